From an optimization exercise on the open Yosys and OpenROAD flow, aimed at small area and a short achievable clock period; shortcuts taken in it are not production practice. RTL that was checked went through simulation tests only; none was proved equivalent to the original. Order is by start time. A run may have started before the one above it ended, and the first run may already hold edits. The series may have gaps, and a smaller design here may also do less where the tests do not look. The RTL of runs 14 and 23 was laid out without a check of its function. Power figures rest on the tool's default switching activity, not on a simulated workload.

==> flow/design.v <==
module bcdToBinary(
	input [12:0]operand,  
	output reg [10:0]binaryOperand
);
always @(operand) 
	begin
		if(operand[12] == 0)
		begin
			binaryOperand <= ((operand[11:8]* 8'b1100100) + (operand[7:4] * 4'b1010) + operand[3:0]);
		end
		else
			binaryOperand[10:0] <= (~((operand[11:8]* 8'b1100100) + (operand[7:4] * 4'b1010) + operand[3:0]) + 1'b1);
	end
endmodule
module binaryToBcd(
	input [20:0]binaryAnswer,  
	input sign,
	output wire [24:0]bcdAnswer
);
	reg [3:0]ones;
	reg [3:0]tens;
	reg [3:0]hundreds;
	reg [3:0]thousands;
	reg [3:0]tenThousands;
	reg [3:0]hundredThousands;
	assign bcdAnswer = {sign, hundredThousands, tenThousands, thousands, hundreds, tens, ones};
	integer i;
	always @(binaryAnswer)
		begin
			ones = 4'b0000;
			tens = 4'b0000;
			hundreds = 4'b0000;
			thousands = 4'b0000;
			tenThousands = 4'b0000;
			hundredThousands = 4'b0000;
			for(i = 19; i >= 0; i=i-1) 
			begin
				if(hundredThousands >= 5)
					hundredThousands = hundredThousands + 3;
				if(tenThousands >= 5)
					tenThousands = tenThousands + 3;
				if(thousands >= 5)
					thousands = thousands + 3;
				if(hundreds >= 5)	
					hundreds = hundreds + 3;
				if(tens >= 5)
					tens = tens + 3;
				if(ones >= 5)
					ones = ones + 3;
				hundredThousands = hundredThousands << 1;
				hundredThousands[0] = tenThousands[3];
				tenThousands = tenThousands << 1;
				tenThousands[0] = thousands[3];
				thousands = thousands << 1;
				thousands[0] = hundreds[3];
				hundreds = hundreds << 1;
				hundreds[0] = tens[3];
				tens = tens << 1;
				tens[0] = ones[3];
				ones = ones << 1;
				ones[0] = binaryAnswer[i]; 
			end
		end
endmodule
 module seg7 (number, hex);
	input [3:0]number;
	output reg [0:6]hex;
	always@(number)
		case(number)  
			4'b0000: hex = 7'b1000000;  
			4'b0001: hex = 7'b1111001;  
			4'b0010: hex = 7'b0100100;  
			4'b0011: hex = 7'b0110000;  
			4'b0100: hex = 7'b0011001;  
			4'b0101: hex = 7'b0010010;  
			4'b0110: hex = 7'b0000010;  
			4'b0111: hex = 7'b1111000;  
			4'b1000: hex = 7'b0000000;  
			4'b1001: hex = 7'b0011000;  
			4'b1010: hex = 7'b0111111;  
			default: hex = 7'b1111111;  
		endcase 	
endmodule
module calculator(
input Clock,
input [10:0]binaryOperand1,  
input [10:0]binaryOperand2,
input [3:0]operator,
output reg [20:0]answer,
output reg sign
);
	reg [3:0]selectedOperator;
	wire [10:0]normieOperand1 = ~binaryOperand1 + 1'b1; 
	wire [10:0]normieOperand2 = ~binaryOperand2 + 1'b1;
	always @(posedge Clock)
		begin
			case(operator) 
				4'b1101: 
					begin
						sign = (binaryOperand1[10] ^ binaryOperand2[10]);  
						if((binaryOperand1[10] == 0) && (binaryOperand2[10] == 0)) 
							answer = binaryOperand1 * binaryOperand2;
						else if((binaryOperand1[10] == 1) && (binaryOperand2[10] == 0))  
						begin
							answer = normieOperand1 * binaryOperand2; 
						end
						else if((binaryOperand1[10] == 0) && (binaryOperand2[10] == 1))  
						begin
							answer = binaryOperand1 * normieOperand2;
						end
						else if ((binaryOperand1[10] == 1) && (binaryOperand2[10] == 1)) 
							answer = (normieOperand1 * normieOperand2);
					end
				4'b1110: 
					begin
						answer = {{10{binaryOperand1[10]}}, binaryOperand1} - {{10{binaryOperand2[10]}}, binaryOperand2}; 
						if (answer[20] == 1)
						begin
							sign = 1;  
							answer = ~answer + 1'b1;  
						end
						else
							sign = 0; 
					end
				4'b1111: 
					begin
						answer = {{10{binaryOperand1[10]}}, binaryOperand1} + {{10{binaryOperand2[10]}}, binaryOperand2}; 
						if (answer[20] == 1)
						begin
							sign = 1;  
							answer = ~answer + 1'b1;  
						end
						else
							sign = 0; 
					end
				default: answer = answer;
			endcase
		end
endmodule
module calc_core (
	input clk,
	input [12:0] op_a,       
	input [12:0] op_b,       
	input [3:0] operator,    
	output [6:0] hex0,       
	output [6:0] hex1,
	output [6:0] hex2,
	output [6:0] hex3,
	output [6:0] hex4,
	output [6:0] hex5,       
	output [6:0] hex6        
);
	wire [10:0] binaryOperand1;
	wire [10:0] binaryOperand2;
	wire [20:0] binaryAnswer;
	wire sign;
	wire [24:0] bcdAnswer;
	bcdToBinary u_bin1 (op_a, binaryOperand1);
	bcdToBinary u_bin2 (op_b, binaryOperand2);
	calculator u_calc (clk, binaryOperand1, binaryOperand2, operator, binaryAnswer, sign);
	binaryToBcd u_bcd (binaryAnswer, sign, bcdAnswer);
	wire [3:0] signDigit = bcdAnswer[24] ? 4'b1010 : 4'b0000;
	seg7 u_seg0 (bcdAnswer[3:0], hex0);
	seg7 u_seg1 (bcdAnswer[7:4], hex1);
	seg7 u_seg2 (bcdAnswer[11:8], hex2);
	seg7 u_seg3 (bcdAnswer[15:12], hex3);
	seg7 u_seg4 (bcdAnswer[19:16], hex4);
	seg7 u_seg5 (bcdAnswer[23:20], hex5);
	seg7 u_seg6 (signDigit, hex6);
endmodule
==> flow/run.sh <==
#!/bin/bash
# synth_recipe.tcl (not shown) runs the flow's synth.tcl, then flattens the netlist and writes it again
# the make line also repeats each setting of config.mk as NAME=value (left out here)
make -C /OpenROAD-flow-scripts/flow DESIGN_CONFIG=/design/flow/config.mk WORK_HOME=/design/flow/orfs CLKGATE_MAP_FILE= SYNTH_SCRIPT=/design/flow/synth_recipe.tcl finish
==> flow/config.mk <==
export PLATFORM = sky130hd
export DESIGN_NAME = calc_core
export DESIGN_NICKNAME = calc_core
export VERILOG_FILES = /design/flow/design.v
export SDC_FILE = /design/flow/constraint.sdc
export NUM_CORES = 4
export LEC_CHECK = 0
export CAP_MARGIN = 20
export CORE_MARGIN = 2
export CORE_UTILIZATION = 40
export SLEW_MARGIN = 20
==> flow/constraint.sdc <==
create_clock -name core_clock -period 20.0 [get_ports {clk}]
set_input_delay 4.0000 -clock core_clock [delete_from_list [all_inputs] [get_ports {clk}]]
set_output_delay 4.0000 -clock core_clock [all_outputs]
set_load 0.01 [all_outputs]
==> results of run 1 <==
[sequential cells by signal (all words and copies together) (netlist names)]
| register | cells |
|---|---|
| u_calc.sign | 1 |
| u_calc.answer | 20 |
[layer usage]
layer / wire length (µm) / part of all wire (%)
met1: 37000 / 45
met2: 39000 / 47
met3: 3280 / 4.0
met4: 2890 / 3.5
met5: 0 / 0
[repair_timing]
action | CTS | global route
gates resized for setup | 33 | 117
setup endpoints to repair | 18 | 35
pin swaps | 7 | 44
setup buffers | 12 | 49
[worst min-delay path, delay by kind of cell]
family | cells | cell delay [ns]
and+or+nand+nor | 2 | 0.17
buffers and inverters | 1 | 0.45
[cell type report]
type	instances	area, µm²	share of cell area (%)
clock buffers	4	78.8	0.244
inverters	600	2250	6.99
multi-input cells	3026	25900	80.2
flip-flops and latches	21	631	1.96
well taps	950	1190	3.69
repair buffers	268	2230	6.90
[cells by family after synthesis]
logic type / Yosys count / share of synthesized area (%)
AOI/OAI and AO/OA: 864 / 21.0
xor gates and xnor gates: 215 / 6.87
adders and majority gates: 664 / 37.5
buffers and inverters: 771 / 10.4
DFF: 21 / 2.20
muxes: 65 / 2.43
and+or+nand+nor: 1218 / 19.6
[cells in the final DEF, fill, tap and decap left out, types with 13 or more instances in the layout]
cell and count:
mux2_2 21, buf_4 188, a21oi_2 15, a21o_1 37
o21bai_1 41, nor2_1 383, and3_1 19, a211oi_1 50
nand2_1 390, nand2b_1 36, inv_1 575, nand3_1 53
xor2_1 31, or3_1 27, mux2i_1 35, o21a_1 17
a31oi_1 26, xnor2_2 23, o221ai_1 13, o22ai_1 22
nand4_1 18, o211ai_1 32, a21oi_1 192, nor2b_1 20
edfxtp_1 21, xnor2_1 154, fa_1 328, o31ai_1 14
nor3_1 84, clkdlybuf4s50_1 68, ha_1 319, clkinv_1 13
and2_1 71, o21ai_1 23, o21ai_0 146
[through the flow]
step	setup TNS, ns	setup WS (ns)
floorplan	0	0.0501
global placement	-0.790	-0.140
global route	-0.781	-0.164
CTS	-0.0416	-0.0416
finish	0	0.828
detailed placement	-3.66	-0.452
[worst paths after layout]
kind / start / endpoint / cells past startpoint
setup / recovery: u_calc.answer[18] / hex4[5] / 82
hold / removal: operator[3] / u_calc.sign / 3
==> results.yml, run 1 <==
route:
  drc: 0
  via_per_inst: 5.50
  dr.pass1.iters: 5
  wire_per_inst_um: 16.9
  initialDrtViolationCount: 1785
  dr_total_vias: 26797
  wl_um: 82100
  final_antenna_net_count: 0
logic_synthesis:
  syn_area_per_cell_um2: 7.52
  synthFlopType: "edfxtp_1"
  synth.most_common_cell: "inv_1"
  syn_inst: 3818
  synth_top_area_share_pct: 22.9
  synth_area_um2: 28700
  synth_commonest_cells: "inv_1 (580), nand2_1 (392), nor2_1 (392), ha_1 (333), fa_1 (328)"
  synth_edf_count: 21
  ys_seq_elements: 21
  yosys_warnings: 4
  synth_fp_nets: 4510
  seq_area_frac_synth_pct: 2.20
  yosysTopAreaCell: "fa_1"
  ys_types: 128
  synthTopCellsByArea: "fa_1 (23%), ha_1 (15%), inv_1 (7.6%)"
  synthArstFlopShare_pct: 0
floorplanning:
  placementRows: 98
  io_pins: 80
  coreArea_um2: 71200
  die_w_um: 272
  die_h_um: 272
  dieArea_um2: 73900
  initial_utilization_pct: 40.3
setup_path:
  crit_type: "reg2out"
  slowest_stage: "or4_4"
  cp_max_fo: 9
  cpMostUsedCell: "inv_1"
  cp_slowest_stage_delay_ns: 0.55
  cp-start-kind: "flop"
  crit_family: "compound AO/OA/AOI/OAI gates"
  cp.arrival_ns: 15.17
  worst-path-buf-inv: 16
  critPathRequiredTime_ns: 16.00
  end_kind: "primary output"
timing:
  whs_ns: 4.51
  timing.fmax_mhz: 52.2
  post-route-period-util_pct: 95.9
  worst_slew_pin_slew_ns: 1.10
  setup_viol: 0
  period_needed_ns: 19.17
  slew_violations: 0
  slew_headroom_pct: 26.0
  hold_viol_final: 0
grt:
  use_met3_pct: 1.68
  grt_first_pass_wirelength_um: 133000
  first_global_vias: 25703
  grt_max_degree: 40
  met2_usage_pct: 37.4
  met1_usage_pct: 29.2
  antenna_found_initial: 1
  top_usage_layer: "met2"
  track_usage_pct: 21.8
  overflow: 0
status:
  status: "no timing/DRC/antenna violations"
clocking:
  cts_buffers: 3
  clock_path_buffers: 2
  cts_tree: "yes"
  clkSinkCount: 21
  ctsHoldBuffers: 0
  root_buffer: "clkbuf_16"
  cts_max_level: 1
  path_clk_slew_ns: 0.06
placed_design:
  dpl.hpwl_um: 63300
  placed_cell_area_um2: 31100
  io_buffer_count: 79
  place.gp.congestion: 0.893
  dp_cells: 4804
job:
  maxCapViolCount: 0
layout:
  stdcell_count: 4869
  final_cell_area_um2: 32300
  antennaDiodeCount: 0
  layout.nets: 4612
  utilization_pct: 45.3
  drive_gt1_share_pct: 11.5
  syn_to_final_growth_pct: 12.3
  n_fill_cell: 7165
hold_path:
  hold_class: "in2reg"
Power of run 1 is left out: the tool's default activity adds up to more than one toggle a clock period on the data nets, which glitch-free logic cannot reach.
==> inputs of run 2 (changes only) <==
==> flow/design.v (replaced) <==
module bcdToBinary(
	input [11:0] digits,
	output [9:0] mag
);
	assign mag = digits[11:8] * 7'd100 + digits[7:4] * 4'd10 + digits[3:0];
endmodule
module binaryToBcd(
	input [19:0] bin,
	output [23:0] bcd
);
	reg [43:0] s;
	integer i, d;
	always @(*) begin
		s = {24'd0, bin};
		for (i = 0; i < 20; i = i + 1) begin
			for (d = 0; d < 6; d = d + 1)
				if (s[20 + 4*d +: 4] >= 4'd5)
					s[20 + 4*d +: 4] = s[20 + 4*d +: 4] + 4'd3;
			s = s << 1;
		end
	end
	assign bcd = s[43:20];
endmodule
module seg7 (
	input [3:0] number,
	output reg [6:0] hex
);
	always @(*)
		case (number)
			4'd0: hex = 7'b1000000;
			4'd1: hex = 7'b1111001;
			4'd2: hex = 7'b0100100;
			4'd3: hex = 7'b0110000;
			4'd4: hex = 7'b0011001;
			4'd5: hex = 7'b0010010;
			4'd6: hex = 7'b0000010;
			4'd7: hex = 7'b1111000;
			4'd8: hex = 7'b0000000;
			4'd9: hex = 7'b0011000;
			default: hex = 7'bxxxxxxx;
		endcase
endmodule
module calculator(
	input Clock,
	input signA,
	input [9:0] magA,
	input signB,
	input [9:0] magB,
	input [3:0] operator,
	output reg [19:0] answer,
	output reg sign
);
	wire isMul = (operator == 4'd13);
	wire load = (operator[3:2] == 2'b11) && (operator[1:0] != 2'b00);
	wire [19:0] prod = magA * magB;
	wire negA = signA && (magA != 10'd0);
	wire negB = signB && (magB != 10'd0);
	wire subB = negB ^ (operator[1:0] == 2'b10);
	wire [11:0] va = negA ? -{2'b00, magA} : {2'b00, magA};
	wire [11:0] vb = subB ? -{2'b00, magB} : {2'b00, magB};
	wire [11:0] sum = va + vb;
	wire [10:0] sumMag = sum[11] ? -sum[10:0] : sum[10:0];
	always @(posedge Clock)
		if (load) begin
			if (isMul) begin
				answer <= prod;
				sign <= negA ^ negB;
			end else begin
				answer <= {9'd0, sumMag};
				sign <= sum[11];
			end
		end
endmodule
module calc_core (
	input clk,
	input [12:0] op_a,       
	input [12:0] op_b,       
	input [3:0] operator,    
	output [6:0] hex0,       
	output [6:0] hex1,
	output [6:0] hex2,
	output [6:0] hex3,
	output [6:0] hex4,
	output [6:0] hex5,       
	output [6:0] hex6        
);
	wire [9:0] magA, magB;
	bcdToBinary u_bin1 (op_a[11:0], magA);
	bcdToBinary u_bin2 (op_b[11:0], magB);
	wire [19:0] answer;
	wire sign;
	calculator u_calc (clk, op_a[12], magA, op_b[12], magB, operator, answer, sign);
	wire [23:0] bcd;
	binaryToBcd u_bcd (answer, bcd);
	seg7 u_seg0 (bcd[3:0], hex0);
	seg7 u_seg1 (bcd[7:4], hex1);
	seg7 u_seg2 (bcd[11:8], hex2);
	seg7 u_seg3 (bcd[15:12], hex3);
	seg7 u_seg4 (bcd[19:16], hex4);
	seg7 u_seg5 (bcd[23:20], hex5);
	assign hex6 = sign ? 7'b0111111 : 7'b1000000;
endmodule
==> run 2 against run 1 <==
- die area fell by 42%
- sequential share of layout area rose by 1.4 points
- critical path depth fell by 12
- still clean
- setup slack improved by 0.051 ns
- clock-buffer cell count fell by 1
==> results.yml, run 2 <==
layout:
  layout_commonest_cell: "inv_1"
  antennaDiodeCount: 0
  layout.nets: 2572
  multi_input_area_um2: 15000
  n_fill_cell: 4030
  seq_area_um2: 631
  mostFrequentLayoutCells: "inv_1 (199), nand2_1 (184), ha_1 (173), nor2_1 (170), a21oi_1 (144)"
  drive_gt1_share_pct: 13.1
  stdcell_count: 2815
  syn_to_final_growth_pct: 13.8
  largest_reg_flops: 20
logic_synthesis:
  synth_commonest_cells: "inv_1 (200), nand2_1 (186), ha_1 (184), nor2_1 (173), a21oi_1 (149)"
  ys_seq_elements: 21
  synth_fp_nets: 2494
  synth.most_common_cell: "inv_1"
  synth_area_um2: 16400
  seq_area_frac_synth_pct: 3.85
  synthFlopType: "edfxtp_1"
  synth_edf_count: 21
  syn_area_per_cell_um2: 7.43
  syn_inst: 2206
  ys_types: 142
  synthTopCellsByArea: "ha_1 (14%), fa_1 (8.9%), inv_1 (4.6%)"
  yosysTopAreaCell: "ha_1"
  synthArstFlopShare_pct: 0
  synth_top_area_share_pct: 14.0
  yosys_warnings: 3
route:
  dr.pass1.iters: 6
  final_antenna_net_count: 0
  wl_um: 40800
  initialDrtViolationCount: 1173
  drc: 0
  dr_total_vias: 16312
  wire_per_inst_um: 14.5
  via_per_inst: 5.79
setup_path:
  cp.arrival_ns: 15.12
  worst-path-buf-inv: 12
  cp_slowest_stage_delay_ns: 0.58
  slowest_stage: "or4_4"
  critPathRequiredTime_ns: 16.00
  crit_type: "reg2out"
  crit_family: "compound AO/OA/AOI/OAI gates"
  cp_max_fo: 8
  cp-start-kind: "flop"
  end_kind: "primary output"
clocking:
  path_clk_slew_ns: 0.07
  root_buffer: "clkbuf_16"
  clock_path_buffers: 2
  ctsHoldBuffers: 0
  cts_max_level: 1
  clkSinkCount: 21
  cts_tree: "yes"
  cts_buffers: 3
timing:
  worst_slew_pin_slew_ns: 0.979
  slew_violations: 0
  period_needed_ns: 19.12
  slew_headroom_pct: 34.0
  timing.fmax_mhz: 52.3
  setup_viol: 0
  rsz0062_at_grt: "true"
  hold_viol_final: 0
  post-route-period-util_pct: 95.6
grt:
  first_global_vias: 15514
  grt_max_degree: 32
  overflow: 0
  grt_first_pass_wirelength_um: 69900
  antenna_found_initial: 0
  track_usage_pct: 18.7
floorplanning:
  io_pins: 80
  die_h_um: 206
  die_w_um: 206
  initial_utilization_pct: 40.3
  placementRows: 74
  dieArea_um2: 42600
  coreArea_um2: 40600
hold_path:
  min-delay-start: "op_b[12]"
  hold_class: "in2reg"
  holdPathEnd: "u_calc.sign"
  holdPathStages: 5
job:
  maxCapViolCount: 0
placed_design:
  dp_cells: 2789
  dpl.hpwl_um: 31800
  io_buffer_count: 79
  place.gp.congestion: 0.831
status:
  status: "no timing/DRC/antenna violations"
==> run 2: cell types whose count changed in the layout (fill, tap and decap cells not counted), sizes merged, moves of 91 or more <==
cell and delta:
buf -93, fa -255, ha -149, inv -380, nand2 -205, nor2 -222, xnor2 -91
==> run 2: logic make-up after synthesis <==
group | synth area share [%]
mux | 4.19
buf+inv | 7.75
flops | 3.85
fa+ha+maj | 23.1
xor+xnor | 6.77
simple gates | 22.8
compound gates | 31.6
==> run 2: timing repair <==
item                       CTS  global route
buffers inserted             3            18
gates cloned                 0             1
setup endpoints to repair   35            35
pin swaps                    4            13
gates resized for setup     13            86
==> run 2: how the worst max path moves through the flow <==
stage | from | to | slack, ns | cells past startpoint
after floorplan | u_calc.answer[18] | hex5[5] | 0.79 | 76
after global placement | u_calc.answer[18] | hex5[3] | 0.25 | 73
after global routing | u_calc.answer[18] | hex3[5] | -0.22 | 70
after CTS | u_calc.answer[17] | hex5[3] | 0.05 | 72
final | u_calc.answer[18] | hex3[5] | 0.88 | 70
after detailed placement | u_calc.answer[18] | hex5[3] | -0.55 | 72
==> run 2: routing by layer <==
metal | global-route usage, % | wire length, µm
met1 | 24.6 | 19000
met2 | 34.2 | 20300
met3 | 0.662 | 974
met4 | 3.39 | 461
met5 | 0 | 0
==> run 2: final cells by class <==
| class | instances | share of cell area, % |
|---|---|---|
| Inverter | 211 | 4.26 |
| Tap cell | 532 | 3.57 |
| Timing Repair Buffer | 176 | 8.27 |
| Sequential cell | 21 | 3.38 |
| Clock inverter | 1 | 0.0268 |
| Clock buffer | 3 | 0.402 |
| Multi-Input combinational cell | 1871 | 80.1 |
==> run 2: stage by stage <==
step | setup TNS [ns] | utilization (%) | hold slack (ns) | setup slack (ns) | area, µm²
2_1_floorplan | 0 | - | 4.36 | 0.789 | 16400
3_3_place_gp | 0 | 44.2 | 4.94 | 0.255 | 18000
6_report | 0 | 45.9 | 4.69 | 0.878 | 18700
5_1_grt | -0.468 | 45.9 | 4.72 | -0.215 | 18700
3_5_place_dp | -3.96 | 44.2 | 4.95 | -0.547 | 18000
4_1_cts | 0 | 44.6 | 4.69 | 0.0527 | 18100
Power of run 2 is left out for the same reason.
==> inputs of run 3 (changes only) <==
==> flow/design.v (replaced) <==
module bcdToBinary(
	input [11:0] d,
	output [9:0] mag
);
	wire w1 = d[4] ^ d[9];
	wire w2 = d[4] & d[9];
	wire w3 = d[5] ^ d[10];
	wire w4 = d[5] & d[10];
	wire w5 = d[8] ^ d[6];
	wire w6 = d[8] & d[6];
	wire w7 = d[8] ^ d[9];
	wire w8 = d[8] & d[9];
	wire w9 = d[8] ^ d[5];
	wire w10 = d[8] & d[5];
	wire w11 = w1 ^ d[6] ^ d[3];
	wire w12 = (w1 & d[6]) | (w1 & d[3]) | (d[6] & d[3]);
	wire w13 = w2 ^ w3 ^ d[7];
	wire w14 = (w2 & w3) | (w2 & d[7]) | (w3 & d[7]);
	wire w15 = w4 ^ w5 ^ d[11];
	wire w16 = (w4 & w5) | (w4 & d[11]) | (w5 & d[11]);
	wire w17 = w6 ^ w7 ^ d[7];
	wire w18 = (w6 & w7) | (w6 & d[7]) | (w7 & d[7]);
	wire w19 = w8 ^ d[9] ^ d[10];
	wire w20 = (w8 & d[9]) | (w8 & d[10]) | (d[9] & d[10]);
	wire w21 = d[10] ^ d[11];
	wire w22 = d[10] & d[11];
	assign mag = {w22, w20, w18, w16, w14, w12, w10, w9, d[4], d[0]} + {d[11], w21, w19, w17, w15, w13, w11, d[2], d[1], 1'b0};
endmodule
module binaryToBcd(
	input [19:0] bin,
	output [23:0] bcd
);
	function [3:0] add3;
		input [3:0] d;
		begin
			add3[3] = d[3] | (d[2] & d[0]) | (d[2] & d[1]);
			add3[2] = (d[3] & d[0]) | (d[2] & ~d[1] & ~d[0]);
			add3[1] = (d[3] & ~d[0]) | (~d[2] & d[1]) | (d[1] & d[0]);
			add3[0] = (d[3] & ~d[0]) | (~d[3] & ~d[2] & d[0]) | (d[2] & d[1] & ~d[0]);
		end
	endfunction
	reg [43:0] s;
	integer i, d;
	always @(*) begin
		s = {24'd0, bin};
		for (i = 0; i < 20; i = i + 1) begin
			for (d = 0; d < 6; d = d + 1)
				s[20 + 4*d +: 4] = add3(s[20 + 4*d +: 4]);
			s = s << 1;
		end
	end
	assign bcd = s[43:20];
endmodule
module seg7 (
	input [3:0] number,
	output reg [6:0] hex
);
	always @(*)
		case (number)
			4'd0: hex = 7'b1000000;
			4'd1: hex = 7'b1111001;
			4'd2: hex = 7'b0100100;
			4'd3: hex = 7'b0110000;
			4'd4: hex = 7'b0011001;
			4'd5: hex = 7'b0010010;
			4'd6: hex = 7'b0000010;
			4'd7: hex = 7'b1111000;
			4'd8: hex = 7'b0000000;
			4'd9: hex = 7'b0011000;
			default: hex = 7'b1111111;
		endcase
endmodule
module calculator(
	input Clock,
	input signA,
	input zeroA,             
	input [9:0] magA,
	input signB,
	input zeroB,
	input [9:0] magB,
	input sameMag,           
	input [3:0] operator,
	output reg [19:0] answer,
	output reg sign
);
	wire isMul = (operator == 4'd13);
	wire load = (operator[3:2] == 2'b11) && (operator[1:0] != 2'b00);
	wire [19:0] prod;
	multiplier u_mul (magA, magB, prod);
	wire negA = signA & ~zeroA;
	wire negB = signB & ~zeroB;
	wire effB = negB ^ (operator[1:0] == 2'b10);
	wire diff = negA ^ effB;                  
	wire [11:0] t = {2'b00, magA} + ({2'b00, magB} ^ {12{diff}}) + {11'd0, diff};
	wire borrow = diff & t[11];              
	wire [10:0] sumMag = borrow ? (~t[10:0] + 11'd1) : t[10:0];
	wire sumSign = borrow ? effB : (negA & ~(diff & sameMag));
	always @(posedge Clock)
		if (load) begin
			if (isMul) begin
				answer <= prod;
				sign <= negA ^ negB;
			end else begin
				answer <= {9'd0, sumMag};
				sign <= sumSign;
			end
		end
endmodule
module multiplier(
	input [9:0] a,
	input [9:0] b,
	output [19:0] p
);
	wire pp0_0 = a[0] & b[0];
	wire pp0_1 = a[0] & b[1];
	wire pp0_2 = a[0] & b[2];
	wire pp0_3 = a[0] & b[3];
	wire pp0_4 = a[0] & b[4];
	wire pp0_5 = a[0] & b[5];
	wire pp0_6 = a[0] & b[6];
	wire pp0_7 = a[0] & b[7];
	wire pp0_8 = a[0] & b[8];
	wire pp0_9 = a[0] & b[9];
	wire pp1_0 = a[1] & b[0];
	wire pp1_1 = a[1] & b[1];
	wire pp1_2 = a[1] & b[2];
	wire pp1_3 = a[1] & b[3];
	wire pp1_4 = a[1] & b[4];
	wire pp1_5 = a[1] & b[5];
	wire pp1_6 = a[1] & b[6];
	wire pp1_7 = a[1] & b[7];
	wire pp1_8 = a[1] & b[8];
	wire pp1_9 = a[1] & b[9];
	wire pp2_0 = a[2] & b[0];
	wire pp2_1 = a[2] & b[1];
	wire pp2_2 = a[2] & b[2];
	wire pp2_3 = a[2] & b[3];
	wire pp2_4 = a[2] & b[4];
	wire pp2_5 = a[2] & b[5];
	wire pp2_6 = a[2] & b[6];
	wire pp2_7 = a[2] & b[7];
	wire pp2_8 = a[2] & b[8];
	wire pp2_9 = a[2] & b[9];
	wire pp3_0 = a[3] & b[0];
	wire pp3_1 = a[3] & b[1];
	wire pp3_2 = a[3] & b[2];
	wire pp3_3 = a[3] & b[3];
	wire pp3_4 = a[3] & b[4];
	wire pp3_5 = a[3] & b[5];
	wire pp3_6 = a[3] & b[6];
	wire pp3_7 = a[3] & b[7];
	wire pp3_8 = a[3] & b[8];
	wire pp3_9 = a[3] & b[9];
	wire pp4_0 = a[4] & b[0];
	wire pp4_1 = a[4] & b[1];
	wire pp4_2 = a[4] & b[2];
	wire pp4_3 = a[4] & b[3];
	wire pp4_4 = a[4] & b[4];
	wire pp4_5 = a[4] & b[5];
	wire pp4_6 = a[4] & b[6];
	wire pp4_7 = a[4] & b[7];
	wire pp4_8 = a[4] & b[8];
	wire pp4_9 = a[4] & b[9];
	wire pp5_0 = a[5] & b[0];
	wire pp5_1 = a[5] & b[1];
	wire pp5_2 = a[5] & b[2];
	wire pp5_3 = a[5] & b[3];
	wire pp5_4 = a[5] & b[4];
	wire pp5_5 = a[5] & b[5];
	wire pp5_6 = a[5] & b[6];
	wire pp5_7 = a[5] & b[7];
	wire pp5_8 = a[5] & b[8];
	wire pp5_9 = a[5] & b[9];
	wire pp6_0 = a[6] & b[0];
	wire pp6_1 = a[6] & b[1];
	wire pp6_2 = a[6] & b[2];
	wire pp6_3 = a[6] & b[3];
	wire pp6_4 = a[6] & b[4];
	wire pp6_5 = a[6] & b[5];
	wire pp6_6 = a[6] & b[6];
	wire pp6_7 = a[6] & b[7];
	wire pp6_8 = a[6] & b[8];
	wire pp6_9 = a[6] & b[9];
	wire pp7_0 = a[7] & b[0];
	wire pp7_1 = a[7] & b[1];
	wire pp7_2 = a[7] & b[2];
	wire pp7_3 = a[7] & b[3];
	wire pp7_4 = a[7] & b[4];
	wire pp7_5 = a[7] & b[5];
	wire pp7_6 = a[7] & b[6];
	wire pp7_7 = a[7] & b[7];
	wire pp7_8 = a[7] & b[8];
	wire pp7_9 = a[7] & b[9];
	wire pp8_0 = a[8] & b[0];
	wire pp8_1 = a[8] & b[1];
	wire pp8_2 = a[8] & b[2];
	wire pp8_3 = a[8] & b[3];
	wire pp8_4 = a[8] & b[4];
	wire pp8_5 = a[8] & b[5];
	wire pp8_6 = a[8] & b[6];
	wire pp8_7 = a[8] & b[7];
	wire pp8_8 = a[8] & b[8];
	wire pp8_9 = a[8] & b[9];
	wire pp9_0 = a[9] & b[0];
	wire pp9_1 = a[9] & b[1];
	wire pp9_2 = a[9] & b[2];
	wire pp9_3 = a[9] & b[3];
	wire pp9_4 = a[9] & b[4];
	wire pp9_5 = a[9] & b[5];
	wire pp9_6 = a[9] & b[6];
	wire pp9_7 = a[9] & b[7];
	wire pp9_8 = a[9] & b[8];
	wire pp9_9 = a[9] & b[9];
	wire m1 = pp0_9 ^ pp1_8;
	wire m2 = pp0_9 & pp1_8;
	wire m3 = pp1_9 ^ pp2_8;
	wire m4 = pp1_9 & pp2_8;
	wire m5 = pp0_6 ^ pp1_5;
	wire m6 = pp0_6 & pp1_5;
	wire m7 = pp0_7 ^ pp1_6 ^ pp2_5;
	wire m8 = (pp0_7 & pp1_6) | (pp0_7 & pp2_5) | (pp1_6 & pp2_5);
	wire m9 = pp3_4 ^ pp4_3;
	wire m10 = pp3_4 & pp4_3;
	wire m11 = pp0_8 ^ pp1_7 ^ pp2_6;
	wire m12 = (pp0_8 & pp1_7) | (pp0_8 & pp2_6) | (pp1_7 & pp2_6);
	wire m13 = pp3_5 ^ pp4_4 ^ pp5_3;
	wire m14 = (pp3_5 & pp4_4) | (pp3_5 & pp5_3) | (pp4_4 & pp5_3);
	wire m15 = pp6_2 ^ pp7_1;
	wire m16 = pp6_2 & pp7_1;
	wire m17 = m1 ^ pp2_7 ^ pp3_6;
	wire m18 = (m1 & pp2_7) | (m1 & pp3_6) | (pp2_7 & pp3_6);
	wire m19 = pp4_5 ^ pp5_4 ^ pp6_3;
	wire m20 = (pp4_5 & pp5_4) | (pp4_5 & pp6_3) | (pp5_4 & pp6_3);
	wire m21 = pp7_2 ^ pp8_1 ^ pp9_0;
	wire m22 = (pp7_2 & pp8_1) | (pp7_2 & pp9_0) | (pp8_1 & pp9_0);
	wire m23 = m2 ^ m3 ^ pp3_7;
	wire m24 = (m2 & m3) | (m2 & pp3_7) | (m3 & pp3_7);
	wire m25 = pp4_6 ^ pp5_5 ^ pp6_4;
	wire m26 = (pp4_6 & pp5_5) | (pp4_6 & pp6_4) | (pp5_5 & pp6_4);
	wire m27 = pp7_3 ^ pp8_2 ^ pp9_1;
	wire m28 = (pp7_3 & pp8_2) | (pp7_3 & pp9_1) | (pp8_2 & pp9_1);
	wire m29 = m4 ^ pp2_9 ^ pp3_8;
	wire m30 = (m4 & pp2_9) | (m4 & pp3_8) | (pp2_9 & pp3_8);
	wire m31 = pp4_7 ^ pp5_6 ^ pp6_5;
	wire m32 = (pp4_7 & pp5_6) | (pp4_7 & pp6_5) | (pp5_6 & pp6_5);
	wire m33 = pp7_4 ^ pp8_3 ^ pp9_2;
	wire m34 = (pp7_4 & pp8_3) | (pp7_4 & pp9_2) | (pp8_3 & pp9_2);
	wire m35 = pp3_9 ^ pp4_8 ^ pp5_7;
	wire m36 = (pp3_9 & pp4_8) | (pp3_9 & pp5_7) | (pp4_8 & pp5_7);
	wire m37 = pp6_6 ^ pp7_5 ^ pp8_4;
	wire m38 = (pp6_6 & pp7_5) | (pp6_6 & pp8_4) | (pp7_5 & pp8_4);
	wire m39 = pp4_9 ^ pp5_8 ^ pp6_7;
	wire m40 = (pp4_9 & pp5_8) | (pp4_9 & pp6_7) | (pp5_8 & pp6_7);
	wire m41 = pp0_4 ^ pp1_3;
	wire m42 = pp0_4 & pp1_3;
	wire m43 = pp0_5 ^ pp1_4 ^ pp2_3;
	wire m44 = (pp0_5 & pp1_4) | (pp0_5 & pp2_3) | (pp1_4 & pp2_3);
	wire m45 = pp3_2 ^ pp4_1;
	wire m46 = pp3_2 & pp4_1;
	wire m47 = m5 ^ pp2_4 ^ pp3_3;
	wire m48 = (m5 & pp2_4) | (m5 & pp3_3) | (pp2_4 & pp3_3);
	wire m49 = pp4_2 ^ pp5_1 ^ pp6_0;
	wire m50 = (pp4_2 & pp5_1) | (pp4_2 & pp6_0) | (pp5_1 & pp6_0);
	wire m51 = m6 ^ m7 ^ m9;
	wire m52 = (m6 & m7) | (m6 & m9) | (m7 & m9);
	wire m53 = pp5_2 ^ pp6_1 ^ pp7_0;
	wire m54 = (pp5_2 & pp6_1) | (pp5_2 & pp7_0) | (pp6_1 & pp7_0);
	wire m55 = m8 ^ m10 ^ m11;
	wire m56 = (m8 & m10) | (m8 & m11) | (m10 & m11);
	wire m57 = m13 ^ m15 ^ pp8_0;
	wire m58 = (m13 & m15) | (m13 & pp8_0) | (m15 & pp8_0);
	wire m59 = m12 ^ m14 ^ m16;
	wire m60 = (m12 & m14) | (m12 & m16) | (m14 & m16);
	wire m61 = m17 ^ m19 ^ m21;
	wire m62 = (m17 & m19) | (m17 & m21) | (m19 & m21);
	wire m63 = m18 ^ m20 ^ m22;
	wire m64 = (m18 & m20) | (m18 & m22) | (m20 & m22);
	wire m65 = m23 ^ m25 ^ m27;
	wire m66 = (m23 & m25) | (m23 & m27) | (m25 & m27);
	wire m67 = m24 ^ m26 ^ m28;
	wire m68 = (m24 & m26) | (m24 & m28) | (m26 & m28);
	wire m69 = m29 ^ m31 ^ m33;
	wire m70 = (m29 & m31) | (m29 & m33) | (m31 & m33);
	wire m71 = m30 ^ m32 ^ m34;
	wire m72 = (m30 & m32) | (m30 & m34) | (m32 & m34);
	wire m73 = m35 ^ m37 ^ pp9_3;
	wire m74 = (m35 & m37) | (m35 & pp9_3) | (m37 & pp9_3);
	wire m75 = m36 ^ m38 ^ m39;
	wire m76 = (m36 & m38) | (m36 & m39) | (m38 & m39);
	wire m77 = pp7_6 ^ pp8_5 ^ pp9_4;
	wire m78 = (pp7_6 & pp8_5) | (pp7_6 & pp9_4) | (pp8_5 & pp9_4);
	wire m79 = m40 ^ pp5_9 ^ pp6_8;
	wire m80 = (m40 & pp5_9) | (m40 & pp6_8) | (pp5_9 & pp6_8);
	wire m81 = pp7_7 ^ pp8_6 ^ pp9_5;
	wire m82 = (pp7_7 & pp8_6) | (pp7_7 & pp9_5) | (pp8_6 & pp9_5);
	wire m83 = pp6_9 ^ pp7_8 ^ pp8_7;
	wire m84 = (pp6_9 & pp7_8) | (pp6_9 & pp8_7) | (pp7_8 & pp8_7);
	wire m85 = pp0_3 ^ pp1_2;
	wire m86 = pp0_3 & pp1_2;
	wire m87 = m41 ^ pp2_2 ^ pp3_1;
	wire m88 = (m41 & pp2_2) | (m41 & pp3_1) | (pp2_2 & pp3_1);
	wire m89 = m42 ^ m43 ^ m45;
	wire m90 = (m42 & m43) | (m42 & m45) | (m43 & m45);
	wire m91 = m44 ^ m46 ^ m47;
	wire m92 = (m44 & m46) | (m44 & m47) | (m46 & m47);
	wire m93 = m48 ^ m50 ^ m51;
	wire m94 = (m48 & m50) | (m48 & m51) | (m50 & m51);
	wire m95 = m52 ^ m54 ^ m55;
	wire m96 = (m52 & m54) | (m52 & m55) | (m54 & m55);
	wire m97 = m56 ^ m58 ^ m59;
	wire m98 = (m56 & m58) | (m56 & m59) | (m58 & m59);
	wire m99 = m60 ^ m62 ^ m63;
	wire m100 = (m60 & m62) | (m60 & m63) | (m62 & m63);
	wire m101 = m64 ^ m66 ^ m67;
	wire m102 = (m64 & m66) | (m64 & m67) | (m66 & m67);
	wire m103 = m68 ^ m70 ^ m71;
	wire m104 = (m68 & m70) | (m68 & m71) | (m70 & m71);
	wire m105 = m72 ^ m74 ^ m75;
	wire m106 = (m72 & m74) | (m72 & m75) | (m74 & m75);
	wire m107 = m76 ^ m78 ^ m79;
	wire m108 = (m76 & m78) | (m76 & m79) | (m78 & m79);
	wire m109 = m80 ^ m82 ^ m83;
	wire m110 = (m80 & m82) | (m80 & m83) | (m82 & m83);
	wire m111 = m84 ^ pp7_9 ^ pp8_8;
	wire m112 = (m84 & pp7_9) | (m84 & pp8_8) | (pp7_9 & pp8_8);
	wire m113 = pp0_2 ^ pp1_1;
	wire m114 = pp0_2 & pp1_1;
	wire m115 = m85 ^ pp2_1 ^ pp3_0;
	wire m116 = (m85 & pp2_1) | (m85 & pp3_0) | (pp2_1 & pp3_0);
	wire m117 = m86 ^ m87 ^ pp4_0;
	wire m118 = (m86 & m87) | (m86 & pp4_0) | (m87 & pp4_0);
	wire m119 = m88 ^ m89 ^ pp5_0;
	wire m120 = (m88 & m89) | (m88 & pp5_0) | (m89 & pp5_0);
	wire m121 = m90 ^ m91 ^ m49;
	wire m122 = (m90 & m91) | (m90 & m49) | (m91 & m49);
	wire m123 = m92 ^ m93 ^ m53;
	wire m124 = (m92 & m93) | (m92 & m53) | (m93 & m53);
	wire m125 = m94 ^ m95 ^ m57;
	wire m126 = (m94 & m95) | (m94 & m57) | (m95 & m57);
	wire m127 = m96 ^ m97 ^ m61;
	wire m128 = (m96 & m97) | (m96 & m61) | (m97 & m61);
	wire m129 = m98 ^ m99 ^ m65;
	wire m130 = (m98 & m99) | (m98 & m65) | (m99 & m65);
	wire m131 = m100 ^ m101 ^ m69;
	wire m132 = (m100 & m101) | (m100 & m69) | (m101 & m69);
	wire m133 = m102 ^ m103 ^ m73;
	wire m134 = (m102 & m103) | (m102 & m73) | (m103 & m73);
	wire m135 = m104 ^ m105 ^ m77;
	wire m136 = (m104 & m105) | (m104 & m77) | (m105 & m77);
	wire m137 = m106 ^ m107 ^ m81;
	wire m138 = (m106 & m107) | (m106 & m81) | (m107 & m81);
	wire m139 = m108 ^ m109 ^ pp9_6;
	wire m140 = (m108 & m109) | (m108 & pp9_6) | (m109 & pp9_6);
	wire m141 = m110 ^ m111 ^ pp9_7;
	wire m142 = (m110 & m111) | (m110 & pp9_7) | (m111 & pp9_7);
	wire m143 = m112 ^ pp8_9 ^ pp9_8;
	wire m144 = (m112 & pp8_9) | (m112 & pp9_8) | (pp8_9 & pp9_8);
	assign p = {1'b0, m144, m142, m140, m138, m136, m134, m132, m130, m128, m126, m124, m122, m120, m118, m116, m114, m113, pp0_1, pp0_0} + {1'b0, pp9_9, m143, m141, m139, m137, m135, m133, m131, m129, m127, m125, m123, m121, m119, m117, m115, pp2_0, pp1_0, 1'b0};
endmodule
module calc_core (
	input clk,
	input [12:0] op_a,       
	input [12:0] op_b,       
	input [3:0] operator,    
	output [6:0] hex0,       
	output [6:0] hex1,
	output [6:0] hex2,
	output [6:0] hex3,
	output [6:0] hex4,
	output [6:0] hex5,       
	output [6:0] hex6        
);
	wire [9:0] magA, magB;
	bcdToBinary u_bin1 (op_a[11:0], magA);
	bcdToBinary u_bin2 (op_b[11:0], magB);
	wire zeroA = (op_a[11:0] == 12'd0);
	wire zeroB = (op_b[11:0] == 12'd0);
	wire sameMag = (op_a[11:0] == op_b[11:0]);
	wire [19:0] answer;
	wire sign;
	calculator u_calc (clk, op_a[12], zeroA, magA, op_b[12], zeroB, magB, sameMag, operator, answer, sign);
	wire [23:0] bcd;
	binaryToBcd u_bcd (answer, bcd);
	seg7 u_seg0 (bcd[3:0], hex0);
	seg7 u_seg1 (bcd[7:4], hex1);
	seg7 u_seg2 (bcd[11:8], hex2);
	seg7 u_seg3 (bcd[15:12], hex3);
	seg7 u_seg4 (bcd[19:16], hex4);
	seg7 u_seg5 (bcd[23:20], hex5);
	assign hex6 = sign ? 7'b0111111 : 7'b1000000;
endmodule
==> run 3 against run 2 <==
- final cell count decreased by 18%
- global-route usage increased by 0.63 points
- routed wire length decreased by 14%
- first-iteration DRC count decreased by 9.8%
- critical path type unchanged
- die area decreased by 18%
- critical path depth decreased by 42
==> results.yml, run 3 <==
setup_path:
  cp-start-kind: "flop"
  cp_slowest_stage_delay_ns: 0.91
  slowest_stage: "edfxtp_1"
  cp.arrival_ns: 9.93
  critPathRequiredTime_ns: 16.00
  worst-path-buf-inv: 5
  crit_type: "reg2out"
  cp_max_fo: 28
  cpMostUsedCell: "inv_1"
  crit_family: "compound AO/OA/AOI/OAI gates"
  end_kind: "primary output"
logic_synthesis:
  synth_commonest_cells: "nor2_1 (218), inv_1 (177), nand2_1 (172), a21oi_1 (117), ha_1 (92)"
  synth_edf_count: 21
  seq_area_frac_synth_pct: 4.74
  syn_inst: 1861
  yosysTopAreaCell: "fa_1"
  synthFlopType: "edfxtp_1"
  yosys_warnings: 3
  ys_seq_elements: 21
  synth_top_area_share_pct: 11.3
  ys_types: 123
  synth.most_common_cell: "nor2_1"
  synthTopCellsByArea: "fa_1 (11%), ha_1 (8.6%), nor2_1 (6.1%)"
  syn_area_per_cell_um2: 7.15
  synth_area_um2: 13300
  synth_fp_nets: 2059
  synthArstFlopShare_pct: 0
clocking:
  post_cts_resized: 0
  cts_buffers: 3
  root_buffer: "clkbuf_16"
  cts_max_level: 1
  cts_tree: "yes"
  post-cts-setup-buffers: 0
  clkSinkCount: 21
  path_clk_slew_ns: 0.06
  ctsHoldBuffers: 0
  clock_path_buffers: 2
layout:
  largest_reg_flops: 20
  drive_gt1_share_pct: 6.07
  multi_input_area_um2: 11500
  mostFrequentLayoutCells: "nor2_1 (218), inv_1 (177), nand2_1 (172), a21oi_1 (117), ha_1 (92)"
  layout_commonest_cell: "nor2_1"
  syn_to_final_growth_pct: 8.00
  n_fill_cell: 3343
  layout.nets: 2060
  antennaDiodeCount: 0
  final_cell_area_um2: 14400
  seq_area_um2: 631
timing:
  rsz0062_at_grt: "false"
  slew_headroom_pct: 25.9
  worst_slew_pin_slew_ns: 1.11
  period_needed_ns: 13.93
  slew_violations: 0
  hold_viol_final: 0
  setup_viol: 0
  worst_slack_ns: 6.07
  timing.fmax_mhz: 71.8
  post-route-period-util_pct: 69.6
  tns_ns: 0
hold_path:
  min-delay-start: "op_b[12]"
  holdPathStages: 6
  hold_class: "in2reg"
  holdPathEnd: "u_calc.sign"
floorplanning:
  die_h_um: 186
  die_w_um: 186
  dieArea_um2: 34800
  coreArea_um2: 32600
  placementRows: 66
  io_pins: 80
  initial_utilization_pct: 40.8
grt:
  grt_max_degree: 35
  first_global_vias: 12712
  track_usage_pct: 19.3
  antenna_found_initial: 0
  overflow: 0
  grt_first_pass_wirelength_um: 59500
placed_design:
  place.gp.congestion: 0.893
  io_buffer_count: 79
  placed_cell_area_um2: 14300
  dpl.hpwl_um: 27300
  place_ws_ns: 6.51
route:
  via_per_inst: 5.95
  wl_um: 35200
  wire_per_inst_um: 15.3
  dr.pass1.iters: 6
  initialDrtViolationCount: 1058
  drc: 0
  final_antenna_net_count: 0
  dr_total_vias: 13692
status:
  status: "no timing/DRC/antenna violations"
job:
  maxCapViolCount: 0
run 3: changes by cell type after synthesis, moves of 10 or more:
cell,previous run,this run
ha_1,184,92
and2_1,72,14
nor2_1,173,218
xnor2_1,80,47
a21oi_1,149,117
inv_1,200,177
mux2_2,18,4
nand2_1,186,172
nand3_1,72,58
xor2_1,24,37
o21ai_0,90,78
a211oi_1,31,20
and3_1,19,9
run 3: logic make-up (layout without fill, tap and decap cells):
kind of cell / count (synthesis) / count (layout) / share of synthesized area, %
adders and majority gates: 178 / 178 / 20.8
DFF: 21 / 21 / 4.74
AOI/OAI and AO/OA: 569 / 569 / 31.8
and+or+nand+nor: 688 / 688 / 25.4
buffers and inverters: 286 / 286 / 9.03
xor gates and xnor gates: 84 / 84 / 5.53
muxes: 35 / 35 / 2.68
run 3: worst max path at each step:
| stage | startpoint | to | cells past startpoint |
|---|---|---|---|
| after floorplan | u_calc.answer[18] | hex4[5] | 30 |
| after global placement | u_calc.answer[19] | hex2[3] | 28 |
| after detailed placement | u_calc.answer[19] | hex5[1] | 26 |
| after CTS | u_calc.answer[19] | hex5[1] | 26 |
| after global routing | u_calc.answer[19] | hex4[5] | 26 |
| final | u_calc.answer[19] | hex2[3] | 28 |
run 3: final cells by class:
class                           instances  area share, %
Clock buffer                            4          0.548
Inverter                              182           4.75
Multi-Input combinational cell       1554           79.9
Sequential cell                        21           4.39
Tap cell                              442           3.85
Timing Repair Buffer                  100           6.60
run 3: metal layers:
metal	global-route usage, %	routed length [µm]
met1	25.5	16300
met2	35.1	17200
met3	1.02	1230
met4	3.42	460
met5	0	0
run 3: metrics by stage:
| step | std cells | util [%] | hold WS, ns |
|---|---|---|---|
| 2_1_floorplan | 1861 | - | 4.34 |
| 3_3_place_gp | 2299 | 43.8 | 4.88 |
| 3_5_place_dp | 2299 | 43.8 | 4.92 |
| 4_1_cts | 2303 | 44.1 | 4.62 |
| 5_1_grt | 2303 | 44.1 | 4.69 |
| 6_report | 2303 | 44.1 | 4.63 |
Power of run 3 is left out for the same reason.
==> inputs of run 4 (changes only) <==
--- a/flow/config.mk
+++ b/flow/config.mk
@@ -5,6 +5,7 @@
 export SDC_FILE = /design/flow/constraint.sdc
 export NUM_CORES = 4
 export LEC_CHECK = 0
+export ABC_AREA = 1
 export CAP_MARGIN = 20
 export CORE_MARGIN = 2
 export CORE_UTILIZATION = 40
==> run 4 against run 3 <==
- still clean
- cell area decreased by 13%
- routed wire length decreased by 26%
- synthesized cell count increased by 0.32%
- via count decreased by 18%
- setup slack improved by 2.4 ns
- first-iteration DRC count decreased by 55%
- die area decreased by 15%
- sequential cell count unchanged
- critical path type is now in2reg
- largest cell class unchanged
==> results.yml, run 4 <==
logic_synthesis:
  synthTopCellsByArea: "nand2_1 (16%), fa_1 (13%), ha_1 (10%)"
  synth_edf_count: 21
  synthFlopType: "edfxtp_1"
  synth_area_um2: 11200
  synth.most_common_cell: "nand2_1"
  synth_top_area_share_pct: 15.5
  synth_commonest_cells: "nand2_1 (464), inv_1 (300), nor2_1 (231), nand3_1 (169), ha_1 (92)"
  ys_types: 42
  syn_inst: 1867
  synthArstFlopShare_pct: 0
  yosys_warnings: 3
  ys_seq_elements: 21
  yosysTopAreaCell: "nand2_1"
  synth_fp_nets: 2065
  syn_area_per_cell_um2: 6.01
  seq_area_frac_synth_pct: 5.62
route:
  dr_total_vias: 11249
  drc: 0
  dr.pass1.iters: 5
  via_per_inst: 4.85
  initialDrtViolationCount: 471
  wire_per_inst_um: 11.3
  wl_um: 26200
  final_antenna_net_count: 0
layout:
  syn_to_final_growth_pct: 11.8
  antennaDiodeCount: 0
  utilization_pct: 45.2
  n_fill_cell: 2924
  layout.nets: 2139
  largest_reg_flops: 20
  drive_gt1_share_pct: 12.0
  mostFrequentLayoutCells: "nand2_1 (464), inv_1 (300), nor2_1 (231), nand3_1 (169), ha_1 (92)"
  layout_commonest_cell: "nand2_1"
floorplanning:
  die_h_um: 171
  die_w_um: 171
  placementRows: 61
  dieArea_um2: 29400
  initial_utilization_pct: 40.5
  io_pins: 80
  coreArea_um2: 27700
timing:
  tns_ns: 0
  period_needed_ns: 11.56
  setup_viol: 0
  rsz0062_at_grt: "false"
  slew_headroom_pct: 27.5
  whs_ns: 4.58
  worst_slew_pin_slew_ns: 1.08
  timing.fmax_mhz: 86.5
  slew_violations: 0
  post-route-period-util_pct: 57.8
  hold_viol_final: 0
setup_path:
  crit_family: "adder cells"
  slowest_stage: "xor2_1"
  cp_max_fo: 11
  cp-start-kind: "primary input"
  end_kind: "flop"
  cp_slowest_stage_delay_ns: 0.73
  worst-path-buf-inv: 10
  critPathRequiredTime_ns: 20.11
  cpMostUsedCell: "inv_1"
  crit_type: "in2reg"
  cp.arrival_ns: 11.67
status:
  status: "no timing/DRC/antenna violations"
clocking:
  cts_max_level: 1
  post_cts_resized: 0
  clkSinkCount: 21
  root_buffer: "clkbuf_16"
  ctsHoldBuffers: 0
  clock_path_buffers: 2
  cts_tree: "yes"
  path_clk_slew_ns: 0.07
  post-cts-setup-buffers: 0
  cts_buffers: 3
placed_design:
  dpl.hpwl_um: 22700
  place.gp.congestion: 0.879
  io_buffer_count: 79
hold_path:
  hold_class: "in2reg"
grt:
  overflow: 0
  grt_max_degree: 22
  antenna_found_initial: 0
  first_global_vias: 10639
  grt_first_pass_wirelength_um: 45700
  track_usage_pct: 18.2
job:
  maxCapViolCount: 0
==> run 4: final timing paths <==
check                 to     start  cells after the start  slack (ns)
min          u_calc.sign  op_b[12]                      4        4.58
max    u_calc.answer[18]   op_b[4]                     41        8.44
==> run 4: kinds of logic after synthesis <==
logic type | after synthesis | share of synthesized area (%)
simple gates | 1068 | 44.2
buf+inv | 352 | 12.0
compound gates | 220 | 11.5
xor+xnor | 39 | 3.05
fa+ha+maj | 167 | 23.7
flops | 21 | 5.62
==> run 4: final cells by class <==
class / count / area, µm² / area share, %
Timing Repair Buffer: 87 / 851 / 6.79
Multi-Input combinational cell: 1494 / 9240 / 73.8
Inverter: 334 / 1250 / 10.0
Clock buffer: 3 / 75.1 / 0.599
Clock inverter: 1 / 5.00 / 0.0399
Sequential cell: 21 / 631 / 5.03
Tap cell: 378 / 473 / 3.77
==> run 4: through the flow <==
stage                     worst slack, ns  instances  cell area, µm²
after floorplan                      9.50       1867           11200
after global placement               8.44       2314           12500
after detailed placement             8.27       2314           12500
after CTS                            8.52       2318           12500
after global routing                 7.69       2318           12500
final                                8.44       2318           12500
==> run 4: layer usage <==
| metal | vias to the layer above | wire, µm | GRT usage (%) |
|---|---|---|---|
| met5 | - | 0 | 0 |
| met2 | 119 | 13300 | 35.0 |
| met4 | 0 | 393 | 3.57 |
| li1 | 6034 | - | - |
| met1 | 5072 | 12200 | 22.6 |
| met3 | 24 | 374 | 0.483 |
Power of run 4 is left out for the same reason.
==> inputs of run 5 (changes only) <==
--- a/flow/design.v
+++ b/flow/design.v
@@ -32,12 +32,15 @@
 );
 	function [3:0] add3;
 		input [3:0] d;
-		begin
-			add3[3] = d[3] | (d[2] & d[0]) | (d[2] & d[1]);
-			add3[2] = (d[3] & d[0]) | (d[2] & ~d[1] & ~d[0]);
-			add3[1] = (d[3] & ~d[0]) | (~d[2] & d[1]) | (d[1] & d[0]);
-			add3[0] = (d[3] & ~d[0]) | (~d[3] & ~d[2] & d[0]) | (d[2] & d[1] & ~d[0]);
-		end
+		case (d)
+			4'd5: add3 = 4'd8;
+			4'd6: add3 = 4'd9;
+			4'd7: add3 = 4'd10;
+			4'd8: add3 = 4'd11;
+			4'd9: add3 = 4'd12;
+			4'd10, 4'd11, 4'd12, 4'd13, 4'd14, 4'd15: add3 = 4'bxxxx;
+			default: add3 = d;
+		endcase
 	endfunction
 	reg [43:0] s;
 	integer i, d;
--- a/flow/config.mk
+++ b/flow/config.mk
@@ -8,5 +8,5 @@
 export ABC_AREA = 1
 export CAP_MARGIN = 20
 export CORE_MARGIN = 2
-export CORE_UTILIZATION = 40
+export CORE_UTILIZATION = 60
 export SLEW_MARGIN = 20
==> run 5 against run 4 <==
- still clean
- non-clock buffer count down 6
- global-route usage up 7.1 points
- cell area down 8.5%
- hold slack better by 0.12 ns
- synthesized cell count down 9.0%
- largest cell class unchanged
- highest routed layer unchanged
==> results.yml, run 5 <==
route:
  wire_per_inst_um: 11.4
  initialDrtViolationCount: 447
  final_antenna_net_count: 0
  via_per_inst: 5.20
  drc: 0
  wl_um: 22800
  dr.pass1.iters: 5
  dr_total_vias: 10353
timing:
  hold_viol_final: 0
  rsz0062_at_grt: "false"
  post-route-period-util_pct: 57.2
  slew_violations: 0
  worst_slew_pin_slew_ns: 1.09
  setup_viol: 0
  tns_ns: 0
  timing.fmax_mhz: 87.4
  period_needed_ns: 11.44
  slew_headroom_pct: 27.2
logic_synthesis:
  synthArstFlopShare_pct: 0
  synth_top_area_share_pct: 14.5
  ys_types: 51
  synthFlopType: "edfxtp_1"
  syn_inst: 1699
  ys_seq_elements: 21
  synth_fp_nets: 1907
  synth_commonest_cells: "nand2_1 (380), inv_1 (313), nor2_1 (188), nand3_1 (129), ha_1 (102)"
  syn_area_per_cell_um2: 6.10
  synth_edf_count: 21
  yosysTopAreaCell: "fa_1"
  seq_area_frac_synth_pct: 6.08
  synth.most_common_cell: "nand2_1"
  yosys_warnings: 3
  synth_area_um2: 10400
  synthTopCellsByArea: "fa_1 (14%), nand2_1 (14%), ha_1 (12%)"
layout:
  mostFrequentLayoutCells: "nand2_1 (380), inv_1 (313), nor2_1 (188), nand3_1 (129), ha_1 (102)"
  antennaDiodeCount: 0
  stdcell_count: 1992
  drive_gt1_share_pct: 10.7
  n_fill_cell: 1628
  largest_reg_flops: 20
  layout.nets: 1976
  syn_to_final_growth_pct: 10.6
  layout_commonest_cell: "nand2_1"
clocking:
  post-cts-setup-buffers: 0
  root_buffer: "clkbuf_16"
  cts_tree: "yes"
  cts_buffers: 3
  path_clk_slew_ns: 0.06
  cts_max_level: 1
  clkSinkCount: 21
  ctsHoldBuffers: 0
  post_cts_resized: 0
  clock_path_buffers: 2
floorplanning:
  dieArea_um2: 18300
  coreArea_um2: 17100
  die_h_um: 135
  initial_utilization_pct: 60.6
  die_w_um: 135
  io_pins: 80
  placementRows: 48
placed_design:
  place.gp.congestion: 0.898
  dp_cells: 1988
  io_buffer_count: 79
  dpl.hpwl_um: 20000
hold_path:
  hold_class: "in2reg"
  holdPathStages: 4
setup_path:
  critPathRequiredTime_ns: 20.02
  slowest_stage: "xor2_1"
  cp.arrival_ns: 11.46
  cp-start-kind: "primary input"
  cp_max_fo: 8
  crit_start: "op_b[4]"
  cp_slowest_stage_delay_ns: 0.60
  crit_path_end: "u_calc.answer[19]"
  end_kind: "flop"
  cpMostUsedCell: "inv_1"
  crit_type: "in2reg"
grt:
  antenna_found_initial: 0
  first_global_vias: 9621
  track_usage_pct: 25.3
  grt_first_pass_wirelength_um: 39500
  overflow: 0
  grt_max_degree: 25
job:
  maxCapViolCount: 0
status:
  status: "no timing/DRC/antenna violations"
==> run 5: area by class of cell <==
cell class | count | area [µm²] | area share [%]
timing repair buffer | 81 | 806 | 7.03
inverter | 379 | 1420 | 12.4
clock buffer | 3 | 75.1 | 0.655
clock inverter | 1 | 7.51 | 0.0655
sequential | 21 | 631 | 5.50
multi-input combinational | 1282 | 8240 | 71.9
tap | 225 | 282 | 2.46
==> run 5: kinds of logic (layout without fill, tap and decap cells) <==
group / Yosys count / count (layout) / synth area share [%]
DFF: 21 / 21 / 6.08
and+or+nand+nor: 824 / 824 / 35.0
adders and majority gates: 177 / 177 / 26.8
xor gates and xnor gates: 37 / 37 / 3.13
AOI/OAI and AO/OA: 244 / 244 / 14.5
buffers and inverters: 396 / 464 / 14.6
==> run 5: how the worst min path moves through the flow <==
| stage | slack (ns) | startpoint | to |
|---|---|---|---|
| floorplan | 4.32 | op_b[0] | u_calc.answer[0] |
| global placement | 4.95 | op_b[12] | u_calc.sign |
| detailed placement | 4.96 | u_calc.sign | hex6[6] |
| CTS | 4.71 | operator[0] | u_calc.sign |
| global route | 4.76 | operator[2] | u_calc.sign |
| finish | 4.69 | operator[3] | u_calc.sign |
==> run 5: critical path: cells and delay by family <==
kind | cells | cell delay (ns)
adders and majority gates | 9 | 3.61
AOI/OAI and AO/OA | 9 | 1.26
xor gates and xnor gates | 1 | 0.60
and+or+nand+nor | 12 | 0.87
buffers and inverters | 10 | 1.11
==> run 5: layer usage <==
layer | GRT usage [%] | vias up | part of all wire, %
met4 | 5.84 | 0 | 1.7
li1 | - | 5477 | -
met3 | 1.05 | 30 | 2.5
met2 | 49.7 | 162 | 52
met1 | 30.3 | 4684 | 44
met5 | 0 | - | 0
==> run 5: per-stage QoR <==
step                      worst slack [ns]  cell area, µm²  util [%]  hold WS, ns
after floorplan                       9.52           10400         -         4.32
after global placement                8.53           11400      66.5         4.95
after detailed placement              8.25           11400      66.5         4.96
after CTS                             8.50           11500      67.0         4.71
after global routing                  7.70           11500      67.0         4.76
final                                 8.56           11500      67.0         4.69
Power of run 5 is left out for the same reason.
==> inputs of run 6 (changes only) <==
==> flow/flow/run.sh (new file) <==
#!/bin/bash
# Own layout flow: the standard ORFS flow, with synthesis mapping the
# logic with flow/abc_area.script and without extracting adder cells.
set -euo pipefail
WORK=$(pwd)
rm -rf "$WORK/scripts_own"
cp -r "$FLOW_HOME/scripts" "$WORK/scripts_own"
cp "$WORK/flow/abc_area.script" "$WORK/scripts_own/abc_area.script"
EXTRA=""
[ -f "$WORK/flow/extra.txt" ] && EXTRA=$(cat "$WORK/flow/extra.txt")
bash standard.sh finish ABC_AREA=1 ADDER_MAP_FILE= SCRIPTS_DIR="$WORK/scripts_own" $EXTRA > "$WORK/flow_make.log" 2>&1
==> flow/flow/abc_area.script (new file) <==
strash
dch
amap
topo
stime -c
buffer -c
upsize -c
dnsize -c
==> flow/standard.sh (new file) <==
#!/bin/bash
# synth_recipe.tcl (not shown) runs the flow's synth.tcl, then flattens the netlist and writes it again
# the make line also repeats each setting of config.mk as NAME=value (left out here)
make -C /OpenROAD-flow-scripts/flow DESIGN_CONFIG=/design/flow/config.mk WORK_HOME=/design/flow/orfs CLKGATE_MAP_FILE= SYNTH_SCRIPT=/design/flow/synth_recipe.tcl "${@:-finish}"
removed: flow/run.sh
==> run 6 against run 5 <==
- utilization grew 1.7 points
- highest routed layer unchanged
- final cell count fell by 8.1%
- maximum frequency shrank 30%
- global-route usage rose by 4.3 points
==> results.yml, run 6 <==
status:
  status: "no timing/DRC/antenna violations"
layout:
  syn_to_final_growth_pct: 12.7
  antennaDiodeCount: 0
  final_cell_area_um2: 9470
  layout.nets: 1683
  mostFrequentLayoutCells: "nor2_1 (450), a21oi_1 (193), nand2_1 (175), o21ai_0 (139), inv_1 (128)"
  drive_gt1_share_pct: 7.57
  largest_reg_flops: 20
  layout_commonest_cell: "nor2_1"
logic_synthesis:
  synthTopCellsByArea: "nor2_1 (20%), a21oi_1 (12%), o21ai_0 (8.5%)"
  seq_area_frac_synth_pct: 7.51
  synth_commonest_cells: "nor2_1 (450), a21oi_1 (194), nand2_1 (175), o21ai_0 (142), inv_1 (128)"
  syn_inst: 1583
  synth_area_um2: 8400
  syn_area_per_cell_um2: 5.31
  synth_edf_count: 21
  synthArstFlopShare_pct: 0
  synthFlopType: "edfxtp_1"
  ys_seq_elements: 21
  synth_top_area_share_pct: 20.1
  synth_fp_nets: 1614
  yosys_warnings: 3
  ys_types: 64
  synth.most_common_cell: "nor2_1"
  yosysTopAreaCell: "nor2_1"
setup_path:
  crit_type: "reg2out"
  critPathRequiredTime_ns: 16.00
  cp-start-kind: "flop"
  cp_max_fo: 7
  cpMostUsedCell: "nor2_1"
  end_kind: "primary output"
  cp.arrival_ns: 12.30
  cp_slowest_stage_delay_ns: 0.55
  slowest_stage: "clkdlybuf4s50_1"
placed_design:
  place.gp.congestion: 0.946
  placed_cell_area_um2: 9380
  io_buffer_count: 79
  place_ws_ns: 4.18
  dpl.hpwl_um: 18500
clocking:
  clock_path_buffers: 2
  cts_max_level: 1
  path_clk_slew_ns: 0.06
  cts_buffers: 3
  root_buffer: "clkbuf_16"
  ctsHoldBuffers: 0
  cts_tree: "yes"
  clkSinkCount: 21
  post_cts_resized: 0
  post-cts-setup-buffers: 0
route:
  dr_total_vias: 10666
  via_per_inst: 5.83
  final_antenna_net_count: 0
  wire_per_inst_um: 12.4
  initialDrtViolationCount: 825
  dr.pass1.iters: 6
  drc: 0
  wl_um: 22800
grt:
  first_global_vias: 8843
  antenna_found_initial: 0
  track_usage_pct: 29.6
  grt_max_degree: 22
  overflow: 0
  grt_first_pass_wirelength_um: 38000
timing:
  post-route-period-util_pct: 81.5
  slew_violations: 0
  worst_slew_pin_slew_ns: 0.866
  setup_viol: 0
  hold_viol_final: 0
  period_needed_ns: 16.30
  timing.fmax_mhz: 61.4
  slew_headroom_pct: 42.2
  worst_slack_ns: 3.70
  whs_ns: 4.66
  rsz0062_at_grt: "false"
  tns_ns: 0
hold_path:
  min-delay-start: "op_b[12]"
  hold_class: "in2reg"
  holdPathStages: 4
  holdPathEnd: "u_calc.sign"
floorplanning:
  initial_utilization_pct: 61.0
  io_pins: 80
  die_w_um: 122
  die_h_um: 122
  placementRows: 43
  dieArea_um2: 15000
  coreArea_um2: 13800
job:
  maxCapViolCount: 0
==> run 6: metal layers <==
| metal | global-route usage [%] | vias to the layer above | part of all wire [%] |
|---|---|---|---|
| li1 | - | 5740 | - |
| met1 | 37.9 | 4614 | 45 |
| met2 | 54.2 | 273 | 48 |
| met3 | 1.67 | 39 | 5.0 |
| met4 | 7.26 | 0 | 2.0 |
| met5 | 0 | - | 0 |
==> run 6: kinds of logic (layout without fill, tap and decap cells) <==
kind of cell,count (synthesis),count (layout),synth area share (%)
simple gates,752,752,37.2
xor+xnor,4,4,0.417
flops,21,21,7.51
compound gates,604,604,45.5
buf+inv,202,270,9.34
==> run 6: critical path: cells and delay by family, from the launching register on <==
family / cells / cell delay [ns]
AO/OA/AOI/OAI: 25 / 5.54
AND/OR/NAND/NOR: 33 / 4.15
buffers and inverters: 14 / 1.92
flip-flops: 1 / 0.42
==> run 6: how the worst max path moves through the flow <==
stage               slack (ns)              start  endpoint
finish                    3.70  u_calc.answer[17]   hex0[0]
global route              2.19  u_calc.answer[17]   hex0[0]
CTS                       3.82  u_calc.answer[17]   hex0[0]
detailed placement        4.18  u_calc.answer[17]   hex0[0]
global placement          4.58  u_calc.answer[17]   hex0[0]
floorplan                 6.16  u_calc.answer[17]   hex1[5]
==> run 6: cell type report <==
cell class | instances | area (µm²)
inverters | 175 | 661
flip-flops and latches | 21 | 631
clock buffers | 3 | 75.1
well taps | 180 | 225
repair buffers | 91 | 881
clock inverters | 1 | 5.00
fillers | 1343 | 4310
multi-input cells | 1360 | 6990
==> run 6: through the flow <==
| step | utilization, % | cells |
|---|---|---|
| after floorplan | - | 1583 |
| after global routing | 68.7 | 1831 |
| after global placement | 68.1 | 1827 |
| after detailed placement | 68.1 | 1827 |
| final | 68.7 | 1831 |
| after CTS | 68.7 | 1831 |
Power of run 6 is left out for the same reason.
==> inputs of run 7 (changes only) <==
==> flow/flow/abc_area.script (replaced) <==
strash
dch
map -B 0.9
topo
stime -c
buffer -c
upsize -c
dnsize -c
==> run 7 against run 6 <==
- still clean
- hold slack got worse by 0.19 ns
- synthesized cell count rose by 30%
- utilization decreased by 0.97 points
- via count increased by 11%
- setup slack improved by 5.6 ns
- critical path depth decreased by 23
- maximum frequency rose by 52%
- sequential share of layout area down 1.1 points
- critical endpoint is now hex2[5]
- largest cell class unchanged
==> results.yml, run 7 <==
logic_synthesis:
  synth-xor-area-share_pct: 9.83
  synthArstFlopShare_pct: 0
  synth_top_family_by_area: "simple AND/OR/NAND/NOR gates"
  synthSimpleGateAreaFrac_pct: 52.2
  syn_area_per_cell_um2: 5.00
  seq_area_frac_synth_pct: 6.15
  synth_area_um2: 10200
  synthFlopType: "edfxtp_1"
  synth_commonest_cells: "nand2_1 (629), inv_1 (337), nor2_1 (261), nand3_1 (133), xor2_1 (89)"
  syn_inst: 2050
  yosysTopAreaCell: "nand2_1"
  synth_edf_count: 21
  yosys_warnings: 3
  synth_top_area_share_pct: 23.0
  ys_seq_elements: 21
  synth_fp_nets: 2081
  synth.most_common_cell: "nand2_1"
  synth-compound-area-share_pct: 16.1
  yosys.area_share.adder_pct: 0.0977
  synthMuxAreaShare_pct: 0.0977
  synthTopCellsByArea: "nand2_1 (23%), inv_1 (12%), nor2_1 (9.6%)"
  ys_types: 51
setup_path:
  cp-start-kind: "flop"
  slowest_stage: "clkdlybuf4s50_1"
  cpMostUsedCell: "nand2_1"
  cp_max_fo: 7
  crit_type: "reg2out"
  end_kind: "primary output"
  cp.arrival_ns: 6.73
  worst-path-buf-inv: 7
  cp_slowest_stage_delay_ns: 0.54
  crit_family: "simple AND/OR/NAND/NOR gates"
  critPathRequiredTime_ns: 16.00
clocking:
  post-cts-setup-buffers: 0
  path_clk_slew_ns: 0.07
  post_cts_resized: 0
  cts_tree: "yes"
  cts_max_level: 1
  ctsHoldBuffers: 0
  cts_buffers: 3
  clock_path_buffers: 2
  clkSinkCount: 21
  root_buffer: "clkbuf_16"
floorplanning:
  dieArea_um2: 18100
  initial_utilization_pct: 61.6
  die_w_um: 135
  die_h_um: 135
  coreArea_um2: 16600
  placementRows: 47
  io_pins: 80
route:
  wl_um: 24000
  dr.pass1.iters: 5
  wire_per_inst_um: 10.3
  drc: 0
  initialDrtViolationCount: 621
  final_antenna_net_count: 0
  dr_total_vias: 11792
  via_per_inst: 5.07
layout:
  mostFrequentLayoutCells: "nand2_1 (629), inv_1 (337), nor2_1 (261), nand3_1 (133), xor2_1 (89)"
  drive_gt1_share_pct: 10.4
  layout_commonest_cell: "nand2_1"
  layout.nets: 2138
  antennaDiodeCount: 0
  largest_reg_flops: 20
  syn_to_final_growth_pct: 10.0
timing:
  tns_ns: 0
  worst_slack_ns: 9.27
  setup_viol: 0
  worst_slew_pin_slew_ns: 1.06
  rsz0062_at_grt: "false"
  timing.fmax_mhz: 93.2
  period_needed_ns: 10.73
  post-route-period-util_pct: 53.6
  slew_headroom_pct: 29.3
  hold_viol_final: 0
  slew_violations: 0
placed_design:
  io_buffer_count: 79
  place.gp.congestion: 0.966
  dpl.hpwl_um: 20100
  place_ws_ns: 9.58
status:
  status: "no timing/DRC/antenna violations"
grt:
  antenna_found_initial: 0
  overflow: 0
  track_usage_pct: 26.2
  grt_max_degree: 21
  first_global_vias: 10129
  grt_first_pass_wirelength_um: 41700
hold_path:
  hold_class: "in2reg"
job:
  maxCapViolCount: 0
[run 7: cells by family (layout without fill, tap and decap cells)]
family | after synthesis | count (layout)
flip-flops | 21 | 21
AO/OA/AOI/OAI | 276 | 276
buffers and inverters | 414 | 470
AND/OR/NAND/NOR | 1222 | 1222
XOR/XNOR | 115 | 115
adder cells (fa/ha/maj) | 1 | 1
multiplexers | 1 | 1
[run 7: path summary, 6_finish.rpt]
check / start / endpoint / slack (ns) / cells after the start
max: u_calc.answer[17] / hex2[5] / 9.27 / 49
min: operator[3] / u_calc.sign / 4.47 / 3
[run 7: layer usage]
layer	GRT usage [%]	routed length, µm	vias to the layer above
met3	1.80	952	24
met4	5.20	340	0
met2	46.5	10900	207
li1	-	-	6506
met5	0	0	-
met1	35.0	11700	5055
[run 7: per-stage QoR]
stage                     area (µm²)  hold WS, ns  cells  utilization (%)
after floorplan                10200         4.31   2050                -
after global placement         11200         4.75   2322             67.3
after detailed placement       11200         4.75   2322             67.3
after CTS                      11300         4.47   2326             67.8
after global routing           11300         4.51   2326             67.8
final                          11300         4.47   2326             67.8
[run 7: area by class of cell]
| class | instances | area [µm²] |
|---|---|---|
| clock buffer | 3 | 75.1 |
| clock inverter | 1 | 5.00 |
| fill | 1617 | 5370 |
| inverter | 384 | 1440 |
| multi-input combinational | 1615 | 8040 |
| sequential | 21 | 631 |
| tap | 220 | 275 |
| timing repair buffer | 82 | 813 |
Power of run 7 is left out for the same reason.
==> inputs of run 8 (changes only) <==
==> flow/design.v (replaced) <==
module bcdToBinary(
	input [11:0] d,
	output [9:0] mag
);
	wire w1 = d[4] ^ d[9];
	wire w2 = d[4] & d[9];
	wire w3 = d[5] ^ d[10];
	wire w4 = d[5] & d[10];
	wire w5 = d[8] ^ d[6];
	wire w6 = d[8] & d[6];
	wire w7 = d[8] ^ d[9];
	wire w8 = d[8] & d[9];
	wire w9 = d[8] ^ d[5];
	wire w10 = d[8] & d[5];
	wire w11 = w1 ^ d[6] ^ d[3];
	wire w12 = (w1 & d[6]) | (w1 & d[3]) | (d[6] & d[3]);
	wire w13 = w2 ^ w3 ^ d[7];
	wire w14 = (w2 & w3) | (w2 & d[7]) | (w3 & d[7]);
	wire w15 = w4 ^ w5 ^ d[11];
	wire w16 = (w4 & w5) | (w4 & d[11]) | (w5 & d[11]);
	wire w17 = w6 ^ w7 ^ d[7];
	wire w18 = (w6 & w7) | (w6 & d[7]) | (w7 & d[7]);
	wire w19 = w8 ^ d[9] ^ d[10];
	wire w20 = (w8 & d[9]) | (w8 & d[10]) | (d[9] & d[10]);
	wire w21 = d[10] ^ d[11];
	wire w22 = d[10] & d[11];
	assign mag = {w22, w20, w18, w16, w14, w12, w10, w9, d[4], d[0]} + {d[11], w21, w19, w17, w15, w13, w11, d[2], d[1], 1'b0};
endmodule
module binaryToBcd(
	input [19:0] bin,
	output [23:0] bcd
);
	function [3:0] add3;
		input [3:0] d;
		case (d)
			4'd5: add3 = 4'd8;
			4'd6: add3 = 4'd9;
			4'd7: add3 = 4'd10;
			4'd8: add3 = 4'd11;
			4'd9: add3 = 4'd12;
			4'd10, 4'd11, 4'd12, 4'd13, 4'd14, 4'd15: add3 = 4'bxxxx;
			default: add3 = d;
		endcase
	endfunction
	reg [43:0] s;
	integer i, d;
	always @(*) begin
		s = {24'd0, bin};
		for (i = 0; i < 20; i = i + 1) begin
			for (d = 0; d < 6; d = d + 1)
				s[20 + 4*d +: 4] = add3(s[20 + 4*d +: 4]);
			s = s << 1;
		end
	end
	assign bcd = s[43:20];
endmodule
module seg7 (
	input [3:0] number,
	output reg [6:0] hex
);
	always @(*)
		case (number)
			4'd0: hex = 7'b1000000;
			4'd1: hex = 7'b1111001;
			4'd2: hex = 7'b0100100;
			4'd3: hex = 7'b0110000;
			4'd4: hex = 7'b0011001;
			4'd5: hex = 7'b0010010;
			4'd6: hex = 7'b0000010;
			4'd7: hex = 7'b1111000;
			4'd8: hex = 7'b0000000;
			4'd9: hex = 7'b0011000;
			default: hex = 7'b1111111;
		endcase
endmodule
module calculator(
	input Clock,
	input signA,
	input zeroA,             
	input [9:0] magA,
	input signB,
	input zeroB,
	input [9:0] magB,
	input sameMag,           
	input lessMag,           
	input [3:0] operator,
	output reg [19:0] answer,
	output reg sign
);
	wire isMul = (operator == 4'd13);
	wire load = (operator[3:2] == 2'b11) && (operator[1:0] != 2'b00);
	wire negA = signA & ~zeroA;
	wire negB = signB & ~zeroB;
	wire effB = negB ^ (operator[1:0] == 2'b10);
	wire diff = ~isMul & (negA ^ effB);      
	wire swap = diff & lessMag;               
	wire invB = diff & ~lessMag;              
	wire [9:0] y = isMul ? magB : {{9{swap}}, 1'b1};
	wire [9:0] r = {10{~isMul}} & (magB ^ {10{invB}});
	wire [19:0] p;
	multiplier u_mul (magA, y, r, invB, p);
	wire [19:0] next = {p[19:10] & {10{~diff}}, p[9:0]};
	wire nextSign = isMul ? (negA ^ negB) :
	                diff ? (swap ? effB : (negA & ~sameMag)) : negA;
	always @(posedge Clock)
		if (load) begin
			answer <= next;
			sign <= nextSign;
		end
endmodule
module multiplier(
	input [9:0] a,
	input [9:0] b,
	input [9:0] r,
	input cin,
	output [19:0] p
);
	wire pp0_0 = a[0] & b[0];
	wire pp0_1 = a[0] & b[1];
	wire pp0_2 = a[0] & b[2];
	wire pp0_3 = a[0] & b[3];
	wire pp0_4 = a[0] & b[4];
	wire pp0_5 = a[0] & b[5];
	wire pp0_6 = a[0] & b[6];
	wire pp0_7 = a[0] & b[7];
	wire pp0_8 = a[0] & b[8];
	wire pp0_9 = a[0] & b[9];
	wire pp1_0 = a[1] & b[0];
	wire pp1_1 = a[1] & b[1];
	wire pp1_2 = a[1] & b[2];
	wire pp1_3 = a[1] & b[3];
	wire pp1_4 = a[1] & b[4];
	wire pp1_5 = a[1] & b[5];
	wire pp1_6 = a[1] & b[6];
	wire pp1_7 = a[1] & b[7];
	wire pp1_8 = a[1] & b[8];
	wire pp1_9 = a[1] & b[9];
	wire pp2_0 = a[2] & b[0];
	wire pp2_1 = a[2] & b[1];
	wire pp2_2 = a[2] & b[2];
	wire pp2_3 = a[2] & b[3];
	wire pp2_4 = a[2] & b[4];
	wire pp2_5 = a[2] & b[5];
	wire pp2_6 = a[2] & b[6];
	wire pp2_7 = a[2] & b[7];
	wire pp2_8 = a[2] & b[8];
	wire pp2_9 = a[2] & b[9];
	wire pp3_0 = a[3] & b[0];
	wire pp3_1 = a[3] & b[1];
	wire pp3_2 = a[3] & b[2];
	wire pp3_3 = a[3] & b[3];
	wire pp3_4 = a[3] & b[4];
	wire pp3_5 = a[3] & b[5];
	wire pp3_6 = a[3] & b[6];
	wire pp3_7 = a[3] & b[7];
	wire pp3_8 = a[3] & b[8];
	wire pp3_9 = a[3] & b[9];
	wire pp4_0 = a[4] & b[0];
	wire pp4_1 = a[4] & b[1];
	wire pp4_2 = a[4] & b[2];
	wire pp4_3 = a[4] & b[3];
	wire pp4_4 = a[4] & b[4];
	wire pp4_5 = a[4] & b[5];
	wire pp4_6 = a[4] & b[6];
	wire pp4_7 = a[4] & b[7];
	wire pp4_8 = a[4] & b[8];
	wire pp4_9 = a[4] & b[9];
	wire pp5_0 = a[5] & b[0];
	wire pp5_1 = a[5] & b[1];
	wire pp5_2 = a[5] & b[2];
	wire pp5_3 = a[5] & b[3];
	wire pp5_4 = a[5] & b[4];
	wire pp5_5 = a[5] & b[5];
	wire pp5_6 = a[5] & b[6];
	wire pp5_7 = a[5] & b[7];
	wire pp5_8 = a[5] & b[8];
	wire pp5_9 = a[5] & b[9];
	wire pp6_0 = a[6] & b[0];
	wire pp6_1 = a[6] & b[1];
	wire pp6_2 = a[6] & b[2];
	wire pp6_3 = a[6] & b[3];
	wire pp6_4 = a[6] & b[4];
	wire pp6_5 = a[6] & b[5];
	wire pp6_6 = a[6] & b[6];
	wire pp6_7 = a[6] & b[7];
	wire pp6_8 = a[6] & b[8];
	wire pp6_9 = a[6] & b[9];
	wire pp7_0 = a[7] & b[0];
	wire pp7_1 = a[7] & b[1];
	wire pp7_2 = a[7] & b[2];
	wire pp7_3 = a[7] & b[3];
	wire pp7_4 = a[7] & b[4];
	wire pp7_5 = a[7] & b[5];
	wire pp7_6 = a[7] & b[6];
	wire pp7_7 = a[7] & b[7];
	wire pp7_8 = a[7] & b[8];
	wire pp7_9 = a[7] & b[9];
	wire pp8_0 = a[8] & b[0];
	wire pp8_1 = a[8] & b[1];
	wire pp8_2 = a[8] & b[2];
	wire pp8_3 = a[8] & b[3];
	wire pp8_4 = a[8] & b[4];
	wire pp8_5 = a[8] & b[5];
	wire pp8_6 = a[8] & b[6];
	wire pp8_7 = a[8] & b[7];
	wire pp8_8 = a[8] & b[8];
	wire pp8_9 = a[8] & b[9];
	wire pp9_0 = a[9] & b[0];
	wire pp9_1 = a[9] & b[1];
	wire pp9_2 = a[9] & b[2];
	wire pp9_3 = a[9] & b[3];
	wire pp9_4 = a[9] & b[4];
	wire pp9_5 = a[9] & b[5];
	wire pp9_6 = a[9] & b[6];
	wire pp9_7 = a[9] & b[7];
	wire pp9_8 = a[9] & b[8];
	wire pp9_9 = a[9] & b[9];
	wire m1 = pp0_8 ^ pp1_7;
	wire m2 = pp0_8 & pp1_7;
	wire m3 = pp0_9 ^ pp1_8 ^ pp2_7;
	wire m4 = (pp0_9 & pp1_8) | (pp0_9 & pp2_7) | (pp1_8 & pp2_7);
	wire m5 = pp3_6 ^ pp4_5;
	wire m6 = pp3_6 & pp4_5;
	wire m7 = pp1_9 ^ pp2_8 ^ pp3_7;
	wire m8 = (pp1_9 & pp2_8) | (pp1_9 & pp3_7) | (pp2_8 & pp3_7);
	wire m9 = pp0_5 ^ pp1_4;
	wire m10 = pp0_5 & pp1_4;
	wire m11 = pp0_6 ^ pp1_5 ^ pp2_4;
	wire m12 = (pp0_6 & pp1_5) | (pp0_6 & pp2_4) | (pp1_5 & pp2_4);
	wire m13 = pp3_3 ^ pp4_2;
	wire m14 = pp3_3 & pp4_2;
	wire m15 = pp0_7 ^ pp1_6 ^ pp2_5;
	wire m16 = (pp0_7 & pp1_6) | (pp0_7 & pp2_5) | (pp1_6 & pp2_5);
	wire m17 = pp3_4 ^ pp4_3 ^ pp5_2;
	wire m18 = (pp3_4 & pp4_3) | (pp3_4 & pp5_2) | (pp4_3 & pp5_2);
	wire m19 = pp6_1 ^ pp7_0;
	wire m20 = pp6_1 & pp7_0;
	wire m21 = m1 ^ pp2_6 ^ pp3_5;
	wire m22 = (m1 & pp2_6) | (m1 & pp3_5) | (pp2_6 & pp3_5);
	wire m23 = pp4_4 ^ pp5_3 ^ pp6_2;
	wire m24 = (pp4_4 & pp5_3) | (pp4_4 & pp6_2) | (pp5_3 & pp6_2);
	wire m25 = pp7_1 ^ pp8_0 ^ r[8];
	wire m26 = (pp7_1 & pp8_0) | (pp7_1 & r[8]) | (pp8_0 & r[8]);
	wire m27 = m2 ^ m3 ^ m5;
	wire m28 = (m2 & m3) | (m2 & m5) | (m3 & m5);
	wire m29 = pp5_4 ^ pp6_3 ^ pp7_2;
	wire m30 = (pp5_4 & pp6_3) | (pp5_4 & pp7_2) | (pp6_3 & pp7_2);
	wire m31 = pp8_1 ^ pp9_0 ^ r[9];
	wire m32 = (pp8_1 & pp9_0) | (pp8_1 & r[9]) | (pp9_0 & r[9]);
	wire m33 = m4 ^ m6 ^ m7;
	wire m34 = (m4 & m6) | (m4 & m7) | (m6 & m7);
	wire m35 = pp4_6 ^ pp5_5 ^ pp6_4;
	wire m36 = (pp4_6 & pp5_5) | (pp4_6 & pp6_4) | (pp5_5 & pp6_4);
	wire m37 = pp7_3 ^ pp8_2 ^ pp9_1;
	wire m38 = (pp7_3 & pp8_2) | (pp7_3 & pp9_1) | (pp8_2 & pp9_1);
	wire m39 = m8 ^ pp2_9 ^ pp3_8;
	wire m40 = (m8 & pp2_9) | (m8 & pp3_8) | (pp2_9 & pp3_8);
	wire m41 = pp4_7 ^ pp5_6 ^ pp6_5;
	wire m42 = (pp4_7 & pp5_6) | (pp4_7 & pp6_5) | (pp5_6 & pp6_5);
	wire m43 = pp7_4 ^ pp8_3 ^ pp9_2;
	wire m44 = (pp7_4 & pp8_3) | (pp7_4 & pp9_2) | (pp8_3 & pp9_2);
	wire m45 = pp3_9 ^ pp4_8 ^ pp5_7;
	wire m46 = (pp3_9 & pp4_8) | (pp3_9 & pp5_7) | (pp4_8 & pp5_7);
	wire m47 = pp6_6 ^ pp7_5 ^ pp8_4;
	wire m48 = (pp6_6 & pp7_5) | (pp6_6 & pp8_4) | (pp7_5 & pp8_4);
	wire m49 = pp4_9 ^ pp5_8 ^ pp6_7;
	wire m50 = (pp4_9 & pp5_8) | (pp4_9 & pp6_7) | (pp5_8 & pp6_7);
	wire m51 = pp0_3 ^ pp1_2;
	wire m52 = pp0_3 & pp1_2;
	wire m53 = pp0_4 ^ pp1_3 ^ pp2_2;
	wire m54 = (pp0_4 & pp1_3) | (pp0_4 & pp2_2) | (pp1_3 & pp2_2);
	wire m55 = pp3_1 ^ pp4_0;
	wire m56 = pp3_1 & pp4_0;
	wire m57 = m9 ^ pp2_3 ^ pp3_2;
	wire m58 = (m9 & pp2_3) | (m9 & pp3_2) | (pp2_3 & pp3_2);
	wire m59 = pp4_1 ^ pp5_0 ^ r[5];
	wire m60 = (pp4_1 & pp5_0) | (pp4_1 & r[5]) | (pp5_0 & r[5]);
	wire m61 = m10 ^ m11 ^ m13;
	wire m62 = (m10 & m11) | (m10 & m13) | (m11 & m13);
	wire m63 = pp5_1 ^ pp6_0 ^ r[6];
	wire m64 = (pp5_1 & pp6_0) | (pp5_1 & r[6]) | (pp6_0 & r[6]);
	wire m65 = m12 ^ m14 ^ m15;
	wire m66 = (m12 & m14) | (m12 & m15) | (m14 & m15);
	wire m67 = m17 ^ m19 ^ r[7];
	wire m68 = (m17 & m19) | (m17 & r[7]) | (m19 & r[7]);
	wire m69 = m16 ^ m18 ^ m20;
	wire m70 = (m16 & m18) | (m16 & m20) | (m18 & m20);
	wire m71 = m21 ^ m23 ^ m25;
	wire m72 = (m21 & m23) | (m21 & m25) | (m23 & m25);
	wire m73 = m22 ^ m24 ^ m26;
	wire m74 = (m22 & m24) | (m22 & m26) | (m24 & m26);
	wire m75 = m27 ^ m29 ^ m31;
	wire m76 = (m27 & m29) | (m27 & m31) | (m29 & m31);
	wire m77 = m28 ^ m30 ^ m32;
	wire m78 = (m28 & m30) | (m28 & m32) | (m30 & m32);
	wire m79 = m33 ^ m35 ^ m37;
	wire m80 = (m33 & m35) | (m33 & m37) | (m35 & m37);
	wire m81 = m34 ^ m36 ^ m38;
	wire m82 = (m34 & m36) | (m34 & m38) | (m36 & m38);
	wire m83 = m39 ^ m41 ^ m43;
	wire m84 = (m39 & m41) | (m39 & m43) | (m41 & m43);
	wire m85 = m40 ^ m42 ^ m44;
	wire m86 = (m40 & m42) | (m40 & m44) | (m42 & m44);
	wire m87 = m45 ^ m47 ^ pp9_3;
	wire m88 = (m45 & m47) | (m45 & pp9_3) | (m47 & pp9_3);
	wire m89 = m46 ^ m48 ^ m49;
	wire m90 = (m46 & m48) | (m46 & m49) | (m48 & m49);
	wire m91 = pp7_6 ^ pp8_5 ^ pp9_4;
	wire m92 = (pp7_6 & pp8_5) | (pp7_6 & pp9_4) | (pp8_5 & pp9_4);
	wire m93 = m50 ^ pp5_9 ^ pp6_8;
	wire m94 = (m50 & pp5_9) | (m50 & pp6_8) | (pp5_9 & pp6_8);
	wire m95 = pp7_7 ^ pp8_6 ^ pp9_5;
	wire m96 = (pp7_7 & pp8_6) | (pp7_7 & pp9_5) | (pp8_6 & pp9_5);
	wire m97 = pp6_9 ^ pp7_8 ^ pp8_7;
	wire m98 = (pp6_9 & pp7_8) | (pp6_9 & pp8_7) | (pp7_8 & pp8_7);
	wire m99 = pp0_2 ^ pp1_1;
	wire m100 = pp0_2 & pp1_1;
	wire m101 = m51 ^ pp2_1 ^ pp3_0;
	wire m102 = (m51 & pp2_1) | (m51 & pp3_0) | (pp2_1 & pp3_0);
	wire m103 = m52 ^ m53 ^ m55;
	wire m104 = (m52 & m53) | (m52 & m55) | (m53 & m55);
	wire m105 = m54 ^ m56 ^ m57;
	wire m106 = (m54 & m56) | (m54 & m57) | (m56 & m57);
	wire m107 = m58 ^ m60 ^ m61;
	wire m108 = (m58 & m60) | (m58 & m61) | (m60 & m61);
	wire m109 = m62 ^ m64 ^ m65;
	wire m110 = (m62 & m64) | (m62 & m65) | (m64 & m65);
	wire m111 = m66 ^ m68 ^ m69;
	wire m112 = (m66 & m68) | (m66 & m69) | (m68 & m69);
	wire m113 = m70 ^ m72 ^ m73;
	wire m114 = (m70 & m72) | (m70 & m73) | (m72 & m73);
	wire m115 = m74 ^ m76 ^ m77;
	wire m116 = (m74 & m76) | (m74 & m77) | (m76 & m77);
	wire m117 = m78 ^ m80 ^ m81;
	wire m118 = (m78 & m80) | (m78 & m81) | (m80 & m81);
	wire m119 = m82 ^ m84 ^ m85;
	wire m120 = (m82 & m84) | (m82 & m85) | (m84 & m85);
	wire m121 = m86 ^ m88 ^ m89;
	wire m122 = (m86 & m88) | (m86 & m89) | (m88 & m89);
	wire m123 = m90 ^ m92 ^ m93;
	wire m124 = (m90 & m92) | (m90 & m93) | (m92 & m93);
	wire m125 = m94 ^ m96 ^ m97;
	wire m126 = (m94 & m96) | (m94 & m97) | (m96 & m97);
	wire m127 = m98 ^ pp7_9 ^ pp8_8;
	wire m128 = (m98 & pp7_9) | (m98 & pp8_8) | (pp7_9 & pp8_8);
	wire m129 = pp0_0 ^ r[0];
	wire m130 = pp0_0 & r[0];
	wire m131 = pp0_1 ^ pp1_0 ^ r[1];
	wire m132 = (pp0_1 & pp1_0) | (pp0_1 & r[1]) | (pp1_0 & r[1]);
	wire m133 = m99 ^ pp2_0 ^ r[2];
	wire m134 = (m99 & pp2_0) | (m99 & r[2]) | (pp2_0 & r[2]);
	wire m135 = m100 ^ m101 ^ r[3];
	wire m136 = (m100 & m101) | (m100 & r[3]) | (m101 & r[3]);
	wire m137 = m102 ^ m103 ^ r[4];
	wire m138 = (m102 & m103) | (m102 & r[4]) | (m103 & r[4]);
	wire m139 = m104 ^ m105 ^ m59;
	wire m140 = (m104 & m105) | (m104 & m59) | (m105 & m59);
	wire m141 = m106 ^ m107 ^ m63;
	wire m142 = (m106 & m107) | (m106 & m63) | (m107 & m63);
	wire m143 = m108 ^ m109 ^ m67;
	wire m144 = (m108 & m109) | (m108 & m67) | (m109 & m67);
	wire m145 = m110 ^ m111 ^ m71;
	wire m146 = (m110 & m111) | (m110 & m71) | (m111 & m71);
	wire m147 = m112 ^ m113 ^ m75;
	wire m148 = (m112 & m113) | (m112 & m75) | (m113 & m75);
	wire m149 = m114 ^ m115 ^ m79;
	wire m150 = (m114 & m115) | (m114 & m79) | (m115 & m79);
	wire m151 = m116 ^ m117 ^ m83;
	wire m152 = (m116 & m117) | (m116 & m83) | (m117 & m83);
	wire m153 = m118 ^ m119 ^ m87;
	wire m154 = (m118 & m119) | (m118 & m87) | (m119 & m87);
	wire m155 = m120 ^ m121 ^ m91;
	wire m156 = (m120 & m121) | (m120 & m91) | (m121 & m91);
	wire m157 = m122 ^ m123 ^ m95;
	wire m158 = (m122 & m123) | (m122 & m95) | (m123 & m95);
	wire m159 = m124 ^ m125 ^ pp9_6;
	wire m160 = (m124 & m125) | (m124 & pp9_6) | (m125 & pp9_6);
	wire m161 = m126 ^ m127 ^ pp9_7;
	wire m162 = (m126 & m127) | (m126 & pp9_7) | (m127 & pp9_7);
	wire m163 = m128 ^ pp8_9 ^ pp9_8;
	wire m164 = (m128 & pp8_9) | (m128 & pp9_8) | (pp8_9 & pp9_8);
	assign p = {1'b0, m164, m162, m160, m158, m156, m154, m152, m150, m148, m146, m144, m142, m140, m138, m136, m134, m132, m130, m129} + {1'b0, pp9_9, m163, m161, m159, m157, m155, m153, m151, m149, m147, m145, m143, m141, m139, m137, m135, m133, m131, cin};
endmodule
module calc_core (
	input clk,
	input [12:0] op_a,       
	input [12:0] op_b,       
	input [3:0] operator,    
	output [6:0] hex0,       
	output [6:0] hex1,
	output [6:0] hex2,
	output [6:0] hex3,
	output [6:0] hex4,
	output [6:0] hex5,       
	output [6:0] hex6        
);
	wire [9:0] magA, magB;
	bcdToBinary u_bin1 (op_a[11:0], magA);
	bcdToBinary u_bin2 (op_b[11:0], magB);
	wire zeroA = (op_a[11:0] == 12'd0);
	wire zeroB = (op_b[11:0] == 12'd0);
	wire sameMag = (op_a[11:0] == op_b[11:0]);
	wire lessMag = (op_a[11:0] < op_b[11:0]);
	wire [19:0] answer;
	wire sign;
	calculator u_calc (clk, op_a[12], zeroA, magA, op_b[12], zeroB, magB, sameMag, lessMag, operator, answer, sign);
	wire [23:0] bcd;
	binaryToBcd u_bcd (answer, bcd);
	seg7 u_seg0 (bcd[3:0], hex0);
	seg7 u_seg1 (bcd[7:4], hex1);
	seg7 u_seg2 (bcd[11:8], hex2);
	seg7 u_seg3 (bcd[15:12], hex3);
	seg7 u_seg4 (bcd[19:16], hex4);
	seg7 u_seg5 (bcd[23:20], hex5);
	assign hex6 = sign ? 7'b0111111 : 7'b1000000;
endmodule
==> flow/flow/run.sh (replaced) <==
#!/bin/bash
# Own layout flow: the standard ORFS flow (standard.sh), with synthesis
# mapping logic with flow/abc_area.script and without adder cells, and the
# extra make variables listed one per line in flow/make_args.txt.
set -euo pipefail
WORK=$(pwd)
rm -rf "$WORK/scripts_own"
cp -r "$FLOW_HOME/scripts" "$WORK/scripts_own"
cp "$WORK/flow/abc_area.script" "$WORK/scripts_own/abc_area.script"
ARGS=()
if [ -f "$WORK/flow/make_args.txt" ]; then
  while IFS= read -r line; do
    [ -n "$line" ] && ARGS+=("$line")
  done < "$WORK/flow/make_args.txt"
fi
bash standard.sh finish ABC_AREA=1 ADDER_MAP_FILE= SCRIPTS_DIR="$WORK/scripts_own" "${ARGS[@]}" > "$WORK/flow_make.log" 2>&1
==> flow/flow/make_args.txt (new file) <==
BUFFER_PORTS_ARGS=-buffer_cell sky130_fd_sc_hd__buf_2
SETUP_SLACK_MARGIN=11
==> run 8 against run 7 <==
- the flow now stops in global routing (5_1_grt)
- synthesized area down 2.8%
- synthesized cell count down 0.29%
==> results.yml, run 8 <==
status:
  status: "aborted with a tool error"
  haltStage: "global routing (5_1_grt)"
  firstError: "[ERROR DPL-0038] Utilization greater than 100%, impossible to legalize"
logic_synthesis:
  synth_commonest_cells: "nand2_1 (693), inv_1 (294), nor2_1 (262), nand3_1 (127), a21oi_1 (86)"
  ys_seq_elements: 21
  synth_top_area_share_pct: 26.1
  synthArstFlopShare_pct: 0
  synth_edf_count: 21
  synth_area_um2: 9970
  syn_area_per_cell_um2: 4.88
  seq_area_frac_synth_pct: 6.33
  synth.most_common_cell: "nand2_1"
  yosysTopAreaCell: "nand2_1"
  yosys_warnings: 3
  synthTopCellsByArea: "nand2_1 (26%), inv_1 (11%), nor2_1 (9.9%)"
  synth_fp_nets: 2075
  ys_types: 51
  synthFlopType: "edfxtp_1"
  syn_inst: 2044
timing:
  worst-ep-kind: "primary output"
  worstEndpointGrtRepair: "hex3[5]"
clocking:
  ctsHoldBuffers: 0
  clkSinkCount: 21
  root_buffer: "clkbuf_16"
  cts_buffers: 3
  cts_max_level: 1
  clock_path_buffers: 2
placed_design:
  placed_cell_area_um2: 11000
  place.gp.congestion: 0.935
  dpl.hpwl_um: 21500
  io_buffer_count: 79
grt:
  grt_max_degree: 22
floorplanning:
  die_h_um: 133
  io_pins: 80
  die_w_um: 133
  placementRows: 47
  initial_utilization_pct: 60.7
==> run 8: cell count changes after synthesis, sizes merged, moves of 5 or more <==
cell,before,now
o21ai,144,155
o211ai,1,6
nand2,687,715
nor3,19,14
inv,381,370
nand3,156,131
clkbuf,16,7
xnor2,26,31
a21oi,76,98
nor2,291,282
xor2,89,71
and2,4,9
nand4,21,12
==> run 8: worst max path at each step <==
stage | start | endpoint
floorplan | u_calc.answer[17] | hex2[0]
global placement | u_calc.answer[18] | hex3[5]
detailed placement | u_calc.answer[18] | hex2[3]
CTS | u_calc.answer[18] | hex3[5]
==> run 8: cell families after synthesis <==
| family | count (synthesis) | share of synthesized area, % |
|---|---|---|
| AOI/OAI and AO/OA | 315 | 18.7 |
| and+or+nand+nor | 1216 | 51.1 |
| DFF | 21 | 6.33 |
| buffers and inverters | 390 | 15.0 |
| xor gates and xnor gates | 102 | 8.96 |
==> run 8: repair_timing <==
item / in CTS
setup buffers: 216
endpoints found under the hold margin: 0
resized for setup: 535
pin swaps: 225
gates cloned: 0
endpoints found under the setup margin: 51
==> run 8: per-stage QoR <==
step,std cells,worst slack [ns],utilization [%],hold WS [ns]
2_1_floorplan,2044,10.59,-,4.37
3_3_place_gp,2327,9.83,67.3,4.54
3_5_place_dp,2327,9.65,67.3,4.55
4_1_cts,2547,9.71,89.8,4.34
==> inputs of run 9 (changes only) <==
==> flow/flow/make_args.txt (replaced) <==
BUFFER_PORTS_ARGS=-buffer_cell sky130_fd_sc_hd__buf_2
SETUP_SLACK_MARGIN=9.7
--- a/flow/config.mk
+++ b/flow/config.mk
@@ -8,5 +8,5 @@
 export ABC_AREA = 1
 export CAP_MARGIN = 20
 export CORE_MARGIN = 2
-export CORE_UTILIZATION = 60
+export CORE_UTILIZATION = 45
 export SLEW_MARGIN = 20
==> run 9 against run 8 <==
- now clean on timing, DRC and antenna
- synthesized cell count unchanged
- synthesized area unchanged
==> results.yml, run 9 <==
logic_synthesis:
  synthSimpleGateAreaFrac_pct: 51.1
  synth-compound-area-share_pct: 18.7
  seq_area_frac_synth_pct: 6.33
  yosys_warnings: 3
  synth_area_um2: 9970
  synthArstFlopShare_pct: 0
  synth_top_family_by_area: "simple AND/OR/NAND/NOR gates"
  yosysTopAreaCell: "nand2_1"
  yosys.area_share.adder_pct: 0
  synth_top_area_share_pct: 26.1
  syn_area_per_cell_um2: 4.88
  synth_edf_count: 21
  synth.most_common_cell: "nand2_1"
  ys_seq_elements: 21
  synthMuxAreaShare_pct: 0
  syn_inst: 2044
  synth_fp_nets: 2075
  ys_types: 51
  synthFlopType: "edfxtp_1"
  synthTopCellsByArea: "nand2_1 (26%), inv_1 (11%), nor2_1 (9.9%)"
  synth_commonest_cells: "nand2_1 (693), inv_1 (294), nor2_1 (262), nand3_1 (127), a21oi_1 (86)"
  synth-xor-area-share_pct: 8.96
hold_path:
  hold_class: "in2reg"
  min-delay-start: "op_b[12]"
setup_path:
  cpMostUsedCell: "nand2_2"
  crit_start: "u_calc.answer[17]"
  end_kind: "primary output"
  cp_slowest_stage_delay_ns: 0.49
  critPathRequiredTime_ns: 16.00
  slowest_stage: "edfxtp_1"
  cp-start-kind: "flop"
  crit_type: "reg2out"
  cp_max_fo: 7
  cp.arrival_ns: 7.32
layout:
  drive_gt1_share_pct: 36.0
  antennaDiodeCount: 0
  layout_commonest_cell: "nand2_1"
  utilization_pct: 66.1
  mostFrequentLayoutCells: "nand2_1 (521), inv_1 (274), nor2_1 (212), nand2_2 (124), buf_4 (102)"
  syn_to_final_growth_pct: 44.3
  layout.nets: 2267
  largest_reg_flops: 20
  n_fill_cell: 1855
timing:
  timing.fmax_mhz: 88.4
  slew_headroom_pct: 49.7
  worst_slew_pin_slew_ns: 0.746
  post-route-period-util_pct: 56.6
  slew_violations: 0
  period_needed_ns: 11.32
  setup_viol: 0
  rsz0062_at_grt: "true"
  tns_ns: 0
  hold_viol_final: 0
  whs_ns: 4.29
route:
  via_per_inst: 5.32
  dr.pass1.iters: 5
  wire_per_inst_um: 14.1
  wl_um: 35400
  drc: 0
  final_antenna_net_count: 0
  dr_total_vias: 13386
  initialDrtViolationCount: 712
clocking:
  cts_tree: "yes"
  clock_path_buffers: 2
  clkSinkCount: 21
  path_clk_slew_ns: 0.06
  root_buffer: "clkbuf_16"
  cts_max_level: 1
  cts_buffers: 3
status:
  status: "no timing/DRC/antenna violations"
grt:
  grt_max_degree: 22
  overflow: 0
  grt_first_pass_wirelength_um: 47000
  track_usage_pct: 22.9
  antenna_found_initial: 0
  first_global_vias: 10965
floorplanning:
  placementRows: 54
  die_w_um: 153
  initial_utilization_pct: 45.8
  dieArea_um2: 23400
  coreArea_um2: 21800
  die_h_um: 153
  io_pins: 80
placed_design:
  place.gp.congestion: 0.987
  io_buffer_count: 79
  dpl.hpwl_um: 21900
job:
  maxCapViolCount: 0
## run 9: cell counts after synthesis
No cell type changed its count.
## run 9: layout make-up
class	instances	area [µm²]	share of cell area, %
multi-input cells	1633	10400	72.4
flip-flops and latches	21	631	4.38
repair buffers	204	1460	10.2
inverters	373	1450	10.1
well taps	280	350	2.44
clock buffers	3	75.1	0.522
clock inverters	1	5.00	0.0348
## run 9: path summary, 6_finish.rpt
kind | slack, ns | cells after the start | endpoint
worst max-delay path | 8.68 | 56 | hex1[6]
worst min-delay path | 4.29 | 5 | u_calc.sign
## run 9: cell families (layout without fill, tap and decap cells)
kind of cell / after synthesis / in the layout
simple gates: 1216 / 1216
buf+inv: 390 / 581
compound gates: 315 / 315
xor+xnor: 102 / 102
flops: 21 / 21
## run 9: through the flow
| step | worst slack, ns | instance area, µm² | instances |
|---|---|---|---|
| 2_1_floorplan | 10.54 | 9970 | 2044 |
| 3_3_place_gp | 9.74 | 10600 | 2389 |
| 3_5_place_dp | 9.67 | 10600 | 2389 |
| 4_1_cts | 9.63 | 11700 | 2427 |
| 5_1_grt | 8.44 | 14400 | 2515 |
| 6_report | 8.68 | 14400 | 2515 |
## run 9: critical path: cells and delay by family, from the launching register on
kind | cells | cell delay (ns)
simple gates | 36 | 4.08
flops | 1 | 0.49
compound gates | 11 | 1.47
buf+inv | 9 | 1.00
## run 9: what timing repair did
action | 4_1_cts | 5_1_grt
buffers inserted | 34 | 88
gates resized for setup | 194 | 467
hold buffers | 0 | 0
pin swaps | 50 | 179
setup endpoints to repair | 42 | 49
## run 9: per-layer routing
layer / part of all wire (%) / global-route usage (%)
met1: 40 / 28.2
met2: 51 / 43.7
met3: 4.0 / 0.794
met4: 4.9 / 5.51
met5: 0 / 0
Power of run 9 is left out for the same reason.
==> inputs of run 10 (changes only) <==
==> flow/flow/make_args.txt (replaced) <==
BUFFER_PORTS_ARGS=-buffer_cell sky130_fd_sc_hd__buf_2
--- a/flow/config.mk
+++ b/flow/config.mk
@@ -8,5 +8,5 @@
 export ABC_AREA = 1
 export CAP_MARGIN = 20
 export CORE_MARGIN = 2
-export CORE_UTILIZATION = 45
+export CORE_UTILIZATION = 60
 export SLEW_MARGIN = 20
==> run 10 against run 9 <==
- still clean on timing, DRC and antenna
- die area is 24% lower
- first-iteration DRC count fell by 13%
- clock-buffer cell count unchanged
- setup slack better by 0.66 ns
- sequential share of layout area up 1.5 points
- synthesized cell count did not move
==> results.yml, run 10 <==
status:
  status: "no timing/DRC/antenna violations"
timing:
  tns_ns: 0
  period_needed_ns: 10.66
  slew_headroom_pct: 36.8
  worst_slack_ns: 9.34
  worst_slew_pin_slew_ns: 0.942
  whs_ns: 4.28
  rsz0062_at_grt: "false"
  setup_viol: 0
  slew_violations: 0
  timing.fmax_mhz: 93.8
  post-route-period-util_pct: 53.3
  hold_viol_final: 0
layout:
  mostFrequentLayoutCells: "nand2_1 (693), inv_1 (294), nor2_1 (262), nand3_1 (127), a21oi_1 (85)"
  stdcell_count: 2331
  seq_area_um2: 631
  largest_reg_flops: 20
  antennaDiodeCount: 0
  n_fill_cell: 1706
  syn_to_final_growth_pct: 6.80
  layout_commonest_cell: "nand2_1"
  multi_input_area_um2: 7860
  layout.nets: 2143
  drive_gt1_share_pct: 12.9
setup_path:
  cpMostUsedCell: "nand2_1"
  slowest_stage: "edfxtp_1"
  cp.arrival_ns: 6.66
  critPathRequiredTime_ns: 16.00
  end_kind: "primary output"
  cp_slowest_stage_delay_ns: 0.50
  cp-start-kind: "flop"
  crit_type: "reg2out"
  cp_max_fo: 7
route:
  wire_per_inst_um: 10.6
  initialDrtViolationCount: 621
  final_antenna_net_count: 0
  dr_total_vias: 11849
  drc: 0
  via_per_inst: 5.08
  dr.pass1.iters: 5
  wl_um: 24600
clocking:
  clock_path_buffers: 2
  path_clk_slew_ns: 0.05
  post_cts_resized: 0
  cts_buffers: 3
  clkSinkCount: 21
  post-cts-setup-buffers: 0
  cts_max_level: 1
  ctsHoldBuffers: 0
  cts_tree: "yes"
  root_buffer: "clkbuf_16"
logic_synthesis:
  synth_commonest_cells: "nand2_1 (693), inv_1 (294), nor2_1 (262), nand3_1 (127), a21oi_1 (86)"
  ys_seq_elements: 21
  synthTopCellsByArea: "nand2_1 (26%), inv_1 (11%), nor2_1 (9.9%)"
  syn_area_per_cell_um2: 4.88
  synthArstFlopShare_pct: 0
  yosys_warnings: 3
  yosysTopAreaCell: "nand2_1"
  synthFlopType: "edfxtp_1"
  synth_area_um2: 9970
  synth.most_common_cell: "nand2_1"
  ys_types: 51
  synth_top_area_share_pct: 26.1
  seq_area_frac_synth_pct: 6.33
  syn_inst: 2044
  synth_edf_count: 21
  synth_fp_nets: 2075
floorplanning:
  initial_utilization_pct: 60.7
  coreArea_um2: 16400
  die_w_um: 133
  dieArea_um2: 17700
  placementRows: 47
  die_h_um: 133
  io_pins: 80
grt:
  antenna_found_initial: 0
  grt_max_degree: 22
  first_global_vias: 10225
  grt_first_pass_wirelength_um: 42200
  track_usage_pct: 27.5
  overflow: 0
placed_design:
  place.gp.congestion: 1.03
  dp_cells: 2327
  place_ws_ns: 9.67
  io_buffer_count: 79
  dpl.hpwl_um: 21300
hold_path:
  hold_class: "in2reg"
job:
  maxCapViolCount: 0
[run 10: area by class of cell]
| class | instances | area share, % |
|---|---|---|
| Clock buffer | 3 | 0.705 |
| Clock inverter | 1 | 0.0470 |
| Inverter | 373 | 13.2 |
| Multi-Input combinational cell | 1633 | 73.8 |
| Sequential cell | 21 | 5.92 |
| Tap cell | 220 | 2.59 |
| Timing Repair Buffer | 80 | 3.78 |
[run 10: logic make-up after synthesis]
kind of cell    after synthesis  synth area share [%]
buf+inv                     390                  15.0
compound gates              315                  18.7
flops                        21                  6.33
xor+xnor                    102                  8.96
simple gates               1216                  51.1
[run 10: worst paths after layout]
kind	slack [ns]	depth (start not counted)	startpoint	to
worst min-delay path	4.28	3	operator[3]	u_calc.answer[17]
worst max-delay path	9.34	53	u_calc.answer[18]	hex4[5]
[run 10: metrics by stage]
| stage | cell area (µm²) | util, % |
|---|---|---|
| floorplan | 9970 | - |
| global placement | 10600 | 64.3 |
| detailed placement | 10600 | 64.3 |
| CTS | 10600 | 64.8 |
| global route | 10600 | 64.9 |
| finish | 10600 | 64.9 |
[run 10: worst max-delay path, delay by kind of cell, from the launching register on]
kind | cells | cell delay (ns)
AO/OA/AOI/OAI | 12 | 2.00
flip-flops | 1 | 0.50
AND/OR/NAND/NOR | 33 | 3.26
buffers and inverters | 8 | 0.65
[run 10: metal layers]
layer,global-route usage (%),up-vias,wire length (µm)
met1,33.5,5047,11100
li1,-,6515,-
met3,0.920,42,972
met4,8.12,0,638
met2,52.2,245,11900
met5,0,-,0
Power of run 10 is left out for the same reason.
==> inputs of run 11 (changes only) <==
--- a/flow/config.mk
+++ b/flow/config.mk
@@ -8,5 +8,5 @@
 export ABC_AREA = 1
 export CAP_MARGIN = 20
 export CORE_MARGIN = 2
-export CORE_UTILIZATION = 60
+export CORE_UTILIZATION = 75
 export SLEW_MARGIN = 20
==> run 11 against run 10 <==
- via count grew 8.1%
- non-clock buffer count is the same
- critical endpoint is now hex2[0]
- synthesized area is the same
- still clean on timing, DRC and antenna
==> results.yml, run 11 <==
status:
  status: "no timing/DRC/antenna violations"
setup_path:
  cp_max_fo: 7
  critPathRequiredTime_ns: 16.00
  crit_type: "reg2out"
  crit_family: "simple AND/OR/NAND/NOR gates"
  end_kind: "primary output"
  worst-path-buf-inv: 11
  cp_slowest_stage_delay_ns: 0.50
  slowest_stage: "edfxtp_1"
  cpMostUsedCell: "nand2_1"
  cp.arrival_ns: 6.89
  cp-start-kind: "flop"
floorplanning:
  dieArea_um2: 14200
  placementRows: 42
  io_pins: 80
  die_h_um: 119
  die_w_um: 119
  coreArea_um2: 13100
  initial_utilization_pct: 76.2
grt:
  grt_first_pass_wirelength_um: 47100
  track_usage_pct: 38.1
  first_global_vias: 11652
  antenna_found_initial: 0
  overflow: 0
  grt_max_degree: 22
route:
  wire_per_inst_um: 12.1
  dr.pass1.iters: 6
  drc: 0
  via_per_inst: 5.60
  dr_total_vias: 12811
  initialDrtViolationCount: 1199
  final_antenna_net_count: 0
  wl_um: 27600
clocking:
  cts_buffers: 3
  ctsHoldBuffers: 0
  clock_path_buffers: 2
  clkSinkCount: 21
  post-cts-setup-buffers: 0
  root_buffer: "clkbuf_16"
  cts_max_level: 1
  path_clk_slew_ns: 0.06
  cts_tree: "yes"
  post_cts_resized: 0
placed_design:
  placed_cell_area_um2: 10500
  dpl.hpwl_um: 22700
  place.gp.congestion: 1.10
  dp_cells: 2283
  io_buffer_count: 79
timing:
  slew_headroom_pct: 33.2
  rsz0062_at_grt: "false"
  whs_ns: 4.30
  worst_slew_pin_slew_ns: 0.996
  timing.fmax_mhz: 91.8
  post-route-period-util_pct: 54.4
  setup_viol: 0
  slew_violations: 0
  period_needed_ns: 10.89
  tns_ns: 0
  hold_viol_final: 0
job:
  maxCapViolCount: 0
layout:
  syn_to_final_growth_pct: 6.25
  layout.nets: 2143
  layout_commonest_cell: "nand2_1"
  drive_gt1_share_pct: 12.9
  final_cell_area_um2: 10600
  stdcell_count: 2287
  mostFrequentLayoutCells: "nand2_1 (693), inv_1 (294), nor2_1 (262), nand3_1 (127), a21oi_1 (85)"
  largest_reg_flops: 20
  antennaDiodeCount: 0
logic_synthesis:
  synth_commonest_cells: "nand2_1 (693), inv_1 (294), nor2_1 (262), nand3_1 (127), a21oi_1 (86)"
  ys_seq_elements: 21
  synth_edf_count: 21
  syn_area_per_cell_um2: 4.88
  synth_top_area_share_pct: 26.1
  synthArstFlopShare_pct: 0
  synth_area_um2: 9970
  synth.most_common_cell: "nand2_1"
  synthFlopType: "edfxtp_1"
  ys_types: 51
  yosys_warnings: 3
  yosysTopAreaCell: "nand2_1"
  synth_fp_nets: 2075
  synthTopCellsByArea: "nand2_1 (26%), inv_1 (11%), nor2_1 (9.9%)"
  seq_area_frac_synth_pct: 6.33
  syn_inst: 2044
hold_path:
  min-delay-start: "operator[3]"
  holdPathEnd: "u_calc.sign"
  hold_class: "in2reg"
  holdPathStages: 3
run 11: kinds of logic after synthesis:
group,share of synthesized area (%)
AO/OA/AOI/OAI,18.7
AND/OR/NAND/NOR,51.1
buffers and inverters,15.0
flip-flops,6.33
XOR/XNOR,8.96
run 11: worst max path at each step:
stage                      startpoint      end  slack (ns)  depth (start not counted)
floorplan           u_calc.answer[17]  hex2[0]       10.54                         55
global placement    u_calc.answer[18]  hex2[0]        9.85                         54
detailed placement  u_calc.answer[18]  hex2[0]        9.56                         56
CTS                 u_calc.answer[18]  hex2[0]        9.26                         56
global route        u_calc.answer[17]  hex4[0]        8.17                         56
finish              u_calc.answer[18]  hex2[0]        9.11                         58
run 11: stage by stage:
step / utilization (%) / worst slack, ns
floorplan: - / 10.54
global placement: 80.3 / 9.85
detailed placement: 80.3 / 9.56
CTS: 80.9 / 9.26
global route: 80.9 / 8.17
finish: 80.9 / 9.11
run 11: routing by layer:
layer / track usage, % / vias up / part of all wire (%) / wire, µm
li1: - / 6518 / - / -
met4: 19.3 / 0 / 4.4 / 1220
met5: 0 / - / 0 / 0
met1: 41.8 / 5551 / 39 / 10900
met2: 72.4 / 609 / 50 / 13700
met3: 3.35 / 133 / 6.5 / 1800
run 11: final cells by class:
type / instances / area, µm²
multi-input combinational: 1633 / 7860
clock buffer: 3 / 75.1
tap: 176 / 220
inverter: 373 / 1400
clock inverter: 1 / 5.00
fill: 980 / 2490
sequential: 21 / 631
timing repair buffer: 80 / 403
Power of run 11 is left out for the same reason.
==> inputs of run 12 (changes only) <==
==> flow/design.v (replaced) <==
module resolve(
	input [3:0] s0,
	input [4:0] s1, s2, s3, s4,
	input [3:0] s5,
	output [23:0] digits
);
	function [5:0] split;      
		input [4:0] s;
		reg [4:0] u;
		begin
			u = (s >= 5'd20) ? s - 5'd20 : (s >= 5'd10) ? s - 5'd10 : s;
			split = {(s >= 5'd20) ? 2'd2 : (s >= 5'd10) ? 2'd1 : 2'd0, u[3:0]};
		end
	endfunction
	wire [5:0] q1 = split(s1);
	wire [5:0] q2 = split(s2);
	wire [5:0] q3 = split(s3);
	wire [5:0] q4 = split(s4);
	wire [3:0] w0 = s0;
	wire [3:0] w1 = q1[3:0];
	wire [3:0] w2 = q2[3:0] + q1[5:4];
	wire [3:0] w3 = q3[3:0] + q2[5:4];
	wire [3:0] w4 = q4[3:0] + q3[5:4];
	wire [3:0] w5 = s5 + q4[5:4];
	wire k1 = (w1 >= 4'd10) ? 1'b1 : 1'b0;
	wire k2 = (w2 >= 4'd10) | ((w2 == 4'd9) & k1);
	wire k3 = (w3 >= 4'd10) | ((w3 == 4'd9) & k2);
	wire k4 = (w4 >= 4'd10) | ((w4 == 4'd9) & k3);
	function [3:0] dig;
		input [3:0] w;
		input k;
		dig = (w + k >= 4'd10) ? w + k - 4'd10 : w + k;
	endfunction
	assign digits = {dig(w5, k4), dig(w4, k3), dig(w3, k2), dig(w2, k1), dig(w1, 1'b0), w0};
endmodule
module colDigits(
	input [7:0] bin,
	output [1:0] h,
	output [3:0] t,
	output [3:0] o
);
	function [3:0] add3;
		input [3:0] d;
		case (d)
			4'd5: add3 = 4'd8;
			4'd6: add3 = 4'd9;
			4'd7: add3 = 4'd10;
			4'd8: add3 = 4'd11;
			4'd9: add3 = 4'd12;
			4'd10, 4'd11, 4'd12, 4'd13, 4'd14, 4'd15: add3 = 4'bxxxx;
			default: add3 = d;
		endcase
	endfunction
	reg [19:0] s;
	integer i, d;
	always @(*) begin
		s = {12'd0, bin};
		for (i = 0; i < 8; i = i + 1) begin
			for (d = 0; d < 3; d = d + 1)
				s[8 + 4*d +: 4] = add3(s[8 + 4*d +: 4]);
			s = s << 1;
		end
	end
	assign o = s[11:8];
	assign t = s[15:12];
	assign h = s[17:16];
endmodule
module seg7 (
	input [3:0] number,
	output reg [6:0] hex
);
	always @(*)
		case (number)
			4'd0: hex = 7'b1000000;
			4'd1: hex = 7'b1111001;
			4'd2: hex = 7'b0100100;
			4'd3: hex = 7'b0110000;
			4'd4: hex = 7'b0011001;
			4'd5: hex = 7'b0010010;
			4'd6: hex = 7'b0000010;
			4'd7: hex = 7'b1111000;
			4'd8: hex = 7'b0000000;
			4'd9: hex = 7'b0011000;
			default: hex = 7'b1111111;
		endcase
endmodule
module calculator(
	input Clock,
	input [3:0] a0, a1, a2,
	input [3:0] b0, b1, b2,
	input signA,
	input zeroA,             
	input signB,
	input zeroB,
	input sameMag,           
	input lessMag,           
	input [3:0] operator,
	output reg [3:0] s0,
	output reg [4:0] s1, s2, s3, s4,
	output reg [3:0] s5,
	output reg sign,
	output reg high0         
);
	wire isMul = (operator == 4'd13);
	wire load = (operator[3:2] == 2'b11) && (operator[1:0] != 2'b00);
	wire negA = signA & ~zeroA;
	wire negB = signB & ~zeroB;
	wire effB = negB ^ (operator[1:0] == 2'b10);
	wire diff = ~isMul & (negA ^ effB);      
	wire swap = diff & lessMag;               
	wire invB = diff & ~lessMag;              
	wire [3:0] bb0 = isMul ? b0 : {swap, 2'b00, 1'b1};
	wire [3:0] bb1 = isMul ? b1 : {swap, 2'b00, swap};
	wire [3:0] bb2 = isMul ? b2 : {swap, 2'b00, swap};
	wire [3:0] e0 = isMul ? 4'd0 : invB ? 4'd9 - b0 : b0;
	wire [3:0] e1 = isMul ? 4'd0 : invB ? 4'd9 - b1 : b1;
	wire [3:0] e2 = isMul ? 4'd0 : invB ? 4'd9 - b2 : b2;
	wire [6:0] c0;
	wire [7:0] c1, c2, c3;
	wire [6:0] c4;
	columns u_col (a0, a1, a2, bb0, bb1, bb2, e0, e1, e2, invB, c0, c1, c2, c3, c4);
	wire [1:0] h0, h1, h2, h3, h4;
	wire [3:0] t0, t1, t2, t3, t4;
	wire [3:0] o0, o1, o2, o3, o4;
	colDigits u_d0 ({1'b0, c0}, h0, t0, o0);
	colDigits u_d1 (c1, h1, t1, o1);
	colDigits u_d2 (c2, h2, t2, o2);
	colDigits u_d3 (c3, h3, t3, o3);
	colDigits u_d4 ({1'b0, c4}, h4, t4, o4);
	wire [4:0] n1 = o1 + t0;
	wire [4:0] n2 = o2 + t1 + h0;
	wire [4:0] n3 = o3 + t2 + h1;
	wire [4:0] n4 = o4 + t3 + h2;
	wire [3:0] n5 = t4 + h3;
	wire nextSign = isMul ? (negA ^ negB) :
	                diff ? (swap ? effB : (negA & ~sameMag)) : negA;
	always @(posedge Clock)
		if (load) begin
			s0 <= o0;
			s1 <= n1;
			s2 <= n2;
			s3 <= n3;
			s4 <= n4;
			s5 <= n5;
			sign <= nextSign;
			high0 <= diff;
		end
endmodule
module columns(
	input [3:0] a0, a1, a2,
	input [3:0] b0, b1, b2,
	input [3:0] e0, e1, e2,
	input cin,
	output [6:0] c0,
	output [7:0] c1, c2, c3,
	output [6:0] c4
);
	wire k1 = (a0[0] & b0[2]) ^ (a0[1] & b0[1]);
	wire k2 = (a0[0] & b0[2]) & (a0[1] & b0[1]);
	wire k3 = ((a0[0] & b0[3]) | (a0[1] & b0[2])) ^ ((a0[2] & b0[1]) | (a0[3] & b0[0]));
	wire k4 = ((a0[0] & b0[3]) | (a0[1] & b0[2])) & ((a0[2] & b0[1]) | (a0[3] & b0[0]));
	wire k5 = (a0[0] & b0[0]) ^ e0[0];
	wire k6 = (a0[0] & b0[0]) & e0[0];
	wire k7 = (a0[0] & b0[1]) ^ (a0[1] & b0[0]) ^ e0[1];
	wire k8 = ((a0[0] & b0[1]) & (a0[1] & b0[0])) | ((a0[0] & b0[1]) & e0[1]) | ((a0[1] & b0[0]) & e0[1]);
	wire k9 = k1 ^ (a0[2] & b0[0]) ^ e0[2];
	wire k10 = (k1 & (a0[2] & b0[0])) | (k1 & e0[2]) | ((a0[2] & b0[0]) & e0[2]);
	wire k11 = k2 ^ k3 ^ e0[3];
	wire k12 = (k2 & k3) | (k2 & e0[3]) | (k3 & e0[3]);
	wire k13 = k4 ^ ((a0[1] & b0[3]) | (a0[2] & b0[2]) | (a0[3] & b0[1]));
	wire k14 = k4 & ((a0[1] & b0[3]) | (a0[2] & b0[2]) | (a0[3] & b0[1]));
	assign c0 = {(a0[3] & b0[3]), k14, k12, k10, k8, k6, k5} + {1'b0, ((a0[2] & b0[3]) | (a0[3] & b0[2])), k13, k11, k9, k7, cin};
	wire k15 = (a0[0] & b1[2]) ^ (a0[1] & b1[1]);
	wire k16 = (a0[0] & b1[2]) & (a0[1] & b1[1]);
	wire k17 = (a0[0] & b1[1]) ^ (a0[1] & b1[0]);
	wire k18 = (a0[0] & b1[1]) & (a0[1] & b1[0]);
	wire k19 = k15 ^ (a0[2] & b1[0]) ^ (a1[0] & b0[2]);
	wire k20 = (k15 & (a0[2] & b1[0])) | (k15 & (a1[0] & b0[2])) | ((a0[2] & b1[0]) & (a1[0] & b0[2]));
	wire k21 = (a1[1] & b0[1]) ^ (a1[2] & b0[0]);
	wire k22 = (a1[1] & b0[1]) & (a1[2] & b0[0]);
	wire k23 = k16 ^ ((a0[0] & b1[3]) | (a0[1] & b1[2])) ^ ((a0[2] & b1[1]) | (a0[3] & b1[0]));
	wire k24 = (k16 & ((a0[0] & b1[3]) | (a0[1] & b1[2]))) | (k16 & ((a0[2] & b1[1]) | (a0[3] & b1[0]))) | (((a0[0] & b1[3]) | (a0[1] & b1[2])) & ((a0[2] & b1[1]) | (a0[3] & b1[0])));
	wire k25 = ((a1[0] & b0[3]) | (a1[1] & b0[2])) ^ ((a1[2] & b0[1]) | (a1[3] & b0[0])) ^ e1[3];
	wire k26 = (((a1[0] & b0[3]) | (a1[1] & b0[2])) & ((a1[2] & b0[1]) | (a1[3] & b0[0]))) | (((a1[0] & b0[3]) | (a1[1] & b0[2])) & e1[3]) | (((a1[2] & b0[1]) | (a1[3] & b0[0])) & e1[3]);
	wire k27 = k17 ^ (a1[0] & b0[1]);
	wire k28 = k17 & (a1[0] & b0[1]);
	wire k29 = k18 ^ k19 ^ k21;
	wire k30 = (k18 & k19) | (k18 & k21) | (k19 & k21);
	wire k31 = k20 ^ k22 ^ k23;
	wire k32 = (k20 & k22) | (k20 & k23) | (k22 & k23);
	wire k33 = k24 ^ k26 ^ ((a0[1] & b1[3]) | (a0[2] & b1[2]) | (a0[3] & b1[1]));
	wire k34 = (k24 & k26) | (k24 & ((a0[1] & b1[3]) | (a0[2] & b1[2]) | (a0[3] & b1[1]))) | (k26 & ((a0[1] & b1[3]) | (a0[2] & b1[2]) | (a0[3] & b1[1])));
	wire k35 = (a0[0] & b1[0]) ^ (a1[0] & b0[0]);
	wire k36 = (a0[0] & b1[0]) & (a1[0] & b0[0]);
	wire k37 = k27 ^ (a1[1] & b0[0]) ^ e1[1];
	wire k38 = (k27 & (a1[1] & b0[0])) | (k27 & e1[1]) | ((a1[1] & b0[0]) & e1[1]);
	wire k39 = k28 ^ k29 ^ e1[2];
	wire k40 = (k28 & k29) | (k28 & e1[2]) | (k29 & e1[2]);
	wire k41 = k30 ^ k31 ^ k25;
	wire k42 = (k30 & k31) | (k30 & k25) | (k31 & k25);
	wire k43 = k32 ^ k33 ^ ((a1[1] & b0[3]) | (a1[2] & b0[2]) | (a1[3] & b0[1]));
	wire k44 = (k32 & k33) | (k32 & ((a1[1] & b0[3]) | (a1[2] & b0[2]) | (a1[3] & b0[1]))) | (k33 & ((a1[1] & b0[3]) | (a1[2] & b0[2]) | (a1[3] & b0[1])));
	wire k45 = k34 ^ ((a0[2] & b1[3]) | (a0[3] & b1[2])) ^ ((a1[2] & b0[3]) | (a1[3] & b0[2]));
	wire k46 = (k34 & ((a0[2] & b1[3]) | (a0[3] & b1[2]))) | (k34 & ((a1[2] & b0[3]) | (a1[3] & b0[2]))) | (((a0[2] & b1[3]) | (a0[3] & b1[2])) & ((a1[2] & b0[3]) | (a1[3] & b0[2])));
	wire k47 = (a0[3] & b1[3]) ^ (a1[3] & b0[3]);
	wire k48 = (a0[3] & b1[3]) & (a1[3] & b0[3]);
	assign c1 = {k48, k46, k44, k42, k40, k38, k36, k35} + {1'b0, k47, k45, k43, k41, k39, k37, e1[0]};
	wire k49 = (a0[0] & b2[2]) ^ (a0[1] & b2[1]);
	wire k50 = (a0[0] & b2[2]) & (a0[1] & b2[1]);
	wire k51 = (a0[0] & b2[1]) ^ (a0[1] & b2[0]);
	wire k52 = (a0[0] & b2[1]) & (a0[1] & b2[0]);
	wire k53 = k49 ^ (a0[2] & b2[0]) ^ (a1[0] & b1[2]);
	wire k54 = (k49 & (a0[2] & b2[0])) | (k49 & (a1[0] & b1[2])) | ((a0[2] & b2[0]) & (a1[0] & b1[2]));
	wire k55 = (a1[1] & b1[1]) ^ (a1[2] & b1[0]) ^ (a2[0] & b0[2]);
	wire k56 = ((a1[1] & b1[1]) & (a1[2] & b1[0])) | ((a1[1] & b1[1]) & (a2[0] & b0[2])) | ((a1[2] & b1[0]) & (a2[0] & b0[2]));
	wire k57 = k50 ^ ((a0[0] & b2[3]) | (a0[1] & b2[2])) ^ ((a0[2] & b2[1]) | (a0[3] & b2[0]));
	wire k58 = (k50 & ((a0[0] & b2[3]) | (a0[1] & b2[2]))) | (k50 & ((a0[2] & b2[1]) | (a0[3] & b2[0]))) | (((a0[0] & b2[3]) | (a0[1] & b2[2])) & ((a0[2] & b2[1]) | (a0[3] & b2[0])));
	wire k59 = ((a1[0] & b1[3]) | (a1[1] & b1[2])) ^ ((a1[2] & b1[1]) | (a1[3] & b1[0])) ^ ((a2[0] & b0[3]) | (a2[1] & b0[2]));
	wire k60 = (((a1[0] & b1[3]) | (a1[1] & b1[2])) & ((a1[2] & b1[1]) | (a1[3] & b1[0]))) | (((a1[0] & b1[3]) | (a1[1] & b1[2])) & ((a2[0] & b0[3]) | (a2[1] & b0[2]))) | (((a1[2] & b1[1]) | (a1[3] & b1[0])) & ((a2[0] & b0[3]) | (a2[1] & b0[2])));
	wire k61 = k51 ^ (a1[0] & b1[1]) ^ (a1[1] & b1[0]);
	wire k62 = (k51 & (a1[0] & b1[1])) | (k51 & (a1[1] & b1[0])) | ((a1[0] & b1[1]) & (a1[1] & b1[0]));
	wire k63 = k52 ^ k53 ^ k55;
	wire k64 = (k52 & k53) | (k52 & k55) | (k53 & k55);
	wire k65 = (a2[1] & b0[1]) ^ (a2[2] & b0[0]);
	wire k66 = (a2[1] & b0[1]) & (a2[2] & b0[0]);
	wire k67 = k54 ^ k56 ^ k57;
	wire k68 = (k54 & k56) | (k54 & k57) | (k56 & k57);
	wire k69 = k59 ^ ((a2[2] & b0[1]) | (a2[3] & b0[0])) ^ e2[3];
	wire k70 = (k59 & ((a2[2] & b0[1]) | (a2[3] & b0[0]))) | (k59 & e2[3]) | (((a2[2] & b0[1]) | (a2[3] & b0[0])) & e2[3]);
	wire k71 = k58 ^ k60 ^ ((a0[1] & b2[3]) | (a0[2] & b2[2]) | (a0[3] & b2[1]));
	wire k72 = (k58 & k60) | (k58 & ((a0[1] & b2[3]) | (a0[2] & b2[2]) | (a0[3] & b2[1]))) | (k60 & ((a0[1] & b2[3]) | (a0[2] & b2[2]) | (a0[3] & b2[1])));
	wire k73 = ((a1[1] & b1[3]) | (a1[2] & b1[2]) | (a1[3] & b1[1])) ^ ((a2[1] & b0[3]) | (a2[2] & b0[2]) | (a2[3] & b0[1]));
	wire k74 = ((a1[1] & b1[3]) | (a1[2] & b1[2]) | (a1[3] & b1[1])) & ((a2[1] & b0[3]) | (a2[2] & b0[2]) | (a2[3] & b0[1]));
	wire k75 = ((a0[2] & b2[3]) | (a0[3] & b2[2])) ^ ((a1[2] & b1[3]) | (a1[3] & b1[2]));
	wire k76 = ((a0[2] & b2[3]) | (a0[3] & b2[2])) & ((a1[2] & b1[3]) | (a1[3] & b1[2]));
	wire k77 = (a0[0] & b2[0]) ^ (a1[0] & b1[0]);
	wire k78 = (a0[0] & b2[0]) & (a1[0] & b1[0]);
	wire k79 = k61 ^ (a2[0] & b0[1]) ^ (a2[1] & b0[0]);
	wire k80 = (k61 & (a2[0] & b0[1])) | (k61 & (a2[1] & b0[0])) | ((a2[0] & b0[1]) & (a2[1] & b0[0]));
	wire k81 = k62 ^ k63 ^ k65;
	wire k82 = (k62 & k63) | (k62 & k65) | (k63 & k65);
	wire k83 = k64 ^ k66 ^ k67;
	wire k84 = (k64 & k66) | (k64 & k67) | (k66 & k67);
	wire k85 = k68 ^ k70 ^ k71;
	wire k86 = (k68 & k70) | (k68 & k71) | (k70 & k71);
	wire k87 = k72 ^ k74 ^ k75;
	wire k88 = (k72 & k74) | (k72 & k75) | (k74 & k75);
	wire k89 = k76 ^ (a0[3] & b2[3]) ^ (a1[3] & b1[3]);
	wire k90 = (k76 & (a0[3] & b2[3])) | (k76 & (a1[3] & b1[3])) | ((a0[3] & b2[3]) & (a1[3] & b1[3]));
	wire k91 = k77 ^ (a2[0] & b0[0]);
	wire k92 = k77 & (a2[0] & b0[0]);
	wire k93 = k78 ^ k79 ^ e2[1];
	wire k94 = (k78 & k79) | (k78 & e2[1]) | (k79 & e2[1]);
	wire k95 = k80 ^ k81 ^ e2[2];
	wire k96 = (k80 & k81) | (k80 & e2[2]) | (k81 & e2[2]);
	wire k97 = k82 ^ k83 ^ k69;
	wire k98 = (k82 & k83) | (k82 & k69) | (k83 & k69);
	wire k99 = k84 ^ k85 ^ k73;
	wire k100 = (k84 & k85) | (k84 & k73) | (k85 & k73);
	wire k101 = k86 ^ k87 ^ ((a2[2] & b0[3]) | (a2[3] & b0[2]));
	wire k102 = (k86 & k87) | (k86 & ((a2[2] & b0[3]) | (a2[3] & b0[2]))) | (k87 & ((a2[2] & b0[3]) | (a2[3] & b0[2])));
	wire k103 = k88 ^ k89 ^ (a2[3] & b0[3]);
	wire k104 = (k88 & k89) | (k88 & (a2[3] & b0[3])) | (k89 & (a2[3] & b0[3]));
	assign c2 = {k104, k102, k100, k98, k96, k94, k92, k91} + {k90, k103, k101, k99, k97, k95, k93, e2[0]};
	wire k105 = (a1[0] & b2[2]) ^ (a1[1] & b2[1]) ^ (a1[2] & b2[0]);
	wire k106 = ((a1[0] & b2[2]) & (a1[1] & b2[1])) | ((a1[0] & b2[2]) & (a1[2] & b2[0])) | ((a1[1] & b2[1]) & (a1[2] & b2[0]));
	wire k107 = ((a1[0] & b2[3]) | (a1[1] & b2[2])) ^ ((a1[2] & b2[1]) | (a1[3] & b2[0]));
	wire k108 = ((a1[0] & b2[3]) | (a1[1] & b2[2])) & ((a1[2] & b2[1]) | (a1[3] & b2[0]));
	wire k109 = (a1[0] & b2[1]) ^ (a1[1] & b2[0]);
	wire k110 = (a1[0] & b2[1]) & (a1[1] & b2[0]);
	wire k111 = k105 ^ (a2[0] & b1[2]) ^ (a2[1] & b1[1]);
	wire k112 = (k105 & (a2[0] & b1[2])) | (k105 & (a2[1] & b1[1])) | ((a2[0] & b1[2]) & (a2[1] & b1[1]));
	wire k113 = k106 ^ k107 ^ ((a2[0] & b1[3]) | (a2[1] & b1[2]));
	wire k114 = (k106 & k107) | (k106 & ((a2[0] & b1[3]) | (a2[1] & b1[2]))) | (k107 & ((a2[0] & b1[3]) | (a2[1] & b1[2])));
	wire k115 = k108 ^ ((a1[1] & b2[3]) | (a1[2] & b2[2]) | (a1[3] & b2[1]));
	wire k116 = k108 & ((a1[1] & b2[3]) | (a1[2] & b2[2]) | (a1[3] & b2[1]));
	wire k117 = k109 ^ (a2[0] & b1[1]);
	wire k118 = k109 & (a2[0] & b1[1]);
	wire k119 = k110 ^ k111 ^ (a2[2] & b1[0]);
	wire k120 = (k110 & k111) | (k110 & (a2[2] & b1[0])) | (k111 & (a2[2] & b1[0]));
	wire k121 = k112 ^ k113 ^ ((a2[2] & b1[1]) | (a2[3] & b1[0]));
	wire k122 = (k112 & k113) | (k112 & ((a2[2] & b1[1]) | (a2[3] & b1[0]))) | (k113 & ((a2[2] & b1[1]) | (a2[3] & b1[0])));
	wire k123 = k114 ^ k115 ^ ((a2[1] & b1[3]) | (a2[2] & b1[2]) | (a2[3] & b1[1]));
	wire k124 = (k114 & k115) | (k114 & ((a2[1] & b1[3]) | (a2[2] & b1[2]) | (a2[3] & b1[1]))) | (k115 & ((a2[1] & b1[3]) | (a2[2] & b1[2]) | (a2[3] & b1[1])));
	wire k125 = k116 ^ ((a1[2] & b2[3]) | (a1[3] & b2[2])) ^ ((a2[2] & b1[3]) | (a2[3] & b1[2]));
	wire k126 = (k116 & ((a1[2] & b2[3]) | (a1[3] & b2[2]))) | (k116 & ((a2[2] & b1[3]) | (a2[3] & b1[2]))) | (((a1[2] & b2[3]) | (a1[3] & b2[2])) & ((a2[2] & b1[3]) | (a2[3] & b1[2])));
	wire k127 = (a1[3] & b2[3]) ^ (a2[3] & b1[3]);
	wire k128 = (a1[3] & b2[3]) & (a2[3] & b1[3]);
	assign c3 = {k128, k126, k124, k122, k120, k118, k117, (a1[0] & b2[0])} + {1'b0, k127, k125, k123, k121, k119, (a2[1] & b1[0]), (a2[0] & b1[0])};
	wire k129 = (a2[0] & b2[2]) ^ (a2[1] & b2[1]);
	wire k130 = (a2[0] & b2[2]) & (a2[1] & b2[1]);
	wire k131 = ((a2[0] & b2[3]) | (a2[1] & b2[2])) ^ ((a2[2] & b2[1]) | (a2[3] & b2[0]));
	wire k132 = ((a2[0] & b2[3]) | (a2[1] & b2[2])) & ((a2[2] & b2[1]) | (a2[3] & b2[0]));
	assign c4 = {(a2[3] & b2[3]), ((a2[2] & b2[3]) | (a2[3] & b2[2])), k132, k130, k129, (a2[0] & b2[1]), (a2[0] & b2[0])} + {1'b0, 1'b0, ((a2[1] & b2[3]) | (a2[2] & b2[2]) | (a2[3] & b2[1])), k131, (a2[2] & b2[0]), (a2[1] & b2[0]), 1'b0};
endmodule
module calc_core (
	input clk,
	input [12:0] op_a,       
	input [12:0] op_b,       
	input [3:0] operator,    
	output [6:0] hex0,       
	output [6:0] hex1,
	output [6:0] hex2,
	output [6:0] hex3,
	output [6:0] hex4,
	output [6:0] hex5,       
	output [6:0] hex6        
);
	wire zeroA = (op_a[11:0] == 12'd0);
	wire zeroB = (op_b[11:0] == 12'd0);
	wire sameMag = (op_a[11:0] == op_b[11:0]);
	wire lessMag = (op_a[11:0] < op_b[11:0]);
	wire [3:0] s0, s5;
	wire [4:0] s1, s2, s3, s4;
	wire sign, high0;
	calculator u_calc (clk, op_a[3:0], op_a[7:4], op_a[11:8], op_b[3:0], op_b[7:4], op_b[11:8],
		op_a[12], zeroA, op_b[12], zeroB, sameMag, lessMag, operator,
		s0, s1, s2, s3, s4, s5, sign, high0);
	wire [23:0] d;
	resolve u_res (s0, s1, s2, s3, s4, s5, d);
	wire [23:0] bcd = {d[23:12] & {12{~high0}}, d[11:0]};
	seg7 u_seg0 (bcd[3:0], hex0);
	seg7 u_seg1 (bcd[7:4], hex1);
	seg7 u_seg2 (bcd[11:8], hex2);
	seg7 u_seg3 (bcd[15:12], hex3);
	seg7 u_seg4 (bcd[19:16], hex4);
	seg7 u_seg5 (bcd[23:20], hex5);
	assign hex6 = sign ? 7'b0111111 : 7'b1000000;
endmodule
--- a/flow/config.mk
+++ b/flow/config.mk
@@ -8,5 +8,5 @@
 export ABC_AREA = 1
 export CAP_MARGIN = 20
 export CORE_MARGIN = 2
-export CORE_UTILIZATION = 75
+export CORE_UTILIZATION = 60
 export SLEW_MARGIN = 20
==> run 12 against run 11 <==
- maximum frequency up 13%
- critical path depth down 12
- die area up 34%
- synthesized cell count up 1.7%
- first-iteration DRC count down 35%
- critical path type is now in2reg
- setup slack better by 1.2 ns
- sequential cell count up 16
- sequential share of layout area up 3.1 points
==> results.yml, run 12 <==
logic_synthesis:
  synth_commonest_cells: "nand2_1 (740), inv_1 (282), nand3_1 (205), nor2_1 (190), nand2_2 (74)"
  ys_types: 65
  synth.most_common_cell: "nand2_1"
  syn_area_per_cell_um2: 5.17
  synthArstFlopShare_pct: 0
  synth_area_um2: 10800
  synth_fp_nets: 2109
  yosysTopAreaCell: "nand2_1"
  syn_inst: 2078
  ys_seq_elements: 37
  synthTopCellsByArea: "nand2_1 (26%), inv_1 (9.8%), nand3_1 (9.5%)"
  seq_area_frac_synth_pct: 9.68
  yosys_warnings: 4
  synth_edf_count: 30
  synth_top_area_share_pct: 25.8
  synthFlopType: "edfxtp_1"
placed_design:
  placed_cell_area_um2: 11300
  dp_cells: 2356
  place.gp.congestion: 1.03
  dpl.hpwl_um: 23300
  io_buffer_count: 79
route:
  wire_per_inst_um: 11.9
  dr_total_vias: 12555
  final_antenna_net_count: 0
  wl_um: 28200
  drc: 0
  initialDrtViolationCount: 782
  via_per_inst: 5.31
  dr.pass1.iters: 5
clocking:
  clock_path_buffers: 2
  post_cts_resized: 0
  root_buffer: "clkbuf_16"
  path_clk_slew_ns: 0.07
  worstSkewPairLatency_ns: 0.29
  cts_max_level: 2
  clkSinkCount: 37
  cts_tree: "yes"
  ctsHoldBuffers: 0
  cts_buffers: 5
  post-cts-setup-buffers: 0
layout:
  syn_to_final_growth_pct: 6.87
  drive_gt1_share_pct: 15.3
  layout_commonest_cell: "nand2_1"
  utilization_pct: 66.0
  antennaDiodeCount: 0
  layout.nets: 2170
  stdcell_count: 2365
  final_cell_area_um2: 11500
  mostFrequentLayoutCells: "nand2_1 (740), inv_1 (282), nand3_1 (205), nor2_1 (190), buf_2 (79)"
  largest_reg_flops: 7
grt:
  first_global_vias: 10493
  grt_first_pass_wirelength_um: 46000
  grt_max_degree: 38
  antenna_found_initial: 1
  track_usage_pct: 29.4
  overflow: 0
timing:
  period_needed_ns: 9.65
  worst_slew_pin_slew_ns: 0.757
  hold_viol_final: 0
  tns_ns: 0
  rsz0062_at_grt: "false"
  timing.fmax_mhz: 104
  skew_ns: 0.00285
  slew_violations: 0
  slew_headroom_pct: 48.7
  setup_viol: 0
  post-route-period-util_pct: 48.2
job:
  maxCapViolCount: 0
setup_path:
  cp_slowest_stage_delay_ns: 0.56
  cp-start-kind: "primary input"
  slowest_stage: "nor3_4"
  cp.arrival_ns: 9.69
  crit_type: "in2reg"
  cpMostUsedCell: "nand2_1"
  r2r_cells: 9
  crit_start: "operator[3]"
  cp_max_fo: 15
  worstReg2RegStart: "u_calc.s0[0]"
  end_kind: "flop"
  critPathRequiredTime_ns: 20.04
floorplanning:
  coreArea_um2: 17400
  io_pins: 80
  die_w_um: 138
  die_h_um: 138
  initial_utilization_pct: 61.7
  dieArea_um2: 19000
  placementRows: 48
power:
  fin_total_pwr_w: 0.00198
  power_density_nw_per_um2: 172
  ir_drop_v: 0.000254
  power_leakage_nw: 6.62
status:
  status: "no timing/DRC/antenna violations"
hold_path:
  hold_class: "reg2reg"
  min-delay-start: "u_calc.s0[2]"
  holdPathStages: 3
-- run 12: cell types whose count changed after synthesis, moves of 23 or more --
cell and change:
nand4_1 +23, nor2_1 -72, a21oi_1 -29, nand3_2 +27, nand2_2 +52, xor2_1 -26, o21ai_1 -35, nand3_1 +78
nand2_1 +47
-- run 12: kinds of logic (layout without fill, tap and decap cells) --
kind of cell / after synthesis / after routing / share of synthesized area [%]
simple gates: 1351 / 1351 / 56.7
fa+ha+maj: 1 / 1 / 0.105
xor+xnor: 71 / 71 / 6.16
compound gates: 241 / 241 / 13.6
flops: 37 / 37 / 9.68
buf+inv: 377 / 439 / 13.8
-- run 12: cell type report --
| class | count | area (µm²) |
|---|---|---|
| Multi-Input combinational cell | 1664 | 8240 |
| Fill cell | 1757 | 5930 |
| Inverter | 351 | 1320 |
| Sequential cell | 37 | 1040 |
| Timing Repair Buffer | 80 | 423 |
| Tap cell | 225 | 282 |
| Clock buffer | 7 | 175 |
| Clock inverter | 1 | 8.76 |
-- run 12: stage by stage --
stage | setup WS [ns] | hold slack [ns]
after floorplan | 11.50 | 0.629
after detailed placement | 10.25 | 0.671
after global routing | 9.68 | 0.746
after CTS | 10.45 | 0.682
final | 10.35 | 0.685
after global placement | 10.34 | 0.661
-- run 12: power breakdown --
group	switching (W)	internal, W	leakage [nW]
logic	0.00112	0.000601	6.20
clock network	0.0000343	0.0000619	0.0908
registers	0.0000151	0.000148	0.329
-- run 12: worst paths after layout --
path	to	slack, ns
min reg2reg	hex0[2]	0.68
max reg2reg	hex0[0]	18.51
max	u_calc.s3[3]	10.35
min	hex0[2]	0.68
-- run 12: metal layers --
layer	track usage, %	vias to the layer above	share of wire (%)
li1	-	6725	-
met1	37.8	5420	46
met2	52.0	347	45
met3	2.92	61	6.0
met4	8.45	2	2.6
met5	0	-	0.035
-- run 12: worst max-delay path, delay by kind of cell --
family                 cells  cell delay [ns]
AO/OA/AOI/OAI              4             0.61
buffers and inverters      5             0.73
AND/OR/NAND/NOR           37             4.35
==> inputs of run 13 (changes only) <==
--- a/flow/config.mk
+++ b/flow/config.mk
@@ -8,5 +8,5 @@
 export ABC_AREA = 1
 export CAP_MARGIN = 20
 export CORE_MARGIN = 2
-export CORE_UTILIZATION = 60
+export CORE_UTILIZATION = 50
 export SLEW_MARGIN = 20
==> run 13 against run 12 <==
- setup slack lost 0.0023 ns
- largest power group unchanged
- cell area up 0.25%
- maximum frequency about the same
- sequential share of layout area hardly changed
- largest cell class unchanged
- utilization is 11 points lower
- highest routed layer is now met4
==> results.yml, run 13 <==
grt:
  top_usage_layer: "met2"
  grt_first_pass_wirelength_um: 48300
  first_global_vias: 10599
  met2_usage_pct: 45.0
  antenna_found_initial: 0
  met1_usage_pct: 34.6
  track_usage_pct: 25.7
  grt_max_degree: 38
  overflow: 0
  use_met3_pct: 1.61
layout:
  seq_area_um2: 1040
  mostFrequentLayoutCells: "nand2_1 (740), inv_1 (282), nand3_1 (205), nor2_1 (190), buf_2 (79)"
  largest_reg_flops: 7
  layout.nets: 2170
  multi_input_area_um2: 8240
  final_cell_area_um2: 11500
  drive_gt1_share_pct: 15.3
  layout_commonest_cell: "nand2_1"
  antennaDiodeCount: 0
  n_fill_cell: 2223
  syn_to_final_growth_pct: 7.13
clocking:
  root_buffer: "clkbuf_16"
  cts_max_level: 2
  post-cts-setup-buffers: 0
  clkSinkCount: 37
  clock_path_buffers: 2
  worstSkewPairLatency_ns: 0.28
  cts_buffers: 5
  cts_tree: "yes"
  path_clk_slew_ns: 0.06
  post_cts_resized: 0
  ctsHoldBuffers: 0
logic_synthesis:
  synthArstFlopShare_pct: 0
  synth_area_um2: 10800
  yosys_warnings: 4
  synthMuxAreaShare_pct: 0
  syn_inst: 2078
  synthTopCellsByArea: "nand2_1 (26%), inv_1 (9.8%), nand3_1 (9.5%)"
  synth_fp_nets: 2109
  ys_seq_elements: 37
  synth-compound-area-share_pct: 13.6
  yosys.area_share.adder_pct: 0.105
  seq_area_frac_synth_pct: 9.68
  yosysTopAreaCell: "nand2_1"
  synthSimpleGateAreaFrac_pct: 56.7
  synth-xor-area-share_pct: 6.16
  synthFlopType: "edfxtp_1"
  ys_types: 65
  synth_top_area_share_pct: 25.8
  synth_commonest_cells: "nand2_1 (740), inv_1 (282), nand3_1 (205), nor2_1 (190), nand2_2 (74)"
  synth_top_family_by_area: "simple AND/OR/NAND/NOR gates"
  synth_edf_count: 30
  syn_area_per_cell_um2: 5.17
  synth.most_common_cell: "nand2_1"
hold_path:
  holdPathStages: 3
  min-delay-start: "u_calc.s0[2]"
  hold_class: "reg2reg"
  holdPathEnd: "hex0[2]"
route:
  drc: 0
  via_per_inst: 5.16
  dr.pass1.iters: 5
  dr_total_vias: 12455
  wire_per_inst_um: 12.1
  final_antenna_net_count: 0
  initialDrtViolationCount: 652
  wl_um: 29200
timing:
  tns_ns: 0
  worst_slew_pin_slew_ns: 1.10
  slew_violations: 0
  slew_headroom_pct: 25.4
  rsz0062_at_grt: "false"
  setup_viol: 0
  period_needed_ns: 9.65
  post-route-period-util_pct: 48.2
  skew_ns: 0.00390
  hold_viol_final: 0
  timing.fmax_mhz: 104
floorplanning:
  initial_utilization_pct: 51.0
  coreArea_um2: 21100
  die_h_um: 151
  io_pins: 80
  die_w_um: 151
  placementRows: 53
  dieArea_um2: 22700
setup_path:
  cp_max_fo: 15
  crit_type: "in2reg"
  slowest_stage: "nor3_4"
  cp-start-kind: "primary input"
  end_kind: "flop"
  r2r_cells: 9
  critPathRequiredTime_ns: 20.03
  worst-path-buf-inv: 6
  worstReg2RegStart: "u_calc.s0[0]"
  cpMostUsedCell: "nand2_1"
  crit_family: "simple AND/OR/NAND/NOR gates"
  cp_slowest_stage_delay_ns: 0.57
  reg2reg_to: "hex0[0]"
  ff2ff_setup_slack_ns: 18.53
  cp.arrival_ns: 9.68
power:
  power_leakage_nw: 6.61
  power_density_nw_per_um2: 170
  ir_drop_v: 0.000101
placed_design:
  placed_cell_area_um2: 11300
  place.gp.congestion: 0.963
  io_buffer_count: 79
  dpl.hpwl_um: 24600
job:
  maxCapViolCount: 0
status:
  status: "no timing/DRC/antenna violations"
==> run 13: routing by layer <==
metal	share of wire, %	wire length (µm)	up-vias
met5	0	0	-
met4	2.1	605	0
met3	5.4	1570	44
met2	45	13100	320
met1	48	13900	5369
li1	-	-	6722
==> run 13: area by class of cell <==
type	instances	area share [%]
clock buffers	7	1.42
repair buffers	80	3.50
multi-input cells	1664	71.5
well taps	275	2.99
flip-flops and latches	37	9.04
clock inverters	1	0.0543
inverters	351	11.5
==> run 13: logic make-up after synthesis <==
| logic type | Yosys count |
|---|---|
| AND/OR/NAND/NOR | 1351 |
| buffers and inverters | 377 |
| AO/OA/AOI/OAI | 241 |
| XOR/XNOR | 71 |
| flip-flops | 37 |
| adder cells (fa/ha/maj) | 1 |
==> run 13: worst max-delay path by stage <==
stage | from | endpoint | slack (ns) | cells past startpoint
after floorplan | op_a[9] | u_calc.s3[4] | 11.50 | 49
after global placement | operator[3] | u_calc.s2[4] | 10.14 | 43
after detailed placement | operator[3] | u_calc.s2[4] | 10.15 | 48
after CTS | operator[3] | u_calc.s2[4] | 10.41 | 48
after global routing | operator[3] | u_calc.s2[4] | 9.63 | 51
final | operator[3] | u_calc.s2[4] | 10.35 | 45
==> run 13: power breakdown <==
part,switching [W],internal (W)
clock,0.0000317,0.0000573
sequential,0.0000156,0.000148
combinational,0.00110,0.000600
total,0.00115,0.000806
==> run 13: stage by stage <==
step / power (W) / hold slack (ns) / worst slack (ns) / util, % / instances
3_5_place_dp: 0.00187 / 0.686 / 10.15 / 53.8 / 2407
5_1_grt: 0.00222 / 0.741 / 9.63 / 54.6 / 2415
6_report: 0.00196 / 0.695 / 10.35 / 54.6 / 2415
4_1_cts: 0.00196 / 0.695 / 10.41 / 54.6 / 2415
3_3_place_gp: 0.00185 / 0.666 / 10.14 / 53.8 / 2407
2_1_floorplan: 0.00150 / 0.629 / 11.50 / - / 2078
==> run 13: worst reg2reg max path, delay by kind of cell, from the launching register on <==
family | cells | cell delay, ns
and+or+nand+nor | 5 | 0.39
DFF | 1 | 0.33
buffers and inverters | 3 | 0.22
AOI/OAI and AO/OA | 1 | 0.43
==> inputs of run 14 (changes only) <==
--- a/flow/design.v
+++ b/flow/design.v
@@ -101,11 +101,11 @@
 	output reg sign,
 	output reg high0         
 );
-	wire isMul = (operator == 4'd13);
 	wire load = (operator[3:2] == 2'b11) && (operator[1:0] != 2'b00);
+	wire isMul = operator[0] & ~operator[1];
 	wire negA = signA & ~zeroA;
 	wire negB = signB & ~zeroB;
-	wire effB = negB ^ (operator[1:0] == 2'b10);
+	wire effB = negB ^ (operator[1] & ~operator[0]);
 	wire diff = ~isMul & (negA ^ effB);      
 	wire swap = diff & lessMag;               
 	wire invB = diff & ~lessMag;              
--- a/flow/config.mk
+++ b/flow/config.mk
@@ -8,5 +8,5 @@
 export ABC_AREA = 1
 export CAP_MARGIN = 20
 export CORE_MARGIN = 2
-export CORE_UTILIZATION = 50
+export CORE_UTILIZATION = 60
 export SLEW_MARGIN = 20
==> run 14 against run 13 <==
- register-to-register slack lost 0.02 ns
- utilization is 10 points higher
- critical path depth rose by 2
- sequential cell count stayed put
==> results.yml, run 14 <==
setup_path:
  cp_slowest_stage_delay_ns: 0.39
  end_kind: "flop"
  ff2ff_setup_slack_ns: 18.51
  cpMostUsedCell: "nand2_1"
  cp-start-kind: "primary input"
  critPathRequiredTime_ns: 20.04
  crit_type: "in2reg"
  worst-path-buf-inv: 8
  slowest_stage: "nor2_4"
  cp.arrival_ns: 9.58
  cp_max_fo: 17
  crit_family: "simple AND/OR/NAND/NOR gates"
logic_synthesis:
  synth_area_um2: 10500
  synthTopCellsByArea: "nand2_1 (24%), inv_1 (11%), nand3_1 (8.8%)"
  ys_types: 71
  ys_seq_elements: 37
  seq_area_frac_synth_pct: 9.88
  synth_top_area_share_pct: 23.8
  synth_commonest_cells: "nand2_1 (669), inv_1 (299), nor2_1 (193), nand3_1 (186), nand2_2 (79)"
  yosys_warnings: 4
  synthFlopType: "edfxtp_1"
  synthArstFlopShare_pct: 0
  synth_fp_nets: 2032
  syn_inst: 2001
  syn_area_per_cell_um2: 5.27
  synth_edf_count: 30
  yosysTopAreaCell: "nand2_1"
  synth.most_common_cell: "nand2_1"
clocking:
  clkSinkCount: 37
  path_clk_slew_ns: 0.06
  ctsHoldBuffers: 0
  root_buffer: "clkbuf_16"
  post-cts-setup-buffers: 0
  post_cts_resized: 0
  cts_max_level: 2
  cts_buffers: 5
  cts_tree: "yes"
  clock_path_buffers: 2
  worstSkewPairLatency_ns: 0.29
grt:
  antenna_found_initial: 0
  track_usage_pct: 28.6
  grt_first_pass_wirelength_um: 44600
  grt_max_degree: 36
  overflow: 0
  first_global_vias: 10243
timing:
  period_needed_ns: 9.54
  setup_viol: 0
  post-route-period-util_pct: 47.7
  slew_headroom_pct: 37.7
  worst_slew_pin_slew_ns: 0.932
  skew_ns: 0.00413
  timing.fmax_mhz: 105
  tns_ns: 0
  slew_violations: 0
  rsz0062_at_grt: "false"
  hold_viol_final: 0
floorplanning:
  initial_utilization_pct: 61.1
  io_pins: 80
  coreArea_um2: 17200
  die_h_um: 137
  die_w_um: 137
  dieArea_um2: 18600
  placementRows: 48
hold_path:
  hold_class: "reg2reg"
status:
  status: "no timing/DRC/antenna violations"
layout:
  drive_gt1_share_pct: 15.5
  largest_reg_flops: 7
  layout_commonest_cell: "nand2_1"
  syn_to_final_growth_pct: 6.17
  antennaDiodeCount: 0
  mostFrequentLayoutCells: "nand2_1 (669), inv_1 (299), nor2_1 (192), nand3_1 (186)"
  layout.nets: 2087
job:
  maxCapViolCount: 0
route:
  initialDrtViolationCount: 897
  drc: 0
  wl_um: 26600
  dr_total_vias: 11958
  wire_per_inst_um: 11.7
  via_per_inst: 5.24
  dr.pass1.iters: 6
  final_antenna_net_count: 0
placed_design:
  io_buffer_count: 79
  dpl.hpwl_um: 22300
  place.gp.congestion: 1.01
[run 14: path summary, 6_finish.rpt]
path	to	depth (start not counted)	startpoint
hold / removal	hex0[3]	4	u_calc.s0[3]
setup / recovery	u_calc.s3[3]	47	operator[1]
setup reg to reg	hex0[3]	7	u_calc.s0[0]
hold reg to reg	hex0[3]	4	u_calc.s0[3]
[run 14: worst register-to-register path, cell delays in order (launching register included)]
cell and delay, ns:
edfxtp_1 0.32, inv_1 0.03, o21ai_0 0.46, inv_1 0.15
nand3_1 0.19, nand3_1 0.11, nand3_1 0.08, nand2_1 0.05
[run 14: area by class of cell]
| class | count | area [µm²] |
|---|---|---|
| Timing Repair Buffer | 79 | 395 |
| Multi-Input combinational cell | 1580 | 7960 |
| Clock inverter | 2 | 15.0 |
| Clock buffer | 6 | 150 |
| Sequential cell | 37 | 1040 |
| Fill cell | 1747 | 6050 |
| Tap cell | 225 | 282 |
| Inverter | 353 | 1340 |
[run 14: logic make-up (layout without fill, tap and decap cells)]
| kind of cell | count (synthesis) | count (layout) | synth area share [%] |
|---|---|---|---|
| compound gates | 244 | 244 | 14.4 |
| xor+xnor | 79 | 79 | 7.03 |
| buf+inv | 384 | 440 | 14.6 |
| flops | 37 | 37 | 9.88 |
| simple gates | 1257 | 1257 | 54.0 |
[run 14: routing by layer]
| metal | GRT usage [%] | routed length (µm) |
|---|---|---|
| met1 | 36.9 | 12100 |
| met5 | 0 | 0 |
| met4 | 10.2 | 801 |
| met3 | 1.70 | 1470 |
| met2 | 50.4 | 12300 |
[run 14: per-stage QoR]
step / setup slack (ns) / cell area (µm²) / util [%] / hold slack [ns] / instances
after floorplan: 11.54 / 10500 / - / 0.597 / 2001
after global placement: 10.34 / 11000 / 64.0 / 0.654 / 2274
after detailed placement: 10.25 / 11000 / 64.0 / 0.659 / 2274
after CTS: 10.54 / 11200 / 64.9 / 0.669 / 2282
after global routing: 9.79 / 11200 / 64.9 / 0.731 / 2282
final: 10.46 / 11200 / 64.9 / 0.660 / 2282
Power of run 14 is not shown: the default activity estimate is doubtful for this run.
==> inputs of run 15 (changes only) <==
--- a/flow/design.v
+++ b/flow/design.v
@@ -4,18 +4,26 @@
 	input [3:0] s5,
 	output [23:0] digits
 );
-	function [5:0] split;      
+	function [4:0] split1;
+		input [4:0] s;
+		reg [4:0] u;
+		begin
+			u = (s >= 5'd10) ? s - 5'd10 : s;
+			split1 = {(s >= 5'd10), u[3:0]};
+		end
+	endfunction
+	function [5:0] split2;
 		input [4:0] s;
 		reg [4:0] u;
 		begin
 			u = (s >= 5'd20) ? s - 5'd20 : (s >= 5'd10) ? s - 5'd10 : s;
-			split = {(s >= 5'd20) ? 2'd2 : (s >= 5'd10) ? 2'd1 : 2'd0, u[3:0]};
+			split2 = {(s >= 5'd20) ? 2'd2 : (s >= 5'd10) ? 2'd1 : 2'd0, u[3:0]};
 		end
 	endfunction
-	wire [5:0] q1 = split(s1);
-	wire [5:0] q2 = split(s2);
-	wire [5:0] q3 = split(s3);
-	wire [5:0] q4 = split(s4);
+	wire [5:0] q1 = {1'b0, split1(s1)};
+	wire [5:0] q2 = {1'b0, split1(s2)};
+	wire [5:0] q3 = {1'b0, split1(s3)};
+	wire [5:0] q4 = split2(s4);
 	wire [3:0] w0 = s0;
 	wire [3:0] w1 = q1[3:0];
 	wire [3:0] w2 = q2[3:0] + q1[5:4];
@@ -65,6 +73,36 @@
 	assign t = s[15:12];
 	assign h = s[17:16];
 endmodule
+module colDigits2(
+	input [6:0] bin,
+	output [3:0] t,
+	output [3:0] o
+);
+	function [3:0] add3;
+		input [3:0] d;
+		case (d)
+			4'd5: add3 = 4'd8;
+			4'd6: add3 = 4'd9;
+			4'd7: add3 = 4'd10;
+			4'd8: add3 = 4'd11;
+			4'd9: add3 = 4'd12;
+			4'd10, 4'd11, 4'd12, 4'd13, 4'd14, 4'd15: add3 = 4'bxxxx;
+			default: add3 = d;
+		endcase
+	endfunction
+	reg [14:0] s;
+	integer i, d;
+	always @(*) begin
+		s = {8'd0, bin};
+		for (i = 0; i < 7; i = i + 1) begin
+			for (d = 0; d < 2; d = d + 1)
+				s[7 + 4*d +: 4] = add3(s[7 + 4*d +: 4]);
+			s = s << 1;
+		end
+	end
+	assign o = s[10:7];
+	assign t = s[14:11];
+endmodule
 module seg7 (
 	input [3:0] number,
 	output reg [6:0] hex
@@ -119,19 +157,19 @@
 	wire [7:0] c1, c2, c3;
 	wire [6:0] c4;
 	columns u_col (a0, a1, a2, bb0, bb1, bb2, e0, e1, e2, invB, c0, c1, c2, c3, c4);
-	wire [1:0] h0, h1, h2, h3, h4;
+	wire [1:0] h1, h2, h3;
 	wire [3:0] t0, t1, t2, t3, t4;
 	wire [3:0] o0, o1, o2, o3, o4;
-	colDigits u_d0 ({1'b0, c0}, h0, t0, o0);
+	colDigits2 u_d0 (c0, t0, o0);
 	colDigits u_d1 (c1, h1, t1, o1);
 	colDigits u_d2 (c2, h2, t2, o2);
 	colDigits u_d3 (c3, h3, t3, o3);
-	colDigits u_d4 ({1'b0, c4}, h4, t4, o4);
+	colDigits2 u_d4 (c4, t4, o4);
 	wire [4:0] n1 = o1 + t0;
-	wire [4:0] n2 = o2 + t1 + h0;
-	wire [4:0] n3 = o3 + t2 + h1;
+	wire [4:0] n2 = o2 + t1;
+	wire [4:0] n3 = o3 + t2 + h1[0];
 	wire [4:0] n4 = o4 + t3 + h2;
-	wire [3:0] n5 = t4 + h3;
+	wire [3:0] n5 = t4 + h3[0];
 	wire nextSign = isMul ? (negA ^ negB) :
 	                diff ? (swap ? effB : (negA & ~sameMag)) : negA;
 	always @(posedge Clock)
--- a/flow/config.mk
+++ b/flow/config.mk
@@ -9,4 +9,5 @@
 export CAP_MARGIN = 20
 export CORE_MARGIN = 2
 export CORE_UTILIZATION = 60
+export CTS_BUF_LIST = sky130_fd_sc_hd__clkbuf_2 sky130_fd_sc_hd__clkbuf_4
 export SLEW_MARGIN = 20
==> run 15 against run 14 <==
- still clean
- via count shrank 0.45%
- global-route usage increased by 1.4 points
- sequential share of layout area rose by 0.32 points
- synthesized cell count down 1.3%
- register-to-register slack gained 0.14 ns
- critical path type unchanged
==> results.yml, run 15 <==
clocking:
  post_cts_resized: 0
  post-cts-setup-buffers: 0
  clock_path_buffers: 2
  path_clk_slew_ns: 0.12
  ctsHoldBuffers: 0
  worstSkewPairLatency_ns: 0.36
  cts_buffers: 5
  cts_tree: "yes"
  cts_max_level: 2
  root_buffer: "clkbuf_4"
  clkSinkCount: 37
layout:
  syn_to_final_growth_pct: 5.67
  final_cell_area_um2: 10800
  drive_gt1_share_pct: 13.2
  n_fill_cell: 1685
  layout_commonest_cell: "nand2_1"
  layout.nets: 2063
  largest_reg_flops: 7
  mostFrequentLayoutCells: "nand2_1 (702), inv_1 (272), nor2_1 (219), nand3_1 (165), o21ai_0 (82)"
logic_synthesis:
  ys_types: 62
  synth_edf_count: 30
  synthFlopType: "edfxtp_1"
  seq_area_frac_synth_pct: 10.2
  yosys_warnings: 5
  synthTopCellsByArea: "nand2_1 (26%), inv_1 (10%), edfxtp_1 (8.8%)"
  synth.most_common_cell: "nand2_1"
  synth_top_area_share_pct: 25.7
  syn_inst: 1974
  syn_area_per_cell_um2: 5.19
  ys_seq_elements: 37
  synth_fp_nets: 2005
  yosysTopAreaCell: "nand2_1"
  synth_commonest_cells: "nand2_1 (702), inv_1 (272), nor2_1 (220), nand3_1 (165), o21ai_0 (82)"
  synth_area_um2: 10200
  synthArstFlopShare_pct: 0
timing:
  period_needed_ns: 9.37
  tns_ns: 0
  hold_viol_final: 0
  skew_ns: 0.00593
  slew_headroom_pct: 62.8
  slew_violations: 0
  timing.fmax_mhz: 107
  post-route-period-util_pct: 46.9
  worst_slew_pin_slew_ns: 0.553
  setup_viol: 0
  worst_slack_ns: 10.63
  rsz0062_at_grt: "false"
route:
  final_antenna_net_count: 0
  initialDrtViolationCount: 636
  dr_total_vias: 11904
  wire_per_inst_um: 12.1
  drc: 0
  via_per_inst: 5.28
  dr.pass1.iters: 5
  wl_um: 27300
floorplanning:
  initial_utilization_pct: 61.5
  io_pins: 80
  die_w_um: 135
  dieArea_um2: 18100
  die_h_um: 135
  placementRows: 47
  coreArea_um2: 16600
placed_design:
  placed_cell_area_um2: 10800
  place.gp.congestion: 0.999
  dpl.hpwl_um: 22800
  io_buffer_count: 79
  place_ws_ns: 10.25
setup_path:
  critPathRequiredTime_ns: 20.13
  cp_slowest_stage_delay_ns: 0.36
  cpMostUsedCell: "nand2_1"
  slowest_stage: "o31ai_2"
  cp_max_fo: 13
  crit_type: "in2reg"
  r2r_cells: 7
  cp.arrival_ns: 9.51
  cp-start-kind: "primary input"
  end_kind: "flop"
grt:
  first_global_vias: 10448
  grt_max_degree: 37
  overflow: 0
  track_usage_pct: 30.0
  antenna_found_initial: 1
  grt_first_pass_wirelength_um: 45700
status:
  status: "no timing/DRC/antenna violations"
hold_path:
  holdPathStages: 4
  hold_class: "reg2reg"
job:
  maxCapViolCount: 0
[run 15: cell count changes after synthesis, moves of 11 or more]
cell,previous run,this run
nand2_1,669,702
nand2_2,79,46
inv_1,299,272
nor2_1,193,220
nand3_1,186,165
o21ai_0,66,82
inv_2,46,35
[run 15: kinds of logic after synthesis]
group | Yosys count | share of synthesized area [%]
xor gates and xnor gates | 72 | 6.66
and+or+nand+nor | 1274 | 55.0
buffers and inverters | 342 | 13.1
adders and majority gates | 1 | 0.0978
DFF | 37 | 10.2
AOI/OAI and AO/OA | 247 | 14.8
muxes | 1 | 0.110
[run 15: path summary, 6_finish.rpt]
| kind | start | endpoint | slack [ns] |
|---|---|---|---|
| max reg2reg | u_calc.s0[2] | hex0[0] | 18.65 |
| min | u_calc.s0[0] | hex0[4] | 0.66 |
| max | op_a[10] | u_calc.s3[4] | 10.63 |
| min reg2reg | u_calc.s0[0] | hex0[4] | 0.66 |
[run 15: cell type report]
type | instances | area, µm² | area share, %
antenna | 2 | 5.00 | 0.0463
multi-input combinational | 1595 | 7860 | 72.6
sequential | 37 | 1040 | 9.62
inverter | 312 | 1180 | 10.9
tap | 220 | 275 | 2.54
clock inverter | 2 | 10.0 | 0.0925
timing repair buffer | 81 | 410 | 3.79
clock buffer | 6 | 45.0 | 0.416
[run 15: worst max-delay path: cells and delay by family]
family | cells | cell delay, ns
simple gates | 29 | 3.11
compound gates | 6 | 1.29
buf+inv | 4 | 0.70
xor+xnor | 2 | 0.38
[run 15: through the flow]
stage          instances  hold slack (ns)  util [%]
4_1_cts             2253            0.664      65.0
5_1_grt             2254            0.729      65.0
3_5_place_dp        2245            0.636      64.6
6_report            2255            0.656      65.0
2_1_floorplan       1974            0.594         -
3_3_place_gp        2245            0.638      64.6
[run 15: routing by layer]
metal  track usage, %  part of all wire, %
met1             37.9                   45
met5                0                    0
met2             53.1                   46
met4             11.6                  3.7
met3             2.55                  5.0
Power of run 15 is not shown: the default activity estimate is doubtful for this run.
==> inputs of run 16 (changes only) <==
--- a/flow/config.mk
+++ b/flow/config.mk
@@ -9,5 +9,4 @@
 export CAP_MARGIN = 20
 export CORE_MARGIN = 2
 export CORE_UTILIZATION = 60
-export CTS_BUF_LIST = sky130_fd_sc_hd__clkbuf_2 sky130_fd_sc_hd__clkbuf_4
 export SLEW_MARGIN = 20
==> run 16 against run 15 <==
- first-iteration DRC count is 9.1% higher
- routed wire length hardly changed
- utilization is 0.53 points higher
- global-route usage hardly changed
- synthesized cell count stayed put
- register-to-register slack hardly changed
- setup slack worse by 0.10 ns
- critical path depth stayed put
- clock skew is 0.0044 ns lower
- maximum frequency is 1.1% lower
- synthesized area stayed put
- critical path type unchanged
==> results.yml, run 16 <==
status:
  status: "no timing/DRC/antenna violations"
floorplanning:
  io_pins: 80
  coreArea_um2: 16600
  die_w_um: 135
  initial_utilization_pct: 61.5
  placementRows: 47
  die_h_um: 135
  dieArea_um2: 18100
layout:
  layout_commonest_cell: "nand2_1"
  drive_gt1_share_pct: 13.2
  n_fill_cell: 1678
  final_cell_area_um2: 10900
  stdcell_count: 2253
  syn_to_final_growth_pct: 6.54
  antennaDiodeCount: 0
  mostFrequentLayoutCells: "nand2_1 (702), inv_1 (272), nor2_1 (219), nand3_1 (165), o21ai_0 (82)"
  layout.nets: 2063
  largest_reg_flops: 7
setup_path:
  worst-path-buf-inv: 4
  cpMostUsedCell: "nand2_1"
  slowest_stage: "o31ai_2"
  cp_max_fo: 13
  critPathRequiredTime_ns: 20.04
  cp-start-kind: "primary input"
  end_kind: "flop"
  worstReg2RegStart: "u_calc.s0[2]"
  cp_slowest_stage_delay_ns: 0.36
  cp.arrival_ns: 9.52
  crit_family: "simple AND/OR/NAND/NOR gates"
  crit_start: "op_a[10]"
  crit_type: "in2reg"
timing:
  post-route-period-util_pct: 47.4
  tns_ns: 0
  timing.fmax_mhz: 106
  skew_ns: 0.00154
  rsz0062_at_grt: "false"
  slew_headroom_pct: 62.6
  worst_slew_pin_slew_ns: 0.556
  period_needed_ns: 9.48
  setup_viol: 0
  slew_violations: 0
  hold_viol_final: 0
placed_design:
  place.gp.congestion: 0.999
  io_buffer_count: 79
  dpl.hpwl_um: 22800
  dp_cells: 2245
  placed_cell_area_um2: 10800
route:
  final_antenna_net_count: 0
  initialDrtViolationCount: 694
  dr_total_vias: 11901
  drc: 0
  dr.pass1.iters: 5
  via_per_inst: 5.28
  wl_met2_um: 12700
  top_layer_used: "met4"
  wire_per_inst_um: 12.1
  wl_um: 27300
  wirelength_met1_um: 12000
  wl_met3_um: 1640
logic_synthesis:
  ys_types: 62
  syn_area_per_cell_um2: 5.19
  synth_edf_count: 30
  synth.most_common_cell: "nand2_1"
  ys_seq_elements: 37
  synth_commonest_cells: "nand2_1 (702), inv_1 (272), nor2_1 (220), nand3_1 (165), o21ai_0 (82)"
  synthFlopType: "edfxtp_1"
  synth_fp_nets: 2005
  synth_top_area_share_pct: 25.7
  synthArstFlopShare_pct: 0
  seq_area_frac_synth_pct: 10.2
  yosysTopAreaCell: "nand2_1"
  yosys_warnings: 5
  synth_area_um2: 10200
  syn_inst: 1974
  synthTopCellsByArea: "nand2_1 (26%), inv_1 (10%), edfxtp_1 (8.8%)"
grt:
  grt_first_pass_wirelength_um: 45700
  overflow: 0
  grt_max_degree: 37
  antenna_found_initial: 0
  track_usage_pct: 30.0
  first_global_vias: 10447
job:
  maxCapViolCount: 0
clocking:
  cts_tree: "yes"
  ctsHoldBuffers: 0
  path_clk_slew_ns: 0.06
  post_cts_resized: 0
  cts_buffers: 5
  post-cts-setup-buffers: 0
  cts_max_level: 2
  clkSinkCount: 37
  worstSkewPairLatency_ns: 0.28
  root_buffer: "clkbuf_16"
  clock_path_buffers: 2
hold_path:
  min-delay-start: "u_calc.s0[0]"
  hold_class: "reg2reg"
[run 16: cell counts after synthesis]
No cell type changed its count.
[run 16: metrics by stage]
stage	worst slack, ns	hold WS (ns)	utilization [%]
after floorplan	11.47	0.594	-
after global placement	10.40	0.638	64.6
after detailed placement	10.25	0.636	64.6
after CTS	10.53	0.653	65.5
after global routing	9.87	0.730	65.5
final	10.52	0.655	65.5
[run 16: layer usage]
layer	track usage [%]	vias up
met4	10.9	0
met2	53.2	356
met5	0	-
met1	38.1	5103
met3	2.33	65
li1	-	6377
[run 16: worst paths after layout]
kind | to | slack [ns] | depth (start not counted)
max reg2reg | hex0[0] | 18.66 | 7
min reg2reg | hex0[4] | 0.66 | 4
max | u_calc.s3[4] | 10.52 | 41
min | hex0[4] | 0.66 | 4
[run 16: cells by family (layout without fill, tap and decap cells)]
logic type / count (synthesis) / in the layout / share of synthesized area (%)
xor gates and xnor gates: 72 / 72 / 6.66
DFF: 37 / 37 / 10.2
adders and majority gates: 1 / 1 / 0.0978
muxes: 1 / 1 / 0.110
AOI/OAI and AO/OA: 247 / 247 / 14.8
and+or+nand+nor: 1274 / 1274 / 55.0
buffers and inverters: 342 / 401 / 13.1
[run 16: layout make-up]
cell class	count	area, µm²	share of cell area [%]
Sequential cell	37	1040	9.54
Clock buffer	7	143	1.31
Multi-Input combinational cell	1595	7860	72.0
Timing Repair Buffer	81	410	3.76
Tap cell	220	275	2.52
Clock inverter	1	6.26	0.0574
Inverter	312	1180	10.8
[run 16: tightest hold or removal path: stages, from the launching register on]
cell and delay (ns):
edfxtp_1 0.32, o21ai_0 0.10, nand3_1 0.11, nand2_1 0.05, nand2_1 0.04
Power of run 16 is not shown: the default activity estimate is doubtful for this run.
==> inputs of run 17 (changes only) <==
--- a/flow/design.v
+++ b/flow/design.v
@@ -105,22 +105,18 @@
 endmodule
 module seg7 (
 	input [3:0] number,
-	output reg [6:0] hex
+	output [6:0] hex
 );
-	always @(*)
-		case (number)
-			4'd0: hex = 7'b1000000;
-			4'd1: hex = 7'b1111001;
-			4'd2: hex = 7'b0100100;
-			4'd3: hex = 7'b0110000;
-			4'd4: hex = 7'b0011001;
-			4'd5: hex = 7'b0010010;
-			4'd6: hex = 7'b0000010;
-			4'd7: hex = 7'b1111000;
-			4'd8: hex = 7'b0000000;
-			4'd9: hex = 7'b0011000;
-			default: hex = 7'b1111111;
-		endcase
+	assign hex = (number == 4'd0) ? 7'b1000000 :
+	             (number == 4'd1) ? 7'b1111001 :
+	             (number == 4'd2) ? 7'b0100100 :
+	             (number == 4'd3) ? 7'b0110000 :
+	             (number == 4'd4) ? 7'b0011001 :
+	             (number == 4'd5) ? 7'b0010010 :
+	             (number == 4'd6) ? 7'b0000010 :
+	             (number == 4'd7) ? 7'b1111000 :
+	             (number == 4'd8) ? 7'b0000000 :
+	             (number == 4'd9) ? 7'b0011000 : 7'b1111111;
 endmodule
 module calculator(
 	input Clock,
==> flow/flow/run.sh (replaced) <==
#!/bin/bash
# Own layout flow: the standard ORFS flow (standard.sh), with synthesis
# mapping logic with flow/abc_area.script and without adder cells, and the
# extra make variables listed one per line in flow/make_args.txt
# (@WORK@ there stands for the work folder).
set -euo pipefail
WORK=$(pwd)
rm -rf "$WORK/scripts_own"
cp -r "$FLOW_HOME/scripts" "$WORK/scripts_own"
cp "$WORK/flow/abc_area.script" "$WORK/scripts_own/abc_area.script"
ARGS=()
if [ -f "$WORK/flow/make_args.txt" ]; then
  while IFS= read -r line; do
    [ -n "$line" ] && ARGS+=("${line//@WORK@/$WORK}")
  done < "$WORK/flow/make_args.txt"
fi
bash standard.sh finish ABC_AREA=1 ADDER_MAP_FILE= SCRIPTS_DIR="$WORK/scripts_own" "${ARGS[@]}" > "$WORK/flow_make.log" 2>&1
==> flow/flow/make_args.txt (replaced) <==
BUFFER_PORTS_ARGS=-inputs -buffer_cell sky130_fd_sc_hd__buf_2
POST_GLOBAL_PLACE_TCL=@WORK@/flow/ports.tcl
==> flow/flow/ports.tcl (new file) <==
# Output port buffers: buf_1, each drives one output pin with its fixed load.
# (The input ports get buf_2 from buffer_ports in global_place.tcl.)
buffer_ports -outputs -buffer_cell sky130_fd_sc_hd__buf_1
==> run 17 against run 16 <==
- highest routed layer unchanged
- non-clock buffer count is 2 lower
- routed wire length is 3.5% lower
- cell area is 2.5% lower
- setup slack worse by 0.019 ns
- global-route usage is 0.57 points lower
==> results.yml, run 17 <==
hold_path:
  hold_class: "in2reg"
logic_synthesis:
  yosys.area_share.adder_pct: 0
  synth_edf_count: 30
  synth-xor-area-share_pct: 6.47
  synth_top_family_by_area: "simple AND/OR/NAND/NOR gates"
  synthFlopType: "edfxtp_1"
  synthSimpleGateAreaFrac_pct: 55.1
  ys_seq_elements: 30
  synth_fp_nets: 2008
  synth_area_um2: 10100
  yosys_warnings: 4
  synthTopCellsByArea: "nand2_1 (27%), inv_1 (11%), edfxtp_1 (9.0%)"
  seq_area_frac_synth_pct: 8.96
  synthMuxAreaShare_pct: 0.112
  synth_commonest_cells: "nand2_1 (722), inv_1 (294), nor2_1 (190), nand3_1 (180), o21ai_0 (65)"
  synthArstFlopShare_pct: 0
  yosysTopAreaCell: "nand2_1"
  syn_inst: 1977
  syn_area_per_cell_um2: 5.09
  synth_top_area_share_pct: 27.0
  ys_types: 64
  synth.most_common_cell: "nand2_1"
  synth-compound-area-share_pct: 14.8
route:
  dr_total_vias: 11856
  wl_um: 26300
  final_antenna_net_count: 0
  wl_met2_um: 12100
  drc: 0
  top_layer_used: "met4"
  via_per_inst: 5.26
  dr.pass1.iters: 6
  initialDrtViolationCount: 826
  wire_per_inst_um: 11.7
  wl_met3_um: 1540
  wirelength_met1_um: 11900
layout:
  layout_commonest_cell: "nand2_1"
  mostFrequentLayoutCells: "nand2_1 (722), inv_1 (294), nor2_1 (190), nand3_1 (180), o21ai_0 (65)"
  syn_to_final_growth_pct: 5.76
  n_fill_cell: 1716
  antennaDiodeCount: 0
  stdcell_count: 2255
  drive_gt1_share_pct: 10.5
  layout.nets: 2065
clocking:
  root_buffer: "clkbuf_16"
  cts_tree: "yes"
  post_cts_resized: 0
  cts_buffers: 5
  clock_path_buffers: 2
  post-cts-setup-buffers: 0
  cts_max_level: 2
  ctsHoldBuffers: 0
  path_clk_slew_ns: 0.05
  clkSinkCount: 30
timing:
  worst_slew_pin_slew_ns: 0.832
  tns_ns: 0
  period_needed_ns: 9.50
  post-route-period-util_pct: 47.5
  worst_slack_ns: 10.50
  slew_violations: 0
  timing.fmax_mhz: 105
  setup_viol: 0
  hold_viol_final: 0
  rsz0062_at_grt: "false"
  slew_headroom_pct: 44.3
setup_path:
  crit_type: "in2reg"
  cpMostUsedCell: "nand2_1"
  slowest_stage: "nor3_1"
  cp-start-kind: "primary input"
  critPathRequiredTime_ns: 20.03
  end_kind: "flop"
  cp_slowest_stage_delay_ns: 0.50
  cp.arrival_ns: 9.53
  cp_max_fo: 17
placed_design:
  place_ws_ns: 10.32
  io_buffer_count: 79
  dpl.hpwl_um: 21800
  dp_cells: 2247
floorplanning:
  initial_utilization_pct: 61.1
  placementRows: 47
  die_h_um: 133
  io_pins: 80
  die_w_um: 133
  coreArea_um2: 16500
  dieArea_um2: 17800
grt:
  grt_first_pass_wirelength_um: 44700
  antenna_found_initial: 0
  first_global_vias: 10401
  overflow: 0
  grt_max_degree: 31
  track_usage_pct: 29.4
job:
  maxCapViolCount: 0
status:
  status: "no timing/DRC/antenna violations"
-- run 17: cell types whose count changed after synthesis, sizes merged, moves of 5 or more --
cell	before	now
inv	309	341
dfxtp	7	0
nor2	239	208
nand2	753	768
buf	19	14
or2	18	11
nor3	24	29
o21ai	117	101
-- run 17: cells by family (layout without fill, tap and decap cells) --
group / count (synthesis) / after routing
xor gates and xnor gates: 70 / 70
and+or+nand+nor: 1265 / 1265
buffers and inverters: 372 / 430
DFF: 30 / 30
AOI/OAI and AO/OA: 239 / 239
muxes: 1 / 1
-- run 17: worst paths after layout --
check                    start            to  cells after the start
worst min-delay path  op_a[12]   u_calc.sign                      5
worst max-delay path  op_a[11]  u_calc.s3[4]                     49
-- run 17: routing by layer --
| layer | global-route usage (%) | vias to the layer above |
|---|---|---|
| li1 | - | 6369 |
| met1 | 37.1 | 5061 |
| met2 | 53.1 | 361 |
| met3 | 2.40 | 65 |
| met4 | 9.57 | 0 |
| met5 | 0 | - |
-- run 17: layout make-up --
cell class	count	area, µm²	share of cell area (%)
multi-input combinational	1575	7690	72.3
inverter	343	1290	12.2
sequential	30	901	8.47
timing repair buffer	79	334	3.14
tap	220	275	2.59
clock buffer	5	125	1.18
clock inverter	3	16.3	0.153
-- run 17: through the flow --
step / util, % / cell area, µm² / hold WS (ns)
after floorplan: - / 10100 / 4.38
after CTS: 64.6 / 10600 / 4.26
after global routing: 64.6 / 10600 / 4.32
after detailed placement: 63.7 / 10500 / 4.54
after global placement: 62.6 / 10300 / 4.48
final: 64.6 / 10600 / 4.26
-- run 17: critical path: cells and delay by family --
kind	cells	cell delay (ns)
and+or+nand+nor	43	4.60
buffers and inverters	4	0.56
AOI/OAI and AO/OA	2	0.36
Power of run 17 is not shown: the default activity estimate is doubtful for this run.
==> inputs of run 18 (changes only) <==
==> flow/flow/run.sh (replaced) <==
#!/bin/bash
# Own layout flow: the standard ORFS flow (standard.sh), with synthesis
# mapping logic with flow/abc_area.script and without adder cells, and the
# extra make variables listed one per line in flow/make_args.txt.
set -euo pipefail
WORK=$(pwd)
rm -rf "$WORK/scripts_own"
cp -r "$FLOW_HOME/scripts" "$WORK/scripts_own"
cp "$WORK/flow/abc_area.script" "$WORK/scripts_own/abc_area.script"
ARGS=()
if [ -f "$WORK/flow/make_args.txt" ]; then
  while IFS= read -r line; do
    [ -n "$line" ] && ARGS+=("$line")
  done < "$WORK/flow/make_args.txt"
fi
bash standard.sh finish ABC_AREA=1 ADDER_MAP_FILE= SCRIPTS_DIR="$WORK/scripts_own" "${ARGS[@]}" > "$WORK/flow_make.log" 2>&1
==> flow/flow/make_args.txt (replaced) <==
BUFFER_PORTS_ARGS=-buffer_cell sky130_fd_sc_hd__buf_2
SETUP_SLACK_MARGIN=10.5
TNS_END_PERCENT=10
SETUP_MOVE_SEQUENCE=sizeup,swap
removed: flow/flow/ports.tcl
==> run 18 against run 17 <==
- still clean
- setup slack improved by 0.40 ns
- synthesized cell count did not move
- first-iteration DRC count fell by 2.9%
- clock-buffer cell count did not move
- sequential cell count did not move
- die area did not move
- cell area rose by 6.5%
- routed wire length rose by 4.9%
- synthesized area did not move
- utilization rose by 4.2 points
- maximum frequency rose by 4.4%
- critical path type unchanged
- critical endpoint is now u_calc.s3[3]
- highest routed layer unchanged
==> results.yml, run 18 <==
hold_path:
  hold_class: "in2reg"
  holdPathStages: 5
  min-delay-start: "op_a[12]"
placed_design:
  place.gp.congestion: 0.970
  io_buffer_count: 79
  dpl.hpwl_um: 22000
logic_synthesis:
  ys_seq_elements: 30
  synth_fp_nets: 2008
  synthArstFlopShare_pct: 0
  seq_area_frac_synth_pct: 8.96
  syn_area_per_cell_um2: 5.09
  yosys_warnings: 4
  synthFlopType: "edfxtp_1"
  yosysTopAreaCell: "nand2_1"
  syn_inst: 1977
  ys_types: 64
  synth_top_area_share_pct: 27.0
  synthTopCellsByArea: "nand2_1 (27%), inv_1 (11%), edfxtp_1 (9.0%)"
  synth_area_um2: 10100
  synth_commonest_cells: "nand2_1 (722), inv_1 (294), nor2_1 (190), nand3_1 (180), o21ai_0 (65)"
  synth.most_common_cell: "nand2_1"
  synth_edf_count: 30
route:
  dr_total_vias: 12152
  via_per_inst: 5.39
  top_layer_used: "met4"
  wl_met2_um: 12900
  dr.pass1.iters: 6
  final_antenna_net_count: 0
  drc: 0
  initialDrtViolationCount: 802
  wire_per_inst_um: 12.2
  wl_met3_um: 1740
  wl_um: 27600
  wirelength_met1_um: 12100
floorplanning:
  dieArea_um2: 17800
  placementRows: 47
  io_pins: 80
  coreArea_um2: 16500
  die_w_um: 133
  die_h_um: 133
  initial_utilization_pct: 61.1
timing:
  post-route-period-util_pct: 45.5
  timing.fmax_mhz: 110
  rsz0062_at_grt: "true"
  whs_ns: 4.25
  hold_viol_final: 0
  slew_violations: 0
  worst_slew_pin_slew_ns: 0.823
  slew_headroom_pct: 44.9
  tns_ns: 0
  setup_viol: 0
  period_needed_ns: 9.10
setup_path:
  end_kind: "flop"
  cp_slowest_stage_delay_ns: 0.34
  crit_start: "op_a[2]"
  cpMostUsedCell: "nand2_1"
  critPathRequiredTime_ns: 20.03
  cp_max_fo: 10
  slowest_stage: "nor2_1"
  cp.arrival_ns: 9.13
  cp-start-kind: "primary input"
  crit_type: "in2reg"
grt:
  track_usage_pct: 30.1
  first_global_vias: 10576
  grt_first_pass_wirelength_um: 45900
  antenna_found_initial: 0
  grt_max_degree: 31
  overflow: 0
layout:
  seq_area_um2: 901
  mostFrequentLayoutCells: "nand2_1 (656), inv_1 (284), nor2_1 (176), nand3_1 (163), nand2_2 (100)"
  layout.nets: 2065
  syn_to_final_growth_pct: 12.6
  drive_gt1_share_pct: 19.4
  multi_input_area_um2: 8270
  layout_commonest_cell: "nand2_1"
  n_fill_cell: 1625
  antennaDiodeCount: 0
clocking:
  clock_path_buffers: 2
  clkSinkCount: 30
  post-cts-setup-buffers: 0
  root_buffer: "clkbuf_16"
  cts_max_level: 2
  cts_tree: "yes"
  ctsHoldBuffers: 0
  path_clk_slew_ns: 0.05
  post_cts_resized: 0
  cts_buffers: 5
status:
  status: "no timing/DRC/antenna violations"
job:
  maxCapViolCount: 0
-- run 18: changes by cell type in the layout (fill, tap and decap cells not counted), sizes merged --
cell | previous run | this run
inv | 341 | 334
clkinvlp | 1 | 7
buf | 79 | 75
clkbuf | 5 | 9
clkinv | 4 | 5
-- run 18: logic make-up (layout without fill, tap and decap cells) --
| kind of cell | count (synthesis) | count (layout) | share of synthesized area, % |
|---|---|---|---|
| XOR/XNOR | 70 | 70 | 6.47 |
| multiplexers | 1 | 1 | 0.112 |
| flip-flops | 30 | 30 | 8.96 |
| buffers and inverters | 372 | 430 | 14.6 |
| AND/OR/NAND/NOR | 1265 | 1265 | 55.1 |
| AO/OA/AOI/OAI | 239 | 239 | 14.8 |
-- run 18: worst max-delay path, delay by kind of cell --
kind / cells / cell delay [ns]
compound gates: 3 / 0.52
simple gates: 35 / 3.80
buf+inv: 7 / 0.76
-- run 18: through the flow --
stage                     setup slack, ns  cells  instance area (µm²)  util (%)
final                               10.90   2255                11300      68.7
after global routing                10.39   2255                11300      68.7
after CTS                           10.63   2255                10700      64.9
after detailed placement            10.35   2247                10600      64.1
after global placement              10.51   2247                10600      64.1
after floorplan                     11.60   1977                10100         -
-- run 18: worst paths after layout --
kind                            to
worst max-delay path  u_calc.s3[3]
worst min-delay path   u_calc.sign
-- run 18: final cells by class --
type | instances | area share (%)
well taps | 220 | 2.43
inverters | 343 | 11.7
repair buffers | 79 | 3.60
clock inverters | 3 | 0.144
multi-input cells | 1575 | 73.1
clock buffers | 5 | 1.11
flip-flops and latches | 30 | 7.96
-- run 18: metal layers --
| layer | GRT usage, % | vias up |
|---|---|---|
| met4 | 11.6 | 0 |
| met5 | 0 | - |
| met2 | 53.2 | 396 |
| met3 | 2.93 | 77 |
| li1 | - | 6379 |
| met1 | 37.8 | 5300 |
Power of run 18 is not shown: the default activity estimate is doubtful for this run.
==> inputs of run 19 (changes only) <==
==> flow/flow/make_args.txt (replaced) <==
BUFFER_PORTS_ARGS=-buffer_cell sky130_fd_sc_hd__buf_2
==> run 19 against run 18 <==
- still clean on timing, DRC and antenna
- via count fell by 1.2%
- non-clock buffer count stayed put
- clock-buffer cell count unchanged
- die area did not move
- highest routed layer unchanged
==> results.yml, run 19 <==
floorplanning:
  die_w_um: 133
  die_h_um: 133
  coreArea_um2: 16500
  placementRows: 47
  io_pins: 80
  initial_utilization_pct: 61.1
  dieArea_um2: 17800
grt:
  grt_first_pass_wirelength_um: 45900
  antenna_found_initial: 0
  overflow: 0
  first_global_vias: 10576
  grt_max_degree: 31
  track_usage_pct: 30.1
route:
  dr_total_vias: 12009
  via_per_inst: 5.33
  initialDrtViolationCount: 903
  wire_per_inst_um: 11.9
  wl_um: 26800
  dr.pass1.iters: 6
  final_antenna_net_count: 0
  drc: 0
logic_synthesis:
  synthFlopType: "edfxtp_1"
  syn_inst: 1977
  synth_area_um2: 10100
  synth_top_area_share_pct: 27.0
  seq_area_frac_synth_pct: 8.96
  ys_seq_elements: 30
  synth.most_common_cell: "nand2_1"
  synthTopCellsByArea: "nand2_1 (27%), inv_1 (11%), edfxtp_1 (9.0%)"
  yosysTopAreaCell: "nand2_1"
  synthArstFlopShare_pct: 0
  yosys_warnings: 4
  ys_types: 64
  synth_edf_count: 30
  syn_area_per_cell_um2: 5.09
  synth_commonest_cells: "nand2_1 (722), inv_1 (294), nor2_1 (190), nand3_1 (180), o21ai_0 (65)"
  synth_fp_nets: 2008
clocking:
  path_clk_slew_ns: 0.05
  post-cts-setup-buffers: 0
  cts_max_level: 2
  clkSinkCount: 30
  cts_tree: "yes"
  post_cts_resized: 0
  ctsHoldBuffers: 0
  clock_path_buffers: 2
  root_buffer: "clkbuf_16"
  cts_buffers: 5
timing:
  post-route-period-util_pct: 47.4
  slew_violations: 0
  slew_headroom_pct: 44.8
  setup_viol: 0
  worst_slew_pin_slew_ns: 0.825
  rsz0062_at_grt: "false"
  timing.fmax_mhz: 106
  period_needed_ns: 9.47
  hold_viol_final: 0
  tns_ns: 0
setup_path:
  slowest_stage: "nor3_1"
  cp.arrival_ns: 9.50
  cpMostUsedCell: "nand2_1"
  crit_family: "simple AND/OR/NAND/NOR gates"
  cp_slowest_stage_delay_ns: 0.48
  critPathRequiredTime_ns: 20.03
  crit_type: "in2reg"
  worst-path-buf-inv: 6
  end_kind: "flop"
  cp-start-kind: "primary input"
  cp_max_fo: 17
hold_path:
  hold_class: "in2reg"
layout:
  layout.nets: 2065
  syn_to_final_growth_pct: 6.37
  layout_commonest_cell: "nand2_1"
  mostFrequentLayoutCells: "nand2_1 (722), inv_1 (294), nor2_1 (190), nand3_1 (180), buf_2 (79)"
  n_fill_cell: 1712
  antennaDiodeCount: 0
  drive_gt1_share_pct: 12.9
placed_design:
  dpl.hpwl_um: 22000
  io_buffer_count: 79
  place.gp.congestion: 0.970
job:
  maxCapViolCount: 0
status:
  status: "no timing/DRC/antenna violations"
-- run 19: layer usage --
metal	global-route usage (%)	wire, µm	vias up
met5	0	0	-
met4	11.6	987	0
met3	2.93	1690	84
met2	53.2	12100	373
met1	37.8	12000	5176
li1	-	-	6376
-- run 19: final cells by class --
class | count | area, µm² | area share (%)
inverters | 343 | 1290 | 12.1
repair buffers | 79 | 395 | 3.70
clock inverters | 3 | 16.3 | 0.152
multi-input cells | 1575 | 7690 | 71.9
clock buffers | 5 | 125 | 1.17
flip-flops and latches | 30 | 901 | 8.42
well taps | 220 | 275 | 2.57
-- run 19: cells by family after synthesis --
logic type                count (synthesis)  synth area share, %
muxes                                     1                0.112
DFF                                      30                 8.96
AOI/OAI and AO/OA                       239                 14.8
xor gates and xnor gates                 70                 6.47
buffers and inverters                   372                 14.6
and+or+nand+nor                        1265                 55.1
-- run 19: metrics by stage --
stage          instances  hold slack, ns  worst slack [ns]  util [%]  area (µm²)
2_1_floorplan       1977            4.38             11.60         -       10100
3_3_place_gp        2247            4.53             10.51      64.1       10600
3_5_place_dp        2247            4.54             10.35      64.1       10600
4_1_cts             2255            4.25             10.63      64.9       10700
5_1_grt             2255            4.29              9.76      64.9       10700
6_report            2255            4.26             10.53      64.9       10700
-- run 19: worst paths after layout --
kind / start / end / slack [ns] / depth (start not counted)
worst max-delay path: op_a[11] / u_calc.s3[3] / 10.53 / 49
worst min-delay path: op_a[12] / u_calc.sign / 4.26 / 5
-- run 19: worst min-delay path, stage by stage --
cell	delay, ns
buf_2	0.09
nand2_2	0.08
xor2_1	0.13
nand2_1	0.06
nand2_1	0.07
Power of run 19 is not shown: the default activity estimate is doubtful for this run.
==> inputs of run 20 (changes only) <==
--- a/flow/design.v
+++ b/flow/design.v
@@ -104,19 +104,16 @@
 	assign t = s[14:11];
 endmodule
 module seg7 (
-	input [3:0] number,
+	input [3:0] n,
 	output [6:0] hex
 );
-	assign hex = (number == 4'd0) ? 7'b1000000 :
-	             (number == 4'd1) ? 7'b1111001 :
-	             (number == 4'd2) ? 7'b0100100 :
-	             (number == 4'd3) ? 7'b0110000 :
-	             (number == 4'd4) ? 7'b0011001 :
-	             (number == 4'd5) ? 7'b0010010 :
-	             (number == 4'd6) ? 7'b0000010 :
-	             (number == 4'd7) ? 7'b1111000 :
-	             (number == 4'd8) ? 7'b0000000 :
-	             (number == 4'd9) ? 7'b0011000 : 7'b1111111;
+	assign hex[6] = (n[2] & n[1] & n[0]) | (~n[3] & ~n[2] & ~n[1]);
+	assign hex[5] = (n[1] & n[0]) | (~n[2] & n[1]) | (~n[3] & ~n[2] & n[0]);
+	assign hex[4] = n[0] | (n[2] & ~n[1]);
+	assign hex[3] = (~n[2] & ~n[1] & n[0]) | (n[2] & ~n[1] & ~n[0]) | (n[2] & n[1] & n[0]);
+	assign hex[2] = ~n[2] & n[1] & ~n[0];
+	assign hex[1] = n[2] & (n[1] ^ n[0]);
+	assign hex[0] = ~(n[3] | n[1] | (~n[2] & ~n[0]) | (n[2] & n[0]));
 endmodule
 module calculator(
 	input Clock,
==> run 20 against run 19 <==
- via count shrank 2.4%
- setup slack got worse by 0.19 ns
- maximum frequency down 1.9%
- critical path type unchanged
- largest cell class unchanged
- first-iteration DRC count down 16%
- critical path depth increased by 2
- cell area is 3.3% lower
- die area fell by 3.4%
- sequential cell count is the same
- final cell count is 2.3% lower
- critical endpoint is now u_calc.s3[4]
==> results.yml, run 20 <==
timing:
  period_needed_ns: 9.66
  slew_headroom_pct: 47.6
  timing.fmax_mhz: 104
  slew_violations: 0
  hold_viol_final: 0
  worst_slack_ns: 10.34
  post-route-period-util_pct: 48.3
  tns_ns: 0
  rsz0062_at_grt: "false"
  setup_viol: 0
  worst_slew_pin_slew_ns: 0.786
floorplanning:
  die_h_um: 131
  initial_utilization_pct: 61.3
  coreArea_um2: 15800
  placementRows: 46
  die_w_um: 131
  io_pins: 80
  dieArea_um2: 17200
setup_path:
  crit_type: "in2reg"
  critPathRequiredTime_ns: 20.03
  cp_max_fo: 16
  slowest_stage: "nor2_2"
  cp-start-kind: "primary input"
  cp_slowest_stage_delay_ns: 0.54
  end_kind: "flop"
  cpMostUsedCell: "nand2_1"
  cp.arrival_ns: 9.69
route:
  dr_total_vias: 11717
  initialDrtViolationCount: 758
  dr.pass1.iters: 8
  final_antenna_net_count: 0
  drc: 0
  wire_per_inst_um: 12.0
  via_per_inst: 5.32
  wl_um: 26400
placed_design:
  place_ws_ns: 10.21
  dpl.hpwl_um: 22100
  io_buffer_count: 79
  place.gp.congestion: 1.03
job:
  maxCapViolCount: 0
logic_synthesis:
  yosysTopAreaCell: "nand2_1"
  yosys_warnings: 4
  ys_types: 57
  synthTopCellsByArea: "nand2_1 (28%), inv_1 (10%), edfxtp_1 (9.3%)"
  synthArstFlopShare_pct: 0
  synth.most_common_cell: "nand2_1"
  syn_inst: 1930
  seq_area_frac_synth_pct: 9.28
  synth_edf_count: 30
  synthFlopType: "edfxtp_1"
  synth_top_area_share_pct: 28.5
  synth_area_um2: 9700
  syn_area_per_cell_um2: 5.03
  synth_fp_nets: 1961
  synth_commonest_cells: "nand2_1 (736), inv_1 (259), nor2_1 (202), nand3_1 (166), o21ai_0 (87)"
  ys_seq_elements: 30
grt:
  overflow: 0
  antenna_found_initial: 0
  grt_max_degree: 31
  first_global_vias: 10106
  grt_first_pass_wirelength_um: 44700
  track_usage_pct: 30.3
layout:
  antennaDiodeCount: 0
  n_fill_cell: 1669
  mostFrequentLayoutCells: "nand2_1 (736), inv_1 (259), nor2_1 (202), nand3_1 (166), o21ai_0 (87)"
  syn_to_final_growth_pct: 6.60
  layout_commonest_cell: "nand2_1"
  layout.nets: 2020
  drive_gt1_share_pct: 11.0
hold_path:
  min-delay-start: "op_b[12]"
  holdPathStages: 5
  hold_class: "in2reg"
  holdPathEnd: "u_calc.sign"
clocking:
  post-cts-setup-buffers: 0
  ctsHoldBuffers: 0
  cts_tree: "yes"
  cts_max_level: 2
  path_clk_slew_ns: 0.05
  post_cts_resized: 0
  clock_path_buffers: 2
  root_buffer: "clkbuf_16"
  cts_buffers: 5
  clkSinkCount: 30
status:
  status: "no timing/DRC/antenna violations"
[run 20: worst max-delay path: cells and delay by family]
| family | cells | cell delay [ns] |
|---|---|---|
| AND/OR/NAND/NOR | 44 | 4.71 |
| buffers and inverters | 5 | 0.77 |
| AO/OA/AOI/OAI | 2 | 0.20 |
[run 20: worst max path at each step]
stage                     slack, ns          from  depth (start not counted)           end
final                         10.34   operator[1]                         51  u_calc.s3[4]
after global routing           9.55   operator[0]                         45  u_calc.s2[4]
after CTS                     10.43   operator[1]                         51  u_calc.s3[4]
after detailed placement      10.21   operator[1]                         51  u_calc.s3[4]
after global placement        10.37   operator[1]                         40  u_calc.s2[4]
after floorplan               11.61  u_calc.s2[2]                         37       hex5[1]
[run 20: cell type report]
class	instances	area, µm²	share of cell area, %
Inverter	294	1110	10.8
Tap cell	216	270	2.61
Clock inverter	1	3.75	0.0363
Timing Repair Buffer	80	403	3.89
Clock buffer	5	125	1.21
Sequential cell	30	901	8.71
Multi-Input combinational cell	1578	7530	72.8
[run 20: metal layers]
layer | wire length [µm] | GRT usage [%] | vias to the layer above
met3 | 1910 | 2.93 | 64
met1 | 11900 | 39.7 | 5013
met5 | 0 | 0 | -
met4 | 896 | 11.8 | 0
li1 | - | - | 6249
met2 | 11700 | 51.3 | 391
[run 20: logic make-up (layout without fill, tap and decap cells)]
logic type / after synthesis / after routing / synth area share, %
AO/OA/AOI/OAI: 239 / 239 / 14.2
XOR/XNOR: 68 / 68 / 6.60
buffers and inverters: 322 / 380 / 13.1
flip-flops: 30 / 30 / 9.28
multiplexers: 2 / 2 / 0.219
AND/OR/NAND/NOR: 1269 / 1269 / 56.6
[run 20: through the flow]
stage | instances | hold slack (ns) | util (%) | area [µm²]
2_1_floorplan | 1930 | 4.36 | - | 9700
3_3_place_gp | 2198 | 4.49 | 64.5 | 10200
3_5_place_dp | 2198 | 4.50 | 64.5 | 10200
4_1_cts | 2204 | 4.30 | 65.4 | 10300
5_1_grt | 2204 | 4.35 | 65.4 | 10300
6_report | 2204 | 4.32 | 65.4 | 10300
Power of run 20 is not shown: the default activity estimate is doubtful for this run.
==> inputs of run 21 (changes only) <==
==> flow/flow/abc_area.script (replaced) <==
strash
dc2
dch -f
map -B 0.9
strash
dch -f
map -B 0.9
topo
stime -c
buffer -c
upsize -c
dnsize -c
==> run 21 against run 20 <==
- setup slack worse by 0.17 ns
- critical path depth decreased by 2
- via count fell by 10%
- clock-buffer cell count unchanged
- die area is 6.7% lower
- global-route usage fell by 0.50 points
- synthesized cell count fell by 9.5%
- sequential share of layout area rose by 0.63 points
- utilization up 0.50 points
- final cell count is 9.7% lower
- non-clock buffer count is 1 lower
- maximum frequency fell by 1.8%
- largest cell class unchanged
==> results.yml, run 21 <==
clocking:
  post_cts_resized: 0
  clkSinkCount: 30
  cts_tree: "yes"
  cts_max_level: 2
  ctsHoldBuffers: 0
  cts_buffers: 5
  clock_path_buffers: 2
  post-cts-setup-buffers: 0
  root_buffer: "clkbuf_16"
  path_clk_slew_ns: 0.06
timing:
  setup_viol: 0
  slew_headroom_pct: 47.2
  tns_ns: 0
  post-route-period-util_pct: 49.2
  slew_violations: 0
  period_needed_ns: 9.83
  timing.fmax_mhz: 102
  worst_slew_pin_slew_ns: 0.792
  worst_slack_ns: 10.17
  rsz0062_at_grt: "false"
  hold_viol_final: 0
logic_synthesis:
  ys_types: 60
  yosys_warnings: 4
  synthSimpleGateAreaFrac_pct: 51.4
  yosysTopAreaCell: "nand2_1"
  synth_commonest_cells: "nand2_1 (612), inv_1 (281), nor2_1 (170), nand3_1 (146), o21ai_0 (87)"
  ys_seq_elements: 30
  synth.most_common_cell: "nand2_1"
  synthTopCellsByArea: "nand2_1 (25%), inv_1 (12%), edfxtp_1 (10%)"
  seq_area_frac_synth_pct: 9.98
  synth_area_um2: 9030
  synthMuxAreaShare_pct: 0
  synth-xor-area-share_pct: 7.80
  yosys.area_share.adder_pct: 0.111
  synth_fp_nets: 1777
  syn_inst: 1746
  synthArstFlopShare_pct: 0
  syn_area_per_cell_um2: 5.17
  synth_top_family_by_area: "simple AND/OR/NAND/NOR gates"
  synthFlopType: "edfxtp_1"
  synth_edf_count: 30
  synth_top_area_share_pct: 25.4
  synth-compound-area-share_pct: 16.0
grt:
  track_usage_pct: 29.8
  antenna_found_initial: 0
  overflow: 0
  grt_first_pass_wirelength_um: 40700
  grt_max_degree: 31
  first_global_vias: 9389
route:
  final_antenna_net_count: 0
  dr_total_vias: 10500
  initialDrtViolationCount: 695
  drc: 0
  wire_per_inst_um: 11.7
  dr.pass1.iters: 5
  via_per_inst: 5.28
  wl_um: 23200
setup_path:
  cp_slowest_stage_delay_ns: 0.43
  end_kind: "flop"
  crit_start: "op_a[6]"
  cpMostUsedCell: "nand2_1"
  crit_type: "in2reg"
  cp_max_fo: 13
  critPathRequiredTime_ns: 20.04
  cp-start-kind: "primary input"
  crit_path_end: "u_calc.s4[3]"
  cp.arrival_ns: 9.87
  slowest_stage: "inv_1"
placed_design:
  place.gp.congestion: 1.04
  place_ws_ns: 10.06
  dpl.hpwl_um: 19200
  io_buffer_count: 79
floorplanning:
  die_w_um: 127
  placementRows: 44
  dieArea_um2: 16000
  coreArea_um2: 14600
  io_pins: 80
  die_h_um: 127
  initial_utilization_pct: 61.7
layout:
  syn_to_final_growth_pct: 6.80
  antennaDiodeCount: 0
  drive_gt1_share_pct: 11.7
  layout.nets: 1836
  mostFrequentLayoutCells: "nand2_1 (612), inv_1 (281), nor2_1 (170), nand3_1 (146), o21ai_0 (87)"
  layout_commonest_cell: "nand2_1"
job:
  maxCapViolCount: 0
hold_path:
  hold_class: "in2reg"
status:
  status: "no timing/DRC/antenna violations"
run 21: cell types whose count changed in the layout (fill, tap and decap cells not counted), moves of 9 or more:
| cell | before | now |
|---|---|---|
| o21ai_1 | 26 | 15 |
| nor2_1 | 202 | 170 |
| nand4_1 | 34 | 22 |
| nand2_2 | 31 | 40 |
| xor2_1 | 42 | 53 |
| nand3_1 | 166 | 146 |
| o22ai_1 | 33 | 44 |
| nand2_1 | 736 | 612 |
| inv_1 | 259 | 281 |
run 21: critical path: cells and delay by family:
family                 cells  cell delay (ns)
buffers and inverters      6             1.08
AND/OR/NAND/NOR           42             4.48
AO/OA/AOI/OAI              1             0.28
run 21: area by class of cell:
type	count	area, µm²
repair buffers	79	395
clock inverters	3	40.0
clock buffers	5	125
well taps	184	230
inverters	304	1150
fillers	1458	5000
flip-flops and latches	30	901
multi-input cells	1385	6810
run 21: kinds of logic (layout without fill, tap and decap cells):
kind of cell | after synthesis | after routing
xor gates and xnor gates | 77 | 77
AOI/OAI and AO/OA | 239 | 239
buffers and inverters | 331 | 391
adders and majority gates | 1 | 1
DFF | 30 | 30
and+or+nand+nor | 1068 | 1068
run 21: worst min path at each step:
stage / startpoint / endpoint / cells after the start / slack [ns]
CTS: op_a[12] / u_calc.high0 / 4 / 4.30
floorplan: op_b[12] / u_calc.sign / 2 / 4.32
finish: op_a[12] / u_calc.high0 / 4 / 4.30
global route: op_b[12] / u_calc.sign / 3 / 4.31
detailed placement: u_calc.s0[3] / hex0[0] / 2 / 4.51
global placement: u_calc.s0[3] / hex0[0] / 2 / 4.51
run 21: layer usage:
layer / wire length (µm) / vias to the layer above / global-route usage [%]
li1: - / 5667 / -
met1: 10700 / 4426 / 38.6
met2: 10200 / 339 / 50.8
met3: 1610 / 68 / 3.63
met4: 743 / 0 / 11.3
met5: 0 / - / 0
run 21: stage by stage:
step           std cells  area [µm²]  utilization [%]  hold WS, ns
3_3_place_gp        1982        9480             64.7         4.51
4_1_cts             1990        9640             65.9         4.30
5_1_grt             1990        9640             65.9         4.31
6_report            1990        9640             65.9         4.30
3_5_place_dp        1982        9480             64.7         4.51
2_1_floorplan       1746        9030                -         4.32
Power of run 21 is not shown: the default activity estimate is doubtful for this run.
==> inputs of run 22 (changes only) <==
==> flow/flow/abc_area.script (replaced) <==
strash
dc2
dch -f
map -B 0.9
topo
stime -c
buffer -c
upsize -c
dnsize -c
==> run 22 against run 21 <==
- die area increased by 1.2%
- non-clock buffer count grew 2
- via count is 1.8% higher
- synthesized area is 1.3% higher
- synthesized cell count grew 0.57%
- critical path type unchanged
==> results.yml, run 22 <==
status:
  status: "no timing/DRC/antenna violations"
clocking:
  clkSinkCount: 30
  clock_path_buffers: 2
  post-cts-setup-buffers: 0
  post_cts_resized: 0
  cts_tree: "yes"
  ctsHoldBuffers: 0
  root_buffer: "clkbuf_16"
  path_clk_slew_ns: 0.05
  cts_max_level: 2
  cts_buffers: 5
job:
  maxCapViolCount: 0
layout:
  seq_area_um2: 901
  n_fill_cell: 1524
  mostFrequentLayoutCells: "nand2_1 (612), inv_1 (261), nor2_1 (159), nand3_1 (146), buf_2 (79)"
  antennaDiodeCount: 0
  stdcell_count: 2003
  layout_commonest_cell: "nand2_1"
  multi_input_area_um2: 6900
  syn_to_final_growth_pct: 6.75
  layout.nets: 1845
  drive_gt1_share_pct: 14.2
logic_synthesis:
  synth-compound-area-share_pct: 16.3
  synth_area_um2: 9150
  synthArstFlopShare_pct: 0
  synthTopCellsByArea: "nand2_1 (25%), inv_1 (11%), edfxtp_1 (9.9%)"
  synth.most_common_cell: "nand2_1"
  syn_inst: 1756
  ys_types: 61
  synth_fp_nets: 1787
  syn_area_per_cell_um2: 5.21
  synth_top_area_share_pct: 25.1
  synthFlopType: "edfxtp_1"
  ys_seq_elements: 30
  synthMuxAreaShare_pct: 0
  synthSimpleGateAreaFrac_pct: 52.4
  yosys_warnings: 4
  synth-xor-area-share_pct: 6.69
  seq_area_frac_synth_pct: 9.85
  synth_commonest_cells: "nand2_1 (612), inv_1 (261), nor2_1 (159), nand3_1 (146), o21ai_0 (71)"
  synth_top_family_by_area: "simple AND/OR/NAND/NOR gates"
  yosysTopAreaCell: "nand2_1"
  yosys.area_share.adder_pct: 0.109
  synth_edf_count: 30
timing:
  tns_ns: 0
  worst_slew_pin_slew_ns: 0.575
  setup_viol: 0
  hold_viol_final: 0
  post-route-period-util_pct: 48.2
  period_needed_ns: 9.65
  timing.fmax_mhz: 104
  rsz0062_at_grt: "false"
  slew_headroom_pct: 61.3
  slew_violations: 0
placed_design:
  io_buffer_count: 79
  dp_cells: 1995
  dpl.hpwl_um: 19600
  place.gp.congestion: 0.979
grt:
  first_global_vias: 9195
  overflow: 0
  track_usage_pct: 29.6
  antenna_found_initial: 0
  grt_first_pass_wirelength_um: 40700
  grt_max_degree: 30
setup_path:
  end_kind: "flop"
  critPathRequiredTime_ns: 20.03
  cp_slowest_stage_delay_ns: 0.36
  crit_type: "in2reg"
  slowest_stage: "inv_1"
  cp_max_fo: 15
  cp.arrival_ns: 9.68
  cp-start-kind: "primary input"
  cpMostUsedCell: "nand2_1"
floorplanning:
  dieArea_um2: 16200
  coreArea_um2: 15000
  die_w_um: 127
  placementRows: 45
  io_pins: 80
  die_h_um: 127
  initial_utilization_pct: 60.8
route:
  initialDrtViolationCount: 745
  dr_total_vias: 10688
  drc: 0
  wl_um: 24000
  wire_per_inst_um: 12.0
  via_per_inst: 5.34
  dr.pass1.iters: 6
  final_antenna_net_count: 0
hold_path:
  hold_class: "in2reg"
[run 22: logic make-up after synthesis]
family / Yosys count
simple gates: 1080
buf+inv: 341
compound gates: 235
xor+xnor: 69
flops: 30
fa+ha+maj: 1
[run 22: per-layer routing]
layer	routed length (µm)	GRT usage [%]
met1	10600	38.2
met2	10900	51.0
met3	1620	2.47
met4	940	11.8
met5	0	0
[run 22: critical path: cells and delay by family]
family,cells,cell delay [ns]
AO/OA/AOI/OAI,2,0.40
buffers and inverters,3,0.52
AND/OR/NAND/NOR,48,4.76
[run 22: final timing paths]
check	endpoint	start	slack [ns]	cells after the start
worst max-delay path	u_calc.s2[3]	op_a[10]	10.35	53
worst min-delay path	u_calc.high0	operator[3]	4.11	2
[run 22: stage by stage]
step	utilization (%)	cell area [µm²]	hold WS, ns	worst slack [ns]
2_1_floorplan	-	9150	4.35	11.34
3_3_place_gp	64.0	9620	4.38	10.27
3_5_place_dp	64.0	9620	4.41	10.17
4_1_cts	64.9	9760	4.12	10.42
5_1_grt	64.9	9760	4.12	9.62
6_report	64.9	9760	4.11	10.35
[run 22: cell type report]
| type | count | area share, % |
|---|---|---|
| well taps | 188 | 2.41 |
| inverters | 311 | 12.0 |
| repair buffers | 81 | 4.20 |
| clock inverters | 2 | 0.0897 |
| clock buffers | 6 | 1.32 |
| multi-input cells | 1385 | 70.7 |
| flip-flops and latches | 30 | 9.23 |
Power of run 22 is not shown: the default activity estimate is doubtful for this run.
==> inputs of run 23 (changes only) <==
--- a/flow/design.v
+++ b/flow/design.v
@@ -4,42 +4,46 @@
 	input [3:0] s5,
 	output [23:0] digits
 );
-	function [4:0] split1;
-		input [4:0] s;
-		reg [4:0] u;
-		begin
-			u = (s >= 5'd10) ? s - 5'd10 : s;
-			split1 = {(s >= 5'd10), u[3:0]};
-		end
-	endfunction
-	function [5:0] split2;
-		input [4:0] s;
-		reg [4:0] u;
-		begin
-			u = (s >= 5'd20) ? s - 5'd20 : (s >= 5'd10) ? s - 5'd10 : s;
-			split2 = {(s >= 5'd20) ? 2'd2 : (s >= 5'd10) ? 2'd1 : 2'd0, u[3:0]};
-		end
-	endfunction
-	wire [5:0] q1 = {1'b0, split1(s1)};
-	wire [5:0] q2 = {1'b0, split1(s2)};
-	wire [5:0] q3 = {1'b0, split1(s3)};
-	wire [5:0] q4 = split2(s4);
-	wire [3:0] w0 = s0;
+	wire [5:0] q1, q2, q3, q4;
+	splitTen u_q1 (s1, q1);
+	splitTen u_q2 (s2, q2);
+	splitTen u_q3 (s3, q3);
+	splitTen u_q4 (s4, q4);
 	wire [3:0] w1 = q1[3:0];
 	wire [3:0] w2 = q2[3:0] + q1[5:4];
 	wire [3:0] w3 = q3[3:0] + q2[5:4];
 	wire [3:0] w4 = q4[3:0] + q3[5:4];
 	wire [3:0] w5 = s5 + q4[5:4];
-	wire k1 = (w1 >= 4'd10) ? 1'b1 : 1'b0;
-	wire k2 = (w2 >= 4'd10) | ((w2 == 4'd9) & k1);
-	wire k3 = (w3 >= 4'd10) | ((w3 == 4'd9) & k2);
-	wire k4 = (w4 >= 4'd10) | ((w4 == 4'd9) & k3);
-	function [3:0] dig;
-		input [3:0] w;
-		input k;
-		dig = (w + k >= 4'd10) ? w + k - 4'd10 : w + k;
-	endfunction
-	assign digits = {dig(w5, k4), dig(w4, k3), dig(w3, k2), dig(w2, k1), dig(w1, 1'b0), w0};
+	wire k3 = w2[3] & w2[1];
+	wire k4 = w3[3] & (w3[1] | (w3[0] & k3));
+	wire k5 = w4[3] & (w4[1] | (w4[0] & k4));
+	wire [3:0] d2, d3, d4, d5;
+	modTen u_d2 (w2, 1'b0, d2);
+	modTen u_d3 (w3, k3, d3);
+	modTen u_d4 (w4, k4, d4);
+	modTen u_d5 (w5, k5, d5);
+	assign digits = {d5, d4, d3, d2, w1, s0};
+endmodule
+module splitTen(
+	input [4:0] s,
+	output [5:0] q
+);
+	assign q[0] = (s[0]);
+	assign q[1] = (~s[4] & ~s[3] & s[1]) | (s[3] & s[2] & ~s[1]) | (s[4] & ~s[2] & ~s[1]);
+	assign q[2] = (~s[4] & ~s[3] & s[2]) | (s[2] & s[1]) | (s[4] & ~s[2] & ~s[1]);
+	assign q[3] = (s[3] & ~s[2] & ~s[1]) | (s[4] & s[1]);
+	assign q[4] = (s[3] & s[1]) | (s[3] & s[2]) | (s[4] & ~s[2]);
+	assign q[5] = (s[4] & s[2]);
+endmodule
+module modTen(
+	input [3:0] w,
+	input k,
+	output [3:0] d
+);
+	assign d[0] = (~w[0] & k) | (w[0] & ~k);
+	assign d[1] = (~w[3] & ~w[1] & w[0] & k) | (~w[3] & w[1] & ~w[0]) | (~w[3] & w[1] & ~k) | (w[3] & w[1] & w[0] & k);
+	assign d[2] = (~w[3] & ~w[2] & w[1] & w[0] & k) | (w[2] & ~w[1]) | (w[2] & ~w[0]) | (w[2] & ~k);
+	assign d[3] = (w[3] & ~w[1] & ~w[0]) | (w[3] & ~w[1] & ~k) | (w[2] & w[1] & w[0] & k);
 endmodule
 module colDigits(
 	input [7:0] bin,
==> run 23 against run 22 <==
- die area shrank 1.6%
- final cell count grew 0.60%
- clock-buffer cell count is the same
- non-clock buffer count shrank 1
- utilization grew 0.96 points
- cell area shrank 1.5%
- first-iteration DRC count shrank 11%
==> results.yml, run 23 <==
status:
  status: "no timing/DRC/antenna violations"
route:
  wl_um: 23400
  drc: 0
  dr_total_vias: 10701
  dr.pass1.iters: 6
  wire_per_inst_um: 11.6
  via_per_inst: 5.31
  final_antenna_net_count: 0
  initialDrtViolationCount: 664
timing:
  timing.fmax_mhz: 102
  tns_ns: 0
  slew_violations: 0
  slew_headroom_pct: 49.6
  post-route-period-util_pct: 49.2
  hold_viol_final: 0
  period_needed_ns: 9.84
  rsz0062_at_grt: "false"
  worst_slew_pin_slew_ns: 0.756
  setup_viol: 0
setup_path:
  critPathRequiredTime_ns: 20.04
  cp_max_fo: 11
  worst-path-buf-inv: 9
  crit_type: "in2reg"
  cp.arrival_ns: 9.87
  cpMostUsedCell: "nand2_1"
  crit_family: "simple AND/OR/NAND/NOR gates"
  cp-start-kind: "primary input"
  end_kind: "flop"
  slowest_stage: "inv_1"
  cp_slowest_stage_delay_ns: 0.41
power:
  p_seq_share_pct: 9.3
  switchingPower_w: 0.000927
  ir_drop_v: 0.000101
  power_leakage_nw: 5.57
  intPower_w: 0.000672
  power_density_nw_per_um2: 166
  clock_power_share_pct: 4.4
  combPwrFrac_pct: 86.3
  switching_share_pct: 58.0
floorplanning:
  die_h_um: 126
  io_pins: 80
  initial_utilization_pct: 61.7
  die_w_um: 126
  coreArea_um2: 14600
  placementRows: 44
  dieArea_um2: 16000
layout:
  syn_to_final_growth_pct: 6.89
  drive_gt1_share_pct: 11.7
  multi_input_area_um2: 6790
  layout_commonest_cell: "nand2_1"
  seq_area_um2: 901
  n_fill_cell: 1499
  mostFrequentLayoutCells: "nand2_1 (626), inv_1 (266), nor2_1 (183), nand3_1 (147), o21ai_0 (89)"
  layout.nets: 1860
  stdcell_count: 2015
logic_synthesis:
  syn_inst: 1769
  ys_seq_elements: 30
  yosysTopAreaCell: "nand2_1"
  syn_area_per_cell_um2: 5.08
  synth_commonest_cells: "nand2_1 (626), inv_1 (266), nor2_1 (183), nand3_1 (147), o21ai_0 (89)"
  synthArstFlopShare_pct: 0
  synthFlopType: "edfxtp_1"
  synthTopCellsByArea: "nand2_1 (26%), inv_1 (11%), edfxtp_1 (10%)"
  synth_edf_count: 30
  synth.most_common_cell: "nand2_1"
  yosys_warnings: 3
  synth_fp_nets: 1800
  synth_top_area_share_pct: 26.1
  synth_area_um2: 8990
  seq_area_frac_synth_pct: 10.0
  ys_types: 54
job:
  maxCapViolCount: 0
grt:
  first_global_vias: 9314
  grt_max_degree: 31
  grt_first_pass_wirelength_um: 40200
  overflow: 0
  track_usage_pct: 29.3
  antenna_found_initial: 0
placed_design:
  place.gp.congestion: 1.03
  dpl.hpwl_um: 19300
  io_buffer_count: 79
  dp_cells: 2006
clocking:
  post-cts-setup-buffers: 0
  ctsHoldBuffers: 0
  post_cts_resized: 0
  path_clk_slew_ns: 0.05
  cts_tree: "yes"
  cts_buffers: 5
  clock_path_buffers: 2
  cts_max_level: 2
  root_buffer: "clkbuf_16"
  clkSinkCount: 30
hold_path:
  hold_class: "in2reg"
-- run 23: cell count changes in the layout (fill, tap and decap cells not counted), sizes merged, moves of 3 or more --
| cell | change |
|---|---|
| o21ai | +15 |
| a21o | -7 |
| inv | -8 |
| nand4 | -3 |
| nand3b | -4 |
| o22ai | -11 |
| nand3 | -4 |
| or2 | +9 |
| a21oi | +10 |
| o31ai | -3 |
| xor2 | -6 |
| nor2 | +25 |
| a31oi | -3 |
| xnor2 | +10 |
-- run 23: final timing paths --
path | endpoint | slack, ns | cells past startpoint | from
hold / removal | u_calc.high0 | 4.36 | 4 | op_a[12]
setup / recovery | u_calc.s2[3] | 10.16 | 51 | op_a[4]
-- run 23: cell families after synthesis --
logic type	after synthesis	synth area share (%)
and+or+nand+nor	1100	52.9
buffers and inverters	329	14.5
AOI/OAI and AO/OA	236	15.3
xor gates and xnor gates	73	7.28
DFF	30	10.0
adders and majority gates	1	0.111
-- run 23: per-layer routing --
metal  routed length (µm)  GRT usage [%]
met5                    0              0
met4                  803           9.95
met3                 1840           2.70
met2                10000           48.9
met1                10700           39.8
-- run 23: power by group through the flow --
stage                clock, W  combinational [W]  sequential [W]
global placement            0            0.00134        0.000149
global route        0.0000735            0.00160        0.000152
finish              0.0000700            0.00138        0.000149
floorplan                   0            0.00110        0.000145
detailed placement          0            0.00137        0.000150
CTS                 0.0000710            0.00138        0.000148
-- run 23: cell type report --
class | count | share of cell area (%)
timing repair buffer | 80 | 4.19
tap | 184 | 2.39
antenna | 1 | 0.0260
clock inverter | 2 | 0.0911
inverter | 302 | 11.9
clock buffer | 6 | 1.34
multi-input combinational | 1410 | 70.7
sequential | 30 | 9.37
-- run 23: stage by stage --
| stage | setup WS (ns) | util [%] | hold slack, ns | cell area, µm² | power [W] |
|---|---|---|---|---|---|
| floorplan | 11.30 | - | 4.33 | 8990 | 0.00125 |
| global placement | 10.05 | 64.9 | 4.50 | 9470 | 0.00149 |
| detailed placement | 10.04 | 64.9 | 4.51 | 9470 | 0.00152 |
| CTS | 10.30 | 65.9 | 4.32 | 9610 | 0.00160 |
| global route | 9.56 | 65.9 | 4.37 | 9610 | 0.00182 |
| finish | 10.16 | 65.9 | 4.36 | 9610 | 0.00160 |
-- run 23: worst min-delay path, delay by kind of cell --
kind | cells | cell delay [ns]
AND/OR/NAND/NOR | 2 | 0.21
AO/OA/AOI/OAI | 1 | 0.13
buffers and inverters | 1 | 0.11
==> inputs of run 24 (changes only) <==
==> flow/design.v: back to that of run 20 <==
--- a/flow/config.mk
+++ b/flow/config.mk
@@ -8,5 +8,5 @@
 export ABC_AREA = 1
 export CAP_MARGIN = 20
 export CORE_MARGIN = 2
-export CORE_UTILIZATION = 60
+export CORE_UTILIZATION = 70
 export SLEW_MARGIN = 20
==> run 24 against run 23 <==
- hold slack worse by 0.27 ns
- utilization grew 11 points
- via count up 3.4%
- sequential share of layout area fell by 0.12 points
- critical endpoint is now u_calc.s2[4]
- sequential cell count unchanged
- die area decreased by 12%
==> results.yml, run 24 <==
status:
  status: "no timing/DRC/antenna violations"
logic_synthesis:
  ys_seq_elements: 30
  synth_top_area_share_pct: 25.1
  syn_inst: 1756
  yosysTopAreaCell: "nand2_1"
  synthTopCellsByArea: "nand2_1 (25%), inv_1 (11%), edfxtp_1 (9.9%)"
  seq_area_frac_synth_pct: 9.85
  yosys_warnings: 4
  ys_types: 61
  synthFlopType: "edfxtp_1"
  synth_area_um2: 9150
  synth_edf_count: 30
  synth_commonest_cells: "nand2_1 (612), inv_1 (261), nor2_1 (159), nand3_1 (146), o21ai_0 (71)"
  synth.most_common_cell: "nand2_1"
  synth_fp_nets: 1787
  syn_area_per_cell_um2: 5.21
  synthArstFlopShare_pct: 0
route:
  drc: 0
  wire_per_inst_um: 12.3
  via_per_inst: 5.57
  wl_um: 24300
  dr_total_vias: 11065
  final_antenna_net_count: 0
  dr.pass1.iters: 8
  initialDrtViolationCount: 1018
setup_path:
  cp_slowest_stage_delay_ns: 0.36
  crit_type: "in2reg"
  cpMostUsedCell: "nand2_1"
  slowest_stage: "inv_1"
  critPathRequiredTime_ns: 20.03
  end_kind: "flop"
  cp_max_fo: 15
  cp-start-kind: "primary input"
  cp.arrival_ns: 9.82
floorplanning:
  die_h_um: 118
  io_pins: 80
  dieArea_um2: 14000
  placementRows: 41
  initial_utilization_pct: 72.2
  coreArea_um2: 12700
  die_w_um: 118
timing:
  worst_slack_ns: 10.21
  slew_headroom_pct: 45.0
  tns_ns: 0
  timing.fmax_mhz: 102
  worst_slew_pin_slew_ns: 0.822
  post-route-period-util_pct: 48.9
  rsz0062_at_grt: "false"
  slew_violations: 0
  setup_viol: 0
  period_needed_ns: 9.79
  hold_viol_final: 0
clocking:
  post-cts-setup-buffers: 0
  clock_path_buffers: 2
  root_buffer: "clkbuf_16"
  post_cts_resized: 0
  path_clk_slew_ns: 0.05
  cts_max_level: 2
  cts_tree: "yes"
  cts_buffers: 5
  clkSinkCount: 30
  ctsHoldBuffers: 0
hold_path:
  hold_class: "in2reg"
grt:
  grt_max_degree: 30
  first_global_vias: 9772
  track_usage_pct: 34.3
  overflow: 0
  grt_first_pass_wirelength_um: 41300
  antenna_found_initial: 0
layout:
  layout_commonest_cell: "nand2_1"
  layout.nets: 1844
  syn_to_final_growth_pct: 6.49
  drive_gt1_share_pct: 14.2
  mostFrequentLayoutCells: "nand2_1 (612), inv_1 (261), nor2_1 (159), nand3_1 (146), buf_2 (79)"
  antennaDiodeCount: 0
placed_design:
  dpl.hpwl_um: 19600
  place.gp.congestion: 1.15
  place_ws_ns: 10.13
  io_buffer_count: 79
job:
  maxCapViolCount: 0
==> run 24: cell type report <==
type                       instances  area [µm²]
multi-input combinational       1385        6900
fill                            1121        2930
inverter                         311        1170
sequential                        30         901
timing repair buffer              80         403
tap                              172         215
clock buffer                       5         125
clock inverter                     3        16.3
==> run 24: logic make-up (layout without fill, tap and decap cells) <==
family          Yosys count  after routing  synth area share (%)
compound gates          235            235                  16.3
xor+xnor                 69             69                  6.69
fa+ha+maj                 1              1                 0.109
buf+inv                 341            399                  14.7
flops                    30             30                  9.85
simple gates           1080           1080                  52.4
==> run 24: critical path: cells and delay by family <==
kind                      cells  cell delay [ns]
and+or+nand+nor              36             3.72
AOI/OAI and AO/OA             4             0.63
xor gates and xnor gates      2             0.43
buffers and inverters         8             1.05
==> run 24: metrics by stage <==
stage	util [%]	std cells	instance area (µm²)	hold slack [ns]
2_1_floorplan	-	1756	9150	4.35
3_3_place_gp	75.7	1978	9600	4.38
3_5_place_dp	75.7	1978	9600	4.38
4_1_cts	76.9	1986	9740	4.09
5_1_grt	76.9	1986	9740	4.12
6_report	76.9	1986	9740	4.08
==> run 24: per-layer routing <==
metal  vias up  track usage [%]  share of wire, %
li1       5714                -                 -
met1      4749             43.0                42
met2       512             60.0                46
met3        90             3.19               8.7
met4         0             14.2               3.6
met5         -                0                 0
==> run 24: path summary, 6_finish.rpt <==
kind / end / start / slack (ns) / cells past startpoint
max: u_calc.s2[4] / op_a[10] / 10.21 / 50
min: u_calc.high0 / operator[3] / 4.08 / 2
Power of run 24 is not shown: the default activity estimate is doubtful for this run.

==> separate check: timing with driven ports <==
The results above use ideal ports. As a check the final layouts listed here were re-extracted and re-timed, cells and wires unchanged.
Step 1 assumes that a clkbuf_16 drives the clock port and a buf_2 every other input.
Step 2 moves the port delays by t, midway between the first and last clock arrival at a register: inputs arrive t later, outputs are due t later. That takes back most of the time a late clock gives input paths.
Slacks: no drivers / after step 1 / after step 2; pairs: no drivers / after step 1.
| run | shift t [ns] | setup WS [ns] | worst setup path at the end |
|---|---|---|---|
| run 1 | 0.315 | 0.828 / 0.777 / 1.092 | register to output |
| run 2 | 0.305 | 0.878 / 0.836 / 1.141 | register to output |
| run 3 | 0.298 | 6.071 / 6.032 / 6.330 | register to output |
| run 4 | 0.298 | 8.443 / 8.463 / 8.164 | input to register |
| run 5 | 0.290 | 8.565 / 8.575 / 8.285 | input to register |
| run 6 | 0.290 | 3.701 / 3.668 / 3.959 | register to output |
| run 7 | 0.309 | 9.271 / 9.230 / 9.539 | register to output |
| run 9 | 0.300 | 8.682 / 8.641 / 8.941 | register to output |
| run 10 | 0.291 | 9.340 / 9.306 / 9.597 | register to output |
| run 11 | 0.304 | 9.110 / 9.070 / 9.348 | input to register |
| run 12 | 0.326 | 10.354 / 10.369 / 10.043 | input to register |
| run 13 | 0.321 | 10.351 / 10.369 / 10.048 | input to register |
| run 14 | 0.318 | 10.461 / 10.478 / 10.161 | input to register |
| run 15 | 0.386 | 10.626 / 10.634 / 10.248 | input to register |
| run 16 | 0.316 | 10.522 / 10.526 / 10.210 | input to register |
| run 17 | 0.311 | 10.503 / 10.518 / 10.207 | input to register |
| run 18 | 0.313 | 10.901 / 10.916 / 10.603 | input to register |
| run 19 | 0.311 | 10.528 / 10.540 / 10.229 | input to register |
| run 20 | 0.312 | 10.341 / 10.360 / 10.047 | input to register |
| run 21 | 0.319 | 10.168 / 10.190 / 9.871 | input to register |
| run 22 | 0.308 | 10.351 / 10.370 / 10.062 | input to register |
| run 23 | 0.311 | 10.163 / 10.184 / 9.872 | input to register |
| run 24 | 0.313 | 10.213 / 10.217 / 9.904 | input to register |
After both steps setup and hold are still met in every run listed. For run 15, which loses most, drivers alone change the setup slack by +0.008 ns; drivers and shift together by -0.378 ns.
